This is an optimization exercise on Yosys and OpenROAD, whose aim is a short achievable clock period and few clock cycles, not a production implementation. At most, simulation tests tie the RTL to the original design; equivalence was not proved. Runs are listed by start time; runs that overlapped did not see each other's results, and the first one shown may already differ from the original design. Not every run is shown, and edits may drop behaviour that the tests do not exercise. Only the layout flow was run in run 1; the RTL was not checked for function there. Power and IR drop assume default switching activity.

## config.mk

```make
export PLATFORM = sky130hd
export DESIGN_NAME = one_hz_cpu
export DESIGN_NICKNAME = one_hz_cpu
export VERILOG_FILES = /design/flow/design.v
export SDC_FILE = /design/flow/constraint.sdc
export NUM_CORES = 4
export LEC_CHECK = 0
export CAP_MARGIN = 20
export CORE_MARGIN = 2
export CORE_UTILIZATION = 40
export SLEW_MARGIN = 20
```

## constraint.sdc

```tcl
create_clock -name core_clock -period 10.0 [get_ports {clk}]
set_input_delay 2.0000 -clock core_clock [delete_from_list [all_inputs] [get_ports {clk}]]
set_output_delay 2.0000 -clock core_clock [all_outputs]
set_load 0.01 [all_outputs]
```

## design.v

```verilog
localparam [3:0] ALU_ADD  = 4'b0000;
localparam [3:0] ALU_SL   = 4'b0001;
localparam [3:0] ALU_SEQ  = 4'b0010;
localparam [3:0] ALU_SNE  = 4'b0011;
localparam [3:0] ALU_XOR  = 4'b0100;
localparam [3:0] ALU_SR   = 4'b0101;
localparam [3:0] ALU_OR   = 4'b0110;
localparam [3:0] ALU_AND  = 4'b0111;
localparam [3:0] ALU_SUB  = 4'b1010;
localparam [3:0] ALU_SRA  = 4'b1011;
localparam [3:0] ALU_SLT  = 4'b1100;
localparam [3:0] ALU_SGE  = 4'b1101;
localparam [3:0] ALU_SLTU = 4'b1110;
localparam [3:0] ALU_SGEU = 4'b1111;
localparam OPR2_RS2 = 1'b0;
localparam OPR2_IMM = 1'b1;
localparam [2:0] BR_BEQ  = 3'b000;
localparam [2:0] BR_BNE  = 3'b001;
localparam [2:0] BR_BLT  = 3'b010;
localparam [2:0] BR_BGE  = 3'b011;
localparam [2:0] BR_BLTU = 3'b100;
localparam [2:0] BR_BGEU = 3'b101;
localparam [2:0] BR_JAL  = 3'b110;
localparam [2:0] BR_NONE = 3'b111;
localparam [1:0] MEMFN_ST = 2'b01;
localparam [1:0] MEMFN_LD = 2'b10;
localparam [1:0] MEMFN_NM = 2'b00;
localparam [1:0] MEMSZ_B = 2'd0;
localparam [1:0] MEMSZ_H = 2'd1;
localparam [1:0] MEMSZ_W = 2'd2;
localparam LDEXT_Z = 1'b0;
localparam LDEXT_S = 1'b1;
localparam [1:0] EXU_ALU = 2'b00;
localparam [1:0] EXU_MUL = 2'b01;
localparam [1:0] EXU_JMP = 2'b10;
localparam [1:0] EXU_MEM = 2'b11;
localparam [2:0] FWD_ALU = 3'b000;
localparam [2:0] FWD_MUL = 3'b001;
localparam [2:0] FWD_BRU = 3'b010;
localparam [2:0] FWD_LSU = 3'b011;
localparam [2:0] FWD_RGF = 3'b111;
localparam [1:0] IMM_I = 2'd0;
localparam [1:0] IMM_B = 2'd1;
localparam [1:0] IMM_U = 2'd2;
localparam [1:0] IMM_J = 2'd3;
localparam [5:0] U_ADDI   = 6'd0;
localparam [5:0] U_SLTI   = 6'd1;
localparam [5:0] U_SLTIU  = 6'd2;
localparam [5:0] U_XORI   = 6'd3;
localparam [5:0] U_ORI    = 6'd4;
localparam [5:0] U_ANDI   = 6'd5;
localparam [5:0] U_SLLI   = 6'd6;
localparam [5:0] U_SRLI   = 6'd7;
localparam [5:0] U_SRAI   = 6'd8;
localparam [5:0] U_ADD    = 6'd9;
localparam [5:0] U_SUB    = 6'd10;
localparam [5:0] U_SLL    = 6'd11;
localparam [5:0] U_SLT    = 6'd12;
localparam [5:0] U_SLTU   = 6'd13;
localparam [5:0] U_XORO   = 6'd14;
localparam [5:0] U_SRL    = 6'd15;
localparam [5:0] U_SRA    = 6'd16;
localparam [5:0] U_ORO    = 6'd17;
localparam [5:0] U_ANDO   = 6'd18;
localparam [5:0] U_MUL    = 6'd19;
localparam [5:0] U_MULH   = 6'd20;
localparam [5:0] U_MULHSU = 6'd21;
localparam [5:0] U_MULHU  = 6'd22;
localparam [5:0] U_DIV    = 6'd23;
localparam [5:0] U_DIVU   = 6'd24;
localparam [5:0] U_REM    = 6'd25;
localparam [5:0] U_REMU   = 6'd26;
localparam [5:0] U_ANDN   = 6'd27;
localparam [5:0] U_ORN    = 6'd28;
localparam [5:0] U_XNORO  = 6'd29;
localparam [5:0] U_ROL    = 6'd30;
localparam [5:0] U_ROR    = 6'd31;
localparam [5:0] U_RORI   = 6'd32;
localparam [5:0] U_MIN    = 6'd33;
localparam [5:0] U_MINU   = 6'd34;
localparam [5:0] U_MAX    = 6'd35;
localparam [5:0] U_MAXU   = 6'd36;
localparam [5:0] U_GREVI  = 6'd37;
localparam [5:0] U_GORCI  = 6'd38;
localparam [5:0] U_CBSEXT = 6'd39;
localparam [5:0] U_PACK   = 6'd40;
localparam [5:0] U_LUI    = 6'd41;
localparam [5:0] U_AUIPC  = 6'd42;
localparam [5:0] U_JAL    = 6'd43;
localparam [5:0] U_JALR   = 6'd44;
localparam [5:0] U_BEQ    = 6'd45;
localparam [5:0] U_BNE    = 6'd46;
localparam [5:0] U_BLT    = 6'd47;
localparam [5:0] U_BGE    = 6'd48;
localparam [5:0] U_BLTU   = 6'd49;
localparam [5:0] U_BGEU   = 6'd50;
localparam [5:0] U_LB     = 6'd51;
localparam [5:0] U_LH     = 6'd52;
localparam [5:0] U_LW     = 6'd53;
localparam [5:0] U_LBU    = 6'd54;
localparam [5:0] U_LHU    = 6'd55;
localparam [5:0] U_SB     = 6'd56;
localparam [5:0] U_SH     = 6'd57;
localparam [5:0] U_SW     = 6'd58;
module sync_fifo #(
    parameter width = 8,
    parameter depth_log2 = 2
)
(
    input  logic             clk,
    input  logic             sclr,
    input  logic             push,
    input  logic             pop,
    input  logic [width-1:0] data,
    output logic [width-1:0] q,
    output logic             empty,
    output logic             full
);
    localparam depth = 1 << depth_log2;
    logic [width-1:0] mem [depth];
    logic [depth_log2-1:0] rd_ptr, wr_ptr;
    logic [depth_log2:0] count;
    logic do_push, do_pop;
    assign do_push = push & ~full;
    assign do_pop = pop & ~empty;
    assign empty = count == '0;
    assign full = count == depth[depth_log2:0];
    assign q = mem[rd_ptr];
    always_ff @(posedge clk) begin
        if (sclr) begin
            rd_ptr <= '0;
            wr_ptr <= '0;
            count <= '0;
        end else begin
            if (do_push) wr_ptr <= wr_ptr + 1'b1;
            if (do_pop) rd_ptr <= rd_ptr + 1'b1;
            if (do_push & ~do_pop) count <= count + 1'b1;
            else if (do_pop & ~do_push) count <= count - 1'b1;
        end
    end
    always_ff @(posedge clk) begin
        if (do_push) mem[wr_ptr] <= data;
    end
endmodule
module bht_ram #(
    parameter idx = 8
)
(
    input  logic           clk,
    input  logic           rst,
    input  logic [idx-1:0] rdaddress,
    input  logic [idx-1:0] wraddress,
    input  logic           wren,
    input  logic [1:0]     data,
    output logic [1:0]     q
);
    logic [1:0] mem [1 << idx];
    always_ff @(posedge clk) begin
        if (rst) q <= 2'b00;
        else q <= mem[rdaddress];
    end
    always_ff @(posedge clk) begin
        if (rst) begin
            for (int i = 0; i < (1 << idx); i++) mem[i] <= 2'b00;
        end else if (wren) begin
            mem[wraddress] <= data;
        end
    end
endmodule
module regfile (
    input  logic         clk,
    input  logic         rst,
    input  logic [2:0]   ld,
    input  logic [14:0]  dest,
    input  logic [95:0]  in,
    input  logic [9:0]   src,
    output logic [63:0]  out
);
    logic [31:0] data [32];
    assign out[31:0]  = data[src[4:0]];
    assign out[63:32] = data[src[9:5]];
    always_ff @(posedge clk) begin
        if (rst) begin
            for (int i = 0; i < 32; i++) begin
                data[i] <= '0;
            end
        end else begin
            for (int i = 0; i < 3; i++) begin
                if (ld[i] & (dest[i*5 +: 5] != 5'b0)) begin
                    data[dest[i*5 +: 5]] <= in[i*32 +: 32];
                end
            end
        end
    end
endmodule
module alu (
    input   logic [3:0] fn,
    input   logic [31:0] in1,
    input   logic [31:0] in2,
    output  logic [31:0] out,
    output  logic [31:0] adder_out,
    output  logic [31:0] cmp_out
);
localparam [3:0] ALU_ADD  = 4'b0000;
localparam [3:0] ALU_SL   = 4'b0001;
localparam [3:0] ALU_SEQ  = 4'b0010;
localparam [3:0] ALU_SNE  = 4'b0011;
localparam [3:0] ALU_XOR  = 4'b0100;
localparam [3:0] ALU_SR   = 4'b0101;
localparam [3:0] ALU_OR   = 4'b0110;
localparam [3:0] ALU_AND  = 4'b0111;
localparam [3:0] ALU_SUB  = 4'b1010;
localparam [3:0] ALU_SRA  = 4'b1011;
localparam [3:0] ALU_SLT  = 4'b1100;
localparam [3:0] ALU_SGE  = 4'b1101;
localparam [3:0] ALU_SLTU = 4'b1110;
localparam [3:0] ALU_SGEU = 4'b1111;
localparam OPR2_RS2 = 1'b0;
localparam OPR2_IMM = 1'b1;
localparam [2:0] BR_BEQ  = 3'b000;
localparam [2:0] BR_BNE  = 3'b001;
localparam [2:0] BR_BLT  = 3'b010;
localparam [2:0] BR_BGE  = 3'b011;
localparam [2:0] BR_BLTU = 3'b100;
localparam [2:0] BR_BGEU = 3'b101;
localparam [2:0] BR_JAL  = 3'b110;
localparam [2:0] BR_NONE = 3'b111;
localparam [1:0] MEMFN_ST = 2'b01;
localparam [1:0] MEMFN_LD = 2'b10;
localparam [1:0] MEMFN_NM = 2'b00;
localparam [1:0] MEMSZ_B = 2'd0;
localparam [1:0] MEMSZ_H = 2'd1;
localparam [1:0] MEMSZ_W = 2'd2;
localparam LDEXT_Z = 1'b0;
localparam LDEXT_S = 1'b1;
localparam [1:0] EXU_ALU = 2'b00;
localparam [1:0] EXU_MUL = 2'b01;
localparam [1:0] EXU_JMP = 2'b10;
localparam [1:0] EXU_MEM = 2'b11;
localparam [2:0] FWD_ALU = 3'b000;
localparam [2:0] FWD_MUL = 3'b001;
localparam [2:0] FWD_BRU = 3'b010;
localparam [2:0] FWD_LSU = 3'b011;
localparam [2:0] FWD_RGF = 3'b111;
localparam [1:0] IMM_I = 2'd0;
localparam [1:0] IMM_B = 2'd1;
localparam [1:0] IMM_U = 2'd2;
localparam [1:0] IMM_J = 2'd3;
localparam [5:0] U_ADDI   = 6'd0;
localparam [5:0] U_SLTI   = 6'd1;
localparam [5:0] U_SLTIU  = 6'd2;
localparam [5:0] U_XORI   = 6'd3;
localparam [5:0] U_ORI    = 6'd4;
localparam [5:0] U_ANDI   = 6'd5;
localparam [5:0] U_SLLI   = 6'd6;
localparam [5:0] U_SRLI   = 6'd7;
localparam [5:0] U_SRAI   = 6'd8;
localparam [5:0] U_ADD    = 6'd9;
localparam [5:0] U_SUB    = 6'd10;
localparam [5:0] U_SLL    = 6'd11;
localparam [5:0] U_SLT    = 6'd12;
localparam [5:0] U_SLTU   = 6'd13;
localparam [5:0] U_XORO   = 6'd14;
localparam [5:0] U_SRL    = 6'd15;
localparam [5:0] U_SRA    = 6'd16;
localparam [5:0] U_ORO    = 6'd17;
localparam [5:0] U_ANDO   = 6'd18;
localparam [5:0] U_MUL    = 6'd19;
localparam [5:0] U_MULH   = 6'd20;
localparam [5:0] U_MULHSU = 6'd21;
localparam [5:0] U_MULHU  = 6'd22;
localparam [5:0] U_DIV    = 6'd23;
localparam [5:0] U_DIVU   = 6'd24;
localparam [5:0] U_REM    = 6'd25;
localparam [5:0] U_REMU   = 6'd26;
localparam [5:0] U_ANDN   = 6'd27;
localparam [5:0] U_ORN    = 6'd28;
localparam [5:0] U_XNORO  = 6'd29;
localparam [5:0] U_ROL    = 6'd30;
localparam [5:0] U_ROR    = 6'd31;
localparam [5:0] U_RORI   = 6'd32;
localparam [5:0] U_MIN    = 6'd33;
localparam [5:0] U_MINU   = 6'd34;
localparam [5:0] U_MAX    = 6'd35;
localparam [5:0] U_MAXU   = 6'd36;
localparam [5:0] U_GREVI  = 6'd37;
localparam [5:0] U_GORCI  = 6'd38;
localparam [5:0] U_CBSEXT = 6'd39;
localparam [5:0] U_PACK   = 6'd40;
localparam [5:0] U_LUI    = 6'd41;
localparam [5:0] U_AUIPC  = 6'd42;
localparam [5:0] U_JAL    = 6'd43;
localparam [5:0] U_JALR   = 6'd44;
localparam [5:0] U_BEQ    = 6'd45;
localparam [5:0] U_BNE    = 6'd46;
localparam [5:0] U_BLT    = 6'd47;
localparam [5:0] U_BGE    = 6'd48;
localparam [5:0] U_BLTU   = 6'd49;
localparam [5:0] U_BGEU   = 6'd50;
localparam [5:0] U_LB     = 6'd51;
localparam [5:0] U_LH     = 6'd52;
localparam [5:0] U_LW     = 6'd53;
localparam [5:0] U_LBU    = 6'd54;
localparam [5:0] U_LHU    = 6'd55;
localparam [5:0] U_SB     = 6'd56;
localparam [5:0] U_SH     = 6'd57;
localparam [5:0] U_SW     = 6'd58;
    logic is_sub;
    logic is_cmp;
    logic cmp_unsigned;
    logic cmp_inverted;
    logic cmp_eq;
    assign is_sub = fn[3];
    assign is_cmp = fn >= ALU_SLT;
    assign cmp_unsigned = fn[1];
    assign cmp_inverted = fn[0];
    assign cmp_eq = !fn[3];
    logic [31:0] in2_inv;
    logic [31:0] in1_xor_in2;
    assign in2_inv = is_sub ? ~in2 : in2;
    assign in1_xor_in2 = in1 ^ in2;
    assign adder_out = in1 + in2_inv + is_sub;
    logic slt;
    assign slt = in1[31] == in2[31] 
               ? adder_out[31] 
               : cmp_unsigned ? in2[31] : in1[31];
    assign cmp_out = cmp_inverted ^ (cmp_eq ? in1_xor_in2 == 0 : slt);
    logic [4:0] shamt;
    logic [31:0] shin_r;
    logic [31:0] shin_l;
    assign shamt = in2[4:0];
    assign shin_r = in1;
    always_comb begin
        for (int n = 0; n < 32; n++) begin
            shin_l[n] = in1[31-n];
        end
    end
    logic [31:0] shin;
    logic [31:0] shout_r;
    logic [31:0] shout_l;
    logic [31:0] shout;
    assign shin = fn == ALU_SR || fn == ALU_SRA ? shin_r : shin_l;
    assign shout_r = $signed({is_sub & shin[31], shin}) >>> shamt;
    always_comb begin
        for (int n = 0; n < 32; n++) begin
            shout_l[n] = shout_r[31-n];
        end
    end
    assign shout = (fn == ALU_SR || fn == ALU_SRA ? shout_r : '0) | 
                   (fn == ALU_SL                      ? shout_l : '0);
    logic [31:0] logic_out;
    logic [31:0] shift_logic;
    assign logic_out = (fn == ALU_XOR || fn == ALU_OR ? in1_xor_in2 : '0) | 
                       (fn == ALU_OR || fn == ALU_AND ? in1 & in2 : '0);
    assign shift_logic = (is_cmp & slt) | logic_out | shout;
    assign out = fn == ALU_ADD || fn == ALU_SUB ? adder_out : shift_logic;
endmodule
module decode_unit (
    input  logic [31:0] instr,
    output logic [14:0] ctrl,
    output logic [6:0]  opcode,
    output logic [4:0]  rd,
    output logic [4:0]  rs1,
    output logic [4:0]  rs2,
    output logic [19:0] packed_imm
);
localparam [3:0] ALU_ADD  = 4'b0000;
localparam [3:0] ALU_SL   = 4'b0001;
localparam [3:0] ALU_SEQ  = 4'b0010;
localparam [3:0] ALU_SNE  = 4'b0011;
localparam [3:0] ALU_XOR  = 4'b0100;
localparam [3:0] ALU_SR   = 4'b0101;
localparam [3:0] ALU_OR   = 4'b0110;
localparam [3:0] ALU_AND  = 4'b0111;
localparam [3:0] ALU_SUB  = 4'b1010;
localparam [3:0] ALU_SRA  = 4'b1011;
localparam [3:0] ALU_SLT  = 4'b1100;
localparam [3:0] ALU_SGE  = 4'b1101;
localparam [3:0] ALU_SLTU = 4'b1110;
localparam [3:0] ALU_SGEU = 4'b1111;
localparam OPR2_RS2 = 1'b0;
localparam OPR2_IMM = 1'b1;
localparam [2:0] BR_BEQ  = 3'b000;
localparam [2:0] BR_BNE  = 3'b001;
localparam [2:0] BR_BLT  = 3'b010;
localparam [2:0] BR_BGE  = 3'b011;
localparam [2:0] BR_BLTU = 3'b100;
localparam [2:0] BR_BGEU = 3'b101;
localparam [2:0] BR_JAL  = 3'b110;
localparam [2:0] BR_NONE = 3'b111;
localparam [1:0] MEMFN_ST = 2'b01;
localparam [1:0] MEMFN_LD = 2'b10;
localparam [1:0] MEMFN_NM = 2'b00;
localparam [1:0] MEMSZ_B = 2'd0;
localparam [1:0] MEMSZ_H = 2'd1;
localparam [1:0] MEMSZ_W = 2'd2;
localparam LDEXT_Z = 1'b0;
localparam LDEXT_S = 1'b1;
localparam [1:0] EXU_ALU = 2'b00;
localparam [1:0] EXU_MUL = 2'b01;
localparam [1:0] EXU_JMP = 2'b10;
localparam [1:0] EXU_MEM = 2'b11;
localparam [2:0] FWD_ALU = 3'b000;
localparam [2:0] FWD_MUL = 3'b001;
localparam [2:0] FWD_BRU = 3'b010;
localparam [2:0] FWD_LSU = 3'b011;
localparam [2:0] FWD_RGF = 3'b111;
localparam [1:0] IMM_I = 2'd0;
localparam [1:0] IMM_B = 2'd1;
localparam [1:0] IMM_U = 2'd2;
localparam [1:0] IMM_J = 2'd3;
localparam [5:0] U_ADDI   = 6'd0;
localparam [5:0] U_SLTI   = 6'd1;
localparam [5:0] U_SLTIU  = 6'd2;
localparam [5:0] U_XORI   = 6'd3;
localparam [5:0] U_ORI    = 6'd4;
localparam [5:0] U_ANDI   = 6'd5;
localparam [5:0] U_SLLI   = 6'd6;
localparam [5:0] U_SRLI   = 6'd7;
localparam [5:0] U_SRAI   = 6'd8;
localparam [5:0] U_ADD    = 6'd9;
localparam [5:0] U_SUB    = 6'd10;
localparam [5:0] U_SLL    = 6'd11;
localparam [5:0] U_SLT    = 6'd12;
localparam [5:0] U_SLTU   = 6'd13;
localparam [5:0] U_XORO   = 6'd14;
localparam [5:0] U_SRL    = 6'd15;
localparam [5:0] U_SRA    = 6'd16;
localparam [5:0] U_ORO    = 6'd17;
localparam [5:0] U_ANDO   = 6'd18;
localparam [5:0] U_MUL    = 6'd19;
localparam [5:0] U_MULH   = 6'd20;
localparam [5:0] U_MULHSU = 6'd21;
localparam [5:0] U_MULHU  = 6'd22;
localparam [5:0] U_DIV    = 6'd23;
localparam [5:0] U_DIVU   = 6'd24;
localparam [5:0] U_REM    = 6'd25;
localparam [5:0] U_REMU   = 6'd26;
localparam [5:0] U_ANDN   = 6'd27;
localparam [5:0] U_ORN    = 6'd28;
localparam [5:0] U_XNORO  = 6'd29;
localparam [5:0] U_ROL    = 6'd30;
localparam [5:0] U_ROR    = 6'd31;
localparam [5:0] U_RORI   = 6'd32;
localparam [5:0] U_MIN    = 6'd33;
localparam [5:0] U_MINU   = 6'd34;
localparam [5:0] U_MAX    = 6'd35;
localparam [5:0] U_MAXU   = 6'd36;
localparam [5:0] U_GREVI  = 6'd37;
localparam [5:0] U_GORCI  = 6'd38;
localparam [5:0] U_CBSEXT = 6'd39;
localparam [5:0] U_PACK   = 6'd40;
localparam [5:0] U_LUI    = 6'd41;
localparam [5:0] U_AUIPC  = 6'd42;
localparam [5:0] U_JAL    = 6'd43;
localparam [5:0] U_JALR   = 6'd44;
localparam [5:0] U_BEQ    = 6'd45;
localparam [5:0] U_BNE    = 6'd46;
localparam [5:0] U_BLT    = 6'd47;
localparam [5:0] U_BGE    = 6'd48;
localparam [5:0] U_BLTU   = 6'd49;
localparam [5:0] U_BGEU   = 6'd50;
localparam [5:0] U_LB     = 6'd51;
localparam [5:0] U_LH     = 6'd52;
localparam [5:0] U_LW     = 6'd53;
localparam [5:0] U_LBU    = 6'd54;
localparam [5:0] U_LHU    = 6'd55;
localparam [5:0] U_SB     = 6'd56;
localparam [5:0] U_SH     = 6'd57;
localparam [5:0] U_SW     = 6'd58;
    logic [2:0] funct3;
    logic [6:0] funct7;
    logic [6:0] imm3125;
    logic [4:0] imm2420;
    logic [4:0] imm1107;
    logic [7:0] imm1912;
    instr_parts instr_parts_inst (
        .instr(instr), .opcode(opcode), .funct3(funct3), .funct7(funct7),
        .imm3125(imm3125), .imm2420(imm2420), .imm1107(imm1107),
        .imm1912(imm1912), .rd(rd), .rs1(rs1), .rs2(rs2)
    );
    decode_mux dec_mux_inst (
        .funct7(funct7), .funct3(funct3), .opcode(opcode), .ctrl(ctrl)
    );
    logic [4:0] packed_imm_mid;
    assign packed_imm_mid = ctrl[1:0] == IMM_B || ctrl[2] ? imm1107 : imm2420;
    assign packed_imm = {imm3125, packed_imm_mid, imm1912};
endmodule
module instr_parts (
    input  logic [31:0] instr,
    output logic [6:0]  opcode,
    output logic [2:0]  funct3,
    output logic [6:0]  funct7,
    output logic [6:0]  imm3125,
    output logic [4:0]  imm2420,
    output logic [4:0]  imm1107,
    output logic [7:0]  imm1912,
    output logic [4:0]  rd,
    output logic [4:0]  rs1,
    output logic [4:0]  rs2
);
    assign opcode = instr[6:0];
    assign funct3 = instr[14:12];
    assign funct7 = instr[31:25];
    assign imm3125 = instr[31:25];
    assign imm2420 = instr[24:20];
    assign imm1107 = instr[11:07];
    assign imm1912 = instr[19:12];
    assign rd = instr[11:7];
    assign rs1 = instr[19:15];
    assign rs2 = instr[24:20];
endmodule
module decode_mux (
    input  logic [6:0]  funct7,
    input  logic [2:0]  funct3,
    input  logic [6:0]  opcode,
    output logic [14:0] ctrl
);
localparam [3:0] ALU_ADD  = 4'b0000;
localparam [3:0] ALU_SL   = 4'b0001;
localparam [3:0] ALU_SEQ  = 4'b0010;
localparam [3:0] ALU_SNE  = 4'b0011;
localparam [3:0] ALU_XOR  = 4'b0100;
localparam [3:0] ALU_SR   = 4'b0101;
localparam [3:0] ALU_OR   = 4'b0110;
localparam [3:0] ALU_AND  = 4'b0111;
localparam [3:0] ALU_SUB  = 4'b1010;
localparam [3:0] ALU_SRA  = 4'b1011;
localparam [3:0] ALU_SLT  = 4'b1100;
localparam [3:0] ALU_SGE  = 4'b1101;
localparam [3:0] ALU_SLTU = 4'b1110;
localparam [3:0] ALU_SGEU = 4'b1111;
localparam OPR2_RS2 = 1'b0;
localparam OPR2_IMM = 1'b1;
localparam [2:0] BR_BEQ  = 3'b000;
localparam [2:0] BR_BNE  = 3'b001;
localparam [2:0] BR_BLT  = 3'b010;
localparam [2:0] BR_BGE  = 3'b011;
localparam [2:0] BR_BLTU = 3'b100;
localparam [2:0] BR_BGEU = 3'b101;
localparam [2:0] BR_JAL  = 3'b110;
localparam [2:0] BR_NONE = 3'b111;
localparam [1:0] MEMFN_ST = 2'b01;
localparam [1:0] MEMFN_LD = 2'b10;
localparam [1:0] MEMFN_NM = 2'b00;
localparam [1:0] MEMSZ_B = 2'd0;
localparam [1:0] MEMSZ_H = 2'd1;
localparam [1:0] MEMSZ_W = 2'd2;
localparam LDEXT_Z = 1'b0;
localparam LDEXT_S = 1'b1;
localparam [1:0] EXU_ALU = 2'b00;
localparam [1:0] EXU_MUL = 2'b01;
localparam [1:0] EXU_JMP = 2'b10;
localparam [1:0] EXU_MEM = 2'b11;
localparam [2:0] FWD_ALU = 3'b000;
localparam [2:0] FWD_MUL = 3'b001;
localparam [2:0] FWD_BRU = 3'b010;
localparam [2:0] FWD_LSU = 3'b011;
localparam [2:0] FWD_RGF = 3'b111;
localparam [1:0] IMM_I = 2'd0;
localparam [1:0] IMM_B = 2'd1;
localparam [1:0] IMM_U = 2'd2;
localparam [1:0] IMM_J = 2'd3;
localparam [5:0] U_ADDI   = 6'd0;
localparam [5:0] U_SLTI   = 6'd1;
localparam [5:0] U_SLTIU  = 6'd2;
localparam [5:0] U_XORI   = 6'd3;
localparam [5:0] U_ORI    = 6'd4;
localparam [5:0] U_ANDI   = 6'd5;
localparam [5:0] U_SLLI   = 6'd6;
localparam [5:0] U_SRLI   = 6'd7;
localparam [5:0] U_SRAI   = 6'd8;
localparam [5:0] U_ADD    = 6'd9;
localparam [5:0] U_SUB    = 6'd10;
localparam [5:0] U_SLL    = 6'd11;
localparam [5:0] U_SLT    = 6'd12;
localparam [5:0] U_SLTU   = 6'd13;
localparam [5:0] U_XORO   = 6'd14;
localparam [5:0] U_SRL    = 6'd15;
localparam [5:0] U_SRA    = 6'd16;
localparam [5:0] U_ORO    = 6'd17;
localparam [5:0] U_ANDO   = 6'd18;
localparam [5:0] U_MUL    = 6'd19;
localparam [5:0] U_MULH   = 6'd20;
localparam [5:0] U_MULHSU = 6'd21;
localparam [5:0] U_MULHU  = 6'd22;
localparam [5:0] U_DIV    = 6'd23;
localparam [5:0] U_DIVU   = 6'd24;
localparam [5:0] U_REM    = 6'd25;
localparam [5:0] U_REMU   = 6'd26;
localparam [5:0] U_ANDN   = 6'd27;
localparam [5:0] U_ORN    = 6'd28;
localparam [5:0] U_XNORO  = 6'd29;
localparam [5:0] U_ROL    = 6'd30;
localparam [5:0] U_ROR    = 6'd31;
localparam [5:0] U_RORI   = 6'd32;
localparam [5:0] U_MIN    = 6'd33;
localparam [5:0] U_MINU   = 6'd34;
localparam [5:0] U_MAX    = 6'd35;
localparam [5:0] U_MAXU   = 6'd36;
localparam [5:0] U_GREVI  = 6'd37;
localparam [5:0] U_GORCI  = 6'd38;
localparam [5:0] U_CBSEXT = 6'd39;
localparam [5:0] U_PACK   = 6'd40;
localparam [5:0] U_LUI    = 6'd41;
localparam [5:0] U_AUIPC  = 6'd42;
localparam [5:0] U_JAL    = 6'd43;
localparam [5:0] U_JALR   = 6'd44;
localparam [5:0] U_BEQ    = 6'd45;
localparam [5:0] U_BNE    = 6'd46;
localparam [5:0] U_BLT    = 6'd47;
localparam [5:0] U_BGE    = 6'd48;
localparam [5:0] U_BLTU   = 6'd49;
localparam [5:0] U_BGEU   = 6'd50;
localparam [5:0] U_LB     = 6'd51;
localparam [5:0] U_LH     = 6'd52;
localparam [5:0] U_LW     = 6'd53;
localparam [5:0] U_LBU    = 6'd54;
localparam [5:0] U_LHU    = 6'd55;
localparam [5:0] U_SB     = 6'd56;
localparam [5:0] U_SH     = 6'd57;
localparam [5:0] U_SW     = 6'd58;
    always_comb begin
        casez ({funct7, funct3, opcode})
            17'b???????_???_01101?? : ctrl = {1'b1, U_LUI,    EXU_ALU, 1'b1, 1'b0, 1'b0, 1'b0, IMM_U};
            17'b???????_???_00101?? : ctrl = {1'b1, U_AUIPC,  EXU_JMP, 1'b1, 1'b0, 1'b0, 1'b0, IMM_U};
            17'b???????_???_11011?? : ctrl = {1'b1, U_JAL,    EXU_JMP, 1'b1, 1'b0, 1'b0, 1'b0, IMM_J};
            17'b???????_000_11001?? : ctrl = {1'b1, U_JALR,   EXU_JMP, 1'b1, 1'b1, 1'b0, 1'b0, IMM_I};
            17'b???????_000_11000?? : ctrl = {1'b1, U_BEQ,    EXU_JMP, 1'b0, 1'b1, 1'b1, 1'b0, IMM_B};
            17'b???????_001_11000?? : ctrl = {1'b1, U_BNE,    EXU_JMP, 1'b0, 1'b1, 1'b1, 1'b0, IMM_B};
            17'b???????_100_11000?? : ctrl = {1'b1, U_BLT,    EXU_JMP, 1'b0, 1'b1, 1'b1, 1'b0, IMM_B};
            17'b???????_101_11000?? : ctrl = {1'b1, U_BGE,    EXU_JMP, 1'b0, 1'b1, 1'b1, 1'b0, IMM_B};
            17'b???????_110_11000?? : ctrl = {1'b1, U_BLTU,   EXU_JMP, 1'b0, 1'b1, 1'b1, 1'b0, IMM_B};
            17'b???????_111_11000?? : ctrl = {1'b1, U_BGEU,   EXU_JMP, 1'b0, 1'b1, 1'b1, 1'b0, IMM_B};
            17'b???????_000_00000?? : ctrl = {1'b1, U_LB,     EXU_MEM, 1'b1, 1'b1, 1'b0, 1'b0, IMM_I};
            17'b???????_001_00000?? : ctrl = {1'b1, U_LH,     EXU_MEM, 1'b1, 1'b1, 1'b0, 1'b0, IMM_I};
            17'b???????_010_00000?? : ctrl = {1'b1, U_LW,     EXU_MEM, 1'b1, 1'b1, 1'b0, 1'b0, IMM_I};
            17'b???????_100_00000?? : ctrl = {1'b1, U_LBU,    EXU_MEM, 1'b1, 1'b1, 1'b0, 1'b0, IMM_I};
            17'b???????_101_00000?? : ctrl = {1'b1, U_LHU,    EXU_MEM, 1'b1, 1'b1, 1'b0, 1'b0, IMM_I};
            17'b???????_000_01000?? : ctrl = {1'b1, U_SB,     EXU_MEM, 1'b0, 1'b1, 1'b1, 1'b1, IMM_I};
            17'b???????_001_01000?? : ctrl = {1'b1, U_SH,     EXU_MEM, 1'b0, 1'b1, 1'b1, 1'b1, IMM_I};
            17'b???????_010_01000?? : ctrl = {1'b1, U_SW,     EXU_MEM, 1'b0, 1'b1, 1'b1, 1'b1, IMM_I};
            17'b???????_000_00100?? : ctrl = {1'b1, U_ADDI,   EXU_ALU, 1'b1, 1'b1, 1'b0, 1'b0, IMM_I};
            17'b???????_010_00100?? : ctrl = {1'b1, U_SLTI,   EXU_ALU, 1'b1, 1'b1, 1'b0, 1'b0, IMM_I};
            17'b???????_011_00100?? : ctrl = {1'b1, U_SLTIU,  EXU_ALU, 1'b1, 1'b1, 1'b0, 1'b0, IMM_I};
            17'b???????_100_00100?? : ctrl = {1'b1, U_XORI,   EXU_ALU, 1'b1, 1'b1, 1'b0, 1'b0, IMM_I};
            17'b???????_110_00100?? : ctrl = {1'b1, U_ORI,    EXU_ALU, 1'b1, 1'b1, 1'b0, 1'b0, IMM_I};
            17'b???????_111_00100?? : ctrl = {1'b1, U_ANDI,   EXU_ALU, 1'b1, 1'b1, 1'b0, 1'b0, IMM_I};
            17'b?00????_001_00100?? : ctrl = {1'b1, U_SLLI,   EXU_ALU, 1'b1, 1'b1, 1'b0, 1'b0, IMM_I};
            17'b?00?0??_101_00100?? : ctrl = {1'b1, U_SRLI,   EXU_ALU, 1'b1, 1'b1, 1'b0, 1'b0, IMM_I};
            17'b?10?0??_101_00100?? : ctrl = {1'b1, U_SRAI,   EXU_ALU, 1'b1, 1'b1, 1'b0, 1'b0, IMM_I};
            17'b?0????0_000_01100?? : ctrl = {1'b1, U_ADD,    EXU_ALU, 1'b1, 1'b1, 1'b1, 1'b0, IMM_I};
            17'b?1????0_000_01100?? : ctrl = {1'b1, U_SUB,    EXU_ALU, 1'b1, 1'b1, 1'b1, 1'b0, IMM_I};
            17'b?00???0_001_01100?? : ctrl = {1'b1, U_SLL,    EXU_ALU, 1'b1, 1'b1, 1'b1, 1'b0, IMM_I};
            17'b??????0_010_01100?? : ctrl = {1'b1, U_SLT,    EXU_ALU, 1'b1, 1'b1, 1'b1, 1'b0, IMM_I};
            17'b??????0_011_01100?? : ctrl = {1'b1, U_SLTU,   EXU_ALU, 1'b1, 1'b1, 1'b1, 1'b0, IMM_I};
            17'b?0??0?0_100_01100?? : ctrl = {1'b1, U_XORO,   EXU_ALU, 1'b1, 1'b1, 1'b1, 1'b0, IMM_I};
            17'b?00?0?0_101_01100?? : ctrl = {1'b1, U_SRL,    EXU_ALU, 1'b1, 1'b1, 1'b1, 1'b0, IMM_I};
            17'b?10?0?0_101_01100?? : ctrl = {1'b1, U_SRA,    EXU_ALU, 1'b1, 1'b1, 1'b1, 1'b0, IMM_I};
            17'b?0??0?0_110_01100?? : ctrl = {1'b1, U_ORO,    EXU_ALU, 1'b1, 1'b1, 1'b1, 1'b0, IMM_I};
            17'b?0??0?0_111_01100?? : ctrl = {1'b1, U_ANDO,   EXU_ALU, 1'b1, 1'b1, 1'b1, 1'b0, IMM_I};
            17'b?0????1_000_01100?? : ctrl = {1'b0, U_MUL,    EXU_MUL, 1'b1, 1'b1, 1'b1, 1'b0, IMM_I};
            17'b?00???1_001_01100?? : ctrl = {1'b0, U_MULH,   EXU_MUL, 1'b1, 1'b1, 1'b1, 1'b0, IMM_I};
            17'b??????1_010_01100?? : ctrl = {1'b0, U_MULHSU, EXU_MUL, 1'b1, 1'b1, 1'b1, 1'b0, IMM_I};
            17'b??????1_011_01100?? : ctrl = {1'b0, U_MULHU,  EXU_MUL, 1'b1, 1'b1, 1'b1, 1'b0, IMM_I};
            17'b?0??0?1_100_01100?? : ctrl = {1'b0, U_DIV,    EXU_MUL, 1'b1, 1'b1, 1'b1, 1'b0, IMM_I};
            17'b?00?0?1_101_01100?? : ctrl = {1'b0, U_DIVU,   EXU_MUL, 1'b1, 1'b1, 1'b1, 1'b0, IMM_I};
            17'b?0??0?1_110_01100?? : ctrl = {1'b0, U_REM,    EXU_MUL, 1'b1, 1'b1, 1'b1, 1'b0, IMM_I};
            17'b?0??0?1_111_01100?? : ctrl = {1'b0, U_REMU,   EXU_MUL, 1'b1, 1'b1, 1'b1, 1'b0, IMM_I};
            17'b?1??0?0_111_01100?? : ctrl = {1'b0, U_ANDN,   EXU_ALU, 1'b1, 1'b1, 1'b1, 1'b0, IMM_I};
            17'b?1??0?0_110_01100?? : ctrl = {1'b0, U_ORN,    EXU_ALU, 1'b1, 1'b1, 1'b1, 1'b0, IMM_I};
            17'b?1??0?0_100_01100?? : ctrl = {1'b0, U_XNORO,  EXU_ALU, 1'b1, 1'b1, 1'b1, 1'b0, IMM_I};
            17'b?11????_001_01100?? : ctrl = {1'b0, U_ROL,    EXU_ALU, 1'b1, 1'b1, 1'b1, 1'b0, IMM_I};
            17'b?11?0?0_101_01100?? : ctrl = {1'b0, U_ROR,    EXU_ALU, 1'b1, 1'b1, 1'b1, 1'b0, IMM_I};
            17'b?11?0??_101_00100?? : ctrl = {1'b0, U_RORI,   EXU_ALU, 1'b1, 1'b1, 1'b0, 1'b0, IMM_I};
            17'b?0??1?1_100_01100?? : ctrl = {1'b0, U_MIN,    EXU_ALU, 1'b1, 1'b1, 1'b1, 1'b0, IMM_I};
            17'b?00?1?1_101_01100?? : ctrl = {1'b0, U_MINU,   EXU_ALU, 1'b1, 1'b1, 1'b1, 1'b0, IMM_I};
            17'b?0??1?1_110_01100?? : ctrl = {1'b0, U_MAX,    EXU_ALU, 1'b1, 1'b1, 1'b1, 1'b0, IMM_I};
            17'b?0??1?1_111_01100?? : ctrl = {1'b0, U_MAXU,   EXU_ALU, 1'b1, 1'b1, 1'b1, 1'b0, IMM_I};
            17'b?11?1??_101_00100?? : ctrl = {1'b0, U_GREVI,  EXU_ALU, 1'b1, 1'b1, 1'b0, 1'b0, IMM_I};
            17'b?01?1??_101_00100?? : ctrl = {1'b0, U_GORCI,  EXU_ALU, 1'b1, 1'b1, 1'b0, 1'b0, IMM_I};
            17'b?11????_001_00100?? : ctrl = {1'b0, U_CBSEXT, EXU_ALU, 1'b1, 1'b1, 1'b0, 1'b0, IMM_I};
            17'b?0??1?0_100_01100?? : ctrl = {1'b0, U_PACK,   EXU_ALU, 1'b1, 1'b1, 1'b1, 1'b0, IMM_I};
            default                 : ctrl = {1'b0, U_ADD,    EXU_ALU, 1'b0, 1'b0, 1'b0, 1'b0, IMM_I};
        endcase
    end
endmodule
module branch_target_calc (
    input  logic [31:0] pc,
    input  logic [31:0] instr,
    output logic [31:0] btarget,
    output logic [31:0] jtarget
);
    logic [31:0] b_imm;
    logic [31:0] j_imm;
    assign b_imm = {{20{instr[31]}}, instr[7], instr[30:25], instr[11:8], 1'b0};
    assign j_imm = {{12{instr[31]}}, instr[19:12], instr[20], instr[30:21], 1'b0};
    assign btarget = pc + b_imm;
    assign jtarget = pc + j_imm;
endmodule
module alu_decode (
    input  logic [5:0] uopcode,
    output logic [4:0] ctrl
);
localparam [3:0] ALU_ADD  = 4'b0000;
localparam [3:0] ALU_SL   = 4'b0001;
localparam [3:0] ALU_SEQ  = 4'b0010;
localparam [3:0] ALU_SNE  = 4'b0011;
localparam [3:0] ALU_XOR  = 4'b0100;
localparam [3:0] ALU_SR   = 4'b0101;
localparam [3:0] ALU_OR   = 4'b0110;
localparam [3:0] ALU_AND  = 4'b0111;
localparam [3:0] ALU_SUB  = 4'b1010;
localparam [3:0] ALU_SRA  = 4'b1011;
localparam [3:0] ALU_SLT  = 4'b1100;
localparam [3:0] ALU_SGE  = 4'b1101;
localparam [3:0] ALU_SLTU = 4'b1110;
localparam [3:0] ALU_SGEU = 4'b1111;
localparam OPR2_RS2 = 1'b0;
localparam OPR2_IMM = 1'b1;
localparam [2:0] BR_BEQ  = 3'b000;
localparam [2:0] BR_BNE  = 3'b001;
localparam [2:0] BR_BLT  = 3'b010;
localparam [2:0] BR_BGE  = 3'b011;
localparam [2:0] BR_BLTU = 3'b100;
localparam [2:0] BR_BGEU = 3'b101;
localparam [2:0] BR_JAL  = 3'b110;
localparam [2:0] BR_NONE = 3'b111;
localparam [1:0] MEMFN_ST = 2'b01;
localparam [1:0] MEMFN_LD = 2'b10;
localparam [1:0] MEMFN_NM = 2'b00;
localparam [1:0] MEMSZ_B = 2'd0;
localparam [1:0] MEMSZ_H = 2'd1;
localparam [1:0] MEMSZ_W = 2'd2;
localparam LDEXT_Z = 1'b0;
localparam LDEXT_S = 1'b1;
localparam [1:0] EXU_ALU = 2'b00;
localparam [1:0] EXU_MUL = 2'b01;
localparam [1:0] EXU_JMP = 2'b10;
localparam [1:0] EXU_MEM = 2'b11;
localparam [2:0] FWD_ALU = 3'b000;
localparam [2:0] FWD_MUL = 3'b001;
localparam [2:0] FWD_BRU = 3'b010;
localparam [2:0] FWD_LSU = 3'b011;
localparam [2:0] FWD_RGF = 3'b111;
localparam [1:0] IMM_I = 2'd0;
localparam [1:0] IMM_B = 2'd1;
localparam [1:0] IMM_U = 2'd2;
localparam [1:0] IMM_J = 2'd3;
localparam [5:0] U_ADDI   = 6'd0;
localparam [5:0] U_SLTI   = 6'd1;
localparam [5:0] U_SLTIU  = 6'd2;
localparam [5:0] U_XORI   = 6'd3;
localparam [5:0] U_ORI    = 6'd4;
localparam [5:0] U_ANDI   = 6'd5;
localparam [5:0] U_SLLI   = 6'd6;
localparam [5:0] U_SRLI   = 6'd7;
localparam [5:0] U_SRAI   = 6'd8;
localparam [5:0] U_ADD    = 6'd9;
localparam [5:0] U_SUB    = 6'd10;
localparam [5:0] U_SLL    = 6'd11;
localparam [5:0] U_SLT    = 6'd12;
localparam [5:0] U_SLTU   = 6'd13;
localparam [5:0] U_XORO   = 6'd14;
localparam [5:0] U_SRL    = 6'd15;
localparam [5:0] U_SRA    = 6'd16;
localparam [5:0] U_ORO    = 6'd17;
localparam [5:0] U_ANDO   = 6'd18;
localparam [5:0] U_MUL    = 6'd19;
localparam [5:0] U_MULH   = 6'd20;
localparam [5:0] U_MULHSU = 6'd21;
localparam [5:0] U_MULHU  = 6'd22;
localparam [5:0] U_DIV    = 6'd23;
localparam [5:0] U_DIVU   = 6'd24;
localparam [5:0] U_REM    = 6'd25;
localparam [5:0] U_REMU   = 6'd26;
localparam [5:0] U_ANDN   = 6'd27;
localparam [5:0] U_ORN    = 6'd28;
localparam [5:0] U_XNORO  = 6'd29;
localparam [5:0] U_ROL    = 6'd30;
localparam [5:0] U_ROR    = 6'd31;
localparam [5:0] U_RORI   = 6'd32;
localparam [5:0] U_MIN    = 6'd33;
localparam [5:0] U_MINU   = 6'd34;
localparam [5:0] U_MAX    = 6'd35;
localparam [5:0] U_MAXU   = 6'd36;
localparam [5:0] U_GREVI  = 6'd37;
localparam [5:0] U_GORCI  = 6'd38;
localparam [5:0] U_CBSEXT = 6'd39;
localparam [5:0] U_PACK   = 6'd40;
localparam [5:0] U_LUI    = 6'd41;
localparam [5:0] U_AUIPC  = 6'd42;
localparam [5:0] U_JAL    = 6'd43;
localparam [5:0] U_JALR   = 6'd44;
localparam [5:0] U_BEQ    = 6'd45;
localparam [5:0] U_BNE    = 6'd46;
localparam [5:0] U_BLT    = 6'd47;
localparam [5:0] U_BGE    = 6'd48;
localparam [5:0] U_BLTU   = 6'd49;
localparam [5:0] U_BGEU   = 6'd50;
localparam [5:0] U_LB     = 6'd51;
localparam [5:0] U_LH     = 6'd52;
localparam [5:0] U_LW     = 6'd53;
localparam [5:0] U_LBU    = 6'd54;
localparam [5:0] U_LHU    = 6'd55;
localparam [5:0] U_SB     = 6'd56;
localparam [5:0] U_SH     = 6'd57;
localparam [5:0] U_SW     = 6'd58;
    always_comb begin
        case (uopcode)
            U_LUI    : ctrl = {ALU_ADD,  OPR2_IMM};
            U_ADDI   : ctrl = {ALU_ADD,  OPR2_IMM};
            U_SLTI   : ctrl = {ALU_SLT,  OPR2_IMM};
            U_SLTIU  : ctrl = {ALU_SLTU, OPR2_IMM};
            U_XORI   : ctrl = {ALU_XOR,  OPR2_IMM};
            U_ORI    : ctrl = {ALU_OR,   OPR2_IMM};
            U_ANDI   : ctrl = {ALU_AND,  OPR2_IMM};
            U_SLLI   : ctrl = {ALU_SL,   OPR2_IMM};
            U_SRLI   : ctrl = {ALU_SR,   OPR2_IMM};
            U_SRAI   : ctrl = {ALU_SRA,  OPR2_IMM};
            U_ADD    : ctrl = {ALU_ADD,  OPR2_RS2};
            U_SUB    : ctrl = {ALU_SUB,  OPR2_RS2};
            U_SLL    : ctrl = {ALU_SL,   OPR2_RS2};
            U_SLT    : ctrl = {ALU_SLT,  OPR2_RS2};
            U_SLTU   : ctrl = {ALU_SLTU, OPR2_RS2};
            U_XORO   : ctrl = {ALU_XOR,  OPR2_RS2};
            U_SRL    : ctrl = {ALU_SR,   OPR2_RS2};
            U_SRA    : ctrl = {ALU_SRA,  OPR2_RS2};
            U_ORO    : ctrl = {ALU_OR,   OPR2_RS2};
            U_ANDO   : ctrl = {ALU_AND,  OPR2_RS2};
            default  : ctrl = {ALU_ADD,  OPR2_IMM};
        endcase
    end
endmodule
module bru_decode (
    input  logic [5:0] uopcode,
    output logic [2:0] brfn
);
localparam [3:0] ALU_ADD  = 4'b0000;
localparam [3:0] ALU_SL   = 4'b0001;
localparam [3:0] ALU_SEQ  = 4'b0010;
localparam [3:0] ALU_SNE  = 4'b0011;
localparam [3:0] ALU_XOR  = 4'b0100;
localparam [3:0] ALU_SR   = 4'b0101;
localparam [3:0] ALU_OR   = 4'b0110;
localparam [3:0] ALU_AND  = 4'b0111;
localparam [3:0] ALU_SUB  = 4'b1010;
localparam [3:0] ALU_SRA  = 4'b1011;
localparam [3:0] ALU_SLT  = 4'b1100;
localparam [3:0] ALU_SGE  = 4'b1101;
localparam [3:0] ALU_SLTU = 4'b1110;
localparam [3:0] ALU_SGEU = 4'b1111;
localparam OPR2_RS2 = 1'b0;
localparam OPR2_IMM = 1'b1;
localparam [2:0] BR_BEQ  = 3'b000;
localparam [2:0] BR_BNE  = 3'b001;
localparam [2:0] BR_BLT  = 3'b010;
localparam [2:0] BR_BGE  = 3'b011;
localparam [2:0] BR_BLTU = 3'b100;
localparam [2:0] BR_BGEU = 3'b101;
localparam [2:0] BR_JAL  = 3'b110;
localparam [2:0] BR_NONE = 3'b111;
localparam [1:0] MEMFN_ST = 2'b01;
localparam [1:0] MEMFN_LD = 2'b10;
localparam [1:0] MEMFN_NM = 2'b00;
localparam [1:0] MEMSZ_B = 2'd0;
localparam [1:0] MEMSZ_H = 2'd1;
localparam [1:0] MEMSZ_W = 2'd2;
localparam LDEXT_Z = 1'b0;
localparam LDEXT_S = 1'b1;
localparam [1:0] EXU_ALU = 2'b00;
localparam [1:0] EXU_MUL = 2'b01;
localparam [1:0] EXU_JMP = 2'b10;
localparam [1:0] EXU_MEM = 2'b11;
localparam [2:0] FWD_ALU = 3'b000;
localparam [2:0] FWD_MUL = 3'b001;
localparam [2:0] FWD_BRU = 3'b010;
localparam [2:0] FWD_LSU = 3'b011;
localparam [2:0] FWD_RGF = 3'b111;
localparam [1:0] IMM_I = 2'd0;
localparam [1:0] IMM_B = 2'd1;
localparam [1:0] IMM_U = 2'd2;
localparam [1:0] IMM_J = 2'd3;
localparam [5:0] U_ADDI   = 6'd0;
localparam [5:0] U_SLTI   = 6'd1;
localparam [5:0] U_SLTIU  = 6'd2;
localparam [5:0] U_XORI   = 6'd3;
localparam [5:0] U_ORI    = 6'd4;
localparam [5:0] U_ANDI   = 6'd5;
localparam [5:0] U_SLLI   = 6'd6;
localparam [5:0] U_SRLI   = 6'd7;
localparam [5:0] U_SRAI   = 6'd8;
localparam [5:0] U_ADD    = 6'd9;
localparam [5:0] U_SUB    = 6'd10;
localparam [5:0] U_SLL    = 6'd11;
localparam [5:0] U_SLT    = 6'd12;
localparam [5:0] U_SLTU   = 6'd13;
localparam [5:0] U_XORO   = 6'd14;
localparam [5:0] U_SRL    = 6'd15;
localparam [5:0] U_SRA    = 6'd16;
localparam [5:0] U_ORO    = 6'd17;
localparam [5:0] U_ANDO   = 6'd18;
localparam [5:0] U_MUL    = 6'd19;
localparam [5:0] U_MULH   = 6'd20;
localparam [5:0] U_MULHSU = 6'd21;
localparam [5:0] U_MULHU  = 6'd22;
localparam [5:0] U_DIV    = 6'd23;
localparam [5:0] U_DIVU   = 6'd24;
localparam [5:0] U_REM    = 6'd25;
localparam [5:0] U_REMU   = 6'd26;
localparam [5:0] U_ANDN   = 6'd27;
localparam [5:0] U_ORN    = 6'd28;
localparam [5:0] U_XNORO  = 6'd29;
localparam [5:0] U_ROL    = 6'd30;
localparam [5:0] U_ROR    = 6'd31;
localparam [5:0] U_RORI   = 6'd32;
localparam [5:0] U_MIN    = 6'd33;
localparam [5:0] U_MINU   = 6'd34;
localparam [5:0] U_MAX    = 6'd35;
localparam [5:0] U_MAXU   = 6'd36;
localparam [5:0] U_GREVI  = 6'd37;
localparam [5:0] U_GORCI  = 6'd38;
localparam [5:0] U_CBSEXT = 6'd39;
localparam [5:0] U_PACK   = 6'd40;
localparam [5:0] U_LUI    = 6'd41;
localparam [5:0] U_AUIPC  = 6'd42;
localparam [5:0] U_JAL    = 6'd43;
localparam [5:0] U_JALR   = 6'd44;
localparam [5:0] U_BEQ    = 6'd45;
localparam [5:0] U_BNE    = 6'd46;
localparam [5:0] U_BLT    = 6'd47;
localparam [5:0] U_BGE    = 6'd48;
localparam [5:0] U_BLTU   = 6'd49;
localparam [5:0] U_BGEU   = 6'd50;
localparam [5:0] U_LB     = 6'd51;
localparam [5:0] U_LH     = 6'd52;
localparam [5:0] U_LW     = 6'd53;
localparam [5:0] U_LBU    = 6'd54;
localparam [5:0] U_LHU    = 6'd55;
localparam [5:0] U_SB     = 6'd56;
localparam [5:0] U_SH     = 6'd57;
localparam [5:0] U_SW     = 6'd58;
    always_comb begin
        case (uopcode)
            U_AUIPC  : brfn = BR_NONE;
            U_JAL    : brfn = BR_JAL;
            U_JALR   : brfn = BR_JAL;
            U_BEQ    : brfn = BR_BEQ;
            U_BNE    : brfn = BR_BNE;
            U_BLT    : brfn = BR_BLT;
            U_BGE    : brfn = BR_BGE;
            U_BLTU   : brfn = BR_BLTU;
            U_BGEU   : brfn = BR_BGEU;
            default  : brfn = BR_NONE;
        endcase
    end
endmodule
module imm_dec (
    input   logic [19:0]       packed_imm,
    input   logic [1:0]        imm_type,
    output  logic [31:0]       imm
);
localparam [3:0] ALU_ADD  = 4'b0000;
localparam [3:0] ALU_SL   = 4'b0001;
localparam [3:0] ALU_SEQ  = 4'b0010;
localparam [3:0] ALU_SNE  = 4'b0011;
localparam [3:0] ALU_XOR  = 4'b0100;
localparam [3:0] ALU_SR   = 4'b0101;
localparam [3:0] ALU_OR   = 4'b0110;
localparam [3:0] ALU_AND  = 4'b0111;
localparam [3:0] ALU_SUB  = 4'b1010;
localparam [3:0] ALU_SRA  = 4'b1011;
localparam [3:0] ALU_SLT  = 4'b1100;
localparam [3:0] ALU_SGE  = 4'b1101;
localparam [3:0] ALU_SLTU = 4'b1110;
localparam [3:0] ALU_SGEU = 4'b1111;
localparam OPR2_RS2 = 1'b0;
localparam OPR2_IMM = 1'b1;
localparam [2:0] BR_BEQ  = 3'b000;
localparam [2:0] BR_BNE  = 3'b001;
localparam [2:0] BR_BLT  = 3'b010;
localparam [2:0] BR_BGE  = 3'b011;
localparam [2:0] BR_BLTU = 3'b100;
localparam [2:0] BR_BGEU = 3'b101;
localparam [2:0] BR_JAL  = 3'b110;
localparam [2:0] BR_NONE = 3'b111;
localparam [1:0] MEMFN_ST = 2'b01;
localparam [1:0] MEMFN_LD = 2'b10;
localparam [1:0] MEMFN_NM = 2'b00;
localparam [1:0] MEMSZ_B = 2'd0;
localparam [1:0] MEMSZ_H = 2'd1;
localparam [1:0] MEMSZ_W = 2'd2;
localparam LDEXT_Z = 1'b0;
localparam LDEXT_S = 1'b1;
localparam [1:0] EXU_ALU = 2'b00;
localparam [1:0] EXU_MUL = 2'b01;
localparam [1:0] EXU_JMP = 2'b10;
localparam [1:0] EXU_MEM = 2'b11;
localparam [2:0] FWD_ALU = 3'b000;
localparam [2:0] FWD_MUL = 3'b001;
localparam [2:0] FWD_BRU = 3'b010;
localparam [2:0] FWD_LSU = 3'b011;
localparam [2:0] FWD_RGF = 3'b111;
localparam [1:0] IMM_I = 2'd0;
localparam [1:0] IMM_B = 2'd1;
localparam [1:0] IMM_U = 2'd2;
localparam [1:0] IMM_J = 2'd3;
localparam [5:0] U_ADDI   = 6'd0;
localparam [5:0] U_SLTI   = 6'd1;
localparam [5:0] U_SLTIU  = 6'd2;
localparam [5:0] U_XORI   = 6'd3;
localparam [5:0] U_ORI    = 6'd4;
localparam [5:0] U_ANDI   = 6'd5;
localparam [5:0] U_SLLI   = 6'd6;
localparam [5:0] U_SRLI   = 6'd7;
localparam [5:0] U_SRAI   = 6'd8;
localparam [5:0] U_ADD    = 6'd9;
localparam [5:0] U_SUB    = 6'd10;
localparam [5:0] U_SLL    = 6'd11;
localparam [5:0] U_SLT    = 6'd12;
localparam [5:0] U_SLTU   = 6'd13;
localparam [5:0] U_XORO   = 6'd14;
localparam [5:0] U_SRL    = 6'd15;
localparam [5:0] U_SRA    = 6'd16;
localparam [5:0] U_ORO    = 6'd17;
localparam [5:0] U_ANDO   = 6'd18;
localparam [5:0] U_MUL    = 6'd19;
localparam [5:0] U_MULH   = 6'd20;
localparam [5:0] U_MULHSU = 6'd21;
localparam [5:0] U_MULHU  = 6'd22;
localparam [5:0] U_DIV    = 6'd23;
localparam [5:0] U_DIVU   = 6'd24;
localparam [5:0] U_REM    = 6'd25;
localparam [5:0] U_REMU   = 6'd26;
localparam [5:0] U_ANDN   = 6'd27;
localparam [5:0] U_ORN    = 6'd28;
localparam [5:0] U_XNORO  = 6'd29;
localparam [5:0] U_ROL    = 6'd30;
localparam [5:0] U_ROR    = 6'd31;
localparam [5:0] U_RORI   = 6'd32;
localparam [5:0] U_MIN    = 6'd33;
localparam [5:0] U_MINU   = 6'd34;
localparam [5:0] U_MAX    = 6'd35;
localparam [5:0] U_MAXU   = 6'd36;
localparam [5:0] U_GREVI  = 6'd37;
localparam [5:0] U_GORCI  = 6'd38;
localparam [5:0] U_CBSEXT = 6'd39;
localparam [5:0] U_PACK   = 6'd40;
localparam [5:0] U_LUI    = 6'd41;
localparam [5:0] U_AUIPC  = 6'd42;
localparam [5:0] U_JAL    = 6'd43;
localparam [5:0] U_JALR   = 6'd44;
localparam [5:0] U_BEQ    = 6'd45;
localparam [5:0] U_BNE    = 6'd46;
localparam [5:0] U_BLT    = 6'd47;
localparam [5:0] U_BGE    = 6'd48;
localparam [5:0] U_BLTU   = 6'd49;
localparam [5:0] U_BGEU   = 6'd50;
localparam [5:0] U_LB     = 6'd51;
localparam [5:0] U_LH     = 6'd52;
localparam [5:0] U_LW     = 6'd53;
localparam [5:0] U_LBU    = 6'd54;
localparam [5:0] U_LHU    = 6'd55;
localparam [5:0] U_SB     = 6'd56;
localparam [5:0] U_SH     = 6'd57;
localparam [5:0] U_SW     = 6'd58;
    logic sign;
    assign sign = packed_imm[19];
    assign imm[31]    = sign;
    assign imm[30:20] = imm_type == IMM_U ? packed_imm[18:8] : {11{sign}};
    assign imm[19:12] = imm_type == IMM_U || imm_type == IMM_J ? packed_imm[7:0] : {8{sign}};
    assign imm[11]    = imm_type == IMM_U
                      ? 1'b0
                      : imm_type == IMM_J || imm_type == IMM_B
                        ? packed_imm[8]
                        : sign;
    assign imm[10:5]  = imm_type == IMM_U ? 6'b0 : packed_imm[18:13];
    assign imm[4:1]   = imm_type == IMM_U ? 4'b0 : packed_imm[12:9];
    assign imm[0]     = imm_type == IMM_I ? packed_imm[8] : 1'b0;
endmodule
module mem_decode (
    input  logic [5:0] uopcode,
    output logic [4:0] ctrl
);
localparam [3:0] ALU_ADD  = 4'b0000;
localparam [3:0] ALU_SL   = 4'b0001;
localparam [3:0] ALU_SEQ  = 4'b0010;
localparam [3:0] ALU_SNE  = 4'b0011;
localparam [3:0] ALU_XOR  = 4'b0100;
localparam [3:0] ALU_SR   = 4'b0101;
localparam [3:0] ALU_OR   = 4'b0110;
localparam [3:0] ALU_AND  = 4'b0111;
localparam [3:0] ALU_SUB  = 4'b1010;
localparam [3:0] ALU_SRA  = 4'b1011;
localparam [3:0] ALU_SLT  = 4'b1100;
localparam [3:0] ALU_SGE  = 4'b1101;
localparam [3:0] ALU_SLTU = 4'b1110;
localparam [3:0] ALU_SGEU = 4'b1111;
localparam OPR2_RS2 = 1'b0;
localparam OPR2_IMM = 1'b1;
localparam [2:0] BR_BEQ  = 3'b000;
localparam [2:0] BR_BNE  = 3'b001;
localparam [2:0] BR_BLT  = 3'b010;
localparam [2:0] BR_BGE  = 3'b011;
localparam [2:0] BR_BLTU = 3'b100;
localparam [2:0] BR_BGEU = 3'b101;
localparam [2:0] BR_JAL  = 3'b110;
localparam [2:0] BR_NONE = 3'b111;
localparam [1:0] MEMFN_ST = 2'b01;
localparam [1:0] MEMFN_LD = 2'b10;
localparam [1:0] MEMFN_NM = 2'b00;
localparam [1:0] MEMSZ_B = 2'd0;
localparam [1:0] MEMSZ_H = 2'd1;
localparam [1:0] MEMSZ_W = 2'd2;
localparam LDEXT_Z = 1'b0;
localparam LDEXT_S = 1'b1;
localparam [1:0] EXU_ALU = 2'b00;
localparam [1:0] EXU_MUL = 2'b01;
localparam [1:0] EXU_JMP = 2'b10;
localparam [1:0] EXU_MEM = 2'b11;
localparam [2:0] FWD_ALU = 3'b000;
localparam [2:0] FWD_MUL = 3'b001;
localparam [2:0] FWD_BRU = 3'b010;
localparam [2:0] FWD_LSU = 3'b011;
localparam [2:0] FWD_RGF = 3'b111;
localparam [1:0] IMM_I = 2'd0;
localparam [1:0] IMM_B = 2'd1;
localparam [1:0] IMM_U = 2'd2;
localparam [1:0] IMM_J = 2'd3;
localparam [5:0] U_ADDI   = 6'd0;
localparam [5:0] U_SLTI   = 6'd1;
localparam [5:0] U_SLTIU  = 6'd2;
localparam [5:0] U_XORI   = 6'd3;
localparam [5:0] U_ORI    = 6'd4;
localparam [5:0] U_ANDI   = 6'd5;
localparam [5:0] U_SLLI   = 6'd6;
localparam [5:0] U_SRLI   = 6'd7;
localparam [5:0] U_SRAI   = 6'd8;
localparam [5:0] U_ADD    = 6'd9;
localparam [5:0] U_SUB    = 6'd10;
localparam [5:0] U_SLL    = 6'd11;
localparam [5:0] U_SLT    = 6'd12;
localparam [5:0] U_SLTU   = 6'd13;
localparam [5:0] U_XORO   = 6'd14;
localparam [5:0] U_SRL    = 6'd15;
localparam [5:0] U_SRA    = 6'd16;
localparam [5:0] U_ORO    = 6'd17;
localparam [5:0] U_ANDO   = 6'd18;
localparam [5:0] U_MUL    = 6'd19;
localparam [5:0] U_MULH   = 6'd20;
localparam [5:0] U_MULHSU = 6'd21;
localparam [5:0] U_MULHU  = 6'd22;
localparam [5:0] U_DIV    = 6'd23;
localparam [5:0] U_DIVU   = 6'd24;
localparam [5:0] U_REM    = 6'd25;
localparam [5:0] U_REMU   = 6'd26;
localparam [5:0] U_ANDN   = 6'd27;
localparam [5:0] U_ORN    = 6'd28;
localparam [5:0] U_XNORO  = 6'd29;
localparam [5:0] U_ROL    = 6'd30;
localparam [5:0] U_ROR    = 6'd31;
localparam [5:0] U_RORI   = 6'd32;
localparam [5:0] U_MIN    = 6'd33;
localparam [5:0] U_MINU   = 6'd34;
localparam [5:0] U_MAX    = 6'd35;
localparam [5:0] U_MAXU   = 6'd36;
localparam [5:0] U_GREVI  = 6'd37;
localparam [5:0] U_GORCI  = 6'd38;
localparam [5:0] U_CBSEXT = 6'd39;
localparam [5:0] U_PACK   = 6'd40;
localparam [5:0] U_LUI    = 6'd41;
localparam [5:0] U_AUIPC  = 6'd42;
localparam [5:0] U_JAL    = 6'd43;
localparam [5:0] U_JALR   = 6'd44;
localparam [5:0] U_BEQ    = 6'd45;
localparam [5:0] U_BNE    = 6'd46;
localparam [5:0] U_BLT    = 6'd47;
localparam [5:0] U_BGE    = 6'd48;
localparam [5:0] U_BLTU   = 6'd49;
localparam [5:0] U_BGEU   = 6'd50;
localparam [5:0] U_LB     = 6'd51;
localparam [5:0] U_LH     = 6'd52;
localparam [5:0] U_LW     = 6'd53;
localparam [5:0] U_LBU    = 6'd54;
localparam [5:0] U_LHU    = 6'd55;
localparam [5:0] U_SB     = 6'd56;
localparam [5:0] U_SH     = 6'd57;
localparam [5:0] U_SW     = 6'd58;
    always_comb begin
        case (uopcode)
            U_LB  : ctrl = {MEMFN_LD, MEMSZ_B, LDEXT_S};
            U_LH  : ctrl = {MEMFN_LD, MEMSZ_H, LDEXT_S};
            U_LW  : ctrl = {MEMFN_LD, MEMSZ_W, LDEXT_S};
            U_LBU : ctrl = {MEMFN_LD, MEMSZ_B, LDEXT_Z};
            U_LHU : ctrl = {MEMFN_LD, MEMSZ_H, LDEXT_Z};
            U_SB  : ctrl = {MEMFN_ST, MEMSZ_B, LDEXT_Z};
            U_SH  : ctrl = {MEMFN_ST, MEMSZ_H, LDEXT_Z};
            U_SW  : ctrl = {MEMFN_ST, MEMSZ_W, LDEXT_Z};
            default : ctrl = {MEMFN_NM, 2'b00, LDEXT_Z};
        endcase
    end
endmodule
module mbe_gen (
    input  logic [4:0]  ctrl,
    input  logic [31:0] addr,
    output logic [3:0]  mbe
);
localparam [3:0] ALU_ADD  = 4'b0000;
localparam [3:0] ALU_SL   = 4'b0001;
localparam [3:0] ALU_SEQ  = 4'b0010;
localparam [3:0] ALU_SNE  = 4'b0011;
localparam [3:0] ALU_XOR  = 4'b0100;
localparam [3:0] ALU_SR   = 4'b0101;
localparam [3:0] ALU_OR   = 4'b0110;
localparam [3:0] ALU_AND  = 4'b0111;
localparam [3:0] ALU_SUB  = 4'b1010;
localparam [3:0] ALU_SRA  = 4'b1011;
localparam [3:0] ALU_SLT  = 4'b1100;
localparam [3:0] ALU_SGE  = 4'b1101;
localparam [3:0] ALU_SLTU = 4'b1110;
localparam [3:0] ALU_SGEU = 4'b1111;
localparam OPR2_RS2 = 1'b0;
localparam OPR2_IMM = 1'b1;
localparam [2:0] BR_BEQ  = 3'b000;
localparam [2:0] BR_BNE  = 3'b001;
localparam [2:0] BR_BLT  = 3'b010;
localparam [2:0] BR_BGE  = 3'b011;
localparam [2:0] BR_BLTU = 3'b100;
localparam [2:0] BR_BGEU = 3'b101;
localparam [2:0] BR_JAL  = 3'b110;
localparam [2:0] BR_NONE = 3'b111;
localparam [1:0] MEMFN_ST = 2'b01;
localparam [1:0] MEMFN_LD = 2'b10;
localparam [1:0] MEMFN_NM = 2'b00;
localparam [1:0] MEMSZ_B = 2'd0;
localparam [1:0] MEMSZ_H = 2'd1;
localparam [1:0] MEMSZ_W = 2'd2;
localparam LDEXT_Z = 1'b0;
localparam LDEXT_S = 1'b1;
localparam [1:0] EXU_ALU = 2'b00;
localparam [1:0] EXU_MUL = 2'b01;
localparam [1:0] EXU_JMP = 2'b10;
localparam [1:0] EXU_MEM = 2'b11;
localparam [2:0] FWD_ALU = 3'b000;
localparam [2:0] FWD_MUL = 3'b001;
localparam [2:0] FWD_BRU = 3'b010;
localparam [2:0] FWD_LSU = 3'b011;
localparam [2:0] FWD_RGF = 3'b111;
localparam [1:0] IMM_I = 2'd0;
localparam [1:0] IMM_B = 2'd1;
localparam [1:0] IMM_U = 2'd2;
localparam [1:0] IMM_J = 2'd3;
localparam [5:0] U_ADDI   = 6'd0;
localparam [5:0] U_SLTI   = 6'd1;
localparam [5:0] U_SLTIU  = 6'd2;
localparam [5:0] U_XORI   = 6'd3;
localparam [5:0] U_ORI    = 6'd4;
localparam [5:0] U_ANDI   = 6'd5;
localparam [5:0] U_SLLI   = 6'd6;
localparam [5:0] U_SRLI   = 6'd7;
localparam [5:0] U_SRAI   = 6'd8;
localparam [5:0] U_ADD    = 6'd9;
localparam [5:0] U_SUB    = 6'd10;
localparam [5:0] U_SLL    = 6'd11;
localparam [5:0] U_SLT    = 6'd12;
localparam [5:0] U_SLTU   = 6'd13;
localparam [5:0] U_XORO   = 6'd14;
localparam [5:0] U_SRL    = 6'd15;
localparam [5:0] U_SRA    = 6'd16;
localparam [5:0] U_ORO    = 6'd17;
localparam [5:0] U_ANDO   = 6'd18;
localparam [5:0] U_MUL    = 6'd19;
localparam [5:0] U_MULH   = 6'd20;
localparam [5:0] U_MULHSU = 6'd21;
localparam [5:0] U_MULHU  = 6'd22;
localparam [5:0] U_DIV    = 6'd23;
localparam [5:0] U_DIVU   = 6'd24;
localparam [5:0] U_REM    = 6'd25;
localparam [5:0] U_REMU   = 6'd26;
localparam [5:0] U_ANDN   = 6'd27;
localparam [5:0] U_ORN    = 6'd28;
localparam [5:0] U_XNORO  = 6'd29;
localparam [5:0] U_ROL    = 6'd30;
localparam [5:0] U_ROR    = 6'd31;
localparam [5:0] U_RORI   = 6'd32;
localparam [5:0] U_MIN    = 6'd33;
localparam [5:0] U_MINU   = 6'd34;
localparam [5:0] U_MAX    = 6'd35;
localparam [5:0] U_MAXU   = 6'd36;
localparam [5:0] U_GREVI  = 6'd37;
localparam [5:0] U_GORCI  = 6'd38;
localparam [5:0] U_CBSEXT = 6'd39;
localparam [5:0] U_PACK   = 6'd40;
localparam [5:0] U_LUI    = 6'd41;
localparam [5:0] U_AUIPC  = 6'd42;
localparam [5:0] U_JAL    = 6'd43;
localparam [5:0] U_JALR   = 6'd44;
localparam [5:0] U_BEQ    = 6'd45;
localparam [5:0] U_BNE    = 6'd46;
localparam [5:0] U_BLT    = 6'd47;
localparam [5:0] U_BGE    = 6'd48;
localparam [5:0] U_BLTU   = 6'd49;
localparam [5:0] U_BGEU   = 6'd50;
localparam [5:0] U_LB     = 6'd51;
localparam [5:0] U_LH     = 6'd52;
localparam [5:0] U_LW     = 6'd53;
localparam [5:0] U_LBU    = 6'd54;
localparam [5:0] U_LHU    = 6'd55;
localparam [5:0] U_SB     = 6'd56;
localparam [5:0] U_SH     = 6'd57;
localparam [5:0] U_SW     = 6'd58;
    always_comb begin
        casez ({ctrl[2:1], addr[1:0]})
            {MEMSZ_B, 2'b00} : mbe = 4'b0001;
            {MEMSZ_B, 2'b01} : mbe = 4'b0010;
            {MEMSZ_B, 2'b10} : mbe = 4'b0100;
            {MEMSZ_B, 2'b11} : mbe = 4'b1000;
            {MEMSZ_H, 2'b0?} : mbe = 4'b0011;
            {MEMSZ_H, 2'b1?} : mbe = 4'b1100;
            {MEMSZ_W, 2'b??} : mbe = 4'b1111;
            default          : mbe = 4'b0000;
        endcase
    end
endmodule
module mem_wdata_align (
    input  logic [31:0] addr,
    input  logic [31:0] data_ualgn,
    output logic [31:0] data_algn
);
    always_comb begin
        case (addr[1:0])
            2'b01   : data_algn = {data_ualgn[23:0], 8'b0};
            2'b10   : data_algn = {data_ualgn[15:0], 16'b0};
            2'b11   : data_algn = {data_ualgn[7:0], 24'b0};
            default : data_algn = data_ualgn;
        endcase
    end
endmodule
module one_hz_cpu (
    input  logic        clk,
    input  logic        rst,
    output logic [31:0] pc,
    input  logic [31:0] inst_rdata,
    output logic        inst_read,
    input  logic        inst_resp,
    output logic [31:0] data_address,
    input  logic [31:0] data_rdata,
    output logic [31:0] data_wdata,
    output logic        data_read,
    output logic        data_write,
    output logic [3:0]  data_mbe,
    input  logic        data_resp
);
localparam [3:0] ALU_ADD  = 4'b0000;
localparam [3:0] ALU_SL   = 4'b0001;
localparam [3:0] ALU_SEQ  = 4'b0010;
localparam [3:0] ALU_SNE  = 4'b0011;
localparam [3:0] ALU_XOR  = 4'b0100;
localparam [3:0] ALU_SR   = 4'b0101;
localparam [3:0] ALU_OR   = 4'b0110;
localparam [3:0] ALU_AND  = 4'b0111;
localparam [3:0] ALU_SUB  = 4'b1010;
localparam [3:0] ALU_SRA  = 4'b1011;
localparam [3:0] ALU_SLT  = 4'b1100;
localparam [3:0] ALU_SGE  = 4'b1101;
localparam [3:0] ALU_SLTU = 4'b1110;
localparam [3:0] ALU_SGEU = 4'b1111;
localparam OPR2_RS2 = 1'b0;
localparam OPR2_IMM = 1'b1;
localparam [2:0] BR_BEQ  = 3'b000;
localparam [2:0] BR_BNE  = 3'b001;
localparam [2:0] BR_BLT  = 3'b010;
localparam [2:0] BR_BGE  = 3'b011;
localparam [2:0] BR_BLTU = 3'b100;
localparam [2:0] BR_BGEU = 3'b101;
localparam [2:0] BR_JAL  = 3'b110;
localparam [2:0] BR_NONE = 3'b111;
localparam [1:0] MEMFN_ST = 2'b01;
localparam [1:0] MEMFN_LD = 2'b10;
localparam [1:0] MEMFN_NM = 2'b00;
localparam [1:0] MEMSZ_B = 2'd0;
localparam [1:0] MEMSZ_H = 2'd1;
localparam [1:0] MEMSZ_W = 2'd2;
localparam LDEXT_Z = 1'b0;
localparam LDEXT_S = 1'b1;
localparam [1:0] EXU_ALU = 2'b00;
localparam [1:0] EXU_MUL = 2'b01;
localparam [1:0] EXU_JMP = 2'b10;
localparam [1:0] EXU_MEM = 2'b11;
localparam [2:0] FWD_ALU = 3'b000;
localparam [2:0] FWD_MUL = 3'b001;
localparam [2:0] FWD_BRU = 3'b010;
localparam [2:0] FWD_LSU = 3'b011;
localparam [2:0] FWD_RGF = 3'b111;
localparam [1:0] IMM_I = 2'd0;
localparam [1:0] IMM_B = 2'd1;
localparam [1:0] IMM_U = 2'd2;
localparam [1:0] IMM_J = 2'd3;
localparam [5:0] U_ADDI   = 6'd0;
localparam [5:0] U_SLTI   = 6'd1;
localparam [5:0] U_SLTIU  = 6'd2;
localparam [5:0] U_XORI   = 6'd3;
localparam [5:0] U_ORI    = 6'd4;
localparam [5:0] U_ANDI   = 6'd5;
localparam [5:0] U_SLLI   = 6'd6;
localparam [5:0] U_SRLI   = 6'd7;
localparam [5:0] U_SRAI   = 6'd8;
localparam [5:0] U_ADD    = 6'd9;
localparam [5:0] U_SUB    = 6'd10;
localparam [5:0] U_SLL    = 6'd11;
localparam [5:0] U_SLT    = 6'd12;
localparam [5:0] U_SLTU   = 6'd13;
localparam [5:0] U_XORO   = 6'd14;
localparam [5:0] U_SRL    = 6'd15;
localparam [5:0] U_SRA    = 6'd16;
localparam [5:0] U_ORO    = 6'd17;
localparam [5:0] U_ANDO   = 6'd18;
localparam [5:0] U_MUL    = 6'd19;
localparam [5:0] U_MULH   = 6'd20;
localparam [5:0] U_MULHSU = 6'd21;
localparam [5:0] U_MULHU  = 6'd22;
localparam [5:0] U_DIV    = 6'd23;
localparam [5:0] U_DIVU   = 6'd24;
localparam [5:0] U_REM    = 6'd25;
localparam [5:0] U_REMU   = 6'd26;
localparam [5:0] U_ANDN   = 6'd27;
localparam [5:0] U_ORN    = 6'd28;
localparam [5:0] U_XNORO  = 6'd29;
localparam [5:0] U_ROL    = 6'd30;
localparam [5:0] U_ROR    = 6'd31;
localparam [5:0] U_RORI   = 6'd32;
localparam [5:0] U_MIN    = 6'd33;
localparam [5:0] U_MINU   = 6'd34;
localparam [5:0] U_MAX    = 6'd35;
localparam [5:0] U_MAXU   = 6'd36;
localparam [5:0] U_GREVI  = 6'd37;
localparam [5:0] U_GORCI  = 6'd38;
localparam [5:0] U_CBSEXT = 6'd39;
localparam [5:0] U_PACK   = 6'd40;
localparam [5:0] U_LUI    = 6'd41;
localparam [5:0] U_AUIPC  = 6'd42;
localparam [5:0] U_JAL    = 6'd43;
localparam [5:0] U_JALR   = 6'd44;
localparam [5:0] U_BEQ    = 6'd45;
localparam [5:0] U_BNE    = 6'd46;
localparam [5:0] U_BLT    = 6'd47;
localparam [5:0] U_BGE    = 6'd48;
localparam [5:0] U_BLTU   = 6'd49;
localparam [5:0] U_BGEU   = 6'd50;
localparam [5:0] U_LB     = 6'd51;
localparam [5:0] U_LH     = 6'd52;
localparam [5:0] U_LW     = 6'd53;
localparam [5:0] U_LBU    = 6'd54;
localparam [5:0] U_LHU    = 6'd55;
localparam [5:0] U_SB     = 6'd56;
localparam [5:0] U_SH     = 6'd57;
localparam [5:0] U_SW     = 6'd58;
    localparam [31:0] start_addr = 32'h00000060;
    localparam [31:0] nop_inst = 32'h00000013;
    logic [31:0] pc_f0;
    logic [9:0] bh_f0;
    logic hold_redir;
    logic [31:0] hold_target;
    logic [9:0] hold_bh_snap;
    logic [31:0] pc_f1;
    logic [9:0] bh_f1;
    logic taken_f1;
    logic [1:0] bht_resp_f1;
    logic [3:0] btb_resp_f1;  
    logic [31:0] nxl_target;  
    logic [31:0] btb_target;
    logic [31:0] ras_target;
    logic [31:0] instr_f1;
    logic instr_valid_f1;
    logic is_br_f1;
    logic [31:0] pc_dc;
    logic [1:0] bht_resp_dc;
    logic [9:0] bh_dc;
    logic taken_dc;
    logic [31:0] instr_dc;
    logic instr_valid_dc;
    logic dec_redir;
    logic [31:0] dec_target;
    logic [49:0] ctrl_sigs_dc;
    logic is_br_dc;
    logic is_jal_dc;
    logic taken_dec;
    logic [31:0] pc_is;
    logic [1:0] bht_resp_is;
    logic [9:0] bh_is;
    logic [49:0] ctrl_sigs_is;
    logic [3:0] alufn_is;
    logic [4:0] lsu_ctrl_is;
    logic [2:0] brfn_is;
    logic alu_has_rd_ex;
    logic [4:0] alu_rd_ex;
    logic [3:0] alufn_ex;
    logic [31:0] alu_opr1_ex;
    logic [31:0] alu_opr2_ex;
    logic [31:0] alu_res_ex;
    logic lsu_has_rd_ex;
    logic [4:0] lsu_rd_ex;
    logic [4:0] lsu_ctrl_ex;
    logic [31:0] lsu_valu_ex;
    logic [31:0] lsu_base_ex;
    logic [31:0] lsu_ofst_ex;
    logic mem_stall;
    logic [31:0] lsu_res_ex;
    logic [31:0] pc_br;
    logic [1:0] bru_bht_resp_ex;
    logic bru_has_rd_ex;
    logic [4:0] bru_rd_ex;
    logic [2:0] brfn_ex;
    logic [31:0] bru_cmp1_ex;
    logic [31:0] bru_cmp2_ex;
    logic [31:0] bru_base_ex;
    logic [31:0] bru_ofst_ex;
    logic [31:0] bru_add1_ex;
    logic bru_taken_ex;
    logic [9:0] bru_bh_ex;
    logic bru_redir;
    logic bru_is_br;
    logic [1:0] bru_bht_update;
    logic [31:0] bru_res_ex;
    logic [31:0] bru_target;
    logic [9:0] bru_bh_snap;
    logic alu_has_rd_wb;
    logic [4:0] alu_rd_wb;
    logic [31:0] alu_res_wb;
    logic lsu_has_rd_wb;
    logic [4:0] lsu_rd_wb;
    logic [31:0] lsu_res_wb;
    logic bru_has_rd_wb;
    logic [4:0] bru_rd_wb;
    logic [31:0] bru_res_wb;
    logic stall;
    logic mispred;
    assign mispred = bru_redir;
    assign inst_read = ~stall;
    assign pc = pc_f0;
    logic bht_says_take_f1;
    assign bht_says_take_f1 = bht_resp_f1[1];
    always_comb begin
        casez ({
            inst_resp,
            hold_redir,
            bru_redir,
            dec_redir,
            btb_resp_f1[3:1],
            bht_says_take_f1
        })
            8'b0??????? : {pc_f0, taken_f1} = {pc_f1,       1'b0};
            8'b11?????? : {pc_f0, taken_f1} = {hold_target, 1'b0};
            8'b101????? : {pc_f0, taken_f1} = {bru_target,  1'b0};
            8'b1001???? : {pc_f0, taken_f1} = {dec_target,  1'b0};
            8'b100011?? : {pc_f0, taken_f1} = {ras_target,  1'b1};
            8'b1000101? : {pc_f0, taken_f1} = {btb_target,  1'b1};
            8'b10001001 : {pc_f0, taken_f1} = {btb_target,  1'b1};
            default     : {pc_f0, taken_f1} = {nxl_target,  1'b0};
        endcase
    end
    always_ff @(posedge clk) begin
        if (rst) begin
            hold_redir <= 1'b0;
            hold_target <= start_addr;
            hold_bh_snap <= 10'b0;
        end
        else if (mispred & ~inst_resp) begin
            hold_redir <= 1'b1;
            hold_target <= bru_target;
            hold_bh_snap <= bru_bh_snap;
        end
        else if (hold_redir & inst_resp) begin
            hold_redir <= 1'b0;
            hold_target <= bru_target;
            hold_bh_snap <= bru_bh_snap;
        end
    end
    always_comb begin
        casez ({
            inst_resp,
            hold_redir,
            bru_redir,
            dec_redir & is_br_dc,
            is_br_f1
        })
            5'b11??? : bh_f0 = hold_bh_snap;
            5'b101?? : bh_f0 = bru_bh_snap;
            5'b1001? : bh_f0 = {bh_f1[9:1], 1'b1};
            5'b10001 : bh_f0 = {bh_f1[8:0], bht_says_take_f1};
            default  : bh_f0 = bh_f1;
        endcase
    end
    assign btb_resp_f1 = 4'b0000;
    assign btb_target = 32'h00000218;
    bht_ram #(
        .idx(8)
    )
    bht (
        .clk,
        .rst,
        .rdaddress(pc_f0[9:2] ^ bh_f0[7:0]),
        .wraddress(pc_br[9:2] ^ bru_bh_ex[7:0]),
        .wren(bru_is_br),
        .data(bru_bht_update),
        .q(bht_resp_f1)
    );
    rg #(
        .rst_val(start_addr)
    )
    fetch1_pc_reg (
        .clk,
        .rst,
        .ld(~stall),
        .din(pc_f0),
        .dout(pc_f1)
    );
    rg #(
        .size(10)
    )
    fetch1_bh_reg (
        .clk,
        .rst,
        .ld(~stall),
        .din(bh_f0),
        .dout(bh_f1)
    );
    assign nxl_target = pc_f1 + 4;
    assign ras_target = 32'h0;
    assign is_br_f1 = inst_resp ? inst_rdata[6:2] == 5'b11000 : 1'b0;
    assign instr_f1 = inst_rdata;
    assign instr_valid_f1 = ~(dec_redir | ~inst_resp | hold_redir);
    rg decode_pc_reg (
        .clk,
        .rst,
        .ld(~stall),
        .din(pc_f1),
        .dout(pc_dc)
    );
    rg #(
        .size(10)
    )
    decode_bh_reg (
        .clk,
        .rst,
        .ld(~stall),
        .din(bh_f1),
        .dout(bh_dc)
    );
    rg #(
        .size(1)
    )
    decode_taken_reg (
        .clk,
        .rst,
        .ld(~stall),
        .din(taken_f1),
        .dout(taken_dc)
    );
    rg #(
        .size(2)
    )
    decode_bht_resp_reg (
        .clk,
        .rst(rst | mispred),
        .ld(~stall),
        .din(bht_resp_f1),
        .dout(bht_resp_dc)
    );
    rg #(
        .rst_val(nop_inst)
    )
    decode_instr_reg (
        .clk,
        .rst(rst | mispred),
        .ld(~stall),
        .din(instr_f1),
        .dout(instr_dc)
    );
    rg #(
        .size(1)
    )
    decode_instr_valid_reg (
        .clk,
        .rst(rst | mispred),
        .ld(~stall),
        .din(instr_valid_f1),
        .dout(instr_valid_dc)
    );
    rg #(
        .size(1)
    )
    decode_is_br_reg (
        .clk,
        .rst(rst | mispred),
        .ld(~stall),
        .din(is_br_f1),
        .dout(is_br_dc)
    );
    logic [14:0] dctrl;
    logic [6:0] dopcode;
    logic [4:0] drd, drs1, drs2;
    logic [19:0] dpacked_imm;
    logic [31:0] dbtarget, djtarget;
    decode_unit dec0 (
        .instr(instr_dc),
        .ctrl(dctrl),
        .opcode(dopcode),
        .rd(drd),
        .rs1(drs1),
        .rs2(drs2),
        .packed_imm(dpacked_imm)
    );
    branch_target_calc btc0 (
        .pc(pc_dc),
        .instr(instr_dc),
        .btarget(dbtarget),
        .jtarget(djtarget)
    );
    assign is_jal_dc = dopcode[6:2] == 5'b11011;
    assign dec_target = is_jal_dc ? djtarget : dbtarget;
    logic dec_says_take;
    assign dec_says_take = ((is_jal_dc)
                         | (is_br_dc & bht_resp_dc[1])
                         | (is_br_dc & |bht_resp_dc & instr_dc[31]))
                         & instr_valid_dc;
    assign dec_redir = dec_says_take & ~taken_dc;
    assign taken_dec = (dec_says_take & inst_resp) | taken_dc;
    assign ctrl_sigs_dc = {
        dctrl[13:8],
        dctrl[7:6],
        dctrl[5],
        dctrl[4],
        dctrl[3],
        drd,
        drs1,
        drs2,
        dctrl[1:0],
        dpacked_imm,
        taken_dec,
        1'b0
    };
    logic needs_pc_dc;
    assign needs_pc_dc = dctrl[7:6] == EXU_JMP;
    logic push_iq0, pop_iq0, empty_iq0, full_iq0;
    logic push_pq0, pop_pq0, empty_pq0, full_pq0;
    assign stall = full_iq0 | full_pq0;
    assign push_iq0 = ~stall & instr_valid_dc;
    assign push_pq0 = push_iq0 & needs_pc_dc;
    logic [49:0] ctrl_sigs_iq;
    sync_fifo #(
        .width(50),
        .depth_log2(3)
    )
    iq0 (
        .clk,
        .sclr(rst | mispred),
        .push(push_iq0),
        .pop(pop_iq0),
        .data(ctrl_sigs_dc),
        .q(ctrl_sigs_iq),
        .empty(empty_iq0),
        .full(full_iq0)
    );
    logic [41:0] pq_q;
    sync_fifo #(
        .width(42),
        .depth_log2(2)
    )
    pq0 (
        .clk,
        .sclr(rst | mispred),
        .push(push_pq0),
        .pop(pop_pq0),
        .data({pc_dc[31:2], bh_dc, bht_resp_dc}),
        .q(pq_q),
        .empty(empty_pq0),
        .full(full_pq0)
    );
    assign pc_is = {pq_q[41:12], 2'b00};
    assign bh_is = pq_q[11:2];
    assign bht_resp_is = pq_q[1:0];
    logic [49:0] nop_sigs;
    assign nop_sigs = {U_ADDI, EXU_ALU, 3'b000, 15'b0, IMM_I, 20'b0, 1'b0, 1'b0};
    logic [49:0] ctrl_sigs_rd;
    assign ctrl_sigs_rd = empty_iq0 ? nop_sigs : ctrl_sigs_iq;
    logic [5:0]  iq_uopcode;
    logic [4:0]  iq_rd, iq_rs1, iq_rs2;
    logic [1:0]  iq_imm_type;
    logic [19:0] iq_packed_imm;
    assign iq_uopcode    = ctrl_sigs_iq[49:44];
    assign iq_rd         = ctrl_sigs_iq[38:34];
    assign iq_rs1        = ctrl_sigs_iq[33:29];
    assign iq_rs2        = ctrl_sigs_iq[28:24];
    assign iq_imm_type   = ctrl_sigs_iq[23:22];
    assign iq_packed_imm = ctrl_sigs_iq[21:2];
    logic [2:0] rs1_sel_is, rs2_sel_is;
    logic [4:0] lsu_rd_fwd, bru_rd_fwd, mul_rd_fwd, alu_rd_fwd;
    assign lsu_rd_fwd = 5'b0;
    assign mul_rd_fwd = 5'b0;
    logic can_issue;
    scoreboard sb0 (
        .clk,
        .rst,
        .mispred,
        .exu_type(ctrl_sigs_rd[43:42]),
        .has_rd(ctrl_sigs_rd[41]),
        .has_rs1(ctrl_sigs_rd[40]),
        .has_rs2(ctrl_sigs_rd[39]),
        .rd(iq_rd),
        .rs1(iq_rs1),
        .rs2(iq_rs2),
        .ready(can_issue),
        .rs1_sel(rs1_sel_is),
        .rs2_sel(rs2_sel_is),
        .has_rd_wb({alu_has_rd_wb, lsu_has_rd_wb, bru_has_rd_wb}),
        .rd_wb({alu_rd_wb, lsu_rd_wb, bru_rd_wb}),
        .exu_fwd({lsu_rd_fwd, bru_rd_fwd, mul_rd_fwd, alu_rd_fwd}),
        .exu_status({mem_stall, 1'b0, 1'b1, 1'b0})
    );
    assign ctrl_sigs_is = can_issue ? ctrl_sigs_rd : nop_sigs;
    logic [5:0] is_uopcode;
    logic [1:0] is_exu_type;
    logic is_has_rd;
    logic [4:0] is_rd;
    logic is_taken;
    assign is_uopcode  = ctrl_sigs_is[49:44];
    assign is_exu_type = ctrl_sigs_is[43:42];
    assign is_has_rd   = ctrl_sigs_is[41];
    assign is_rd       = ctrl_sigs_is[38:34];
    assign is_taken    = ctrl_sigs_is[1];
    logic needs_pc_is;
    assign needs_pc_is = ctrl_sigs_iq[43:42] == EXU_JMP;
    assign pop_iq0 = ~empty_iq0 & can_issue;
    assign pop_pq0 = ~empty_pq0 & can_issue & needs_pc_is;
    logic [31:0] rgf_rs1_is, rgf_rs2_is;
    regfile rf (
        .clk,
        .rst,
        .ld({alu_has_rd_wb, lsu_has_rd_wb, bru_has_rd_wb}),
        .dest({alu_rd_wb, lsu_rd_wb, bru_rd_wb}),
        .in({alu_res_wb, lsu_res_wb, bru_res_wb}),
        .src({iq_rs2, iq_rs1}),
        .out({rgf_rs2_is, rgf_rs1_is})
    );
    logic [31:0] imm_out_is;
    imm_dec imm_dec0 (
        .packed_imm(iq_packed_imm),
        .imm_type(iq_imm_type),
        .imm(imm_out_is)
    );
    logic is_lui_is;
    assign is_lui_is = iq_uopcode == U_LUI;
    logic [4:0] alu_ctrl;
    alu_decode alu_dec0 (
        .uopcode(iq_uopcode),
        .ctrl(alu_ctrl)
    );
    assign alufn_is = alu_ctrl[4:1];
    logic alu_has_rd_is;
    assign alu_has_rd_is = is_exu_type == EXU_ALU && is_has_rd;
    logic alu_opr2_sel_is;
    assign alu_opr2_sel_is = alu_ctrl[0];
    mem_decode mem_dec0 (
        .uopcode(is_uopcode),
        .ctrl(lsu_ctrl_is)
    );
    logic lsu_has_rd_is;
    assign lsu_has_rd_is = is_exu_type == EXU_MEM && is_has_rd;
    logic is_jalr_is;
    assign is_jalr_is = iq_uopcode == U_JALR;
    logic is_auipc_is;
    assign is_auipc_is = iq_uopcode == U_AUIPC;
    bru_decode bru_dec0 (
        .uopcode(is_uopcode),
        .brfn(brfn_is)
    );
    logic bru_has_rd_is;
    assign bru_has_rd_is = is_exu_type == EXU_JMP && is_has_rd;
    logic [31:0] rgf_rs1_ex, rgf_rs2_ex;
    logic [31:0] imm_out_ex;
    logic [2:0] rs1_sel_ex, rs2_sel_ex;
    rg exec_rs1_reg (
        .clk,
        .rst(1'b0),
        .ld(1'b1),
        .din(rgf_rs1_is),
        .dout(rgf_rs1_ex)
    );
    rg exec_rs2_reg (
        .clk,
        .rst(1'b0),
        .ld(1'b1),
        .din(rgf_rs2_is),
        .dout(rgf_rs2_ex)
    );
    rg exec_imm_reg (
        .clk,
        .rst(1'b0),
        .ld(1'b1),
        .din(imm_out_is),
        .dout(imm_out_ex)
    );
    rg #(
        .size(3)
    )
    exec_rs1_sel_reg (
        .clk,
        .rst(1'b0),
        .ld(1'b1),
        .din(rs1_sel_is),
        .dout(rs1_sel_ex)
    );
    rg #(
        .size(3)
    )
    exec_rs2_sel_reg (
        .clk,
        .rst(1'b0),
        .ld(1'b1),
        .din(rs2_sel_is),
        .dout(rs2_sel_ex)
    );
    logic [31:0] rs1_out, rs2_out;
    always_comb begin
        case (rs1_sel_ex)
            FWD_ALU : rs1_out = alu_res_wb;
            FWD_MUL : rs1_out = 32'b0;
            FWD_BRU : rs1_out = bru_res_wb;
            FWD_LSU : rs1_out = 32'b0;
            default : rs1_out = rgf_rs1_ex;
        endcase
    end
    always_comb begin
        case (rs2_sel_ex)
            FWD_ALU : rs2_out = alu_res_wb;
            FWD_MUL : rs2_out = 32'b0;
            FWD_BRU : rs2_out = bru_res_wb;
            FWD_LSU : rs2_out = 32'b0;
            default : rs2_out = rgf_rs2_ex;
        endcase
    end
    rg #(
        .size(1)
    )
    exec_alu_has_rd_reg (
        .clk,
        .rst(rst | mispred),
        .ld(1'b1),
        .din(alu_has_rd_is),
        .dout(alu_has_rd_ex)
    );
    rg #(
        .size(5)
    )
    exec_alu_rd_reg (
        .clk,
        .rst(rst | mispred),
        .ld(1'b1),
        .din(is_rd),
        .dout(alu_rd_ex)
    );
    rg #(
        .size(4)
    )
    alu_fn_reg (
        .clk,
        .rst(rst | mispred),
        .ld(1'b1),
        .din(alufn_is),
        .dout(alufn_ex)
    );
    logic is_lui_ex;
    rg #(
        .size(1)
    )
    alu_is_lui_reg (
        .clk,
        .rst(1'b0),
        .ld(1'b1),
        .din(is_lui_is),
        .dout(is_lui_ex)
    );
    logic alu_opr2_sel_ex;
    rg #(
        .size(1)
    )
    alu_opr2_sel_reg (
        .clk,
        .rst(1'b0),
        .ld(1'b1),
        .din(alu_opr2_sel_is),
        .dout(alu_opr2_sel_ex)
    );
    assign alu_opr1_ex = is_lui_ex ? 32'b0 : rs1_out;
    assign alu_opr2_ex = alu_opr2_sel_ex == OPR2_RS2 ? rs2_out : imm_out_ex;
    alu alu0 (
        .fn(alufn_ex),
        .in1(alu_opr1_ex),
        .in2(alu_opr2_ex),
        .out(alu_res_ex),
        .adder_out(),
        .cmp_out()
    );
    assign alu_rd_fwd = alu_has_rd_ex ? alu_rd_ex : 5'b0;
    rg #(
        .size(1)
    )
    wb_alu_has_rd_reg (
        .clk,
        .rst,
        .ld(1'b1),
        .din(alu_has_rd_ex),
        .dout(alu_has_rd_wb)
    );
    rg #(
        .size(5)
    )
    wb_alu_rd_reg (
        .clk,
        .rst,
        .ld(1'b1),
        .din(alu_rd_ex),
        .dout(alu_rd_wb)
    );
    rg wb_alu_res_reg (
        .clk,
        .rst,
        .ld(1'b1),
        .din(alu_res_ex),
        .dout(alu_res_wb)
    );
    rg #(
        .size(1)
    )
    agu_has_rd_reg (
        .clk,
        .rst(rst | (mispred & ~mem_stall)),
        .ld(~mem_stall),
        .din(lsu_has_rd_is),
        .dout(lsu_has_rd_ex)
    );
    rg #(
        .size(5)
    )
    agu_rd_reg (
        .clk,
        .rst(rst | (mispred & ~mem_stall)),
        .ld(~mem_stall),
        .din(is_rd),
        .dout(lsu_rd_ex)
    );
    rg #(
        .size(5)
    )
    agu_mem_ctrl_reg (
        .clk,
        .rst(rst | (mispred & ~mem_stall)),
        .ld(~mem_stall),
        .din(lsu_ctrl_is),
        .dout(lsu_ctrl_ex)
    );
    logic [31:0] lsu_valu_hold;
    logic [31:0] lsu_base_hold;
    logic [31:0] lsu_ofst_hold;
    logic rmem_stall;
    always_ff @(posedge clk) begin
        rmem_stall <= mem_stall;
    end
    rg agu_mem_valu_hold_reg (
        .clk,
        .rst(1'b0),
        .ld(~rmem_stall),
        .din(rs2_out),
        .dout(lsu_valu_hold)
    );
    rg agu_mem_base_hold_reg (
        .clk,
        .rst(1'b0),
        .ld(~rmem_stall),
        .din(rs1_out),
        .dout(lsu_base_hold)
    );
    rg agu_mem_ofst_hold_reg (
        .clk,
        .rst(1'b0),
        .ld(~rmem_stall),
        .din(imm_out_ex),
        .dout(lsu_ofst_hold)
    );
    assign lsu_valu_ex = rmem_stall ? lsu_valu_hold : rs2_out;
    assign lsu_base_ex = rmem_stall ? lsu_base_hold : rs1_out;
    assign lsu_ofst_ex = rmem_stall ? lsu_ofst_hold : imm_out_ex;
    logic agu_has_rd_ex;
    logic [4:0] agu_rd_ex;
    logic [4:0] agu_ctrl_ex;
    logic [31:0] agu_valu_ex;
    logic [31:0] agu_base_ex;
    logic [31:0] agu_ofst_ex;
    logic [31:0] agu_addr_ex;
    logic [3:0] agu_mbe_ex;
    assign agu_has_rd_ex = lsu_has_rd_ex;
    assign agu_rd_ex = lsu_rd_ex;
    assign agu_ctrl_ex = lsu_ctrl_ex;
    assign agu_base_ex = lsu_base_ex;
    assign agu_ofst_ex = lsu_ofst_ex;
    assign agu_addr_ex = agu_base_ex + agu_ofst_ex;
    mbe_gen mbe_gen0 (
        .ctrl(agu_ctrl_ex),
        .addr(agu_addr_ex),
        .mbe(agu_mbe_ex)
    );
    mem_wdata_align mem_wdata_align0 (
        .addr(agu_addr_ex),
        .data_ualgn(lsu_valu_ex),
        .data_algn(agu_valu_ex)
    );
    logic mem_has_rd_ex;
    logic [4:0] mem_rd_ex;
    logic [4:0] mem_ctrl_ex;
    logic [31:0] mem_valu_ex;
    logic [31:0] mem_addr_ex;
    logic [3:0] mem_mbe_ex;
    logic mem_busy;
    assign mem_busy = |mem_ctrl_ex[4:3];
    assign mem_stall = mem_busy & ~data_resp;
    assign data_mbe = mem_stall ? mem_mbe_ex : agu_mbe_ex;
    assign data_address = {mem_stall ? mem_addr_ex[31:2] : agu_addr_ex[31:2], 2'b0};
    assign data_wdata = mem_stall ? mem_valu_ex : agu_valu_ex;
    assign data_read = mem_stall ? mem_ctrl_ex[4] : agu_ctrl_ex[4];
    assign data_write = mem_stall ? mem_ctrl_ex[3] : agu_ctrl_ex[3];
    rg #(
        .size(1)
    )
    mem_has_rd_reg (
        .clk,
        .rst,
        .ld(~mem_stall),
        .din(agu_has_rd_ex),
        .dout(mem_has_rd_ex)
    );
    rg #(
        .size(5)
    )
    mem_rd_reg (
        .clk,
        .rst,
        .ld(~mem_stall),
        .din(agu_rd_ex),
        .dout(mem_rd_ex)
    );
    rg #(
        .size(5)
    )
    mem_mem_ctrl_reg (
        .clk,
        .rst,
        .ld(~mem_stall),
        .din(agu_ctrl_ex),
        .dout(mem_ctrl_ex)
    );
    rg mem_mem_val_reg (
        .clk,
        .rst,
        .ld(~mem_stall),
        .din(agu_valu_ex),
        .dout(mem_valu_ex)
    );
    rg mem_mem_addr_reg (
        .clk,
        .rst,
        .ld(~mem_stall),
        .din(agu_addr_ex),
        .dout(mem_addr_ex)
    );
    rg #(
        .size(4)
    )
    mem_mbe_reg (
        .clk,
        .rst,
        .ld(~mem_stall),
        .din(agu_mbe_ex),
        .dout(mem_mbe_ex)
    );
    logic [31:0] mem_res_ex;
    logic [7:0] ld_byte;
    logic [15:0] ld_half;
    assign ld_byte = data_rdata[mem_addr_ex[1:0]*8 +: 8];
    assign ld_half = data_rdata[mem_addr_ex[1]*16 +: 16];
    always_comb begin
        case ({mem_ctrl_ex[2:1], mem_ctrl_ex[0]})
            {MEMSZ_B, LDEXT_S} : mem_res_ex = {{24{ld_byte[7]}}, ld_byte};
            {MEMSZ_B, LDEXT_Z} : mem_res_ex = {24'b0, ld_byte};
            {MEMSZ_H, LDEXT_S} : mem_res_ex = {{16{ld_half[15]}}, ld_half};
            {MEMSZ_H, LDEXT_Z} : mem_res_ex = {16'b0, ld_half};
            default            : mem_res_ex = data_rdata;
        endcase
    end
    assign lsu_res_ex = mem_res_ex;
    rg #(
        .size(1)
    )
    wb_lsu_has_rd_reg (
        .clk,
        .rst,
        .ld(1'b1),
        .din(mem_has_rd_ex & data_resp),
        .dout(lsu_has_rd_wb)
    );
    rg #(
        .size(5)
    )
    wb_lsu_rd_reg (
        .clk,
        .rst,
        .ld(1'b1),
        .din(mem_rd_ex),
        .dout(lsu_rd_wb)
    );
    rg wb_lsu_res_reg (
        .clk,
        .rst,
        .ld(1'b1),
        .din(lsu_res_ex),
        .dout(lsu_res_wb)
    );
    rg bru_pc_reg (
        .clk,
        .rst(1'b0),
        .ld(1'b1),
        .din(pc_is),
        .dout(pc_br)
    );
    rg #(
        .size(10)
    )
    bru_bh_reg (
        .clk,
        .rst(1'b0),
        .ld(1'b1),
        .din(bh_is),
        .dout(bru_bh_ex)
    );
    rg #(
        .size(1)
    )
    exec_bru_has_rd_reg (
        .clk,
        .rst(rst | mispred),
        .ld(1'b1),
        .din(bru_has_rd_is),
        .dout(bru_has_rd_ex)
    );
    rg #(
        .size(5)
    )
    exec_bru_rd_reg (
        .clk,
        .rst(rst | mispred),
        .ld(1'b1),
        .din(is_rd),
        .dout(bru_rd_ex)
    );
    rg #(
        .size(3),
        .rst_val(BR_NONE)
    )
    bru_fn_reg (
        .clk,
        .rst(rst | mispred),
        .ld(1'b1),
        .din(brfn_is),
        .dout(brfn_ex)
    );
    rg #(
        .size(1)
    )
    bru_taken_reg (
        .clk,
        .rst(rst | mispred),
        .ld(1'b1),
        .din(is_taken),
        .dout(bru_taken_ex)
    );
    rg #(
        .size(2)
    )
    bru_bht_resp_reg (
        .clk,
        .rst(1'b0),
        .ld(1'b1),
        .din(bht_resp_is),
        .dout(bru_bht_resp_ex)
    );
    logic is_jalr_ex;
    rg #(
        .size(1)
    )
    bru_is_jalr_reg (
        .clk,
        .rst(1'b0),
        .ld(1'b1),
        .din(is_jalr_is),
        .dout(is_jalr_ex)
    );
    logic is_auipc_ex;
    rg #(
        .size(1)
    )
    bru_is_auipc_reg (
        .clk,
        .rst(1'b0),
        .ld(1'b1),
        .din(is_auipc_is),
        .dout(is_auipc_ex)
    );
    assign bru_cmp1_ex = rs1_out;
    assign bru_cmp2_ex = rs2_out;
    assign bru_base_ex = is_jalr_ex ? rs1_out : pc_br;
    assign bru_ofst_ex = imm_out_ex;
    assign bru_add1_ex = is_auipc_ex ? imm_out_ex : 32'd4;
    logic eq;
    logic lt;
    logic ltu;
    assign eq  = bru_cmp1_ex == bru_cmp2_ex;
    assign lt  = $signed(bru_cmp1_ex) <  $signed(bru_cmp2_ex);
    assign ltu = bru_cmp1_ex <  bru_cmp2_ex;
    assign bru_res_ex = pc_br + bru_add1_ex;
    logic [31:0] bru_jmp_target;
    logic [31:0] bru_no_jmp_target;
    assign bru_jmp_target = bru_base_ex + bru_ofst_ex;
    assign bru_no_jmp_target = pc_br + 4;
    logic bru_says_take;
    always_comb begin
        case (brfn_ex)
            BR_BEQ  : {bru_says_take, bru_is_br} = {eq,   1'b1};
            BR_BNE  : {bru_says_take, bru_is_br} = {!eq,  1'b1};
            BR_BLT  : {bru_says_take, bru_is_br} = {lt,   1'b1};
            BR_BGE  : {bru_says_take, bru_is_br} = {!lt,  1'b1};
            BR_BLTU : {bru_says_take, bru_is_br} = {ltu,  1'b1};
            BR_BGEU : {bru_says_take, bru_is_br} = {!ltu, 1'b1};
            BR_JAL  : {bru_says_take, bru_is_br} = {1'b1, 1'b0};
            default : {bru_says_take, bru_is_br} = {1'b0, 1'b0};
        endcase
    end
    assign bru_redir = bru_says_take ^ bru_taken_ex;
    assign bru_target = bru_says_take
                      ? bru_jmp_target
                      : bru_no_jmp_target;
    assign bru_bh_snap = bru_is_br
                       ? {bru_bh_ex[8:0], bru_says_take}
                       : bru_bh_ex;
    always_comb begin
        case ({bru_bht_resp_ex, bru_says_take})
            3'b000 : bru_bht_update = 2'b00;
            3'b001 : bru_bht_update = 2'b01;
            3'b010 : bru_bht_update = 2'b00;
            3'b011 : bru_bht_update = 2'b10;
            3'b100 : bru_bht_update = 2'b01;
            3'b101 : bru_bht_update = 2'b11;
            3'b110 : bru_bht_update = 2'b10;
            3'b111 : bru_bht_update = 2'b11;
            default : bru_bht_update = 2'b01;
        endcase
    end
    assign bru_rd_fwd = bru_has_rd_ex ? bru_rd_ex : 5'b0;
    rg #(
        .size(1)
    )
    wb_bru_has_rd_reg (
        .clk,
        .rst,
        .ld(1'b1),
        .din(bru_has_rd_ex),
        .dout(bru_has_rd_wb)
    );
    rg #(
        .size(5)
    )
    wb_bru_rd_reg (
        .clk,
        .rst,
        .ld(1'b1),
        .din(bru_rd_ex),
        .dout(bru_rd_wb)
    );
    rg wb_bru_res_reg (
        .clk,
        .rst,
        .ld(1'b1),
        .din(bru_res_ex),
        .dout(bru_res_wb)
    );
endmodule
module scoreboard (
    input   logic        clk,
    input   logic        rst,
    input   logic        mispred,
    input   logic [1:0]  exu_type,
    input   logic        has_rd,
    input   logic        has_rs1,
    input   logic        has_rs2,
    input   logic [4:0]  rd,
    input   logic [4:0]  rs1,
    input   logic [4:0]  rs2,
    output  logic        ready,
    output  logic [2:0]  rs1_sel,
    output  logic [2:0]  rs2_sel,
    input   logic [2:0]  has_rd_wb,
    input   logic [14:0] rd_wb,
    input   logic [19:0] exu_fwd,
    input   logic [3:0]  exu_status
);
localparam [3:0] ALU_ADD  = 4'b0000;
localparam [3:0] ALU_SL   = 4'b0001;
localparam [3:0] ALU_SEQ  = 4'b0010;
localparam [3:0] ALU_SNE  = 4'b0011;
localparam [3:0] ALU_XOR  = 4'b0100;
localparam [3:0] ALU_SR   = 4'b0101;
localparam [3:0] ALU_OR   = 4'b0110;
localparam [3:0] ALU_AND  = 4'b0111;
localparam [3:0] ALU_SUB  = 4'b1010;
localparam [3:0] ALU_SRA  = 4'b1011;
localparam [3:0] ALU_SLT  = 4'b1100;
localparam [3:0] ALU_SGE  = 4'b1101;
localparam [3:0] ALU_SLTU = 4'b1110;
localparam [3:0] ALU_SGEU = 4'b1111;
localparam OPR2_RS2 = 1'b0;
localparam OPR2_IMM = 1'b1;
localparam [2:0] BR_BEQ  = 3'b000;
localparam [2:0] BR_BNE  = 3'b001;
localparam [2:0] BR_BLT  = 3'b010;
localparam [2:0] BR_BGE  = 3'b011;
localparam [2:0] BR_BLTU = 3'b100;
localparam [2:0] BR_BGEU = 3'b101;
localparam [2:0] BR_JAL  = 3'b110;
localparam [2:0] BR_NONE = 3'b111;
localparam [1:0] MEMFN_ST = 2'b01;
localparam [1:0] MEMFN_LD = 2'b10;
localparam [1:0] MEMFN_NM = 2'b00;
localparam [1:0] MEMSZ_B = 2'd0;
localparam [1:0] MEMSZ_H = 2'd1;
localparam [1:0] MEMSZ_W = 2'd2;
localparam LDEXT_Z = 1'b0;
localparam LDEXT_S = 1'b1;
localparam [1:0] EXU_ALU = 2'b00;
localparam [1:0] EXU_MUL = 2'b01;
localparam [1:0] EXU_JMP = 2'b10;
localparam [1:0] EXU_MEM = 2'b11;
localparam [2:0] FWD_ALU = 3'b000;
localparam [2:0] FWD_MUL = 3'b001;
localparam [2:0] FWD_BRU = 3'b010;
localparam [2:0] FWD_LSU = 3'b011;
localparam [2:0] FWD_RGF = 3'b111;
localparam [1:0] IMM_I = 2'd0;
localparam [1:0] IMM_B = 2'd1;
localparam [1:0] IMM_U = 2'd2;
localparam [1:0] IMM_J = 2'd3;
localparam [5:0] U_ADDI   = 6'd0;
localparam [5:0] U_SLTI   = 6'd1;
localparam [5:0] U_SLTIU  = 6'd2;
localparam [5:0] U_XORI   = 6'd3;
localparam [5:0] U_ORI    = 6'd4;
localparam [5:0] U_ANDI   = 6'd5;
localparam [5:0] U_SLLI   = 6'd6;
localparam [5:0] U_SRLI   = 6'd7;
localparam [5:0] U_SRAI   = 6'd8;
localparam [5:0] U_ADD    = 6'd9;
localparam [5:0] U_SUB    = 6'd10;
localparam [5:0] U_SLL    = 6'd11;
localparam [5:0] U_SLT    = 6'd12;
localparam [5:0] U_SLTU   = 6'd13;
localparam [5:0] U_XORO   = 6'd14;
localparam [5:0] U_SRL    = 6'd15;
localparam [5:0] U_SRA    = 6'd16;
localparam [5:0] U_ORO    = 6'd17;
localparam [5:0] U_ANDO   = 6'd18;
localparam [5:0] U_MUL    = 6'd19;
localparam [5:0] U_MULH   = 6'd20;
localparam [5:0] U_MULHSU = 6'd21;
localparam [5:0] U_MULHU  = 6'd22;
localparam [5:0] U_DIV    = 6'd23;
localparam [5:0] U_DIVU   = 6'd24;
localparam [5:0] U_REM    = 6'd25;
localparam [5:0] U_REMU   = 6'd26;
localparam [5:0] U_ANDN   = 6'd27;
localparam [5:0] U_ORN    = 6'd28;
localparam [5:0] U_XNORO  = 6'd29;
localparam [5:0] U_ROL    = 6'd30;
localparam [5:0] U_ROR    = 6'd31;
localparam [5:0] U_RORI   = 6'd32;
localparam [5:0] U_MIN    = 6'd33;
localparam [5:0] U_MINU   = 6'd34;
localparam [5:0] U_MAX    = 6'd35;
localparam [5:0] U_MAXU   = 6'd36;
localparam [5:0] U_GREVI  = 6'd37;
localparam [5:0] U_GORCI  = 6'd38;
localparam [5:0] U_CBSEXT = 6'd39;
localparam [5:0] U_PACK   = 6'd40;
localparam [5:0] U_LUI    = 6'd41;
localparam [5:0] U_AUIPC  = 6'd42;
localparam [5:0] U_JAL    = 6'd43;
localparam [5:0] U_JALR   = 6'd44;
localparam [5:0] U_BEQ    = 6'd45;
localparam [5:0] U_BNE    = 6'd46;
localparam [5:0] U_BLT    = 6'd47;
localparam [5:0] U_BGE    = 6'd48;
localparam [5:0] U_BLTU   = 6'd49;
localparam [5:0] U_BGEU   = 6'd50;
localparam [5:0] U_LB     = 6'd51;
localparam [5:0] U_LH     = 6'd52;
localparam [5:0] U_LW     = 6'd53;
localparam [5:0] U_LBU    = 6'd54;
localparam [5:0] U_LHU    = 6'd55;
localparam [5:0] U_SB     = 6'd56;
localparam [5:0] U_SH     = 6'd57;
localparam [5:0] U_SW     = 6'd58;
    logic [31:0] reg_states;
    logic [1:0] reg_locs [32];
    logic [4:0] fwd_rs1, fwd_rs2;
    assign fwd_rs1 = exu_fwd[reg_locs[rs1]*5 +: 5];
    assign fwd_rs2 = exu_fwd[reg_locs[rs2]*5 +: 5];
    assign ready = ~(
        ((reg_states[rd]) & has_rd)   |
        ((reg_states[rs1] & ~(fwd_rs1 == rs1)) & has_rs1) |
        ((reg_states[rs2] & ~(fwd_rs2 == rs2)) & has_rs2) |
        (exu_status[exu_type])
    );
    assign rs1_sel = reg_states[rs1] ? {1'b0, reg_locs[rs1]} : FWD_RGF;
    assign rs2_sel = reg_states[rs2] ? {1'b0, reg_locs[rs2]} : FWD_RGF;
    always_ff @(posedge clk) begin
        if (rst) begin
            reg_states <= '0;
        end else begin
            if (ready & ~mispred & rd != '0 & has_rd) begin
                reg_states[rd] <= has_rd;
                reg_locs[rd] <= exu_type;
            end
            for (int i = 0; i < 3; i++) begin
                if (has_rd_wb[i]) begin
                    reg_states[rd_wb[i*5 +: 5]] <= 1'b0;
                end
            end
        end
    end
endmodule
module rg #(
    parameter size = 32,
    parameter [size-1:0] rst_val = '0
)
(
    input  logic            clk,
    input  logic            rst,
    input  logic            ld,
    input  logic [size-1:0] din,
    output logic [size-1:0] dout
);
    always_ff @(posedge clk) begin
        if (rst) dout <= rst_val;
        else if (ld) dout <= din;
    end
endmodule
```

## run.sh

```bash
#!/bin/bash
# synth_recipe.tcl (not shown) runs the flow's synth.tcl, then flattens the netlist and writes it again
# the make line also repeats each setting of config.mk as NAME=value (left out here)
make -C /OpenROAD-flow-scripts/flow DESIGN_CONFIG=/design/flow/config.mk WORK_HOME=/design/flow/orfs CLKGATE_MAP_FILE= SYNTH_SCRIPT=/design/flow/synth_recipe.tcl finish
```

==> impl_metrics.py, run 1 <==
metrics = {
    "layout": {
        "layout_commonest_cell": "nand2_1",
        "syn2layout_area_growth_pct": 11.63,
        "drive_gt1_share_pct": 10.76,
        "layout_common_cells": "2,976 x nand2_1, 2,112 x edfxtp_1, 1,116 x o31ai_1",
        "finalNetCount": 15013,
        "final_core_util_pct": 44.76,
    },
    "route": {
        "drcViolationCount": 0,
        "vias_per_cell": 6.290,
        "routed_wl_um": 564800,
        "antenna_left": 0,
        "wl_per_cell_um": 28.22,
        "firstDrtPassIters": 9,
        "drtIter0Drc": 15884,
        "via_count": 125905,
    },
    "pwr": {
        "comb_power_share_pct": 54.4,
        "p_switching_uw": 28310,
        "seqPwrFrac_pct": 25.8,
        "clockPowerShare_pct": 19.7,
        "power_density_nw_per_um2": 349.8,
        "leakagePower_uw": 0.05767,
        "vdd_ir_drop_max_v": 0.0003328,
        "swShare_pct": 47.39,
        "internal-power_uw": 31420,
    },
    "sta": {
        "drv_slew": 0,
        "rsz0062_at_grt": "no",
        "max_slew_margin_pct": 9.609,
        "period_needed_ns": 9.647,
        "hold_viol_final": 0,
        "setup_viol": 0,
        "period_share_pct": 96.47,
        "final.setup.worst_slack_ns": 0.3533,
        "tightest_slew_ns": 1.335,
        "max_freq_mhz": 103.7,
        "hold_ws_ns": 0.4468,
        "final.setup.tns_ns": 0,
        "finClkSkew_ns": 0.04919,
    },
    "floorplan": {
        "row_count": 227,
        "die_height_um": 622.4,
        "die_area_um2": 387400,
        "ios": 171,
        "start_util_pct": 40.10,
        "coreArea_um2": 381400,
        "die_x_um": 622.4,
    },
    "setup_path": {
        "worst-path-max-fanout": 16,
        "worstSetupPathType": "flip-flop to output port",
        "timing.reg2reg.setup_slack_ns": 1.60,
        "rr_worst_depth": 23,
        "cp.arrival_ns": 7.65,
        "critPathCaptureType": "output port",
        "setup.worst_path.start_class": "flip-flop",
        "critPathRequiredTime_ns": 8.00,
    },
    "synthesis": {
        "synth_cell_types": 104,
        "synthFlopType": "edfxtp_1",
        "ys_ff_latch": 2778,
        "synth_area_per_cell_um2": 9.981,
        "yosys_warnings": 23,
        "ys_seq_area_share_pct": 50.18,
        "synth_edf_count": 2112,
        "synth_area_um2": 153000,
        "postSynthCellCount": 15326,
        "async_reset_ff_share_pct": 0,
    },
    "worst_hold_path": {
        "holdPathStages": 2,
        "hp-class": "flip-flop to flip-flop",
    },
    "run": {
        "drv_cap": 0,
    },
    "placed_design": {
        "dp_hpwl_um": 351600,
        "dp_slack_ns": 1.063,
        "gp_congestion": 0.9638,
        "io_buffers": 166,
    },
    "clocking": {
        "cts_tree": "yes",
        "cts_buffers": 316,
        "cts_setup_buffers": 0,
        "cts_hold_buf": 0,
        "htree_num_levels": 5,
        "clockRootBuffer": "clkbuf_16",
        "clk_pin_slew_ns": 0.06,
        "cts_buffer_depth": 4,
        "clk_latency_ns": 0.97,
        "cts.sinks": 2778,
        "post_cts_resized": 0,
    },
    "grt": {
        "overflow": 0,
        "grt_max_degree": 147,
        "grt_usage_pct": 28.04,
        "antenna_found_initial": 28,
        "grt_pass1_wl_um": 812700,
        "grt_pass1_vias": 119033,
    },
    "status": {
        "status": "no timing/DRC/antenna violations",
    },
}
==> sequential cells by signal (all words and copies together) (netlist names), 64 cells and up, named ones only <==
name	cells
bht.mem	512
pq0.mem	160
rf.data	1024
iq0.mem	352
sb0.reg_locs	64
==> layer usage <==
metal / vias to the layer above / wire length (um) / track usage [%]
met1: 61370 / 218800 / 36.41
li1: 56008 / - / -
met4: 16 / 31520 / 14.46
met2: 7007 / 256700 / 44.53
met5: - / 98 / 0
met3: 1504 / 57590 / 5.364
==> metrics by stage <==
| step | total power [uW] | cells | cell area, um2 |
|---|---|---|---|
| floorplan | 34340 | 15327 | 153000 |
| detailed placement | 47070 | 19403 | 160000 |
| finish | 59730 | 20016 | 170800 |
| CTS | 58840 | 19975 | 170300 |
| global route | 62050 | 20011 | 170700 |
| global placement | 46870 | 19391 | 159700 |
==> cells by family (layout without fill, tap and decap cells) <==
kind of cell             after synthesis  after routing  share of synthesized area (%)
AO/OA/AOI/OAI                       4026           4026                          18.55
XOR/XNOR                             277            277                          1.596
adder cells (fa/ha/maj)              256            256                          2.128
buffers and inverters               1781           1398                          4.508
flip-flops                          2778           2778                          50.18
multiplexers                         754            754                          7.240
other                                  1             36                       0.002452
AND/OR/NAND/NOR                     5453           5453                          15.80
==> layout make-up <==
cell class,instances,area (um2)
Clock inverter,155,1519
Tap cell,5038,6304
Multi-Input combinational cell,10768,70720
Sequential cell,2778,76780
Fill cell,35316,210700
Inverter,201,764.5
Timing Repair Buffer,625,5742
Antenna cell,34,85.08
Clock buffer,417,8832
==> power groups by stage <==
stage | Clock (uW) | Sequential [uW] | Combinational (uW)
5_1_grt | 12300 | 15500 | 34200
2_1_floorplan | 0 | 14800 | 19500
4_1_cts | 11900 | 15400 | 31600
6_report | 11800 | 15400 | 32500
3_5_place_dp | 0 | 15600 | 31400
3_3_place_gp | 0 | 15600 | 31300
==> Yosys cell counts, types with 90 or more instances <==
master       n  area share (%)
a211oi_1   659             3.2
buf_1       90            0.22
clkbuf_1  1414             3.5
nand3_1    151            0.49
xnor2_1    149            0.85
mux2i_1    340             2.2
edfxtp_1  2112              41
and2_1     661             2.7
mux4_2     265             3.9
a311oi_1   405             2.3
ha_1       248             2.0
nor2_1     638             1.6
nor3_1     653             2.1
inv_1      197            0.48
mux2_2     146             1.1
xor2_1     126            0.72
o21ai_0    502             1.6
a21oi_1    528             1.7
dfxtp_1    666             8.7
a31oi_1    196            0.80
o31ai_1   1118             5.5
nand2_1   3002             7.4
==> worst paths after layout <==
check,from,endpoint
hold / removal,mem_rd_reg.dout[2]$_SDFFE_PP0N_,mem_rd_reg.dout[2]$_SDFFE_PP0N_
setup reg to reg,exec_rs1_sel_reg.dout[0]$_SDFF_PP1_,bht.q[0]$_SDFF_PP0_
hold reg to reg,mem_rd_reg.dout[2]$_SDFFE_PP0N_,mem_rd_reg.dout[2]$_SDFFE_PP0N_
setup / recovery,exec_rs1_sel_reg.dout[0]$_SDFF_PP1_,pc[7]
==> critical path: stages (launching register included) <==
cell and delay, ns:
dfxtp_1 0.30, or2_1 0.36, buf_4 0.24, o21ai_0 0.61, ha_1 0.40, nand4_1 0.18, buf_4 0.18, nor4_1 0.36
and3_1 0.46, nand3_1 0.15, nor3_1 0.52, o221ai_1 0.29, o2111a_1 0.41, nor2_2 0.77, buf_4 0.30, nand2_1 0.07
o21ai_0 0.24, inv_1 0.28, clkdlybuf4s50_1 0.55
==> run 2, diff against run 1 <==
==> design.v (replaced) <==
module one_hz_cpu (
    input  logic        clk,
    input  logic        rst,
    output logic [31:0] pc,
    input  logic [31:0] inst_rdata,
    output logic        inst_read,
    input  logic        inst_resp,
    output logic [31:0] data_address,
    input  logic [31:0] data_rdata,
    output logic [31:0] data_wdata,
    output logic        data_read,
    output logic        data_write,
    output logic [3:0]  data_mbe,
    input  logic        data_resp
);
    localparam [29:0] START = 30'h18;  
    localparam [1:0] T_BR  = 2'd0;
    localparam [1:0] T_JMP = 2'd1;
    localparam [1:0] T_RET = 2'd2;
    logic        freeze;         
    logic        ex_redir;       
    logic [29:0] ex_target;
    logic        d_redir;        
    logic [29:0] d_target;
    logic        d_fire;         
    logic [29:0] fpc;
    logic        ireq;
    logic        ibusy, idrop;
    logic [29:0] o_pc, o_pn;
    logic        o_pt, o_hit;
    logic [1:0]  o_ctr;
    logic [31:0] q_inst [4];
    logic [29:0] q_pc   [4];
    logic [29:0] q_pn   [4];
    logic        q_pt   [4];
    logic        q_hit  [4];
    logic [1:0]  q_ctr  [4];
    logic [2:0]  qn;
    logic [29:0] link_d, link_ex;
    logic [63:0] btb_v;
    logic [7:0]  btb_tag [64];
    logic [29:0] btb_tgt [64];
    logic [1:0]  btb_typ [64];
    logic [1:0]  btb_ctr [64];
    logic        ex_valid;
    logic [3:0]  ex_aluop;
    logic [31:0] ex_a, ex_b, ex_s;
    logic        ex_am, ex_aw, ex_bm, ex_bw, ex_sm, ex_sw;
    logic        ex_br, ex_jal, ex_jalr, ex_link, ex_ret, ex_call;
    logic [2:0]  ex_f3;
    logic        ex_pt, ex_tgtmis, ex_hit;
    logic [1:0]  ex_ctr;
    logic [29:0] ex_tgt, ex_pc4, ex_pc;
    logic [31:0] ex_jexp;
    logic        ex_load, ex_store, ex_wen;
    logic [4:0]  ex_rd;
    logic        m_valid, m_wen, m_load;
    logic [4:0]  m_rd;
    logic [31:0] m_res;
    logic [2:0]  m_f3;
    logic [1:0]  m_alo;
    logic        dbusy;
    logic        w_valid, w_wen, w_load;
    logic [4:0]  w_rd;
    logic [31:0] w_res;
    logic [2:0]  w_f3;
    logic [1:0]  w_alo;
    logic [31:0] w_data;
    logic [31:0] rf [32];
    assign pc = {fpc, 2'b00};
    assign inst_read = ireq;
    logic        acc_i;
    assign acc_i = ireq & (~ibusy | inst_resp);
    logic [5:0]  bidx;
    logic        b_hit, b_pt;
    logic [29:0] b_next, fpc4;
    logic [1:0]  b_typ, b_ctr;
    assign bidx  = fpc[5:0];
    assign b_typ = btb_typ[bidx];
    assign b_ctr = btb_ctr[bidx];
    assign b_hit = btb_v[bidx] & (btb_tag[bidx] == fpc[13:6]);
    assign b_pt  = b_hit & ((b_typ != T_BR) | b_ctr[1]);
    assign fpc4  = fpc + 30'd1;
    assign b_next = ~b_pt ? fpc4 : (b_typ == T_RET ? link_d : btb_tgt[bidx]);
    logic push;
    assign push = inst_resp & ibusy & ~idrop;
    logic [2:0] qn_push;
    assign qn_push = qn + {2'b0, push};
    always_ff @(posedge clk) begin
        if (rst) begin
            fpc   <= START;
            ireq  <= 1'b1;
            ibusy <= 1'b0;
            idrop <= 1'b0;
        end else begin
            if (ex_redir)      fpc <= ex_target;
            else if (d_redir)  fpc <= d_target;
            else if (acc_i)    fpc <= b_next;
            if (acc_i) begin
                ibusy <= 1'b1;
                idrop <= ex_redir | d_redir;
            end else if (inst_resp) begin
                ibusy <= 1'b0;
                idrop <= 1'b0;
            end else if (ex_redir | d_redir) begin
                idrop <= 1'b1;
            end
            if (ex_redir | d_redir)
                ireq <= 1'b1;
            else
                ireq <= (qn_push + {2'b0, acc_i | (ibusy & ~inst_resp)}) <= 3'd3;
        end
    end
    always_ff @(posedge clk) begin
        if (acc_i) begin
            o_pc  <= fpc;
            o_pn  <= b_next;
            o_pt  <= b_pt;
            o_hit <= b_hit;
            o_ctr <= b_ctr;
        end
    end
    logic pop;
    assign pop = d_fire;
    always_ff @(posedge clk) begin
        if (rst | ex_redir | d_redir) begin
            qn <= 3'd0;
        end else begin
            qn <= qn + {2'b0, push} - {2'b0, pop};
        end
    end
    always_ff @(posedge clk) begin
        for (int i = 0; i < 4; i++) begin
            if (push && ((pop && qn == i + 1) || (!pop && qn == i))) begin
                q_inst[i] <= inst_rdata;
                q_pc[i]   <= o_pc;
                q_pn[i]   <= o_pn;
                q_pt[i]   <= o_pt;
                q_hit[i]  <= o_hit;
                q_ctr[i]  <= o_ctr;
            end else if (pop && i < 3) begin
                q_inst[i] <= q_inst[i + 1];
                q_pc[i]   <= q_pc[i + 1];
                q_pn[i]   <= q_pn[i + 1];
                q_pt[i]   <= q_pt[i + 1];
                q_hit[i]  <= q_hit[i + 1];
                q_ctr[i]  <= q_ctr[i + 1];
            end
        end
    end
    logic        d_valid;
    logic [31:0] inst;
    logic [29:0] d_pc, d_pn;
    logic        d_pt, d_hit;
    logic [1:0]  d_ctr;
    assign d_valid = qn != 3'd0;
    assign inst  = q_inst[0];
    assign d_pc  = q_pc[0];
    assign d_pn  = q_pn[0];
    assign d_pt  = q_pt[0];
    assign d_hit = q_hit[0];
    assign d_ctr = q_ctr[0];
    logic [6:0] opc;
    logic [2:0] f3;
    logic [4:0] rd, rs1, rs2;
    assign opc = inst[6:0];
    assign f3  = inst[14:12];
    assign rd  = inst[11:7];
    assign rs1 = inst[19:15];
    assign rs2 = inst[24:20];
    logic is_lui, is_auipc, is_jal, is_jalr, is_br, is_load, is_store, is_opi, is_op;
    assign is_lui   = opc[6:2] == 5'b01101;
    assign is_auipc = opc[6:2] == 5'b00101;
    assign is_jal   = opc[6:2] == 5'b11011;
    assign is_jalr  = opc[6:2] == 5'b11001;
    assign is_br    = opc[6:2] == 5'b11000;
    assign is_load  = opc[6:2] == 5'b00000;
    assign is_store = opc[6:2] == 5'b01000;
    assign is_opi   = opc[6:2] == 5'b00100;
    assign is_op    = opc[6:2] == 5'b01100;
    logic use1, use2, wen;
    assign use1 = is_jalr | is_br | is_load | is_store | is_opi | is_op;
    assign use2 = is_br | is_store | is_op;
    assign wen  = (is_lui | is_auipc | is_jal | is_jalr | is_load | is_opi | is_op) & (rd != 5'd0);
    logic [31:0] imm_i, imm_s, imm_b, imm_u, imm_j;
    assign imm_i = {{20{inst[31]}}, inst[31:20]};
    assign imm_s = {{20{inst[31]}}, inst[31:25], inst[11:7]};
    assign imm_b = {{19{inst[31]}}, inst[31], inst[7], inst[30:25], inst[11:8], 1'b0};
    assign imm_u = {inst[31:12], 12'b0};
    assign imm_j = {{11{inst[31]}}, inst[31], inst[19:12], inst[20], inst[30:21], 1'b0};
    logic [31:0] imm;
    always_comb begin
        if (is_store)                imm = imm_s;
        else if (is_lui | is_auipc)  imm = imm_u;
        else                         imm = imm_i;
    end
    logic [3:0] aluop;
    always_comb begin
        aluop = 4'd0;
        if (is_op | is_opi) begin
            case (f3)
                3'd0: aluop = (is_op & inst[30]) ? 4'd1 : 4'd0;
                3'd1: aluop = 4'd2;
                3'd2: aluop = 4'd3;
                3'd3: aluop = 4'd4;
                3'd4: aluop = 4'd5;
                3'd5: aluop = inst[30] ? 4'd7 : 4'd6;
                3'd6: aluop = 4'd8;
                default: aluop = 4'd9;
            endcase
        end
    end
    logic [29:0] d_tgt, d_pc4;
    assign d_tgt = d_pc + (is_jal ? imm_j[31:2] : imm_b[31:2]);
    assign d_pc4 = d_pc + 30'd1;
    logic is_ret, is_call;
    assign is_ret  = is_jalr & (rs1 == 5'd1) & (rd == 5'd0) & (inst[31:20] == 12'd0);
    assign is_call = (is_jal | is_jalr) & (rd == 5'd1);
    logic d_take_jal, d_take_br, d_take_ret, d_unpred;
    assign d_take_jal = is_jal & ~d_pt;
    assign d_take_br  = is_br & ~d_pt & ~d_hit & inst[31];
    assign d_take_ret = is_ret & ~d_pt;
    assign d_unpred   = d_pt & ~(is_jal | is_br | is_jalr);
    logic [29:0] n_pn;
    logic        n_pt;
    always_comb begin
        d_target = d_tgt;
        if (d_take_ret) d_target = link_d;
        else if (d_unpred) d_target = d_pc4;
    end
    assign n_pt = d_pt | d_take_jal | d_take_br | d_take_ret;
    assign n_pn = (d_take_jal | d_take_br | d_take_ret) ? d_target : d_pn;
    logic        w_we;
    assign w_we = w_valid & w_wen;
    logic [31:0] r1, r2;
    assign r1 = (rs1 == 5'd0) ? 32'd0 : (w_we && w_rd == rs1) ? w_data : rf[rs1];
    assign r2 = (rs2 == 5'd0) ? 32'd0 : (w_we && w_rd == rs2) ? w_data : rf[rs2];
    logic ex_fwd_ok, m_fwd_ok;
    assign ex_fwd_ok = ex_valid & ex_wen & ~ex_load;
    assign m_fwd_ok  = m_valid & m_wen & ~m_load;
    logic interlock;
    assign interlock = ((ex_valid & ex_wen & ex_load) &
                        ((use1 & (ex_rd == rs1)) | (use2 & (ex_rd == rs2)))) |
                       ((m_valid & m_wen & m_load) &
                        ((use1 & (m_rd == rs1)) | (use2 & (m_rd == rs2))));
    logic [1:0] sel1, sel2;
    assign sel1 = (ex_fwd_ok && ex_rd == rs1) ? 2'd1 : (m_fwd_ok && m_rd == rs1) ? 2'd2 : 2'd0;
    assign sel2 = (ex_fwd_ok && ex_rd == rs2) ? 2'd1 : (m_fwd_ok && m_rd == rs2) ? 2'd2 : 2'd0;
    assign d_fire  = d_valid & ~interlock & ~freeze;
    assign d_redir = d_fire & (d_take_jal | d_take_br | d_take_ret | d_unpred);
    logic [31:0] jexp;
    assign jexp = d_take_ret ? {link_d, 2'b00} : {d_pn, 2'b00} - imm_i;
    always_ff @(posedge clk) begin
        if (rst | ex_redir) begin
            ex_valid <= 1'b0;
        end else if (~freeze) begin
            ex_valid <= d_fire;
        end
    end
    always_ff @(posedge clk) begin
        if (~freeze) begin
            ex_aluop <= aluop;
            ex_a     <= is_lui ? 32'd0 : is_auipc ? {d_pc, 2'b00} : r1;
            ex_b     <= is_op ? r2 : imm;
            ex_s     <= r2;
            ex_am    <= ~(is_lui | is_auipc) & (sel1 == 2'd1);
            ex_aw    <= ~(is_lui | is_auipc) & (sel1 == 2'd2);
            ex_bm    <= is_op & (sel2 == 2'd1);
            ex_bw    <= is_op & (sel2 == 2'd2);
            ex_sm    <= sel2 == 2'd1;
            ex_sw    <= sel2 == 2'd2;
            ex_br    <= is_br;
            ex_jal   <= is_jal;
            ex_jalr  <= is_jalr;
            ex_link  <= is_jal | is_jalr;
            ex_ret   <= is_ret;
            ex_call  <= is_call;
            ex_f3    <= f3;
            ex_pt    <= n_pt;
            ex_tgtmis <= ~(d_take_jal | d_take_br) & (d_pn != d_tgt);
            ex_hit   <= d_hit;
            ex_ctr   <= d_ctr;
            ex_tgt   <= d_tgt;
            ex_pc4   <= d_pc4;
            ex_pc    <= d_pc;
            ex_jexp  <= jexp;
            ex_load  <= is_load;
            ex_store <= is_store;
            ex_wen   <= wen;
            ex_rd    <= rd;
        end
    end
    logic [31:0] a, b, s;
    assign a = ex_am ? m_res : ex_aw ? w_res : ex_a;
    assign b = ex_bm ? m_res : ex_bw ? w_res : ex_b;
    assign s = ex_sm ? m_res : ex_sw ? w_res : ex_s;
    logic [31:0] sum, diff, alu_out;
    logic        slt, sltu;
    assign sum  = a + b;
    assign diff = a - b;
    assign sltu = a < b;
    assign slt  = $signed(a) < $signed(b);
    always_comb begin
        case (ex_aluop)
            4'd0:    alu_out = sum;
            4'd1:    alu_out = diff;
            4'd2:    alu_out = a << b[4:0];
            4'd3:    alu_out = {31'd0, slt};
            4'd4:    alu_out = {31'd0, sltu};
            4'd5:    alu_out = a ^ b;
            4'd6:    alu_out = a >> b[4:0];
            4'd7:    alu_out = $signed(a) >>> b[4:0];
            4'd8:    alu_out = a | b;
            default: alu_out = a & b;
        endcase
    end
    logic eq, blt, bltu, taken;
    assign eq   = a == s;
    assign blt  = $signed(a) < $signed(s);
    assign bltu = a < s;
    always_comb begin
        case (ex_f3)
            3'd0:    taken = eq;
            3'd1:    taken = ~eq;
            3'd4:    taken = blt;
            3'd5:    taken = ~blt;
            3'd6:    taken = bltu;
            default: taken = ~bltu;
        endcase
    end
    logic mispred;
    always_comb begin
        if (ex_br)        mispred = (taken != ex_pt) | (taken & ex_tgtmis);
        else if (ex_jal)  mispred = ex_tgtmis;
        else if (ex_jalr) mispred = ~ex_pt | (a != ex_jexp);
        else              mispred = 1'b0;
    end
    logic ex_fire;
    assign ex_fire = ex_valid & ~freeze;
    assign ex_redir = ex_fire & mispred;
    assign ex_target = ex_jalr ? sum[31:2] : (ex_br & ~taken) ? ex_pc4 : ex_tgt;
    logic       bw;
    logic [1:0] bw_typ, bw_ctr;
    logic [29:0] bw_tgt;
    always_comb begin
        bw = 1'b0;
        bw_typ = T_JMP;
        bw_ctr = 2'd2;
        bw_tgt = ex_tgt;
        if (ex_br) begin
            bw_typ = T_BR;
            if (ex_hit) begin
                bw = 1'b1;
                bw_ctr = taken ? (ex_ctr == 2'd3 ? 2'd3 : ex_ctr + 2'd1)
                               : (ex_ctr == 2'd0 ? 2'd0 : ex_ctr - 2'd1);
            end else begin
                bw = taken;
            end
        end else if (ex_jal) begin
            bw = 1'b1;
        end else if (ex_jalr) begin
            bw = 1'b1;
            bw_typ = ex_ret ? T_RET : T_JMP;
            bw_tgt = sum[31:2];
        end
    end
    logic        u_we;
    logic [13:0] u_pc;
    logic [29:0] u_tgt;
    logic [1:0]  u_typ, u_ctr;
    always_ff @(posedge clk) begin
        if (rst) u_we <= 1'b0;
        else u_we <= ex_fire & bw;
        u_pc  <= ex_pc[13:0];
        u_tgt <= bw_tgt;
        u_typ <= bw_typ;
        u_ctr <= bw_ctr;
    end
    always_ff @(posedge clk) begin
        if (rst) begin
            btb_v <= 64'd0;
        end else if (u_we) begin
            btb_v[u_pc[5:0]] <= 1'b1;
        end
    end
    always_ff @(posedge clk) begin
        if (u_we) begin
            btb_tag[u_pc[5:0]] <= u_pc[13:6];
            btb_tgt[u_pc[5:0]] <= u_tgt;
            btb_typ[u_pc[5:0]] <= u_typ;
            btb_ctr[u_pc[5:0]] <= u_ctr;
        end
    end
    always_ff @(posedge clk) begin
        if (rst) begin
            link_d  <= 30'd0;
            link_ex <= 30'd0;
        end else begin
            if (ex_fire & ex_call) link_ex <= ex_pc4;
            if (ex_redir)
                link_d <= ex_call ? ex_pc4 : link_ex;
            else if (d_fire & is_call)
                link_d <= d_pc4;
        end
    end
    logic [1:0]  alo;
    logic [3:0]  mbe;
    logic [31:0] wd;
    assign alo = sum[1:0];
    always_comb begin
        case (ex_f3[1:0])
            2'd0:    mbe = 4'b0001 << alo;
            2'd1:    mbe = alo[1] ? 4'b1100 : 4'b0011;
            default: mbe = 4'b1111;
        endcase
        case (alo)
            2'd1:    wd = {s[23:0], 8'b0};
            2'd2:    wd = {s[15:0], 16'b0};
            2'd3:    wd = {s[7:0], 24'b0};
            default: wd = s;
        endcase
    end
    logic m_mem;
    assign m_mem = data_read | data_write;
    always_ff @(posedge clk) begin
        if (rst) begin
            m_valid    <= 1'b0;
            data_read  <= 1'b0;
            data_write <= 1'b0;
        end else if (~freeze) begin
            m_valid    <= ex_valid;
            data_read  <= ex_valid & ex_load;
            data_write <= ex_valid & ex_store;
        end
    end
    always_ff @(posedge clk) begin
        if (~freeze) begin
            m_wen        <= ex_wen;
            m_load       <= ex_load;
            m_rd         <= ex_rd;
            m_res        <= ex_link ? {ex_pc4, 2'b00} : alu_out;
            m_f3         <= ex_f3;
            m_alo        <= alo;
            data_address <= {sum[31:2], 2'b00};
            data_mbe     <= mbe;
            data_wdata   <= wd;
        end
    end
    always_ff @(posedge clk) begin
        if (rst) dbusy <= 1'b0;
        else dbusy <= (m_mem & (~dbusy | data_resp)) | (dbusy & ~data_resp);
    end
    assign freeze = ~data_resp & dbusy & ((w_valid & w_load) | m_mem);
    always_ff @(posedge clk) begin
        if (rst) begin
            w_valid <= 1'b0;
        end else if (~freeze) begin
            w_valid <= m_valid;
        end
    end
    always_ff @(posedge clk) begin
        if (~freeze) begin
            w_wen  <= m_wen;
            w_load <= m_load;
            w_rd   <= m_rd;
            w_res  <= m_res;
            w_f3   <= m_f3;
            w_alo  <= m_alo;
        end
    end
    logic [7:0]  lb;
    logic [15:0] lh;
    logic [31:0] ld;
    assign lb = data_rdata[w_alo * 8 +: 8];
    assign lh = w_alo[1] ? data_rdata[31:16] : data_rdata[15:0];
    always_comb begin
        case (w_f3)
            3'd0:    ld = {{24{lb[7]}}, lb};
            3'd1:    ld = {{16{lh[15]}}, lh};
            3'd4:    ld = {24'd0, lb};
            3'd5:    ld = {16'd0, lh};
            default: ld = data_rdata;
        endcase
    end
    assign w_data = w_load ? ld : w_res;
    always_ff @(posedge clk) begin
        if (w_we & (~w_load | data_resp)) rf[w_rd] <= w_data;
    end
endmodule
--- a/config.mk
+++ b/config.mk
@@ -6,6 +6,8 @@
 export NUM_CORES = 4
 export LEC_CHECK = 0
+export ABC_CLOCK_PERIOD_IN_PS = 3000
 export CAP_MARGIN = 20
 export CORE_MARGIN = 2
 export CORE_UTILIZATION = 40
+export SETUP_SLACK_MARGIN = 5
 export SLEW_MARGIN = 20
==> run 2 against run 1 <==
Net effect:
- clock power rose by 59%
- hold slack got worse by 0.10 ns
- critical path depth rose by 1
- cell count fell by 1.7%
- clock skew rose by 0.043 ns
- non-clock buffer count rose by 75
- sequential share of layout area rose by 13 points
- combinational power rose by 5%
- flip-flop and latch count rose by 1993
- wire length rose by 29%
- count of clock-buffer cells in the layout rose by 279
- largest cell class unchanged
- largest power group unchanged
==> impl_metrics.py, run 2 <==
metrics = {
    "placed_design": {
        "dp_hpwl_um": 445400,
        "gp_congestion": 0.9636,
        "placed_cell_area_um2": 220700,
        "dp_slack_ns": 2.159,
        "io_buffers": 164,
    },
    "grt": {
        "grt_usage_pct": 26.87,
        "overflow": 0,
        "grt_max_degree": 125,
        "grt_pass1_wl_um": 993300,
        "antenna_found_initial": 64,
        "grt_pass1_vias": 121717,
    },
    "synthesis": {
        "synth_area_per_cell_um2": 17.74,
        "synthFlopType": "edfxtp_1",
        "ys_seq_area_share_pct": 67.33,
        "ys_ff_latch": 4771,
        "postSynthCellCount": 11802,
        "yosys.area.top_type": "edfxtp_1",
        "synthTopCellsByCount": "4,540 x edfxtp_1, 1,437 x mux4_2, 671 x nor2_1, 605 x nand2_1, 467 x clkbuf_1",
        "synth_edf_count": 4540,
        "synth_area_um2": 209300,
        "synth_top_area_share_pct": 65.12,
        "async_reset_ff_share_pct": 0,
        "synth_most_common_cell": "edfxtp_1",
        "yosys_warnings": 7,
        "synthTopCellsByArea": "edfxtp_1 65%, mux4_2 15%, mux2i_1 2.2%, dfxtp_1 2.2%, mux2_2 2.0%",
        "synth_cell_types": 102,
    },
    "layout": {
        "finalInstanceArea_um2": 241500,
        "multi_input_area_um2": 67350,
        "fill_cells": 43769,
        "syn2layout_area_growth_pct": 15.37,
        "drive_gt1_share_pct": 28.34,
        "layout_common_cells": "4,540 x edfxtp_1, 1,437 x mux4_2, 591 x nand2_1",
        "finalNetCount": 12558,
        "layout_commonest_cell": "edfxtp_1",
        "largest_reg_flops": 1920,
        "seqCellArea_um2": 141100,
    },
    "clocking": {
        "cts_hold_buf": 0,
        "htree_num_levels": 6,
        "cts_buffer_depth": 4,
        "clk_latency_ns": 1.06,
        "clk_pin_slew_ns": 0.06,
        "cts_buffers": 521,
        "clockRootBuffer": "clkbuf_16",
        "cts.sinks": 4771,
        "cts_tree": "yes",
    },
    "route": {
        "via_count": 122815,
        "routed_wl_um": 729400,
        "wl_per_cell_um": 37.08,
        "drtIter0Drc": 16940,
        "antenna_left": 0,
        "firstDrtPassIters": 6,
        "drcViolationCount": 0,
        "vias_per_cell": 6.244,
    },
    "status": {
        "status": "no timing/DRC/antenna violations",
    },
    "floorplan": {
        "die_height_um": 727.4,
        "row_count": 265,
        "start_util_pct": 40.16,
        "die_area_um2": 529200,
        "coreArea_um2": 521200,
        "die_x_um": 727.4,
        "ios": 171,
    },
    "setup_path": {
        "cp.arrival_ns": 5.91,
        "critPathCaptureType": "flip-flop",
        "crit_chain": "buf_6 > bufbuf_16 > mux2i_1 > o21a_2 > clkinvlp_4 > ha_1 > a211o_1 > a2111oi_4 > buf_4 > o221a_2 > nor3b_2 > o21ai_2 > a31oi_4 > a221oi_4 > buf_4 > nand3b_1 > o31ai_1 > a2111oi_2 > o21ai_2",
        "cpPeakStageDelay_ns": 0.46,
        "cp_slowest_cell": "o21ai_2",
        "cpLargestDelayFamily": "compound AO/OA/AOI/OAI gates",
        "timing.reg2reg.setup_slack_ns": 4.82,
        "endpoint": "m_res[31]$_DFFE_PN_",
        "r2r-end": "m_res[31]$_DFFE_PN_",
        "setup.worst_path.start_class": "flip-flop",
        "cp.depth": 19,
        "critPathRequiredTime_ns": 10.73,
        "worstSetupPathType": "flip-flop to flip-flop",
        "r2r_start": "ex_aw$_DFFE_PN_",
        "cp_num_buf_inv": 5,
        "crit_start": "ex_aw$_DFFE_PN_",
        "worst-path-max-fanout": 10,
        "rr_worst_depth": 19,
    },
    "sta": {
        "setup_viol": 0,
        "final.setup.tns_ns": 0,
        "max_slew_margin_pct": 14.46,
        "hold_viol_final": 0,
        "final.setup.worst_slack_ns": 4.822,
        "period_share_pct": 51.78,
        "period_needed_ns": 5.178,
        "tightest_slew_ns": 1.283,
        "drv_slew": 0,
        "finClkSkew_ns": 0.09247,
        "rsz0062_at_grt": "yes",
        "hold_ws_ns": 0.3473,
        "max_freq_mhz": 193.1,
    },
    "worst_hold_path": {
        "holdPathStages": 0,
        "hp-class": "flip-flop to flip-flop",
    },
    "pwr": {
        "leakagePower_uw": 0.07748,
        "power_density_nw_per_um2": 344.7,
        "vdd_ir_drop_max_v": 0.0004328,
    },
    "run": {
        "drv_cap": 0,
    },
}
[run 2: changes by cell type after synthesis, moves of 126 or more]
cell	change
o21ai_0	-232
mux2i_1	+126
edfxtp_1	+2428
mux4_2	+1172
nor3_1	-582
o31ai_1	-1092
a311oi_1	-391
and2_1	-634
a211oi_1	-569
a31oi_1	-127
dfxtp_1	-435
clkbuf_1	-947
mux2_2	+232
nand2_1	-2397
[run 2: logic make-up after synthesis]
logic type / after synthesis / share of synthesized area (%)
AO/OA/AOI/OAI: 1530 / 4.762
multiplexers: 2292 / 19.85
XOR/XNOR: 249 / 1.063
adder cells (fa/ha/maj): 204 / 1.229
buffers and inverters: 940 / 1.887
flip-flops: 4771 / 67.33
AND/OR/NAND/NOR: 1815 / 3.874
other: 1 / 0.001791
[run 2: worst reg2reg max path: cells and delay by family (launching register included)]
kind                     cells  cell delay, ns
AO/OA/AOI/OAI               10            2.88
adder cells (fa/ha/maj)      1            0.25
AND/OR/NAND/NOR              2            0.19
flip-flops                   1            0.34
multiplexers                 1            0.18
buffers and inverters        5            1.06
[run 2: how the worst min path moves through the flow]
stage | startpoint | to | slack, ns
after floorplan | ex_pc[0]$_DFFE_PN_ | u_pc[0]$_DFF_P_ | 0.32
after global placement | ex_pc[4]$_DFFE_PN_ | u_pc[4]$_DFF_P_ | 0.33
after detailed placement | ex_pc[1]$_DFFE_PN_ | u_pc[1]$_DFF_P_ | 0.33
after CTS | ex_pc[4]$_DFFE_PN_ | u_pc[4]$_DFF_P_ | 0.35
after global routing | ex_pc[4]$_DFFE_PN_ | u_pc[4]$_DFF_P_ | 0.36
final | ex_pc[4]$_DFFE_PN_ | u_pc[4]$_DFF_P_ | 0.35
[run 2: what timing repair did]
action                                  4_1_cts  5_1_grt
hold endpoints to repair                      0        0
gates resized for setup                     309      168
setup buffers                               101       39
pin swaps                                    41       61
cloned                                       21        5
endpoints found under the setup margin      447      472
[run 2: final cells by class]
cell class,instances,area share (%)
sequential,4771,58.42
multi-input combinational,6099,27.89
clock inverter,234,0.9144
clock buffer,696,5.901
timing repair buffer,700,2.905
antenna,33,0.03419
tap,6942,3.596
inverter,194,0.3419
[run 2: through the flow]
step	std cells	power, uW	util (%)
6_report	19669	83260	46.34
5_1_grt	19648	85760	46.33
3_3_place_gp	18534	61570	42.32
2_1_floorplan	11805	47930	-
4_1_cts	19590	82290	46.05
3_5_place_dp	18538	62060	42.35
[run 2: layer usage]
metal | up-vias | GRT usage, % | share of wire [%]
met5 | - | 0 | 0.029
met4 | 32 | 14.13 | 6.2
met3 | 1560 | 5.324 | 9.1
met2 | 6853 | 43.14 | 47
met1 | 65286 | 34.75 | 37
li1 | 49084 | - | -
[run 2: report_power, final]
group          switching (uW)  internal [uW]
logic                   21100          12800
clock network            8070          10700
registers                3400          27100
total                   32600          50700
Testbench counts for the RTL of run 2, summed over its fixed seeds: cycles 163,016.
==> run 3, diff against run 2 <==
--- a/design.v
+++ b/design.v
@@ -46,8 +46,9 @@
     logic [3:0]  ex_aluop;
     logic [31:0] ex_a, ex_b, ex_s;
-    logic        ex_am, ex_aw, ex_bm, ex_bw, ex_sm, ex_sw;
+    logic        ex_am, ex_bm, ex_sm;
+    logic [29:0] ex_pn;
     logic        ex_br, ex_jal, ex_jalr, ex_link, ex_ret, ex_call;
     logic [2:0]  ex_f3;
-    logic        ex_pt, ex_tgtmis, ex_hit;
+    logic        ex_pt, ex_hit;
     logic [1:0]  ex_ctr;
     logic [29:0] ex_tgt, ex_pc4, ex_pc;
@@ -233,10 +234,12 @@
     logic        w_we;
     assign w_we = w_valid & w_wen;
-    logic [31:0] r1, r2;
-    assign r1 = (rs1 == 5'd0) ? 32'd0 : (w_we && w_rd == rs1) ? w_data : rf[rs1];
-    assign r2 = (rs2 == 5'd0) ? 32'd0 : (w_we && w_rd == rs2) ? w_data : rf[rs2];
     logic ex_fwd_ok, m_fwd_ok;
     assign ex_fwd_ok = ex_valid & ex_wen & ~ex_load;
     assign m_fwd_ok  = m_valid & m_wen & ~m_load;
+    logic [31:0] r1, r2;
+    assign r1 = (rs1 == 5'd0) ? 32'd0 : (m_fwd_ok && m_rd == rs1) ? m_res :
+                (w_we && w_rd == rs1) ? w_data : rf[rs1];
+    assign r2 = (rs2 == 5'd0) ? 32'd0 : (m_fwd_ok && m_rd == rs2) ? m_res :
+                (w_we && w_rd == rs2) ? w_data : rf[rs2];
     logic interlock;
     assign interlock = ((ex_valid & ex_wen & ex_load) &
@@ -244,7 +247,7 @@
                        ((m_valid & m_wen & m_load) &
                         ((use1 & (m_rd == rs1)) | (use2 & (m_rd == rs2))));
-    logic [1:0] sel1, sel2;
-    assign sel1 = (ex_fwd_ok && ex_rd == rs1) ? 2'd1 : (m_fwd_ok && m_rd == rs1) ? 2'd2 : 2'd0;
-    assign sel2 = (ex_fwd_ok && ex_rd == rs2) ? 2'd1 : (m_fwd_ok && m_rd == rs2) ? 2'd2 : 2'd0;
+    logic sel1, sel2;
+    assign sel1 = ex_fwd_ok && ex_rd == rs1;
+    assign sel2 = ex_fwd_ok && ex_rd == rs2;
     assign d_fire  = d_valid & ~interlock & ~freeze;
     assign d_redir = d_fire & (d_take_jal | d_take_br | d_take_ret | d_unpred);
@@ -264,10 +267,8 @@
             ex_b     <= is_op ? r2 : imm;
             ex_s     <= r2;
-            ex_am    <= ~(is_lui | is_auipc) & (sel1 == 2'd1);
-            ex_aw    <= ~(is_lui | is_auipc) & (sel1 == 2'd2);
-            ex_bm    <= is_op & (sel2 == 2'd1);
-            ex_bw    <= is_op & (sel2 == 2'd2);
-            ex_sm    <= sel2 == 2'd1;
-            ex_sw    <= sel2 == 2'd2;
+            ex_am    <= ~(is_lui | is_auipc) & sel1;
+            ex_bm    <= is_op & sel2;
+            ex_sm    <= sel2;
+            ex_pn    <= n_pn;
             ex_br    <= is_br;
             ex_jal   <= is_jal;
@@ -278,5 +279,4 @@
             ex_f3    <= f3;
             ex_pt    <= n_pt;
-            ex_tgtmis <= ~(d_take_jal | d_take_br) & (d_pn != d_tgt);
             ex_hit   <= d_hit;
             ex_ctr   <= d_ctr;
@@ -292,7 +292,7 @@
     end
     logic [31:0] a, b, s;
-    assign a = ex_am ? m_res : ex_aw ? w_res : ex_a;
-    assign b = ex_bm ? m_res : ex_bw ? w_res : ex_b;
-    assign s = ex_sm ? m_res : ex_sw ? w_res : ex_s;
+    assign a = ex_am ? m_res : ex_a;
+    assign b = ex_bm ? m_res : ex_b;
+    assign s = ex_sm ? m_res : ex_s;
     logic [31:0] sum, diff, alu_out;
     logic        slt, sltu;
@@ -329,4 +329,6 @@
         endcase
     end
+    logic ex_tgtmis;
+    assign ex_tgtmis = ex_pn != ex_tgt;
     logic mispred;
     always_comb begin
==> run 3 against run 2 <==
Net effect:
- synthesized area rose by 0.17%
- cell area fell by 0.32%
- critical path depth fell by 7
- hold slack improved by 0.0017 ns
- flip-flop and latch count rose by 26
- first-iteration DRC count rose by 7.9%
- maximum frequency rose by 2.8%
==> impl_metrics.py, run 3 <==
metrics = {
    "clocking": {
        "cts_tree": "yes",
        "cts_buffer_depth": 4,
        "clockRootBuffer": "clkbuf_16",
        "htree_num_levels": 5,
        "cts_hold_buf": 0,
        "cts.sinks": 4797,
        "clk_pin_slew_ns": 0.07,
        "clk_latency_ns": 1.08,
        "cts_buffers": 484,
    },
    "synthesis": {
        "synth_area_per_cell_um2": 17.85,
        "synth-xor-area-share_pct": 1.069,
        "synth_area_um2": 209700,
        "postSynthCellCount": 11750,
        "yosys.area_share.adder_pct": 1.227,
        "ys_ff_latch": 4797,
        "synthSimpleGateAreaFrac_pct": 3.705,
        "synth_edf_count": 4566,
        "synth_compound_area_share_pct": 4.621,
        "yosys_warnings": 7,
        "synth_cell_types": 91,
        "synth_most_common_cell": "edfxtp_1",
        "synthTopCellsByCount": "4,566 x edfxtp_1, 1,436 x mux4_2, 637 x nor2_1, 575 x nand2_1, 482 x a21oi_1",
        "synth_top_area_share_pct": 65.38,
        "synth_top_family_by_area": "multiplexers",
        "ys_seq_area_share_pct": 67.59,
        "async_reset_ff_share_pct": 0,
        "synthMuxAreaShare_pct": 19.93,
        "synthTopCellsByArea": "edfxtp_1 65%, mux4_2 15%, dfxtp_1 2.2%, mux2i_1 2.1%, mux2_2 2.1%",
        "yosys.area.top_type": "edfxtp_1",
        "synthFlopType": "edfxtp_1",
    },
    "placed_design": {
        "gp_congestion": 0.9735,
        "io_buffers": 164,
        "dp_cells": 18525,
        "dp_hpwl_um": 442100,
    },
    "setup_path": {
        "crit_chain": "buf_16 > inv_2 > nor3_1 > a2111oi_1 > a21oi_2 > o21ai_0 > and3_2 > buf_6 > mux2i_1 > nor2_1 > a211o_1 > a221o_1",
        "cpPeakStageDelay_ns": 0.66,
        "cp_slowest_cell": "a2111oi_1",
        "worst-path-max-fanout": 46,
        "critPathRequiredTime_ns": 10.90,
        "critPathCaptureType": "flip-flop",
        "timing.reg2reg.setup_slack_ns": 4.96,
        "rr_worst_depth": 12,
        "cp.arrival_ns": 5.94,
        "setup.worst_path.start_class": "flip-flop",
        "worstSetupPathType": "flip-flop to flip-flop",
    },
    "sta": {
        "setup_viol": 0,
        "drv_slew": 0,
        "period_share_pct": 50.37,
        "rsz0062_at_grt": "yes",
        "finClkSkew_ns": 0.1693,
        "max_slew_margin_pct": 15.55,
        "hold_viol_final": 0,
        "period_needed_ns": 5.037,
        "max_freq_mhz": 198.5,
        "tightest_slew_ns": 1.258,
        "final.setup.tns_ns": 0,
    },
    "layout": {
        "fill_cells": 43765,
        "drive_gt1_share_pct": 27.13,
        "multi_input_area_um2": 66880,
        "fin_cells": 19562,
        "finalNetCount": 12429,
        "largest_reg_flops": 1920,
        "syn2layout_area_growth_pct": 14.81,
        "layout_commonest_cell": "edfxtp_1",
        "seqCellArea_um2": 141900,
        "layout_common_cells": "4,566 x edfxtp_1, 1,436 x mux4_2, 571 x nand2_1",
    },
    "grt": {
        "antenna_found_initial": 67,
        "grt_usage_pct": 26.59,
        "overflow": 0,
        "grt_pass1_vias": 120346,
        "grt_max_degree": 141,
        "grt_pass1_wl_um": 985000,
    },
    "worst_hold_path": {
        "worstHoldEndpoint": "u_pc[4]$_DFF_P_",
        "holdCritStartpoint": "ex_pc[4]$_DFFE_PN_",
        "hp-class": "flip-flop to flip-flop",
        "holdPathStages": 0,
    },
    "floorplan": {
        "coreArea_um2": 521600,
        "die_height_um": 728.1,
        "start_util_pct": 40.21,
        "die_area_um2": 530100,
        "ios": 171,
        "die_x_um": 728.1,
        "row_count": 265,
    },
    "pwr": {
        "comb_power_share_pct": 40.0,
        "power_density_nw_per_um2": 343.7,
        "finalPower_uw": 82740,
        "internal-power_uw": 50380,
        "leakagePower_uw": 0.07790,
        "seqPwrFrac_pct": 37.5,
        "swShare_pct": 39.11,
        "p_switching_uw": 32360,
        "vdd_ir_drop_max_v": 0.0002251,
        "clockPowerShare_pct": 22.5,
    },
    "status": {
        "status": "no timing/DRC/antenna violations",
    },
    "route": {
        "drtIter0Drc": 18282,
        "via_count": 123170,
        "routed_wl_um": 723900,
        "firstDrtPassIters": 6,
        "antenna_left": 0,
        "drcViolationCount": 0,
        "vias_per_cell": 6.296,
        "wl_per_cell_um": 37.00,
    },
    "run": {
        "drv_cap": 0,
    },
}
[run 3: cell types whose count changed in the layout (fill, tap and decap cells not counted), sizes merged, moves of 21 or more]
cell	delta
o211ai	-62
xnor2	+21
o21a	-54
o21ai	+40
a21oi	+43
clkbuf	-60
a211o	+39
nand2	-30
buf	-59
edfxtp	+26
nor2	-35
bufinv	+29
[run 3: metrics by stage]
stage | utilization [%] | cell area (um2) | setup slack [ns] | hold slack, ns
floorplan | - | 210800 | -1.997 | 0.3233
global placement | 42.55 | 221900 | 2.706 | 0.3320
detailed placement | 42.56 | 222000 | 2.834 | 0.3278
CTS | 45.95 | 239700 | 5.001 | 0.3515
global route | 46.14 | 240700 | 4.981 | 0.3577
finish | 46.16 | 240800 | 4.963 | 0.3490
[run 3: kinds of logic (layout without fill, tap and decap cells)]
group | after synthesis | after routing
other cells | 1 | 42
compound gates | 1525 | 1525
flops | 4797 | 4797
fa+ha+maj | 204 | 204
xor+xnor | 256 | 256
buf+inv | 925 | 1750
mux | 2298 | 2298
simple gates | 1744 | 1748
[run 3: layout make-up]
cell class | instances | share of cell area (%)
Clock buffer | 637 | 5.480
Tap cell | 6942 | 3.608
Sequential cell | 4797 | 58.94
Timing Repair Buffer | 635 | 2.562
Multi-Input combinational cell | 6035 | 27.78
Timing Repair inverter | 2 | 0.004158
Antenna cell | 38 | 0.03950
Clock inverter | 273 | 1.265
Inverter | 203 | 0.3290
[run 3: power by group through the flow]
stage	Clock, uW	Sequential [uW]	Combinational, uW
after floorplan	0	29300	19100
after global placement	0	31200	30800
after detailed placement	0	31400	31100
after CTS	18800	30900	32100
after global routing	19500	31200	34300
final	18600	31000	33100
[run 3: how the worst max path moves through the flow]
stage                                from                      to  slack, ns  cells after the start
after floorplan                 data_resp   q_ctr[3][0]$_DFFE_PP_      -2.00                      8
after global placement    ex_am$_DFFE_PN_     fpc[4]$_SDFFE_PP1P_       2.71                     15
after detailed placement        data_resp   q_pn[0][29]$_DFFE_PN_       2.83                     11
after CTS                 ex_am$_DFFE_PN_    fpc[19]$_SDFFE_PP0P_       5.00                     19
after global routing      ex_bm$_DFFE_PN_  m_res[0]$_SDFFCE_PP0N_       4.98                     18
final                           flip-flop               flip-flop       4.96                     12
[run 3: metal layers]
metal | vias to the layer above | part of all wire [%] | track usage, %
li1 | 48783 | - | -
met1 | 65868 | 39 | 36.65
met2 | 7169 | 46 | 41.18
met3 | 1320 | 10 | 5.515
met4 | 30 | 4.9 | 11.25
met5 | - | 0.029 | 0
[run 3: what timing repair did]
| action | 4_1_cts | 5_1_grt |
|---|---|---|
| gates cloned | 14 | 4 |
| buffers inserted | 41 | 27 |
| gates resized for setup | 151 | 101 |
| pin swaps | 10 | 25 |
| setup endpoints to repair | 784 | 261 |
[run 3: worst max-delay path, delay by kind of cell, from the launching register on]
kind,cells,cell delay (ns)
AO/OA/AOI/OAI,5,1.93
buffers and inverters,3,1.22
flip-flops,1,0.42
multiplexers,1,0.54
AND/OR/NAND/NOR,3,0.55
Testbench counts for the RTL of run 3, summed over its fixed seeds: cycles 163,016.
==> run 4, diff against run 3 <==
==> flow/run.sh (new file) <==
#!/bin/bash
set -euo pipefail
bash standard.sh SETUP_SLACK_MARGIN=8 finish > flow_make.log 2>&1
==> standard.sh (new file) <==
#!/bin/bash
# synth_recipe.tcl (not shown) runs the flow's synth.tcl, then flattens the netlist and writes it again
# the make line also repeats each setting of config.mk as NAME=value (left out here)
make -C /OpenROAD-flow-scripts/flow DESIGN_CONFIG=/design/flow/config.mk WORK_HOME=/design/flow/orfs CLKGATE_MAP_FILE= SYNTH_SCRIPT=/design/flow/synth_recipe.tcl "${@:-finish}"
--- a/config.mk
+++ b/config.mk
@@ -10,4 +10,3 @@
 export CORE_MARGIN = 2
 export CORE_UTILIZATION = 40
-export SETUP_SLACK_MARGIN = 5
 export SLEW_MARGIN = 20
removed: run.sh
==> run 4 against run 3 <==
Net effect:
- sequential share of layout area shrank 12 points
- sequential power about the same
- clock power is 3% higher
- still clean
- largest cell class unchanged
- total power increased by 25%
- worst setup slack lost 0.036 ns
- highest routed layer unchanged
- count of clock-buffer cells in the layout is the same
- hold slack worse by 0.0052 ns
- first-iteration DRC count increased by 54%
- synthesized cell count did not move
==> impl_metrics.py, run 4 <==
metrics = {
    "synthesis": {
        "synth_area_um2": 209700,
        "synthSimpleGateAreaFrac_pct": 3.705,
        "ys_ff_latch": 4797,
        "postSynthCellCount": 11750,
        "synth_most_common_cell": "edfxtp_1",
        "synth_cell_types": 91,
        "yosys_warnings": 7,
        "ys_seq_area_share_pct": 67.59,
        "synth_compound_area_share_pct": 4.621,
        "synth_edf_count": 4566,
        "async_reset_ff_share_pct": 0,
        "synth_top_family_by_area": "multiplexers",
        "synthFlopType": "edfxtp_1",
        "synthTopCellsByArea": "edfxtp_1 65%, mux4_2 15%, dfxtp_1 2.2%, mux2i_1 2.1%, mux2_2 2.1%",
        "synthMuxAreaShare_pct": 19.93,
        "synth-xor-area-share_pct": 1.069,
        "synth_top_area_share_pct": 65.38,
        "yosys.area_share.adder_pct": 1.227,
        "yosys.area.top_type": "edfxtp_1",
        "synthTopCellsByCount": "4,566 x edfxtp_1, 1,436 x mux4_2, 637 x nor2_1, 575 x nand2_1, 482 x a21oi_1",
        "synth_area_per_cell_um2": 17.85,
    },
    "pwr": {
        "power_density_nw_per_um2": 343.6,
        "vdd_ir_drop_max_v": 0.0002476,
        "leakagePower_uw": 0.1035,
    },
    "placed_design": {
        "dp_hpwl_um": 442100,
        "io_buffers": 164,
        "gp_congestion": 0.9735,
    },
    "layout": {
        "largest_reg_flops": 1920,
        "fill_cells": 36249,
        "seqCellArea_um2": 142000,
        "finalNetCount": 15164,
        "drive_gt1_share_pct": 48.75,
        "syn2layout_area_growth_pct": 43.59,
        "layout_commonest_cell": "edfxtp_1",
        "multi_input_area_um2": 77280,
        "layout_common_cells": "4,566 x edfxtp_1, 1,441 x mux4_2, 817 x buf_6",
        "final_core_util_pct": 57.73,
    },
    "setup_path": {
        "cp_num_buf_inv": 4,
        "crit_chain": "buf_6 > buf_4 > mux4_2 > a22oi_1 > o211ai_1 > xnor2_1 > o21ai_2 > nand3_4 > and3_4 > buf_6 > buf_16 > o21ai_0 > a211o_1 > a221o_1",
        "critPathRequiredTime_ns": 10.94,
        "worst-path-max-fanout": 11,
        "path_common_cell": "buf_6",
        "critPathCaptureType": "flip-flop",
        "worstSetupPathType": "flip-flop to flip-flop",
        "setup.worst_path.start_class": "flip-flop",
        "cpLargestDelayFamily": "compound AO/OA/AOI/OAI gates",
        "cp.arrival_ns": 6.01,
        "cpPeakStageDelay_ns": 0.68,
        "cp_slowest_cell": "o211ai_1",
    },
    "floorplan": {
        "coreArea_um2": 521600,
        "start_util_pct": 40.21,
        "row_count": 265,
        "ios": 171,
        "die_x_um": 728.1,
        "die_height_um": 728.1,
        "die_area_um2": 530100,
    },
    "clocking": {
        "cts_tree": "yes",
        "cts_buffer_depth": 4,
        "clk_pin_slew_ns": 0.07,
        "cts_buffers": 484,
        "clockRootBuffer": "clkbuf_16",
        "htree_num_levels": 5,
        "cts.sinks": 4797,
        "clk_latency_ns": 1.19,
    },
    "route": {
        "drtIter0Drc": 28235,
        "firstDrtPassIters": 9,
        "vias_per_cell": 6.849,
        "wl_per_cell_um": 46.31,
        "drcViolationCount": 0,
        "routed_wl_um": 1036000,
        "via_count": 153148,
        "antenna_left": 0,
    },
    "sta": {
        "finClkSkew_ns": 0.2491,
        "period_needed_ns": 5.073,
        "tightest_slew_ns": 1.298,
        "period_share_pct": 50.73,
        "hold_viol_final": 0,
        "drv_slew": 0,
        "setup_viol": 0,
        "rsz0062_at_grt": "yes",
        "max_freq_mhz": 197.1,
        "max_slew_margin_pct": 13.06,
        "final.setup.tns_ns": 0,
    },
    "grt": {
        "grt_pass1_wl_um": 1267000,
        "grt_max_degree": 71,
        "grt_pass1_vias": 139942,
        "antenna_found_initial": 94,
        "grt_usage_pct": 35.43,
        "overflow": 0,
    },
    "status": {
        "status": "no timing/DRC/antenna violations",
    },
    "run": {
        "drv_cap": 0,
    },
    "worst_hold_path": {
        "holdCritStartpoint": "ex_pc[1]$_DFFE_PN_",
        "hp-class": "flip-flop to flip-flop",
    },
}
## run 4: cell counts after synthesis
No cell type changed its count.
## run 4: worst paths after layout
check	endpoint	slack [ns]	cells after the start
min reg2reg	u_pc[1]$_DFF_P_	0.34	0
min	u_pc[1]$_DFF_P_	0.34	0
max reg2reg	flip-flop	4.93	14
max	flip-flop	4.93	14
## run 4: layout make-up
class,count,area share (%)
clock inverter,273,1.012
timing repair inverter,9,0.03283
antenna,103,0.08560
timing repair buffer,3290,18.46
clock buffer,637,4.381
sequential,4797,47.16
multi-input combinational,6108,25.66
inverter,203,0.3170
tap,6942,2.885
## run 4: kinds of logic after synthesis
family / after synthesis
fa+ha+maj: 204
xor+xnor: 256
flops: 4797
other cells: 1
mux: 2298
compound gates: 1525
simple gates: 1744
buf+inv: 925
## run 4: what timing repair did
item                                    in CTS  in global routing
hold buffers                                 0                  0
buffers inserted                          1470                551
pin swaps                                  584                568
gates resized for setup                   4608               1348
endpoints found under the hold margin        0                  0
gates cloned                               655                147
endpoints found under the setup margin    6533               6383
## run 4: power by group
part | internal, uW | switching (uW)
registers | 27300 | 3750
clock network | 10700 | 8490
logic | 23500 | 29700
total | 61600 | 41900
## run 4: worst reg2reg max path: stages, from the launching register on
cell and delay, ns:
dfxtp_4 0.56, buf_6 0.34, buf_4 0.39, mux4_2 0.36, a22oi_1 0.51, o211ai_1 0.68
xnor2_1 0.45, o21ai_2 0.16, nand3_4 0.16, and3_4 0.30, buf_6 0.14, buf_16 0.13
o21ai_0 0.10, a211o_1 0.30, a221o_1 0.31
## run 4: per-stage QoR
step                      setup slack [ns]  area [um2]  hold WS [ns]  std cells  power (uW)
after floorplan                     -1.997      210800        0.3233      11753       48320
after global placement               2.706      221900        0.3320      18520       61960
after detailed placement             2.834      222000        0.3278      18525       62480
after CTS                            5.502      286500        0.3507      21560       95530
after global routing                 5.076      301000        0.3508      22299      104400
final                                4.927      301100        0.3438      22362      103500
## run 4: metal layers
layer	global-route usage [%]	up-vias	wire, um
met2	50.95	15460	429800
met4	25.62	70	109400
li1	-	54856	-
met3	14.82	4614	169800
met1	42.82	78148	324900
met5	0.5533	-	1665
==> run 5, diff against run 4 <==
--- a/design.v
+++ b/design.v
@@ -33,4 +33,7 @@
     logic [29:0] q_pc   [4];
     logic [29:0] q_pn   [4];
+    logic [29:0] q_tgtj [4];     
+    logic [29:0] q_tgtb [4];
+    logic [29:0] q_pc4  [4];
     logic        q_pt   [4];
     logic        q_hit  [4];
@@ -38,9 +41,9 @@
     logic [2:0]  qn;
     logic [29:0] link_d, link_ex;
-    logic [63:0] btb_v;
-    logic [7:0]  btb_tag [64];
-    logic [29:0] btb_tgt [64];
-    logic [1:0]  btb_typ [64];
-    logic [1:0]  btb_ctr [64];
+    logic [127:0] btb_v;
+    logic [7:0]  btb_tag [128];
+    logic [29:0] btb_tgt [128];
+    logic [1:0]  btb_typ [128];
+    logic [1:0]  btb_ctr [128];
     logic        ex_valid;
     logic [3:0]  ex_aluop;
@@ -73,12 +76,12 @@
     logic        acc_i;
     assign acc_i = ireq & (~ibusy | inst_resp);
-    logic [5:0]  bidx;
+    logic [6:0]  bidx;
     logic        b_hit, b_pt;
     logic [29:0] b_next, fpc4;
     logic [1:0]  b_typ, b_ctr;
-    assign bidx  = fpc[5:0];
+    assign bidx  = fpc[6:0];
     assign b_typ = btb_typ[bidx];
     assign b_ctr = btb_ctr[bidx];
-    assign b_hit = btb_v[bidx] & (btb_tag[bidx] == fpc[13:6]);
+    assign b_hit = btb_v[bidx] & (btb_tag[bidx] == fpc[14:7]);
     assign b_pt  = b_hit & ((b_typ != T_BR) | b_ctr[1]);
     assign fpc4  = fpc + 30'd1;
@@ -131,8 +134,15 @@
         end
     end
+    logic [29:0] n_tgt_j, n_tgt_b, o_pc4;
+    assign n_tgt_j = o_pc + {{12{inst_rdata[31]}}, inst_rdata[19:12], inst_rdata[20], inst_rdata[30:22]};
+    assign n_tgt_b = o_pc + {{20{inst_rdata[31]}}, inst_rdata[7], inst_rdata[30:25], inst_rdata[11:9]};
+    assign o_pc4 = o_pc + 30'd1;
     always_ff @(posedge clk) begin
         for (int i = 0; i < 4; i++) begin
             if (push && ((pop && qn == i + 1) || (!pop && qn == i))) begin
                 q_inst[i] <= inst_rdata;
+                q_tgtj[i] <= n_tgt_j;
+                q_tgtb[i] <= n_tgt_b;
+                q_pc4[i]  <= o_pc4;
                 q_pc[i]   <= o_pc;
                 q_pn[i]   <= o_pn;
@@ -142,4 +152,7 @@
             end else if (pop && i < 3) begin
                 q_inst[i] <= q_inst[i + 1];
+                q_tgtj[i] <= q_tgtj[i + 1];
+                q_tgtb[i] <= q_tgtb[i + 1];
+                q_pc4[i]  <= q_pc4[i + 1];
                 q_pc[i]   <= q_pc[i + 1];
                 q_pn[i]   <= q_pn[i + 1];
@@ -213,6 +226,6 @@
     end
     logic [29:0] d_tgt, d_pc4;
-    assign d_tgt = d_pc + (is_jal ? imm_j[31:2] : imm_b[31:2]);
-    assign d_pc4 = d_pc + 30'd1;
+    assign d_tgt = is_jal ? q_tgtj[0] : q_tgtb[0];
+    assign d_pc4 = q_pc4[0];
     logic is_ret, is_call;
     assign is_ret  = is_jalr & (rs1 == 5'd1) & (rd == 5'd0) & (inst[31:20] == 12'd0);
@@ -297,8 +310,19 @@
     logic [31:0] sum, diff, alu_out;
     logic        slt, sltu;
-    assign sum  = a + b;
-    assign diff = a - b;
-    assign sltu = a < b;
-    assign slt  = $signed(a) < $signed(b);
+    logic [31:0] sum_rr, sum_mr, sum_rm, sum_mm;
+    logic [32:0] dif_rr, dif_mr, dif_rm;
+    assign sum_rr = ex_a + ex_b;
+    assign sum_mr = m_res + ex_b;
+    assign sum_rm = ex_a + m_res;
+    assign sum_mm = {m_res[30:0], 1'b0};
+    assign dif_rr = {1'b0, ex_a} - {1'b0, ex_b};
+    assign dif_mr = {1'b0, m_res} - {1'b0, ex_b};
+    assign dif_rm = {1'b0, ex_a} - {1'b0, m_res};
+    assign sum = ex_am ? (ex_bm ? sum_mm : sum_mr) : (ex_bm ? sum_rm : sum_rr);
+    logic [32:0] dif;
+    assign dif = ex_am ? (ex_bm ? 33'd0 : dif_mr) : (ex_bm ? dif_rm : dif_rr);
+    assign diff = dif[31:0];
+    assign sltu = dif[32];
+    assign slt  = (a[31] ^ b[31]) ? a[31] : dif[31];
     always_comb begin
         case (ex_aluop)
@@ -316,7 +340,16 @@
     end
     logic eq, blt, bltu, taken;
-    assign eq   = a == s;
-    assign blt  = $signed(a) < $signed(s);
-    assign bltu = a < s;
+    logic [32:0] cd_rr, cd_mr, cd_rm, cd;
+    logic        eq_rr, eq_mr, eq_rm;
+    assign cd_rr = {1'b0, ex_a} - {1'b0, ex_s};
+    assign cd_mr = {1'b0, m_res} - {1'b0, ex_s};
+    assign cd_rm = {1'b0, ex_a} - {1'b0, m_res};
+    assign eq_rr = ex_a == ex_s;
+    assign eq_mr = m_res == ex_s;
+    assign eq_rm = ex_a == m_res;
+    assign cd = ex_am ? (ex_sm ? 33'd0 : cd_mr) : (ex_sm ? cd_rm : cd_rr);
+    assign eq = ex_am ? (ex_sm ? 1'b1 : eq_mr) : (ex_sm ? eq_rm : eq_rr);
+    assign bltu = cd[32];
+    assign blt  = (a[31] ^ s[31]) ? a[31] : cd[31];
     always_comb begin
         case (ex_f3)
@@ -331,9 +364,12 @@
     logic ex_tgtmis;
     assign ex_tgtmis = ex_pn != ex_tgt;
+    logic jeq_r, jeq_m;
+    assign jeq_r = ex_a == ex_jexp;
+    assign jeq_m = m_res == ex_jexp;
     logic mispred;
     always_comb begin
         if (ex_br)        mispred = (taken != ex_pt) | (taken & ex_tgtmis);
         else if (ex_jal)  mispred = ex_tgtmis;
-        else if (ex_jalr) mispred = ~ex_pt | (a != ex_jexp);
+        else if (ex_jalr) mispred = ~ex_pt | ~(ex_am ? jeq_m : jeq_r);
         else              mispred = 1'b0;
     end
@@ -368,5 +404,5 @@
     end
     logic        u_we;
-    logic [13:0] u_pc;
+    logic [14:0] u_pc;
     logic [29:0] u_tgt;
     logic [1:0]  u_typ, u_ctr;
@@ -374,5 +410,5 @@
         if (rst) u_we <= 1'b0;
         else u_we <= ex_fire & bw;
-        u_pc  <= ex_pc[13:0];
+        u_pc  <= ex_pc[14:0];
         u_tgt <= bw_tgt;
         u_typ <= bw_typ;
@@ -381,15 +417,15 @@
     always_ff @(posedge clk) begin
         if (rst) begin
-            btb_v <= 64'd0;
+            btb_v <= 128'd0;
         end else if (u_we) begin
-            btb_v[u_pc[5:0]] <= 1'b1;
+            btb_v[u_pc[6:0]] <= 1'b1;
         end
     end
     always_ff @(posedge clk) begin
         if (u_we) begin
-            btb_tag[u_pc[5:0]] <= u_pc[13:6];
-            btb_tgt[u_pc[5:0]] <= u_tgt;
-            btb_typ[u_pc[5:0]] <= u_typ;
-            btb_ctr[u_pc[5:0]] <= u_ctr;
+            btb_tag[u_pc[6:0]] <= u_pc[14:7];
+            btb_tgt[u_pc[6:0]] <= u_tgt;
+            btb_typ[u_pc[6:0]] <= u_typ;
+            btb_ctr[u_pc[6:0]] <= u_ctr;
         end
     end
==> flow/run.sh (replaced) <==
#!/bin/bash
set -euo pipefail
bash standard.sh SETUP_SLACK_MARGIN=8 TNS_END_PERCENT=5 finish > flow_make.log 2>&1
==> run 5 against run 4 <==
Net effect:
- now fails the layout checks on antenna rules
- maximum frequency rose by 0.68%
- utilization fell by 9.7 points
- worst setup slack improved by 0.034 ns
- clock skew fell by 0.16 ns
- synthesized area rose by 60%
- flip-flop and latch count rose by 3115
- critical path depth rose by 6
==> impl_metrics.py, run 5 <==
metrics = {
    "layout": {
        "drive_gt1_share_pct": 31.38,
        "layout_commonest_cell": "edfxtp_1",
        "syn2layout_area_growth_pct": 19.56,
        "seqCellArea_um2": 234900,
        "multi_input_area_um2": 103500,
        "finalNetCount": 20600,
        "largest_reg_flops": 3840,
        "layout_common_cells": "7,615 x edfxtp_1, 2,340 x mux4_2, 1,620 x nand2_1",
        "fill_cells": 68824,
    },
    "clocking": {
        "htree_num_levels": 6,
        "cts_buffers": 769,
        "cts_hold_buf": 0,
        "cts_tree": "yes",
        "cts.sinks": 7912,
        "clockRootBuffer": "clkbuf_16",
        "cts_buffer_depth": 4,
        "clk_latency_ns": 1.19,
        "clk_pin_slew_ns": 0.07,
    },
    "sta": {
        "period_share_pct": 50.39,
        "rsz0062_at_grt": "yes",
        "max_freq_mhz": 198.5,
        "hold_viol_final": 0,
        "final.setup.tns_ns": 0,
        "max_slew_margin_pct": 15.07,
        "tightest_slew_ns": 1.261,
        "finClkSkew_ns": 0.09179,
        "hold_ws_ns": 0.3424,
        "final.setup.worst_slack_ns": 4.961,
        "period_needed_ns": 5.039,
        "setup_viol": 0,
        "drv_slew": 0,
    },
    "run": {
        "drv_cap": 0,
    },
    "route": {
        "via_count": 198280,
        "wl_per_cell_um": 35.97,
        "drtIter0Drc": 29264,
        "drcViolationCount": 0,
        "antenna_left": 1,
        "firstDrtPassIters": 9,
        "routed_wl_um": 1151000,
        "vias_per_cell": 6.198,
    },
    "floorplan": {
        "die_height_um": 921.0,
        "row_count": 336,
        "start_util_pct": 40.17,
        "die_area_um2": 848300,
        "ios": 171,
        "die_x_um": 921.0,
        "coreArea_um2": 837400,
    },
    "synthesis": {
        "synth_top_area_share_pct": 67.98,
        "synth_cell_types": 95,
        "synthTopCellsByArea": "edfxtp_1 68%, mux4_2 16%, nand2_1 1.9%, dfxtp_1 1.8%, ha_1 1.4%",
        "synth_area_um2": 336400,
        "ys_ff_latch": 7912,
        "synth_area_per_cell_um2": 18.00,
        "async_reset_ff_share_pct": 0,
        "postSynthCellCount": 18682,
        "synth_edf_count": 7615,
        "ys_seq_area_share_pct": 69.75,
        "synthTopCellsByCount": "7,615 x edfxtp_1, 2,340 x mux4_2, 1,689 x nand2_1, 853 x nor2_1, 698 x clkbuf_1",
        "yosys_warnings": 10,
        "synth_most_common_cell": "edfxtp_1",
        "yosys.area.top_type": "edfxtp_1",
        "synthFlopType": "edfxtp_1",
    },
    "grt": {
        "grt_usage_pct": 25.61,
        "overflow": 0,
        "antenna_found_initial": 86,
        "grt_max_degree": 146,
        "grt_pass1_vias": 189117,
        "grt_pass1_wl_um": 1530000,
    },
    "placed_design": {
        "gp_congestion": 0.9700,
        "dp_slack_ns": 3.011,
        "io_buffers": 164,
        "dp_hpwl_um": 633900,
    },
    "pwr": {
        "leakagePower_uw": 0.1315,
        "power_density_nw_per_um2": 338.8,
        "vdd_ir_drop_max_v": 0.0002892,
    },
    "setup_path": {
        "worstSetupPathType": "flip-flop to flip-flop",
        "setup.worst_path.start_class": "flip-flop",
        "cp.arrival_ns": 6.10,
        "worst-path-max-fanout": 9,
        "rr_worst_depth": 20,
        "critPathCaptureType": "flip-flop",
        "critPathRequiredTime_ns": 11.06,
    },
    "worst_hold_path": {
        "holdPathStages": 0,
        "hp-class": "flip-flop to flip-flop",
    },
    "status": {
        "violations": "antenna rules",
        "status": "failed layout checks",
    },
}
run 5: path summary, 6_finish.rpt:
check | from | slack (ns) | end
setup / recovery | m_res[0]$_SDFFCE_PP0N_ | 4.96 | fpc[8]$_SDFFE_PP0P_
setup reg to reg | m_res[0]$_SDFFCE_PP0N_ | 4.96 | fpc[8]$_SDFFE_PP0P_
hold / removal | ex_pc[5]$_DFFE_PN_ | 0.34 | u_pc[5]$_DFF_P_
hold reg to reg | ex_pc[5]$_DFFE_PN_ | 0.34 | u_pc[5]$_DFF_P_
run 5: routing by layer:
layer	vias to the layer above	part of all wire (%)	global-route usage (%)
li1	78613	-	-
met1	105174	38	34.45
met2	12159	45	39.62
met3	2314	11	6.157
met4	20	6.0	11.94
met5	-	0.011	0
run 5: power breakdown:
| group | total [uW] | switching, uW | internal (uW) |
|---|---|---|---|
| logic | 58500 | 34900 | 23600 |
| clock network | 28900 | 12900 | 16000 |
| registers | 48900 | 4470 | 44400 |
| total | 136000 | 52300 | 84000 |
run 5: repair_timing:
item | in CTS | in global routing
setup buffers | 465 | 279
pin swaps | 420 | 210
cloned | 173 | 140
endpoints found under the setup margin | 10742 | 12072
gates resized for setup | 1632 | 856
run 5: area by class of cell:
cell class | count | area share, %
diodes | 46 | 0.02862
clock buffers | 957 | 5.031
clock inverters | 451 | 1.076
inverters | 373 | 0.3758
multi-input cells | 9336 | 25.73
flip-flops and latches | 7912 | 58.41
well taps | 11154 | 3.470
repair buffers | 1762 | 5.872
repair inverters | 1 | 0.002178
run 5: critical path, stage by stage, from the launching register on:
cell and delay [ns]:
edfxtp_1 0.38, buf_12 0.14, ha_4 0.12, inv_2 0.04, fa_2 0.37, a21oi_2 0.19, o2bb2ai_2 0.08, o41a_1 0.43
a221o_1 0.39, o41ai_4 0.36, o31ai_4 0.09, o2111a_1 0.29, a221oi_4 0.22, and4_4 0.36, mux2i_4 0.32, nand4bb_4 0.19
buf_12 0.17, buf_12 0.17, nor2_4 0.09, clkbuf_16 0.23, a32o_1 0.21
run 5: logic make-up (layout without fill, tap and decap cells):
| kind of cell | after synthesis | after routing | synth area share (%) |
|---|---|---|---|
| flops | 7912 | 7912 | 69.75 |
| simple gates | 3320 | 3346 | 4.228 |
| mux | 2942 | 2943 | 17.54 |
| compound gates | 2283 | 2291 | 4.260 |
| buf+inv | 1472 | 3544 | 1.828 |
| fa+ha+maj | 378 | 378 | 1.421 |
| xor+xnor | 374 | 374 | 0.9738 |
| other cells | 1 | 50 | 0.001115 |
run 5: per-stage QoR:
| step | area [um2] | total power (uW) | utilization, % | cells |
|---|---|---|---|---|
| final | 402200 | 136200 | 48.02 | 31992 |
| after global routing | 402100 | 139700 | 48.01 | 31954 |
| after CTS | 393700 | 131200 | 47.02 | 31523 |
| after detailed placement | 354100 | 94360 | 42.28 | 29477 |
| after global placement | 354000 | 93810 | 42.27 | 29477 |
| after floorplan | 336500 | 74430 | - | 18685 |
Testbench counts for the RTL of run 5, summed over its fixed seeds: cycles 161,501.
==> run 6, diff against run 5 <==
--- a/design.v
+++ b/design.v
@@ -1,2 +1,65 @@
+module gp_node (
+    input  logic gh,
+    input  logic ph,
+    input  logic gl,
+    input  logic pl,
+    output logic g,
+    output logic p
+);
+    assign g = gh | (ph & gl);
+    assign p = ph & pl;
+endmodule
+module ks_add32 (
+    input  logic [31:0] a,
+    input  logic [31:0] b,
+    input  logic        cin,
+    output logic [31:0] s,
+    output logic        cout
+);
+    logic [31:0] g0, p0, x;
+    logic [31:0] g [6];
+    logic [31:0] p [6];
+    assign x  = a ^ b;
+    assign g0 = (a & b) | {31'd0, x[0] & cin};
+    assign p0 = x;
+    assign g[0] = g0;
+    assign p[0] = p0;
+    for (genvar k = 1; k <= 5; k++) begin : lvl
+        for (genvar i = 0; i < 32; i++) begin : bit_
+            if (i >= (1 << (k - 1))) begin : n
+                gp_node u (.gh(g[k-1][i]), .ph(p[k-1][i]),
+                           .gl(g[k-1][i - (1 << (k - 1))]), .pl(p[k-1][i - (1 << (k - 1))]),
+                           .g(g[k][i]), .p(p[k][i]));
+            end else begin : w
+                assign g[k][i] = g[k-1][i];
+                assign p[k][i] = p[k-1][i];
+            end
+        end
+    end
+    assign s = x ^ {g[5][30:0], cin};
+    assign cout = g[5][31];
+endmodule
+module cmp32 (
+    input  logic [31:0] a,
+    input  logic [31:0] b,
+    output logic        ltu,
+    output logic        lts,
+    output logic        eq
+);
+    logic [31:0] l [6];
+    logic [31:0] e [6];
+    assign l[0] = ~a & b;
+    assign e[0] = ~(a ^ b);
+    for (genvar k = 1; k <= 5; k++) begin : lvl
+        for (genvar i = 0; i < (32 >> k); i++) begin : n
+            gp_node u (.gh(l[k-1][2*i+1]), .ph(e[k-1][2*i+1]),
+                       .gl(l[k-1][2*i]), .pl(e[k-1][2*i]),
+                       .g(l[k][i]), .p(e[k][i]));
+        end
+    end
+    assign ltu = l[5][0];
+    assign eq  = e[5][0];
+    assign lts = (a[31] ^ b[31]) ? a[31] : ltu;
+endmodule
 module one_hz_cpu (
     input  logic        clk,
@@ -41,9 +104,9 @@
     logic [2:0]  qn;
     logic [29:0] link_d, link_ex;
-    logic [127:0] btb_v;
-    logic [7:0]  btb_tag [128];
-    logic [29:0] btb_tgt [128];
-    logic [1:0]  btb_typ [128];
-    logic [1:0]  btb_ctr [128];
+    logic [63:0] btb_v;
+    logic [7:0]  btb_tag [64];
+    logic [29:0] btb_tgt [64];
+    logic [1:0]  btb_typ [64];
+    logic [1:0]  btb_ctr [64];
     logic        ex_valid;
     logic [3:0]  ex_aluop;
@@ -76,12 +139,12 @@
     logic        acc_i;
     assign acc_i = ireq & (~ibusy | inst_resp);
-    logic [6:0]  bidx;
+    logic [5:0]  bidx;
     logic        b_hit, b_pt;
     logic [29:0] b_next, fpc4;
     logic [1:0]  b_typ, b_ctr;
-    assign bidx  = fpc[6:0];
+    assign bidx  = fpc[5:0];
     assign b_typ = btb_typ[bidx];
     assign b_ctr = btb_ctr[bidx];
-    assign b_hit = btb_v[bidx] & (btb_tag[bidx] == fpc[14:7]);
+    assign b_hit = btb_v[bidx] & (btb_tag[bidx] == fpc[13:6]);
     assign b_pt  = b_hit & ((b_typ != T_BR) | b_ctr[1]);
     assign fpc4  = fpc + 30'd1;
@@ -312,11 +375,15 @@
     logic [31:0] sum_rr, sum_mr, sum_rm, sum_mm;
     logic [32:0] dif_rr, dif_mr, dif_rm;
-    assign sum_rr = ex_a + ex_b;
-    assign sum_mr = m_res + ex_b;
-    assign sum_rm = ex_a + m_res;
+    logic c_rr, c_mr, c_rm;
+    ks_add32 add_rr (.a(ex_a), .b(ex_b), .cin(1'b0), .s(sum_rr), .cout());
+    ks_add32 add_mr (.a(m_res), .b(ex_b), .cin(1'b0), .s(sum_mr), .cout());
+    ks_add32 add_rm (.a(ex_a), .b(m_res), .cin(1'b0), .s(sum_rm), .cout());
     assign sum_mm = {m_res[30:0], 1'b0};
-    assign dif_rr = {1'b0, ex_a} - {1'b0, ex_b};
-    assign dif_mr = {1'b0, m_res} - {1'b0, ex_b};
-    assign dif_rm = {1'b0, ex_a} - {1'b0, m_res};
+    ks_add32 sub_rr (.a(ex_a), .b(~ex_b), .cin(1'b1), .s(dif_rr[31:0]), .cout(c_rr));
+    ks_add32 sub_mr (.a(m_res), .b(~ex_b), .cin(1'b1), .s(dif_mr[31:0]), .cout(c_mr));
+    ks_add32 sub_rm (.a(ex_a), .b(~m_res), .cin(1'b1), .s(dif_rm[31:0]), .cout(c_rm));
+    assign dif_rr[32] = ~c_rr;
+    assign dif_mr[32] = ~c_mr;
+    assign dif_rm[32] = ~c_rm;
     assign sum = ex_am ? (ex_bm ? sum_mm : sum_mr) : (ex_bm ? sum_rm : sum_rr);
     logic [32:0] dif;
@@ -340,16 +407,11 @@
     end
     logic eq, blt, bltu, taken;
-    logic [32:0] cd_rr, cd_mr, cd_rm, cd;
-    logic        eq_rr, eq_mr, eq_rm;
-    assign cd_rr = {1'b0, ex_a} - {1'b0, ex_s};
-    assign cd_mr = {1'b0, m_res} - {1'b0, ex_s};
-    assign cd_rm = {1'b0, ex_a} - {1'b0, m_res};
-    assign eq_rr = ex_a == ex_s;
-    assign eq_mr = m_res == ex_s;
-    assign eq_rm = ex_a == m_res;
-    assign cd = ex_am ? (ex_sm ? 33'd0 : cd_mr) : (ex_sm ? cd_rm : cd_rr);
-    assign eq = ex_am ? (ex_sm ? 1'b1 : eq_mr) : (ex_sm ? eq_rm : eq_rr);
-    assign bltu = cd[32];
-    assign blt  = (a[31] ^ s[31]) ? a[31] : cd[31];
+    logic        eq_rr, eq_mr, eq_rm, lu_rr, lu_mr, lu_rm, ls_rr, ls_mr, ls_rm;
+    cmp32 cmp_rr (.a(ex_a), .b(ex_s), .ltu(lu_rr), .lts(ls_rr), .eq(eq_rr));
+    cmp32 cmp_mr (.a(m_res), .b(ex_s), .ltu(lu_mr), .lts(ls_mr), .eq(eq_mr));
+    cmp32 cmp_rm (.a(ex_a), .b(m_res), .ltu(lu_rm), .lts(ls_rm), .eq(eq_rm));
+    assign eq   = ex_am ? (ex_sm ? 1'b1 : eq_mr) : (ex_sm ? eq_rm : eq_rr);
+    assign bltu = ex_am ? (ex_sm ? 1'b0 : lu_mr) : (ex_sm ? lu_rm : lu_rr);
+    assign blt  = ex_am ? (ex_sm ? 1'b0 : ls_mr) : (ex_sm ? ls_rm : ls_rr);
     always_comb begin
         case (ex_f3)
@@ -404,5 +466,5 @@
     end
     logic        u_we;
-    logic [14:0] u_pc;
+    logic [13:0] u_pc;
     logic [29:0] u_tgt;
     logic [1:0]  u_typ, u_ctr;
@@ -410,5 +472,5 @@
         if (rst) u_we <= 1'b0;
         else u_we <= ex_fire & bw;
-        u_pc  <= ex_pc[14:0];
+        u_pc  <= ex_pc[13:0];
         u_tgt <= bw_tgt;
         u_typ <= bw_typ;
@@ -417,15 +479,15 @@
     always_ff @(posedge clk) begin
         if (rst) begin
-            btb_v <= 128'd0;
+            btb_v <= 64'd0;
         end else if (u_we) begin
-            btb_v[u_pc[6:0]] <= 1'b1;
+            btb_v[u_pc[5:0]] <= 1'b1;
         end
     end
     always_ff @(posedge clk) begin
         if (u_we) begin
-            btb_tag[u_pc[6:0]] <= u_pc[14:7];
-            btb_tgt[u_pc[6:0]] <= u_tgt;
-            btb_typ[u_pc[6:0]] <= u_typ;
-            btb_ctr[u_pc[6:0]] <= u_ctr;
+            btb_tag[u_pc[5:0]] <= u_pc[13:6];
+            btb_tgt[u_pc[5:0]] <= u_tgt;
+            btb_typ[u_pc[5:0]] <= u_typ;
+            btb_ctr[u_pc[5:0]] <= u_ctr;
         end
     end
--- a/config.mk
+++ b/config.mk
@@ -11,2 +11,3 @@
 export CORE_UTILIZATION = 40
 export SLEW_MARGIN = 20
+export SYNTH_HIERARCHICAL = 1
==> run 6 against run 5 <==
Net effect:
- now clean on timing, DRC and antenna
- sequential share of layout area is 6.0 points lower
- maximum frequency is 10% higher
- count of clock-buffer cells in the layout is 230 lower
- critical path depth is 5 lower
- cell area is 27% lower
- critical path type unchanged
- total power is 21% lower
- die area is 29% lower
- sequential power is about 30% lower
- clock power is 29% lower
- worst setup slack better by 0.47 ns
- first-iteration DRC count is 25% lower
==> impl_metrics.py, run 6 <==
metrics = {
    "status": {
        "status": "no timing/DRC/antenna violations",
    },
    "setup_path": {
        "cpLargestDelayFamily": "compound AO/OA/AOI/OAI gates",
        "cp.arrival_ns": 5.34,
        "cpPeakStageDelay_ns": 0.64,
        "cp_num_buf_inv": 1,
        "crit_chain": "buf_4 > ha_1 > and2_1 > and2_1 > a21o_1 > a21o_1 > a21o_1 > xor2_2 > mux4_2 > nand2_1 > o21ai_0 > a221oi_1 > o21ai_1 > o32ai_4 > o21ai_0",
        "crit_start": "m_res[15]$_DFFE_PN_",
        "rr_worst_depth": 15,
        "worst-path-max-fanout": 11,
        "worstSetupPathType": "flip-flop to flip-flop",
        "timing.reg2reg.setup_slack_ns": 5.43,
        "critPathCaptureType": "flip-flop",
        "cp.depth": 15,
        "endpoint": "m_res[27]$_DFFE_PN_",
        "critPathRequiredTime_ns": 10.77,
        "r2r_start": "m_res[15]$_DFFE_PN_",
        "r2r-end": "m_res[27]$_DFFE_PN_",
        "cp_slowest_cell": "mux4_2",
        "path_common_cell": "a21o_1",
        "setup.worst_path.start_class": "flip-flop",
    },
    "grt": {
        "grt_usage_pct": 27.98,
        "grt_pass1_vias": 145096,
        "antenna_found_initial": 59,
        "grt_max_degree": 153,
        "overflow": 0,
        "grt_pass1_wl_um": 1183000,
    },
    "route": {
        "wl_per_cell_um": 35.79,
        "firstDrtPassIters": 7,
        "antenna_left": 0,
        "drcViolationCount": 0,
        "routed_wl_um": 889300,
        "via_count": 153515,
        "drtIter0Drc": 22031,
        "vias_per_cell": 6.178,
    },
    "synthesis": {
        "postSynthCellCount": 14936,
        "yosys_warnings": 26,
        "synth_area_um2": 239500,
        "synth_area_per_cell_um2": 16.03,
    },
    "clocking": {
        "htree_num_levels": 6,
        "clk_latency_ns": 1.11,
        "cts_buffers": 556,
        "cts_tree": "yes",
        "cts_buffer_depth": 4,
        "clockRootBuffer": "clkbuf_16",
        "clk_pin_slew_ns": 0.06,
        "cts.sinks": 5157,
    },
    "layout": {
        "layout_commonest_cell": "edfxtp_1",
        "seqCellArea_um2": 152800,
        "fill_cells": 49558,
        "multi_input_area_um2": 88800,
        "finalNetCount": 16856,
        "drive_gt1_share_pct": 31.98,
        "layout_common_cells": "4,926 x edfxtp_1, 1,505 x mux4_2, 983 x nand2_1",
        "syn2layout_area_growth_pct": 21.85,
        "largest_reg_flops": 1920,
    },
    "pwr": {
        "power_density_nw_per_um2": 370.6,
        "finalPower_uw": 108200,
        "vdd_ir_drop_max_v": 0.0003748,
        "leakagePower_uw": 0.1039,
    },
    "floorplan": {
        "coreArea_um2": 597300,
        "row_count": 284,
        "die_x_um": 777.8,
        "die_height_um": 777.8,
        "start_util_pct": 40.09,
        "ios": 171,
        "die_area_um2": 604900,
    },
    "sta": {
        "period_needed_ns": 4.572,
        "period_share_pct": 45.72,
        "setup_viol": 0,
        "max_freq_mhz": 218.7,
        "rsz0062_at_grt": "yes",
        "tightest_slew_ns": 1.273,
        "drv_slew": 0,
        "finClkSkew_ns": 0.09487,
        "max_slew_margin_pct": 14.73,
        "hold_viol_final": 0,
        "final.setup.worst_slack_ns": 5.428,
        "hold_ws_ns": 0.3547,
    },
    "run": {
        "drv_cap": 0,
    },
    "placed_design": {
        "gp_congestion": 1.023,
        "io_buffers": 164,
        "dp_hpwl_um": 514900,
        "dp_slack_ns": 3.152,
    },
    "worst_hold_path": {
        "hp-class": "flip-flop to flip-flop",
    },
}
run 6: how the worst min path moves through the flow:
stage | startpoint | to | slack, ns | depth (start not counted)
after floorplan | ex_pc[0]$_DFFE_PN_ | u_pc[0]$_DFF_P_ | 0.32 | 0
after global placement | ex_pc[6]$_DFFE_PN_ | u_pc[6]$_DFF_P_ | 0.33 | 0
after detailed placement | ex_pc[2]$_DFFE_PN_ | u_pc[2]$_DFF_P_ | 0.33 | 0
after CTS | ex_pc[12]$_DFFE_PN_ | u_pc[12]$_DFF_P_ | 0.35 | 0
after global routing | ex_pc[12]$_DFFE_PN_ | u_pc[12]$_DFF_P_ | 0.37 | 0
final | ex_pc[12]$_DFFE_PN_ | u_pc[12]$_DFF_P_ | 0.35 | 0
run 6: layout make-up:
| type | count | share of cell area [%] |
|---|---|---|
| sequential | 5157 | 52.37 |
| multi-input combinational | 8580 | 30.43 |
| timing repair buffer | 1663 | 6.980 |
| clock buffer | 727 | 5.108 |
| tap | 8008 | 3.434 |
| clock inverter | 272 | 1.059 |
| inverter | 382 | 0.5578 |
| antenna | 51 | 0.04373 |
| timing repair inverter | 10 | 0.01844 |
run 6: stage by stage:
| step | instances | util [%] | TNS (ns) | cell area, um2 |
|---|---|---|---|---|
| after floorplan | 14944 | - | -2833.25 | 239600 |
| after global placement | 22690 | 42.23 | 0 | 252200 |
| after detailed placement | 22696 | 42.25 | 0 | 252400 |
| after CTS | 24348 | 47.46 | 0 | 283500 |
| after global routing | 24818 | 48.84 | 0 | 291700 |
| final | 24850 | 48.85 | 0 | 291800 |
run 6: routing by layer:
metal	up-vias	global-route usage [%]	share of wire, %
li1	61912	-	-
met1	80190	37.23	38
met2	9367	43.12	45
met3	2018	5.839	10
met4	28	15.49	6.8
met5	-	0	0.019
run 6: what timing repair did:
item | 4_1_cts | 5_1_grt
setup buffers | 521 | 386
gates cloned | 132 | 62
hold buffers | 0 | 0
pin swaps | 309 | 209
setup endpoints to repair | 7222 | 7225
resized for setup | 1305 | 1185
run 6: power breakdown:
part	internal, uW	switching (uW)
sequential	30000	4210
clock	11600	8910
combinational	21900	31500
run 6: worst reg2reg max path: cells and delay by family, from the launching register on:
| family | cells | cell delay [ns] |
|---|---|---|
| adder cells (fa/ha/maj) | 1 | 0.41 |
| AO/OA/AOI/OAI | 8 | 1.67 |
| AND/OR/NAND/NOR | 3 | 0.50 |
| buffers and inverters | 1 | 0.45 |
| flip-flops | 1 | 0.40 |
| XOR/XNOR | 1 | 0.22 |
| multiplexers | 1 | 0.64 |
Testbench counts for the RTL of run 6, summed over its fixed seeds: cycles 163,016.
==> run 7, diff against run 6 <==
--- a/design.v
+++ b/design.v
@@ -84,4 +84,7 @@
     logic        ex_redir;       
     logic [29:0] ex_target;
+    logic        mr_redir;       
+    logic [29:0] mr_target;
+    logic        d_done;         
     logic        d_redir;        
     logic [29:0] d_target;
@@ -110,5 +113,5 @@
     logic [1:0]  btb_ctr [64];
     logic        ex_valid;
-    logic [3:0]  ex_aluop;
+    logic [10:0] ex_op;          
     logic [31:0] ex_a, ex_b, ex_s;
     logic        ex_am, ex_bm, ex_sm;
@@ -161,17 +164,17 @@
             idrop <= 1'b0;
         end else begin
-            if (ex_redir)      fpc <= ex_target;
+            if (mr_redir)      fpc <= mr_target;
             else if (d_redir)  fpc <= d_target;
             else if (acc_i)    fpc <= b_next;
             if (acc_i) begin
                 ibusy <= 1'b1;
-                idrop <= ex_redir | d_redir;
+                idrop <= mr_redir | d_redir;
             end else if (inst_resp) begin
                 ibusy <= 1'b0;
                 idrop <= 1'b0;
-            end else if (ex_redir | d_redir) begin
+            end else if (mr_redir | d_redir) begin
                 idrop <= 1'b1;
             end
-            if (ex_redir | d_redir)
+            if (mr_redir | d_redir)
                 ireq <= 1'b1;
             else
@@ -191,6 +194,8 @@
     assign pop = d_fire;
     always_ff @(posedge clk) begin
-        if (rst | ex_redir | d_redir) begin
+        if (rst | mr_redir) begin
             qn <= 3'd0;
+        end else if (d_redir) begin
+            qn <= d_fire ? 3'd0 : 3'd1;
         end else begin
             qn <= qn + {2'b0, push} - {2'b0, pop};
@@ -327,9 +332,13 @@
     assign sel2 = ex_fwd_ok && ex_rd == rs2;
     assign d_fire  = d_valid & ~interlock & ~freeze;
-    assign d_redir = d_fire & (d_take_jal | d_take_br | d_take_ret | d_unpred);
+    assign d_redir = d_valid & ~d_done & (d_take_jal | d_take_br | d_take_ret | d_unpred);
+    always_ff @(posedge clk) begin
+        if (rst | mr_redir | d_fire) d_done <= 1'b0;
+        else if (d_redir) d_done <= 1'b1;
+    end
     logic [31:0] jexp;
     assign jexp = d_take_ret ? {link_d, 2'b00} : {d_pn, 2'b00} - imm_i;
     always_ff @(posedge clk) begin
-        if (rst | ex_redir) begin
+        if (rst | mr_redir) begin
             ex_valid <= 1'b0;
         end else if (~freeze) begin
@@ -339,5 +348,5 @@
     always_ff @(posedge clk) begin
         if (~freeze) begin
-            ex_aluop <= aluop;
+            ex_op    <= (is_jal | is_jalr) ? 11'b1 << 10 : 11'b1 << aluop;
             ex_a     <= is_lui ? 32'd0 : is_auipc ? {d_pc, 2'b00} : r1;
             ex_b     <= is_op ? r2 : imm;
@@ -392,18 +401,17 @@
     assign sltu = dif[32];
     assign slt  = (a[31] ^ b[31]) ? a[31] : dif[31];
-    always_comb begin
-        case (ex_aluop)
-            4'd0:    alu_out = sum;
-            4'd1:    alu_out = diff;
-            4'd2:    alu_out = a << b[4:0];
-            4'd3:    alu_out = {31'd0, slt};
-            4'd4:    alu_out = {31'd0, sltu};
-            4'd5:    alu_out = a ^ b;
-            4'd6:    alu_out = a >> b[4:0];
-            4'd7:    alu_out = $signed(a) >>> b[4:0];
-            4'd8:    alu_out = a | b;
-            default: alu_out = a & b;
-        endcase
-    end
+    logic [31:0] sra;
+    assign sra = $signed(a) >>> b[4:0];
+    assign alu_out = ({32{ex_op[0]}} & sum) |
+                     ({32{ex_op[1]}} & diff) |
+                     ({32{ex_op[2]}} & (a << b[4:0])) |
+                     ({32{ex_op[3]}} & {31'd0, slt}) |
+                     ({32{ex_op[4]}} & {31'd0, sltu}) |
+                     ({32{ex_op[5]}} & (a ^ b)) |
+                     ({32{ex_op[6]}} & (a >> b[4:0])) |
+                     ({32{ex_op[7]}} & sra) |
+                     ({32{ex_op[8]}} & (a | b)) |
+                     ({32{ex_op[9]}} & (a & b)) |
+                     ({32{ex_op[10]}} & {ex_pc4, 2'b00});
     logic eq, blt, bltu, taken;
     logic        eq_rr, eq_mr, eq_rm, lu_rr, lu_mr, lu_rm, ls_rr, ls_mr, ls_rm;
@@ -438,5 +446,17 @@
     logic ex_fire;
     assign ex_fire = ex_valid & ~freeze;
-    assign ex_redir = ex_fire & mispred;
+    assign ex_redir = ex_fire & mispred & ~mr_redir;
+    logic [29:0] mr_sum, mr_tgt, mr_pc4;
+    logic        mr_jalr, mr_taken;
+    always_ff @(posedge clk) begin
+        if (rst) mr_redir <= 1'b0;
+        else mr_redir <= ex_redir;
+        mr_sum   <= sum[31:2];
+        mr_tgt   <= ex_tgt;
+        mr_pc4   <= ex_pc4;
+        mr_jalr  <= ex_jalr;
+        mr_taken <= taken | ~ex_br;
+    end
+    assign mr_target = mr_jalr ? mr_sum : mr_taken ? mr_tgt : mr_pc4;
     assign ex_target = ex_jalr ? sum[31:2] : (ex_br & ~taken) ? ex_pc4 : ex_tgt;
     logic       bw;
@@ -471,5 +491,5 @@
     always_ff @(posedge clk) begin
         if (rst) u_we <= 1'b0;
-        else u_we <= ex_fire & bw;
+        else u_we <= ex_fire & bw & ~mr_redir;
         u_pc  <= ex_pc[13:0];
         u_tgt <= bw_tgt;
@@ -497,7 +517,7 @@
             link_ex <= 30'd0;
         end else begin
-            if (ex_fire & ex_call) link_ex <= ex_pc4;
-            if (ex_redir)
-                link_d <= ex_call ? ex_pc4 : link_ex;
+            if (ex_fire & ex_call & ~mr_redir) link_ex <= ex_pc4;
+            if (mr_redir)
+                link_d <= link_ex;
             else if (d_fire & is_call)
                 link_d <= d_pc4;
@@ -529,7 +549,7 @@
             data_write <= 1'b0;
         end else if (~freeze) begin
-            m_valid    <= ex_valid;
-            data_read  <= ex_valid & ex_load;
-            data_write <= ex_valid & ex_store;
+            m_valid    <= ex_valid & ~mr_redir;
+            data_read  <= ex_valid & ~mr_redir & ex_load;
+            data_write <= ex_valid & ~mr_redir & ex_store;
         end
     end
@@ -539,5 +559,5 @@
             m_load       <= ex_load;
             m_rd         <= ex_rd;
-            m_res        <= ex_link ? {ex_pc4, 2'b00} : alu_out;
+            m_res        <= alu_out;
             m_f3         <= ex_f3;
             m_alo        <= alo;
==> run 7 against run 6 <==
Net effect:
- die area rose by 0.32%
- clock power rose by 2%
- utilization rose by 0.16 points
- first-iteration DRC count rose by 3.3%
- maximum frequency up 4.6%
- non-clock buffer count is 22 higher
- largest power group unchanged
- highest routed layer unchanged
==> impl_metrics.py, run 7 <==
metrics = {
    "setup_path": {
        "cp.depth": 15,
        "setup.worst_path.start_class": "flip-flop",
        "worstSetupPathType": "flip-flop to flip-flop",
        "critPathRequiredTime_ns": 10.96,
        "cpLargestDelayFamily": "multiplexers",
        "cpPeakStageDelay_ns": 0.49,
        "worst-path-max-fanout": 7,
        "cp_slowest_cell": "mux4_2",
        "timing.reg2reg.setup_slack_ns": 5.63,
        "critPathCaptureType": "flip-flop",
        "cp_num_buf_inv": 5,
        "r2r-end": "fpc[0]$_SDFFE_PP0N_",
        "crit_chain": "buf_16 > buf_16 > buf_12 > mux4_2 > mux2_4 > a222oi_1 > nand3_1 > a31oi_4 > o2111ai_4 > nor4b_4 > buf_6 > buf_12 > mux2i_4 > nor2_2 > o32ai_4",
        "endpoint": "fpc[0]$_SDFFE_PP0N_",
        "rr_worst_depth": 15,
        "cp.arrival_ns": 5.33,
    },
    "sta": {
        "setup_viol": 0,
        "final.setup.worst_slack_ns": 5.630,
        "hold_viol_final": 0,
        "final.setup.tns_ns": 0,
        "period_needed_ns": 4.371,
        "period_share_pct": 43.71,
        "rsz0062_at_grt": "yes",
        "finClkSkew_ns": 0.07586,
        "drv_slew": 0,
        "hold_ws_ns": 0.4179,
        "tightest_slew_ns": 1.188,
        "max_freq_mhz": 228.8,
        "max_slew_margin_pct": 18.53,
    },
    "route": {
        "via_count": 152315,
        "firstDrtPassIters": 8,
        "antenna_left": 0,
        "drcViolationCount": 0,
        "drtIter0Drc": 22749,
        "vias_per_cell": 6.172,
        "routed_wl_um": 885100,
        "wl_per_cell_um": 35.86,
    },
    "floorplan": {
        "ios": 171,
        "row_count": 284,
        "die_x_um": 779.0,
        "die_area_um2": 606800,
        "start_util_pct": 40.15,
        "die_height_um": 779.0,
        "coreArea_um2": 598400,
    },
    "grt": {
        "grt_usage_pct": 27.60,
        "grtUsageMet2_pct": 41.85,
        "grt_max_degree": 173,
        "overflow": 0,
        "grt_pass1_vias": 142929,
        "antenna_found_initial": 56,
        "busiest_layer": "met2",
        "use_met1_pct": 37.64,
        "grt_util_met3_pct": 5.981,
        "grt_pass1_wl_um": 1169000,
    },
    "status": {
        "status": "no timing/DRC/antenna violations",
    },
    "clocking": {
        "cts_buffers": 561,
        "cts_buffer_depth": 4,
        "cts_tree": "yes",
        "clockRootBuffer": "clkbuf_16",
        "clk_pin_slew_ns": 0.06,
        "htree_num_levels": 6,
        "cts.sinks": 5257,
        "clk_latency_ns": 1.12,
    },
    "placed_design": {
        "io_buffers": 164,
        "gp_congestion": 1.003,
        "dp_slack_ns": 2.991,
        "dp_hpwl_um": 507500,
    },
    "pwr": {
        "leakagePower_uw": 0.1048,
        "vdd_ir_drop_max_v": 0.0003152,
        "power_density_nw_per_um2": 369.8,
    },
    "synthesis": {
        "postSynthCellCount": 14722,
        "yosys_warnings": 26,
        "synth_area_um2": 240300,
        "synth_area_per_cell_um2": 16.32,
    },
    "run": {
        "drv_cap": 0,
    },
    "layout": {
        "largest_reg_flops": 1920,
        "multi_input_area_um2": 87600,
        "finalNetCount": 16703,
        "drive_gt1_share_pct": 31.41,
        "layout_common_cells": "4,932 x edfxtp_1, 1,485 x mux4_2, 1,050 x nand2_1",
        "syn2layout_area_growth_pct": 22.07,
        "fill_cells": 49806,
        "layout_commonest_cell": "edfxtp_1",
        "seqCellArea_um2": 154800,
    },
    "worst_hold_path": {
        "hp-class": "flip-flop to flip-flop",
        "holdCritStartpoint": "ex_tgt[22]$_DFFE_PN_",
    },
}
==> run 7: layout make-up <==
class                           instances  share of cell area [%]
Antenna cell                           29                 0.02474
Clock buffer                          728                   5.202
Clock inverter                        280                  0.9889
Inverter                              399                  0.5589
Multi-Input combinational cell       8292                   29.87
Sequential cell                      5257                   52.80
Tap cell                             8008                   3.416
Timing Repair Buffer                 1685                   7.141
Timing Repair inverter                  1                0.002560
==> run 7: timing repair <==
item,4_1_cts,5_1_grt
setup buffers,439,502
cloned,113,77
hold buffers,0,0
endpoints found under the setup margin,7271,7272
pin swaps,176,242
resized for setup,1025,1234
==> run 7: worst min path at each step <==
| stage | to | depth (start not counted) |
|---|---|---|
| after floorplan | u_pc[0]$_DFF_P_ | 0 |
| after global placement | mr_jalr$_DFF_P_ | 0 |
| after detailed placement | mr_pc4[19]$_DFF_P_ | 0 |
| after CTS | mr_tgt[22]$_DFF_P_ | 0 |
| after global routing | mr_tgt[22]$_DFF_P_ | 0 |
| final | mr_tgt[22]$_DFF_P_ | 0 |
==> run 7: stage by stage <==
step                      total power [uW]  util, %  cell area [um2]  std cells
after floorplan                      58770        -           240300      14730
after global placement               75890    42.28           253000      22505
after detailed placement             76200    42.30           253100      22509
after CTS                           101100    47.14           282100      24069
after global routing                111400    49.00           293200      24658
final                               108400    49.01           293300      24679
==> run 7: routing by layer <==
metal  share of wire (%)  vias to the layer above
met1                  38                    79623
met5               0.020                        -
li1                    -                    61322
met3                  11                     1867
met2                  44                     9475
met4                 6.4                       28
==> run 7: power by group <==
part / internal (uW) / leakage (uW) / switching, uW
clock network: 11900 / 0.00885 / 8950
registers: 30600 / 0.0483 / 4120
logic: 22300 / 0.0477 / 30600
Testbench counts for the RTL of run 7, summed over its fixed seeds: cycles 165,802.
==> run 8, diff against run 7 <==
--- a/design.v
+++ b/design.v
@@ -91,5 +91,10 @@
     logic        d_fire;         
     logic [29:0] fpc;
-    logic        ireq;
+    logic [29:0] fpc_n;          
+    logic [29:0] pc_r;           
+    logic        ireq;           
+    logic        ireq_n;         
+    logic        ireq_o;         
+    logic [63:0] fidx;           
     logic        ibusy, idrop;
     logic [29:0] o_pc, o_pn;
@@ -138,6 +143,8 @@
     logic [31:0] w_data;
     logic [31:0] rf [32];
-    assign pc = {fpc, 2'b00};
-    assign inst_read = ireq;
+    assign pc = {pc_r, 2'b00};
+    assign fpc = ~fpc_n;
+    assign inst_read = ireq_o;
+    assign ireq = ~ireq_n;
     logic        acc_i;
     assign acc_i = ireq & (~ibusy | inst_resp);
@@ -147,10 +154,33 @@
     logic [1:0]  b_typ, b_ctr;
     assign bidx  = fpc[5:0];
-    assign b_typ = btb_typ[bidx];
-    assign b_ctr = btb_ctr[bidx];
-    assign b_hit = btb_v[bidx] & (btb_tag[bidx] == fpc[13:6]);
+    logic [7:0]  b_tag;
+    logic [29:0] b_tgt;
+    logic        b_v;
+    always_comb begin
+        b_typ = 2'd0;
+        b_ctr = 2'd0;
+        b_tag = 8'd0;
+        b_tgt = 30'd0;
+        b_v   = 1'b0;
+        for (int i = 0; i < 64; i++) begin
+            b_typ = b_typ | ({2{fidx[i]}} & btb_typ[i]);
+            b_ctr = b_ctr | ({2{fidx[i]}} & btb_ctr[i]);
+            b_tag = b_tag | ({8{fidx[i]}} & btb_tag[i]);
+            b_tgt = b_tgt | ({30{fidx[i]}} & btb_tgt[i]);
+            b_v   = b_v | (fidx[i] & btb_v[i]);
+        end
+    end
+    assign b_hit = b_v & (b_tag == fpc[13:6]);
     assign b_pt  = b_hit & ((b_typ != T_BR) | b_ctr[1]);
     assign fpc4  = fpc + 30'd1;
-    assign b_next = ~b_pt ? fpc4 : (b_typ == T_RET ? link_d : btb_tgt[bidx]);
+    assign b_next = ~b_pt ? fpc4 : (b_typ == T_RET ? link_d : b_tgt);
+    logic [29:0] fpc_nx;
+    always_comb begin
+        if (mr_redir)      fpc_nx = mr_target;
+        else if (d_redir)  fpc_nx = d_target;
+        else if (acc_i)    fpc_nx = b_next;
+        else               fpc_nx = fpc;
+    end
+    logic ireq_nx;
     logic push;
     assign push = inst_resp & ibusy & ~idrop;
@@ -159,12 +189,17 @@
     always_ff @(posedge clk) begin
         if (rst) begin
-            fpc   <= START;
-            ireq  <= 1'b1;
+            fpc_n <= ~START;
+            pc_r  <= START;
+            fidx  <= 64'd1 << START[5:0];
+            ireq_n <= 1'b0;
+            ireq_o <= 1'b1;
             ibusy <= 1'b0;
             idrop <= 1'b0;
         end else begin
-            if (mr_redir)      fpc <= mr_target;
-            else if (d_redir)  fpc <= d_target;
-            else if (acc_i)    fpc <= b_next;
+            fpc_n <= ~fpc_nx;
+            pc_r  <= fpc_nx;
+            fidx  <= 64'd1 << fpc_nx[5:0];
+            ireq_n <= ~ireq_nx;
+            ireq_o <= ireq_nx;
             if (acc_i) begin
                 ibusy <= 1'b1;
@@ -176,10 +211,8 @@
                 idrop <= 1'b1;
             end
-            if (mr_redir | d_redir)
-                ireq <= 1'b1;
-            else
-                ireq <= (qn_push + {2'b0, acc_i | (ibusy & ~inst_resp)}) <= 3'd3;
         end
     end
+    assign ireq_nx = (mr_redir | d_redir) |
+                     ((qn_push + {2'b0, acc_i | (ibusy & ~inst_resp)}) <= 3'd3);
     always_ff @(posedge clk) begin
         if (acc_i) begin
==> run 8 against run 7 <==
Net effect:
- hold slack got worse by 0.080 ns
- critical endpoint is now pc_r[26]$_SDFF_PP0_
- highest routed layer unchanged
- utilization about the same
- clock skew up 0.087 ns
==> impl_metrics.py, run 8 <==
metrics = {
    "placed_design": {
        "dp_slack_ns": 3.242,
        "gp_congestion": 0.9600,
        "dp_hpwl_um": 597500,
        "io_buffers": 164,
        "dp_cells": 23595,
    },
    "pwr": {
        "swShare_pct": 41.68,
        "p_switching_uw": 44890,
        "comb_power_share_pct": 48.0,
        "vdd_ir_drop_max_v": 0.0003264,
        "internal-power_uw": 62820,
        "finalPower_uw": 107700,
        "leakagePower_uw": 0.1044,
        "clockPowerShare_pct": 19.4,
        "power_density_nw_per_um2": 373.4,
        "seqPwrFrac_pct": 32.6,
    },
    "synthesis": {
        "synth_area_um2": 236100,
        "synth_area_per_cell_um2": 14.73,
        "yosys_warnings": 26,
        "postSynthCellCount": 16029,
    },
    "route": {
        "drtIter0Drc": 34810,
        "antenna_left": 0,
        "routed_wl_um": 1056000,
        "firstDrtPassIters": 9,
        "drcViolationCount": 0,
        "via_count": 172444,
        "vias_per_cell": 6.654,
        "wl_per_cell_um": 40.73,
    },
    "clocking": {
        "cts.sinks": 5346,
        "cts_hold_buf": 0,
        "htree_num_levels": 6,
        "cts_buffer_depth": 4,
        "clockRootBuffer": "clkbuf_16",
        "clk_pin_slew_ns": 0.06,
        "clk_latency_ns": 1.19,
        "cts_buffers": 565,
        "cts_tree": "yes",
    },
    "setup_path": {
        "crit_chain": "buf_4 > a22o_1 > a221oi_1 > nand4_1 > nor4_4 > xnor2_2 > nor4_4 > nand3_4 > buf_4 > inv_12 > mux2_2 > o211ai_1 > o21ai_0 > o21a_2",
        "cpPeakStageDelay_ns": 0.49,
        "cp_slowest_cell": "dfxtp_4",
        "critPathRequiredTime_ns": 10.94,
        "cpLargestDelayFamily": "simple AND/OR/NAND/NOR gates",
        "cp_num_buf_inv": 3,
        "worst-path-max-fanout": 7,
        "critPathCaptureType": "flip-flop",
        "setup.worst_path.start_class": "flip-flop",
        "worstSetupPathType": "flip-flop to flip-flop",
        "cp.arrival_ns": 5.29,
    },
    "grt": {
        "grt_usage_pct": 33.50,
        "grt_pass1_wl_um": 1359000,
        "overflow": 0,
        "antenna_found_initial": 125,
        "grt_pass1_vias": 154108,
        "grt_max_degree": 163,
    },
    "floorplan": {
        "row_count": 282,
        "die_area_um2": 596400,
        "start_util_pct": 40.09,
        "ios": 171,
        "coreArea_um2": 588900,
        "die_height_um": 772.3,
        "die_x_um": 772.3,
    },
    "sta": {
        "rsz0062_at_grt": "yes",
        "period_share_pct": 43.49,
        "final.setup.tns_ns": 0,
        "period_needed_ns": 4.349,
        "finClkSkew_ns": 0.1627,
        "drv_slew": 0,
        "final.setup.worst_slack_ns": 5.651,
        "hold_viol_final": 0,
        "max_freq_mhz": 229.9,
        "setup_viol": 0,
        "max_slew_margin_pct": 6.871,
        "tightest_slew_ns": 1.397,
    },
    "layout": {
        "largest_reg_flops": 1920,
        "layout_commonest_cell": "edfxtp_1",
        "finalNetCount": 17962,
        "syn2layout_area_growth_pct": 22.17,
        "fill_cells": 49312,
        "seqCellArea_um2": 156800,
        "drive_gt1_share_pct": 25.11,
        "multi_input_area_um2": 81320,
        "final_core_util_pct": 48.98,
        "fin_cells": 25917,
        "layout_common_cells": "4,932 x edfxtp_1, 1,363 x nand2_1, 981 x buf_4",
    },
    "run": {
        "drv_cap": 0,
    },
    "status": {
        "status": "no timing/DRC/antenna violations",
    },
    "worst_hold_path": {
        "hp-class": "flip-flop to flip-flop",
    },
}
## run 8: metrics by stage
| step | instance area, um2 | hold WS [ns] |
|---|---|---|
| after floorplan | 236200 | 0.3233 |
| after global placement | 249300 | 0.3303 |
| after detailed placement | 249500 | 0.3326 |
| after CTS | 278300 | 0.3376 |
| after global routing | 288200 | 0.3551 |
| final | 288400 | 0.3375 |
## run 8: what timing repair did
action,CTS,global route
setup endpoints to repair,7379,7357
resized for setup,1107,1143
cloned,83,66
pin swaps,179,195
buffers inserted,556,397
hold endpoints to repair,0,0
## run 8: worst register-to-register path, delay by kind of cell, from the launching register on
family / cells / cell delay, ns
compound gates: 5 / 1.19
xor+xnor: 1 / 0.18
buf+inv: 3 / 0.67
flops: 1 / 0.49
mux: 1 / 0.40
simple gates: 4 / 1.19
## run 8: metal layers
layer  share of wire [%]  GRT usage [%]
met3                  16          11.70
met5               0.053        0.08045
met4                 7.7          20.71
met1                  35          44.49
met2                  41          46.95
## run 8: cell type report
| class | count | share of cell area (%) |
|---|---|---|
| Sequential cell | 5346 | 54.35 |
| Clock inverter | 283 | 0.9517 |
| Tap cell | 7810 | 3.388 |
| Timing Repair Buffer | 1747 | 7.055 |
| Inverter | 410 | 0.5843 |
| Multi-Input combinational cell | 9381 | 28.19 |
| Timing Repair inverter | 5 | 0.02169 |
| Antenna cell | 196 | 0.1700 |
| Clock buffer | 739 | 5.286 |
## run 8: power groups by stage
stage / clock network, uW / logic (uW) / registers [uW]
final: 20900 / 51700 / 35100
after detailed placement: 0 / 39500 / 36000
after floorplan: 0 / 22800 / 33700
after CTS: 20800 / 44700 / 35000
after global routing: 21700 / 52900 / 35300
after global placement: 0 / 39300 / 35900
## run 8: worst paths after layout
kind                            slack (ns)                   to               start  depth (start not counted)
worst max-delay path                  5.65  pc_r[26]$_SDFF_PP0_  fidx[9]$_SDFF_PP0_                         14
worst min-delay path                  0.34      u_pc[8]$_DFF_P_  ex_pc[8]$_DFFE_PN_                          0
worst max register to register        5.65  pc_r[26]$_SDFF_PP0_  fidx[9]$_SDFF_PP0_                         14
worst min register to register        0.34      u_pc[8]$_DFF_P_  ex_pc[8]$_DFFE_PN_                          0
Testbench counts for the RTL of run 8, summed over its fixed seeds: cycles 165,802.
==> run 9, diff against run 8 <==
--- a/design.v
+++ b/design.v
@@ -119,4 +119,5 @@
     logic        ex_valid;
     logic [10:0] ex_op;          
+    logic [6:0]  ex_as;          
     logic [31:0] ex_a, ex_b, ex_s;
     logic        ex_am, ex_bm, ex_sm;
@@ -364,4 +365,7 @@
     assign sel1 = ex_fwd_ok && ex_rd == rs1;
     assign sel2 = ex_fwd_ok && ex_rd == rs2;
+    logic n_am, n_bm;
+    assign n_am = ~(is_lui | is_auipc) & sel1;
+    assign n_bm = is_op & sel2;
     assign d_fire  = d_valid & ~interlock & ~freeze;
     assign d_redir = d_valid & ~d_done & (d_take_jal | d_take_br | d_take_ret | d_unpred);
@@ -382,9 +386,16 @@
         if (~freeze) begin
             ex_op    <= (is_jal | is_jalr) ? 11'b1 << 10 : 11'b1 << aluop;
+            ex_as    <= {aluop == 4'd1 & ~n_am &  n_bm,
+                         aluop == 4'd1 &  n_am & ~n_bm,
+                         aluop == 4'd1 & ~n_am & ~n_bm,
+                         aluop == 4'd0 & ~(is_jal | is_jalr) &  n_am &  n_bm,
+                         aluop == 4'd0 & ~(is_jal | is_jalr) & ~n_am &  n_bm,
+                         aluop == 4'd0 & ~(is_jal | is_jalr) &  n_am & ~n_bm,
+                         aluop == 4'd0 & ~(is_jal | is_jalr) & ~n_am & ~n_bm};
             ex_a     <= is_lui ? 32'd0 : is_auipc ? {d_pc, 2'b00} : r1;
             ex_b     <= is_op ? r2 : imm;
             ex_s     <= r2;
-            ex_am    <= ~(is_lui | is_auipc) & sel1;
-            ex_bm    <= is_op & sel2;
+            ex_am    <= n_am;
+            ex_bm    <= n_bm;
             ex_sm    <= sel2;
             ex_pn    <= n_pn;
@@ -436,6 +447,11 @@
     logic [31:0] sra;
     assign sra = $signed(a) >>> b[4:0];
-    assign alu_out = ({32{ex_op[0]}} & sum) |
-                     ({32{ex_op[1]}} & diff) |
+    assign alu_out = ({32{ex_as[0]}} & sum_rr) |
+                     ({32{ex_as[1]}} & sum_mr) |
+                     ({32{ex_as[2]}} & sum_rm) |
+                     ({32{ex_as[3]}} & sum_mm) |
+                     ({32{ex_as[4]}} & dif_rr[31:0]) |
+                     ({32{ex_as[5]}} & dif_mr[31:0]) |
+                     ({32{ex_as[6]}} & dif_rm[31:0]) |
                      ({32{ex_op[2]}} & (a << b[4:0])) |
                      ({32{ex_op[3]}} & {31'd0, slt}) |
==> run 9 against run 8 <==
Net effect:
- synthesized cell count barely moved
- sequential power barely moved
- global-route usage fell by 0.50 points
- hold slack got worse by 0.017 ns
- critical path type unchanged
- largest power group unchanged
==> impl_metrics.py, run 9 <==
metrics = {
    "setup_path": {
        "cp.arrival_ns": 5.50,
        "worst-path-max-fanout": 7,
        "r2r_start": "fidx[14]$_SDFF_PP0_",
        "setup.worst_path.start_class": "flip-flop",
        "rr_worst_depth": 15,
        "critPathCaptureType": "flip-flop",
        "worstSetupPathType": "flip-flop to flip-flop",
        "timing.reg2reg.setup_slack_ns": 5.55,
        "r2r-end": "fidx[56]$_SDFF_PP0_",
        "critPathRequiredTime_ns": 11.06,
    },
    "route": {
        "drcViolationCount": 0,
        "firstDrtPassIters": 9,
        "met2_length_um": 428700,
        "top_layer_used": "met5",
        "via_count": 173630,
        "vias_per_cell": 6.669,
        "wl_met1_um": 373500,
        "drtIter0Drc": 33214,
        "routed_wl_um": 1056000,
        "wl_per_cell_um": 40.57,
        "antenna_left": 0,
        "route.met3.wl_um": 173500,
    },
    "placed_design": {
        "dp_hpwl_um": 594100,
        "gp_congestion": 1.034,
        "placed_cell_area_um2": 249800,
        "io_buffers": 164,
        "dp_cells": 23620,
    },
    "synthesis": {
        "yosys_warnings": 26,
        "synth_area_per_cell_um2": 14.72,
        "postSynthCellCount": 16039,
        "synth_area_um2": 236100,
    },
    "floorplan": {
        "ios": 171,
        "coreArea_um2": 588900,
        "die_height_um": 772.3,
        "die_area_um2": 596500,
        "row_count": 282,
        "start_util_pct": 40.10,
        "die_x_um": 772.3,
    },
    "sta": {
        "drv_slew": 0,
        "period_share_pct": 44.47,
        "max_slew_margin_pct": 8.454,
        "period_needed_ns": 4.447,
        "rsz0062_at_grt": "yes",
        "tightest_slew_ns": 1.373,
        "final.setup.tns_ns": 0,
        "finClkSkew_ns": 0.1388,
        "setup_viol": 0,
        "hold_viol_final": 0,
        "max_freq_mhz": 224.9,
    },
    "grt": {
        "grt_max_degree": 171,
        "grt_pass1_vias": 154165,
        "antenna_found_initial": 129,
        "overflow": 0,
        "grt_usage_pct": 33.01,
        "grt_pass1_wl_um": 1345000,
    },
    "pwr": {
        "comb_power_share_pct": 49.7,
        "swShare_pct": 42.26,
        "vdd_ir_drop_max_v": 0.0002740,
        "clockPowerShare_pct": 18.9,
        "power_density_nw_per_um2": 379.1,
        "p_switching_uw": 46940,
        "seqPwrFrac_pct": 31.4,
        "internal-power_uw": 64140,
        "leakagePower_uw": 0.1064,
        "finalPower_uw": 111100,
    },
    "clocking": {
        "clk_latency_ns": 1.18,
        "cts_buffer_depth": 4,
        "cts_buffers": 562,
        "cts.sinks": 5351,
        "htree_num_levels": 6,
        "clk_pin_slew_ns": 0.06,
        "clockRootBuffer": "clkbuf_16",
        "cts_tree": "yes",
    },
    "run": {
        "drv_cap": 0,
    },
    "layout": {
        "largest_reg_flops": 1920,
        "drive_gt1_share_pct": 26.92,
        "finalNetCount": 18096,
        "layout_common_cells": "4,937 x edfxtp_1, 1,486 x nand2_1, 1,024 x buf_4",
        "finalInstanceArea_um2": 293000,
        "syn2layout_area_growth_pct": 24.08,
        "final_core_util_pct": 49.75,
        "layout_commonest_cell": "edfxtp_1",
        "fill_cells": 48908,
        "fin_cells": 26035,
    },
    "worst_hold_path": {
        "hp-class": "flip-flop to flip-flop",
        "holdPathStages": 0,
        "holdCritStartpoint": "ex_pc[2]$_DFFE_PN_",
        "worstHoldEndpoint": "u_pc[2]$_DFF_P_",
    },
    "status": {
        "status": "no timing/DRC/antenna violations",
    },
}
==> run 9: worst max path at each step <==
stage | from | to | slack, ns | cells past startpoint
global placement | data_resp | q_inst[2][10]$_DFFE_PP_ | 3.44 | 9
detailed placement | data_resp | q_tgtb[2][2]$_DFFE_PP_ | 3.35 | 9
CTS | ex_a[25]$_SDFFCE_PN0N_ | u_ctr[0]$_SDFF_PN0_ | 5.70 | 16
global route | fidx[14]$_SDFF_PP0_ | fidx[28]$_SDFF_PP0_ | 5.65 | 14
floorplan | data_resp | link_ex[0]$_SDFFE_PP0P_ | 0.57 | 7
finish | fidx[14]$_SDFF_PP0_ | fidx[56]$_SDFF_PP0_ | 5.55 | 15
==> run 9: worst max-delay path, stage by stage, from the launching register on <==
cell and delay (ns):
dfxtp_4 0.39, buf_12 0.16, a22o_1 0.24, a221oi_4 0.22, nand4_1 0.30, nor4_4 0.86
xnor2_2 0.22, nand4_4 0.16, buf_6 0.16, or3_4 0.44, buf_6 0.17, o211ai_4 0.17
buf_12 0.15, or2b_4 0.31, or2_4 0.29, nor2_4 0.11
==> run 9: layer usage <==
metal	global-route usage [%]	up-vias
li1	-	66402
met5	0.2414	-
met1	44.54	88060
met4	19.77	86
met2	45.72	15669
met3	11.55	3413
==> run 9: layout make-up <==
type                       instances  area, um2  share of cell area, %
clock inverter                   283       2823                 0.9634
sequential                      5351     156900                  53.56
clock buffer                     750      15250                  5.203
timing repair inverter             1      5.005               0.001708
antenna                          166      415.4                 0.1418
tap                             7810       9772                  3.335
multi-input combinational       9381      83300                  28.43
timing repair buffer            1897      22890                  7.811
inverter                         396       1610                 0.5496
==> run 9: power by group through the flow <==
| stage | sequential [uW] | clock [uW] | combinational [uW] |
|---|---|---|---|
| finish | 34900 | 21000 | 55200 |
| detailed placement | 35900 | 0 | 39500 |
| CTS | 35100 | 20900 | 43700 |
| global route | 35100 | 21700 | 55900 |
| floorplan | 33800 | 0 | 22600 |
| global placement | 35800 | 0 | 39400 |
==> run 9: metrics by stage <==
stage               worst slack, ns  hold slack, ns
floorplan                    0.5680          0.3233
finish                        5.553          0.3207
global placement              3.441          0.3270
CTS                           5.701          0.3366
global route                  5.649          0.3445
detailed placement            3.345          0.3345
==> run 9: timing repair <==
action	CTS	global route
pin swaps	107	510
endpoints found under the setup margin	7348	7354
setup buffers	360	668
endpoints found under the hold margin	0	0
resized for setup	784	1961
hold buffers	0	0
gates cloned	83	103
Testbench counts for the RTL of run 9, summed over its fixed seeds: cycles 165,802.
==> run 10, diff against run 9 <==
--- a/design.v
+++ b/design.v
@@ -97,4 +97,5 @@
     logic        ireq_o;         
     logic [63:0] fidx;           
+    logic [63:0] tm;             
     logic        ibusy, idrop;
     logic [29:0] o_pc, o_pn;
@@ -143,4 +144,7 @@
     logic [1:0]  w_alo;
     logic [31:0] w_data;
+    logic        l_we;
+    logic [4:0]  l_rd;
+    logic [31:0] l_data;
     logic [31:0] rf [32];
     assign pc = {pc_r, 2'b00};
@@ -167,11 +171,15 @@
             b_typ = b_typ | ({2{fidx[i]}} & btb_typ[i]);
             b_ctr = b_ctr | ({2{fidx[i]}} & btb_ctr[i]);
-            b_tag = b_tag | ({8{fidx[i]}} & btb_tag[i]);
             b_tgt = b_tgt | ({30{fidx[i]}} & btb_tgt[i]);
-            b_v   = b_v | (fidx[i] & btb_v[i]);
+            b_v   = b_v | (fidx[i] & btb_v[i] & tm[i]);
         end
     end
-    assign b_hit = b_v & (b_tag == fpc[13:6]);
-    assign b_pt  = b_hit & ((b_typ != T_BR) | b_ctr[1]);
+    logic [63:0] e_tk;
+    always_comb begin
+        for (int i = 0; i < 64; i++)
+            e_tk[i] = btb_v[i] & tm[i] & ((btb_typ[i] != T_BR) | btb_ctr[i][1]);
+    end
+    assign b_hit = b_v;
+    assign b_pt  = |(fidx & e_tk);
     assign fpc4  = fpc + 30'd1;
     assign b_next = ~b_pt ? fpc4 : (b_typ == T_RET ? link_d : b_tgt);
@@ -193,4 +201,18 @@
             pc_r  <= START;
             fidx  <= 64'd1 << START[5:0];
+        end else begin
+            fpc_n <= ~fpc_nx;
+            pc_r  <= fpc_nx;
+            fidx  <= 64'd1 << fpc_nx[5:0];
+        end
+    end
+    logic [29:0] fpc_nxr;
+    assign fpc_nxr = rst ? START : fpc_nx;
+    always_ff @(posedge clk) begin
+        for (int i = 0; i < 64; i++)
+            tm[i] <= (u_wdec[i] ? u_pc[13:6] : btb_tag[i]) == fpc_nxr[13:6];
+    end
+    always_ff @(posedge clk) begin
+        if (rst) begin
             ireq_n <= 1'b0;
             ireq_o <= 1'b1;
@@ -198,7 +220,4 @@
             idrop <= 1'b0;
         end else begin
-            fpc_n <= ~fpc_nx;
-            pc_r  <= fpc_nx;
-            fidx  <= 64'd1 << fpc_nx[5:0];
             ireq_n <= ~ireq_nx;
             ireq_o <= ireq_nx;
@@ -237,6 +256,13 @@
     end
     logic [29:0] n_tgt_j, n_tgt_b, o_pc4;
-    assign n_tgt_j = o_pc + {{12{inst_rdata[31]}}, inst_rdata[19:12], inst_rdata[20], inst_rdata[30:22]};
-    assign n_tgt_b = o_pc + {{20{inst_rdata[31]}}, inst_rdata[7], inst_rdata[30:25], inst_rdata[11:9]};
+    logic [31:0] n_sum_j, n_sum_b;
+    ks_add32 tj_add (.a({2'b00, o_pc}),
+                     .b({{14{inst_rdata[31]}}, inst_rdata[19:12], inst_rdata[20], inst_rdata[30:22]}),
+                     .cin(1'b0), .s(n_sum_j), .cout());
+    ks_add32 tb_add (.a({2'b00, o_pc}),
+                     .b({{22{inst_rdata[31]}}, inst_rdata[7], inst_rdata[30:25], inst_rdata[11:9]}),
+                     .cin(1'b0), .s(n_sum_b), .cout());
+    assign n_tgt_j = n_sum_j[29:0];
+    assign n_tgt_b = n_sum_b[29:0];
     assign o_pc4 = o_pc + 30'd1;
     always_ff @(posedge clk) begin
@@ -348,5 +374,5 @@
     assign n_pn = (d_take_jal | d_take_br | d_take_ret) ? d_target : d_pn;
     logic        w_we;
-    assign w_we = w_valid & w_wen;
+    assign w_we = w_valid & w_wen & ~w_load;
     logic ex_fwd_ok, m_fwd_ok;
     assign ex_fwd_ok = ex_valid & ex_wen & ~ex_load;
@@ -354,12 +380,16 @@
     logic [31:0] r1, r2;
     assign r1 = (rs1 == 5'd0) ? 32'd0 : (m_fwd_ok && m_rd == rs1) ? m_res :
-                (w_we && w_rd == rs1) ? w_data : rf[rs1];
+                (w_we && w_rd == rs1) ? w_res :
+                (l_we && l_rd == rs1) ? l_data : rf[rs1];
     assign r2 = (rs2 == 5'd0) ? 32'd0 : (m_fwd_ok && m_rd == rs2) ? m_res :
-                (w_we && w_rd == rs2) ? w_data : rf[rs2];
+                (w_we && w_rd == rs2) ? w_res :
+                (l_we && l_rd == rs2) ? l_data : rf[rs2];
     logic interlock;
     assign interlock = ((ex_valid & ex_wen & ex_load) &
                         ((use1 & (ex_rd == rs1)) | (use2 & (ex_rd == rs2)))) |
                        ((m_valid & m_wen & m_load) &
-                        ((use1 & (m_rd == rs1)) | (use2 & (m_rd == rs2))));
+                        ((use1 & (m_rd == rs1)) | (use2 & (m_rd == rs2)))) |
+                       ((w_valid & w_wen & w_load) &
+                        ((use1 & (w_rd == rs1)) | (use2 & (w_rd == rs2))));
     logic sel1, sel2;
     assign sel1 = ex_fwd_ok && ex_rd == rs1;
@@ -534,11 +564,11 @@
         end
     end
-    logic        u_we;
+    logic [63:0] u_wdec;
     logic [13:0] u_pc;
     logic [29:0] u_tgt;
     logic [1:0]  u_typ, u_ctr;
     always_ff @(posedge clk) begin
-        if (rst) u_we <= 1'b0;
-        else u_we <= ex_fire & bw & ~mr_redir;
+        if (rst) u_wdec <= 64'd0;
+        else u_wdec <= (ex_fire & bw & ~mr_redir) ? (64'd1 << ex_pc[5:0]) : 64'd0;
         u_pc  <= ex_pc[13:0];
         u_tgt <= bw_tgt;
@@ -549,14 +579,16 @@
         if (rst) begin
             btb_v <= 64'd0;
-        end else if (u_we) begin
-            btb_v[u_pc[5:0]] <= 1'b1;
+        end else begin
+            btb_v <= btb_v | u_wdec;
         end
     end
     always_ff @(posedge clk) begin
-        if (u_we) begin
-            btb_tag[u_pc[5:0]] <= u_pc[13:6];
-            btb_tgt[u_pc[5:0]] <= u_tgt;
-            btb_typ[u_pc[5:0]] <= u_typ;
-            btb_ctr[u_pc[5:0]] <= u_ctr;
+        for (int i = 0; i < 64; i++) begin
+            if (u_wdec[i]) begin
+                btb_tag[i] <= u_pc[13:6];
+                btb_tgt[i] <= u_tgt;
+                btb_typ[i] <= u_typ;
+                btb_ctr[i] <= u_ctr;
+            end
         end
     end
@@ -591,5 +623,6 @@
     end
     logic m_mem;
-    assign m_mem = data_read | data_write;
+    logic m_nomem;
+    assign m_mem = ~m_nomem;
     always_ff @(posedge clk) begin
         if (rst) begin
@@ -597,8 +630,10 @@
             data_read  <= 1'b0;
             data_write <= 1'b0;
+            m_nomem    <= 1'b1;
         end else if (~freeze) begin
             m_valid    <= ex_valid & ~mr_redir;
             data_read  <= ex_valid & ~mr_redir & ex_load;
             data_write <= ex_valid & ~mr_redir & ex_store;
+            m_nomem    <= ~(ex_valid & ~mr_redir & (ex_load | ex_store));
         end
     end
@@ -652,7 +687,13 @@
         endcase
     end
-    assign w_data = w_load ? ld : w_res;
     always_ff @(posedge clk) begin
-        if (w_we & (~w_load | data_resp)) rf[w_rd] <= w_data;
+        if (rst) l_we <= 1'b0;
+        else l_we <= w_valid & w_wen & w_load & data_resp;
+        l_rd   <= w_rd;
+        l_data <= ld;
+    end
+    always_ff @(posedge clk) begin
+        if (l_we) rf[l_rd] <= l_data;
+        if (w_we) rf[w_rd] <= w_res;
     end
 endmodule
==> run 10 against run 9 <==
Net effect:
- now fails the layout checks on capacitance limit, slew limit
- cell area is 9.6% higher
- global-route usage is 1.2 points higher
- total power is 7.5% higher
- sequential power is 3% higher
- combinational power is 12% higher
- hold slack better by 0.012 ns
- die area is 12% higher
- utilization is 0.95 points lower
- critical path type unchanged
- critical endpoint is now u_tgt[18]$_DFF_P_
- highest routed layer unchanged
==> impl_metrics.py, run 10 <==
metrics = {
    "pwr": {
        "seqPwrFrac_pct": 30.2,
        "leakagePower_uw": 0.1210,
        "clockPowerShare_pct": 18.0,
        "comb_power_share_pct": 51.9,
        "power_density_nw_per_um2": 371.9,
        "vdd_ir_drop_max_v": 0.0003757,
        "p_switching_uw": 52120,
        "swShare_pct": 43.64,
        "internal-power_uw": 67320,
    },
    "floorplan": {
        "die_area_um2": 666900,
        "row_count": 298,
        "ios": 171,
        "die_x_um": 816.6,
        "die_height_um": 816.6,
        "start_util_pct": 40.14,
        "coreArea_um2": 658100,
    },
    "route": {
        "via_count": 199844,
        "wl_per_cell_um": 40.59,
        "routed_wl_um": 1217000,
        "firstDrtPassIters": 9,
        "drcViolationCount": 0,
        "vias_per_cell": 6.665,
        "antenna_left": 0,
        "drtIter0Drc": 34665,
    },
    "sta": {
        "max_slew_margin_pct": -31.69,
        "tightest_slew_ns": 1.955,
        "period_share_pct": 42.88,
        "hold_viol_final": 0,
        "finClkSkew_ns": 0.1007,
        "rsz0062_at_grt": "yes",
        "drv_slew": 8,
        "final.setup.tns_ns": 0,
        "period_needed_ns": 4.288,
        "max_freq_mhz": 233.2,
        "setup_viol": 0,
    },
    "layout": {
        "seqCellArea_um2": 155200,
        "drive_gt1_share_pct": 30.78,
        "final_core_util_pct": 48.80,
        "largest_reg_flops": 1920,
        "syn2layout_area_growth_pct": 21.60,
        "layout_commonest_cell": "edfxtp_1",
        "multi_input_area_um2": 110700,
        "layout_common_cells": "4,425 x edfxtp_1, 1,805 x mux2_2, 1,202 x nand2_1",
        "finalNetCount": 21158,
        "fill_cells": 56384,
    },
    "clocking": {
        "clk_latency_ns": 1.16,
        "clockRootBuffer": "clkbuf_16",
        "cts_buffer_depth": 4,
        "htree_num_levels": 6,
        "cts_hold_buf": 0,
        "cts_tree": "yes",
        "cts.sinks": 5511,
        "clk_pin_slew_ns": 0.06,
        "cts_buffers": 569,
    },
    "grt": {
        "grt_usage_pct": 34.22,
        "grt_max_degree": 160,
        "grt_pass1_vias": 182175,
        "overflow": 0,
        "grt_pass1_wl_um": 1576000,
        "antenna_found_initial": 105,
    },
    "setup_path": {
        "critPathCaptureType": "flip-flop",
        "cp.arrival_ns": 5.30,
        "critPathRequiredTime_ns": 11.01,
        "worst-path-max-fanout": 5,
        "worstSetupPathType": "flip-flop to flip-flop",
        "setup.worst_path.start_class": "flip-flop",
    },
    "run": {
        "drv_cap": 1,
    },
    "status": {
        "violations": "capacitance limit, slew limit",
        "status": "failed layout checks",
    },
    "placed_design": {
        "io_buffers": 164,
        "gp_congestion": 1.022,
        "dp_hpwl_um": 707400,
    },
    "worst_hold_path": {
        "hp-class": "flip-flop to flip-flop",
    },
    "synthesis": {
        "yosys_warnings": 30,
        "synth_area_per_cell_um2": 13.52,
        "postSynthCellCount": 19541,
        "synth_area_um2": 264100,
    },
}
## run 10: what timing repair did
item,in CTS,in global routing
setup endpoints to repair,5130,5151
setup buffers,546,457
cloned,98,85
pin swaps,192,408
gates resized for setup,1165,1303
## run 10: final timing paths
| check | start | to | slack [ns] | depth (start not counted) |
|---|---|---|---|---|
| worst min-delay path | ex_pc[7]$_DFFE_PN_ | u_pc[7]$_DFF_P_ | 0.33 | 0 |
| worst min register to register | ex_pc[7]$_DFFE_PN_ | u_pc[7]$_DFF_P_ | 0.33 | 0 |
| worst max-delay path | m_res[11]$_DFFE_PN_ | u_tgt[18]$_DFF_P_ | 5.71 | 11 |
| worst max register to register | m_res[11]$_DFFE_PN_ | u_tgt[18]$_DFF_P_ | 5.71 | 11 |
## run 10: per-stage QoR
stage,power [uW],std cells,cell area (um2),setup slack (ns),hold WS (ns)
detailed placement,83770,27573,277400,2.724,0.3288
global placement,83480,27565,277200,2.745,0.3274
global route,121200,29929,321000,5.724,0.3606
floorplan,61200,19551,264300,0.4756,0.3233
CTS,110200,29254,308500,5.993,0.3284
finish,119400,29982,321200,5.712,0.3323
## run 10: layer usage
metal / share of wire [%] / routed length [um] / global-route usage [%]
met1: 36 / 433900 / 44.51
met2: 41 / 500000 / 48.76
met5: 0.027 / 327 / 0.04274
met4: 9.0 / 109200 / 24.19
met3: 14 / 173600 / 10.26
## run 10: critical path, cell delays in order, from the launching register on
cell and delay, ns:
edfxtp_1 0.46, buf_6 0.16, buf_12 0.13, ha_2 0.30, and2_1 0.20, and2_1 0.20
a21o_1 0.18, a21o_1 0.17, a21o_1 0.18, xor2_1 1.00, mux4_2 0.73, mux2_2 0.46
## run 10: final cells by class
type | count | area share, %
repair buffers | 1909 | 7.281
flip-flops and latches | 5511 | 48.32
diodes | 177 | 0.1379
inverters | 533 | 0.6759
well taps | 8700 | 3.389
clock buffers | 799 | 5.011
clock inverters | 238 | 0.6926
repair inverters | 6 | 0.02883
multi-input cells | 12109 | 34.46
## run 10: power groups by stage
| stage | Combinational, uW | Sequential (uW) | Clock (uW) |
|---|---|---|---|
| floorplan | 27500 | 33700 | 0 |
| global placement | 46300 | 37200 | 0 |
| detailed placement | 46500 | 37300 | 0 |
| CTS | 53000 | 35900 | 21400 |
| global route | 62700 | 36200 | 22300 |
| finish | 61900 | 36100 | 21400 |
Testbench counts for the RTL of run 10, summed over its fixed seeds: cycles 166,997.
==> run 11, diff against run 10 <==
--- a/design.v
+++ b/design.v
@@ -207,9 +207,29 @@
         end
     end
-    logic [29:0] fpc_nxr;
-    assign fpc_nxr = rst ? START : fpc_nx;
+    logic [7:0]  tag_eff [64];
+    logic [7:0]  fpc_tag1;
+    logic [63:0] tm_mr, tm_d, tm_ln, tm_bt, tm_f0, tm_f1, tm_nx;
+    assign fpc_tag1 = fpc[13:6] + 8'd1;
+    always_comb begin
+        for (int i = 0; i < 64; i++) begin
+            tag_eff[i] = u_wdec[i] ? u_pc[13:6] : btb_tag[i];
+            tm_mr[i] = tag_eff[i] == mr_target[13:6];
+            tm_d[i]  = tag_eff[i] == d_target[13:6];
+            tm_ln[i] = tag_eff[i] == link_d[13:6];
+            tm_bt[i] = tag_eff[i] == b_tgt[13:6];
+            tm_f0[i] = tag_eff[i] == fpc[13:6];
+            tm_f1[i] = tag_eff[i] == fpc_tag1;
+        end
+        if (mr_redir)      tm_nx = tm_mr;
+        else if (d_redir)  tm_nx = tm_d;
+        else if (acc_i & b_pt)
+            tm_nx = (b_typ == T_RET) ? tm_ln : tm_bt;
+        else if (acc_i & (&fpc[5:0]))
+            tm_nx = tm_f1;
+        else
+            tm_nx = tm_f0;
+    end
     always_ff @(posedge clk) begin
-        for (int i = 0; i < 64; i++)
-            tm[i] <= (u_wdec[i] ? u_pc[13:6] : btb_tag[i]) == fpc_nxr[13:6];
+        tm <= tm_nx;
     end
     always_ff @(posedge clk) begin
==> run 11 against run 10 <==
Net effect:
- the run now finishes clean
- critical path depth fell by 8
- hold slack improved by 0.0084 ns
- critical path type unchanged
- clock skew rose by 0.0036 ns
- worst setup slack improved by 0.19 ns
- critical endpoint is now rf[11][11]$_DFFE_PP_
- register-to-register slack improved by 0.19 ns
- flip-flop and latch count did not move
- count of clock-buffer cells in the layout fell by 9
- synthesized area fell by 0.91%
- wire length fell by 2.0%
==> impl_metrics.py, run 11 <==
metrics = {
    "route": {
        "vias_per_cell": 6.623,
        "drtIter0Drc": 34078,
        "drcViolationCount": 0,
        "antenna_left": 0,
        "via_count": 194353,
        "routed_wl_um": 1193000,
        "firstDrtPassIters": 10,
        "wl_per_cell_um": 40.64,
    },
    "sta": {
        "period_needed_ns": 4.100,
        "finClkSkew_ns": 0.1043,
        "final.setup.worst_slack_ns": 5.900,
        "drv_slew": 0,
        "rsz0062_at_grt": "yes",
        "max_slew_margin_pct": 13.73,
        "setup_viol": 0,
        "max_freq_mhz": 243.9,
        "tightest_slew_ns": 1.294,
        "period_share_pct": 41.00,
        "final.setup.tns_ns": 0,
        "hold_viol_final": 0,
    },
    "clocking": {
        "cts_buffer_depth": 4,
        "clk_pin_slew_ns": 0.06,
        "clockRootBuffer": "clkbuf_16",
        "cts.sinks": 5511,
        "clk_latency_ns": 1.19,
        "cts_buffers": 569,
        "cts_hold_buf": 0,
        "cts_tree": "yes",
        "htree_num_levels": 6,
    },
    "setup_path": {
        "worstSetupPathType": "flip-flop to flip-flop",
        "crit_start": "l_we$_SDFF_PP0_",
        "critPathCaptureType": "flip-flop",
        "cp.arrival_ns": 4.87,
        "worst-path-max-fanout": 20,
        "critPathRequiredTime_ns": 10.77,
        "r2r-end": "rf[11][11]$_DFFE_PP_",
        "rr_worst_depth": 3,
        "endpoint": "rf[11][11]$_DFFE_PP_",
        "timing.reg2reg.setup_slack_ns": 5.90,
        "r2r_start": "l_we$_SDFF_PP0_",
        "setup.worst_path.start_class": "flip-flop",
    },
    "grt": {
        "antenna_found_initial": 124,
        "grt_pass1_wl_um": 1539000,
        "grt_pass1_vias": 176587,
        "grt_max_degree": 179,
        "overflow": 0,
        "grt_usage_pct": 33.94,
    },
    "synthesis": {
        "synth_area_per_cell_um2": 13.78,
        "synth_area_um2": 261700,
        "yosys_warnings": 31,
        "postSynthCellCount": 18987,
    },
    "placed_design": {
        "io_buffers": 164,
        "dp_slack_ns": 2.375,
        "placed_cell_area_um2": 274700,
        "gp_congestion": 1.037,
        "dp_hpwl_um": 678800,
    },
    "pwr": {
        "leakagePower_uw": 0.1184,
        "vdd_ir_drop_max_v": 0.0003089,
        "power_density_nw_per_um2": 383.5,
    },
    "layout": {
        "layout_common_cells": "4,425 x edfxtp_1, 1,865 x mux2_2, 1,090 x a21o_1",
        "finalInstanceArea_um2": 317200,
        "largest_reg_flops": 1920,
        "drive_gt1_share_pct": 30.98,
        "syn2layout_area_growth_pct": 21.19,
        "finalNetCount": 20571,
        "layout_commonest_cell": "edfxtp_1",
        "fill_cells": 56022,
    },
    "floorplan": {
        "die_area_um2": 660800,
        "row_count": 297,
        "ios": 171,
        "die_height_um": 812.9,
        "die_x_um": 812.9,
        "start_util_pct": 40.09,
        "coreArea_um2": 652900,
    },
    "worst_hold_path": {
        "hp-class": "flip-flop to flip-flop",
    },
    "run": {
        "drv_cap": 0,
    },
    "status": {
        "status": "no timing/DRC/antenna violations",
    },
}
## run 11: cell count changes in the layout (fill, tap and decap cells not counted), sizes merged, moves of 82 or more
cell,previous run,this run
buf,1659,1577
nand2,1258,1128
mux2i,457,311
xnor2,272,576
nor2,754,655
inv,551,429
## run 11: worst min-delay path by stage
stage / startpoint / end / slack [ns] / cells past startpoint
final: ex_pc[11]$_DFFE_PN_ / u_pc[11]$_DFF_P_ / 0.34 / 0
after detailed placement: ex_pc[11]$_DFFE_PN_ / u_pc[11]$_DFF_P_ / 0.33 / 0
after global placement: ex_pc[7]$_DFFE_PN_ / u_pc[7]$_DFF_P_ / 0.33 / 0
after floorplan: ex_pc[10]$_DFFE_PN_ / u_pc[10]$_DFF_P_ / 0.32 / 0
after global routing: ex_pc[11]$_DFFE_PN_ / u_pc[11]$_DFF_P_ / 0.35 / 0
after CTS: ex_pc[11]$_DFFE_PN_ / u_pc[11]$_DFF_P_ / 0.34 / 0
## run 11: through the flow
step,hold WS (ns),utilization [%],instances,total power [uW]
after floorplan,0.3233,-,18997,62900
after global placement,0.3276,42.04,26970,84830
after detailed placement,0.3278,42.08,26985,85150
after CTS,0.3419,46.91,28700,113100
after global routing,0.3504,48.54,29244,123400
final,0.3407,48.58,29346,121700
## run 11: area by class of cell
class	instances	area, um2	share of cell area, %
repair inverters	2	23.77	0.007495
repair buffers	1826	22910	7.224
clock buffers	790	15880	5.008
inverters	426	1774	0.5593
clock inverters	230	2163	0.6820
well taps	8671	10850	3.420
flip-flops and latches	5511	155200	48.93
multi-input cells	11715	107900	34.03
diodes	175	437.9	0.1381
## run 11: worst max-delay path, stage by stage (launching register included)
cell     delay, ns
dfxtp_1       0.88
nand3_1       0.93
o21ai_4       1.24
buf_4         0.66
## run 11: repair_timing
action                                  in CTS  in global routing
buffers inserted                           589                369
endpoints found under the hold margin        0                  0
resized for setup                         1247               1085
cloned                                     106                 89
endpoints found under the setup margin    4832               4831
pin swaps                                  247                327
## run 11: layer usage
metal / track usage (%) / vias up / share of wire (%)
li1: - / 75401 / -
met1: 43.81 / 98472 / 35
met2: 48.18 / 16598 / 41
met3: 11.39 / 3822 / 15
met4: 23.16 / 60 / 8.7
met5: 0 / - / 0.043
## run 11: power breakdown
group	switching (uW)	total, uW	internal (uW)
logic	38700	64100	25400
clock network	9510	21300	11800
registers	5170	36300	31100
total	53300	122000	68300
Testbench counts for the RTL of run 11, summed over its fixed seeds: cycles 166,997.
==> run 12, diff against run 11 <==
--- a/design.v
+++ b/design.v
@@ -135,4 +135,6 @@
     logic [4:0]  m_rd;
     logic [31:0] m_res;
+    logic [31:0] m_resn;         
+    logic [31:0] m_res2;         
     logic [2:0]  m_f3;
     logic [1:0]  m_alo;
@@ -399,8 +401,9 @@
     assign m_fwd_ok  = m_valid & m_wen & ~m_load;
     logic [31:0] r1, r2;
-    assign r1 = (rs1 == 5'd0) ? 32'd0 : (m_fwd_ok && m_rd == rs1) ? m_res :
+    assign m_res2 = ~m_resn;
+    assign r1 = (rs1 == 5'd0) ? 32'd0 : (m_fwd_ok && m_rd == rs1) ? m_res2 :
                 (w_we && w_rd == rs1) ? w_res :
                 (l_we && l_rd == rs1) ? l_data : rf[rs1];
-    assign r2 = (rs2 == 5'd0) ? 32'd0 : (m_fwd_ok && m_rd == rs2) ? m_res :
+    assign r2 = (rs2 == 5'd0) ? 32'd0 : (m_fwd_ok && m_rd == rs2) ? m_res2 :
                 (w_we && w_rd == rs2) ? w_res :
                 (l_we && l_rd == rs2) ? l_data : rf[rs2];
@@ -473,5 +476,5 @@
     assign a = ex_am ? m_res : ex_a;
     assign b = ex_bm ? m_res : ex_b;
-    assign s = ex_sm ? m_res : ex_s;
+    assign s = ex_sm ? m_res2 : ex_s;
     logic [31:0] sum, diff, alu_out;
     logic        slt, sltu;
@@ -516,6 +519,6 @@
     logic        eq_rr, eq_mr, eq_rm, lu_rr, lu_mr, lu_rm, ls_rr, ls_mr, ls_rm;
     cmp32 cmp_rr (.a(ex_a), .b(ex_s), .ltu(lu_rr), .lts(ls_rr), .eq(eq_rr));
-    cmp32 cmp_mr (.a(m_res), .b(ex_s), .ltu(lu_mr), .lts(ls_mr), .eq(eq_mr));
-    cmp32 cmp_rm (.a(ex_a), .b(m_res), .ltu(lu_rm), .lts(ls_rm), .eq(eq_rm));
+    cmp32 cmp_mr (.a(m_res2), .b(ex_s), .ltu(lu_mr), .lts(ls_mr), .eq(eq_mr));
+    cmp32 cmp_rm (.a(ex_a), .b(m_res2), .ltu(lu_rm), .lts(ls_rm), .eq(eq_rm));
     assign eq   = ex_am ? (ex_sm ? 1'b1 : eq_mr) : (ex_sm ? eq_rm : eq_rr);
     assign bltu = ex_am ? (ex_sm ? 1'b0 : lu_mr) : (ex_sm ? lu_rm : lu_rr);
@@ -535,5 +538,5 @@
     logic jeq_r, jeq_m;
     assign jeq_r = ex_a == ex_jexp;
-    assign jeq_m = m_res == ex_jexp;
+    assign jeq_m = m_res2 == ex_jexp;
     logic mispred;
     always_comb begin
@@ -664,4 +667,5 @@
             m_rd         <= ex_rd;
             m_res        <= alu_out;
+            m_resn       <= ~alu_out;
             m_f3         <= ex_f3;
             m_alo        <= alo;
@@ -688,5 +692,5 @@
             w_load <= m_load;
             w_rd   <= m_rd;
-            w_res  <= m_res;
+            w_res  <= m_res2;
             w_f3   <= m_f3;
             w_alo  <= m_alo;
==> run 12 against run 11 <==
Net effect:
- cell count is 0.19% higher
- worst setup slack worse by 0.27 ns
- combinational power is 3.6% lower
- die area is 0.69% higher
- count of clock-buffer cells in the layout is 21 higher
- hold slack worse by 0.0087 ns
- critical path type unchanged
==> impl_metrics.py, run 12 <==
metrics = {
    "placed_design": {
        "gp_congestion": 0.9950,
        "dp_cells": 27193,
        "placed_cell_area_um2": 276200,
        "dp_hpwl_um": 702100,
        "io_buffers": 164,
    },
    "sta": {
        "finClkSkew_ns": 0.1227,
        "setup_viol": 0,
        "period_needed_ns": 4.372,
        "drv_slew": 0,
        "max_slew_margin_pct": 15.93,
        "max_freq_mhz": 228.7,
        "hold_viol_final": 0,
        "final.setup.tns_ns": 0,
        "tightest_slew_ns": 1.248,
        "rsz0062_at_grt": "yes",
        "period_share_pct": 43.72,
    },
    "setup_path": {
        "critPathRequiredTime_ns": 11.01,
        "cp.arrival_ns": 5.38,
        "setup.worst_path.start_class": "flip-flop",
        "critPathCaptureType": "flip-flop",
        "worstSetupPathType": "flip-flop to flip-flop",
        "worst-path-max-fanout": 8,
    },
    "route": {
        "firstDrtPassIters": 9,
        "routed_wl_um": 1194000,
        "antenna_left": 0,
        "vias_per_cell": 6.571,
        "via_count": 193213,
        "drtIter0Drc": 32802,
        "wl_per_cell_um": 40.61,
        "drcViolationCount": 0,
    },
    "grt": {
        "overflow": 0,
        "grt_usage_pct": 33.85,
        "grt_max_degree": 166,
        "use_met1_pct": 43.22,
        "grtUsageMet2_pct": 50.21,
        "grt_util_met3_pct": 10.07,
        "grt_pass1_wl_um": 1551000,
        "antenna_found_initial": 121,
        "grt_pass1_vias": 177184,
        "busiest_layer": "met2",
    },
    "synthesis": {
        "postSynthCellCount": 19175,
        "synth_area_um2": 263500,
        "synth_area_per_cell_um2": 13.74,
        "yosys_warnings": 31,
    },
    "layout": {
        "finalNetCount": 20582,
        "drive_gt1_share_pct": 29.92,
        "layout_commonest_cell": "edfxtp_1",
        "syn2layout_area_growth_pct": 19.72,
        "largest_reg_flops": 1920,
        "fill_cells": 56773,
        "finalInstanceArea_um2": 315500,
        "layout_common_cells": "4,457 x edfxtp_1, 1,883 x mux2_2, 1,228 x nand2_1",
        "fin_cells": 29402,
    },
    "floorplan": {
        "row_count": 298,
        "start_util_pct": 40.09,
        "ios": 171,
        "coreArea_um2": 657300,
        "die_area_um2": 665400,
        "die_x_um": 815.7,
        "die_height_um": 815.7,
    },
    "pwr": {
        "power_density_nw_per_um2": 380.5,
        "leakagePower_uw": 0.1184,
        "vdd_ir_drop_max_v": 0.0002699,
    },
    "run": {
        "drv_cap": 0,
    },
    "clocking": {
        "clk_latency_ns": 1.19,
        "htree_num_levels": 6,
        "cts_hold_buf": 0,
        "cts_tree": "yes",
        "cts.sinks": 5543,
        "cts_buffer_depth": 4,
        "clk_pin_slew_ns": 0.06,
        "cts_buffers": 577,
        "clockRootBuffer": "clkbuf_16",
    },
    "status": {
        "status": "no timing/DRC/antenna violations",
    },
    "worst_hold_path": {
        "hp-class": "flip-flop to flip-flop",
    },
}
run 12: cell count changes in the layout (fill, tap and decap cells not counted), moves of 53 or more:
cell | previous run | this run
buf_12 | 301 | 185
a221oi_1 | 417 | 320
xnor2_2 | 39 | 100
o21ai_0 | 355 | 409
clkdlybuf4s50_1 | 39 | 138
a22o_1 | 472 | 366
nand3_1 | 156 | 391
a22oi_1 | 273 | 452
buf_4 | 925 | 857
dlygate4sd2_1 | 93 | 6
xor2_1 | 440 | 493
nand2_1 | 1068 | 1228
xnor2_1 | 532 | 192
a21o_1 | 1090 | 1204
run 12: final timing paths:
kind / from / to / slack, ns / cells after the start
hold reg to reg: ex_pc[9]$_DFFE_PN_ / u_pc[9]$_DFF_P_ / 0.33 / 0
setup / recovery: m_resn[9]$_DFFE_PN_ / u_wdec[42]$_SDFF_PP0_ / 5.63 / 22
setup reg to reg: m_resn[9]$_DFFE_PN_ / u_wdec[42]$_SDFF_PP0_ / 5.63 / 22
hold / removal: ex_pc[9]$_DFFE_PN_ / u_pc[9]$_DFF_P_ / 0.33 / 0
run 12: what timing repair did:
action / in CTS / in global routing
gates resized for setup: 955 / 934
buffers inserted: 469 / 312
gates cloned: 131 / 65
pin swaps: 157 / 207
endpoints found under the setup margin: 5088 / 5046
run 12: layout make-up:
class	count	area, um2	area share [%]
flip-flops and latches	5543	156200	49.49
well taps	8700	10890	3.450
clock inverters	239	2362	0.7487
repair inverters	1	8.758	0.002776
clock buffers	811	16150	5.118
diodes	169	422.9	0.1340
multi-input cells	11899	107400	34.03
inverters	407	1715	0.5437
repair buffers	1633	20450	6.482
run 12: worst max-delay path, stage by stage, from the launching register on:
cell,delay (ns)
edfxtp_1,0.60
clkinvlp_4,0.18
buf_8,0.18
inv_4,0.06
ha_4,0.18
a21o_1,0.15
a21o_1,0.16
a21o_1,0.15
a21o_1,0.19
a21o_1,0.19
mux2_4,0.25
mux2i_1,0.12
mux4_2,0.26
xor2_1,0.16
mux2i_1,0.11
buf_6,0.19
inv_4,0.07
nand2_4,0.06
o2111ai_4,0.38
inv_2,0.08
nand3b_1,0.28
buf_12,0.21
nor2_1,0.05
run 12: per-layer routing:
metal,vias to the layer above,share of wire (%)
met3,3544,13
met5,-,0.068
met1,98457,36
li1,75791,-
met2,15363,43
met4,58,7.9
run 12: power breakdown:
part	switching, uW	internal, uW	leakage, uW	total [uW]
clock network	9520	12100	0.00903	21700
logic	37900	23900	0.0588	61800
registers	5080	31500	0.0505	36600
total	52500	67600	0.118	120000
run 12: per-stage QoR:
stage | hold WS (ns) | util, % | power [uW] | setup slack [ns]
floorplan | 0.3233 | - | 63560 | 0.04125
global placement | 0.3292 | 42.00 | 85770 | 3.021
detailed placement | 0.3259 | 42.02 | 86050 | 2.960
CTS | 0.3389 | 46.62 | 113000 | 5.729
global route | 0.3497 | 47.96 | 122200 | 5.539
finish | 0.3320 | 48.00 | 120100 | 5.628
Testbench counts for the RTL of run 12, summed over its fixed seeds: cycles 166,997.
==> run 13, diff against run 12 <==
--- a/config.mk
+++ b/config.mk
@@ -7,7 +7,7 @@
 export LEC_CHECK = 0
 export ABC_CLOCK_PERIOD_IN_PS = 3000
-export CAP_MARGIN = 20
+export CAP_MARGIN = 40
 export CORE_MARGIN = 2
 export CORE_UTILIZATION = 40
-export SLEW_MARGIN = 20
+export SLEW_MARGIN = 40
 export SYNTH_HIERARCHICAL = 1
==> run 13 against run 12 <==
Net effect:
- largest cell class unchanged
- maximum frequency rose by 1.6%
- count of clock-buffer cells in the layout shrank 17
- largest power group unchanged
- clock power decreased by 2%
==> impl_metrics.py, run 13 <==
metrics = {
    "clocking": {
        "clk_pin_slew_ns": 0.07,
        "htree_num_levels": 6,
        "cts_buffer_depth": 4,
        "cts.sinks": 5543,
        "cts_tree": "yes",
        "clockRootBuffer": "clkbuf_16",
        "clk_latency_ns": 1.16,
        "cts_hold_buf": 0,
        "cts_buffers": 572,
    },
    "worst_hold_path": {
        "holdPathStages": 0,
        "hp-class": "flip-flop to flip-flop",
    },
    "floorplan": {
        "ios": 171,
        "start_util_pct": 40.09,
        "row_count": 298,
        "die_area_um2": 665400,
        "die_x_um": 815.7,
        "coreArea_um2": 657300,
        "die_height_um": 815.7,
    },
    "sta": {
        "hold_viol_final": 0,
        "hold_ws_ns": 0.3489,
        "period_share_pct": 43.02,
        "final.setup.worst_slack_ns": 5.698,
        "tightest_slew_ns": 1.174,
        "max_freq_mhz": 232.5,
        "period_needed_ns": 4.302,
        "final.setup.tns_ns": 0,
        "rsz0062_at_grt": "yes",
        "finClkSkew_ns": 0.1257,
        "max_slew_margin_pct": 21.51,
        "setup_viol": 0,
        "drv_slew": 0,
    },
    "placed_design": {
        "io_buffers": 164,
        "gp_congestion": 0.9950,
        "dp_slack_ns": 3.085,
        "dp_hpwl_um": 714300,
    },
    "layout": {
        "finalNetCount": 20582,
        "syn2layout_area_growth_pct": 19.56,
        "layout_commonest_cell": "edfxtp_1",
        "drive_gt1_share_pct": 29.49,
        "layout_common_cells": "4,457 x edfxtp_1, 1,926 x mux2_2, 1,228 x nand2_1",
        "largest_reg_flops": 1920,
    },
    "grt": {
        "antenna_found_initial": 122,
        "overflow": 0,
        "grt_pass1_wl_um": 1559000,
        "grt_usage_pct": 34.03,
        "grt_pass1_vias": 177678,
        "grt_max_degree": 123,
    },
    "setup_path": {
        "rr_worst_depth": 12,
        "endpoint": "m_res[16]$_DFFE_PN_",
        "crit_start": "ex_a[0]$_SDFFCE_PP0N_",
        "setup.worst_path.start_class": "flip-flop",
        "r2r_start": "ex_a[0]$_SDFFCE_PP0N_",
        "cp.arrival_ns": 5.11,
        "timing.reg2reg.setup_slack_ns": 5.70,
        "critPathCaptureType": "flip-flop",
        "worstSetupPathType": "flip-flop to flip-flop",
        "worst-path-max-fanout": 8,
        "r2r-end": "m_res[16]$_DFFE_PN_",
        "critPathRequiredTime_ns": 10.80,
    },
    "pwr": {
        "power_density_nw_per_um2": 380.7,
        "vdd_ir_drop_max_v": 0.0002719,
        "finalPower_uw": 120000,
        "leakagePower_uw": 0.1181,
    },
    "route": {
        "antenna_left": 0,
        "via_count": 192542,
        "vias_per_cell": 6.556,
        "firstDrtPassIters": 9,
        "wl_per_cell_um": 40.59,
        "routed_wl_um": 1192000,
        "drcViolationCount": 0,
        "drtIter0Drc": 33066,
    },
    "status": {
        "status": "no timing/DRC/antenna violations",
    },
    "run": {
        "drv_cap": 0,
    },
    "synthesis": {
        "yosys_warnings": 31,
        "synth_area_per_cell_um2": 13.74,
        "synth_area_um2": 263500,
        "postSynthCellCount": 19175,
    },
}
run 13: cell type report:
| type | count | area [um2] |
|---|---|---|
| Fill cell | 56908 | 342300 |
| Sequential cell | 5543 | 156200 |
| Multi-Input combinational cell | 11892 | 106300 |
| Timing Repair Buffer | 1645 | 21460 |
| Clock buffer | 794 | 15830 |
| Tap cell | 8700 | 10890 |
| Clock inverter | 248 | 2312 |
| Inverter | 407 | 1713 |
| Antenna cell | 141 | 352.8 |
| Timing Repair inverter | 1 | 8.758 |
run 13: worst min-delay path by stage:
stage | from | slack, ns | to
CTS | ex_pc[8]$_DFFE_PN_ | 0.35 | u_pc[8]$_DFF_P_
detailed placement | ex_pc[11]$_DFFE_PN_ | 0.33 | u_pc[11]$_DFF_P_
global route | ex_pc[6]$_DFFE_PN_ | 0.37 | u_pc[6]$_DFF_P_
global placement | ex_pc[8]$_DFFE_PN_ | 0.33 | u_pc[8]$_DFF_P_
floorplan | ex_pc[10]$_DFFE_PN_ | 0.32 | u_pc[10]$_DFF_P_
finish | ex_pc[13]$_DFFE_PN_ | 0.35 | u_pc[13]$_DFF_P_
run 13: layer usage:
layer  track usage (%)  part of all wire, %  wire, um  vias to the layer above
met1             43.57                   36    425900                    97972
met4             22.31                  8.2     98040                       60
met2             50.05                   43    507800                    15225
met3             10.23                   13    159400                     3592
met5            0.2564                0.075       896                        -
li1                  -                    -         -                    75693
run 13: metrics by stage:
step	util, %	instance area (um2)	std cells
3_3_place_gp	42.00	276100	27185
4_1_cts	46.88	308100	28923
6_report	47.93	315100	29371
2_1_floorplan	-	263700	19185
5_1_grt	47.91	314900	29302
3_5_place_dp	42.31	278100	27279
run 13: critical path, stage by stage, from the launching register on:
cell and delay [ns]:
edfxtp_1 0.38, buf_6 0.18, fa_2 0.50, a21o_4 0.29, a21o_1 0.23, a21o_1 0.23
a21o_1 0.22, xor2_1 0.15, a22oi_2 0.40, nand4_1 0.48, a211oi_2 0.55, o21ai_2 0.15
a21o_1 0.24
run 13: repair_timing:
item / CTS / global route
buffers inserted: 462 / 239
endpoints found under the setup margin: 5048 / 4988
resized for setup: 919 / 651
gates cloned: 140 / 63
pin swaps: 174 / 165
run 13: power by group:
group          internal (uW)  leakage, uW  switching (uW)  total, uW
Sequential             31500       0.0506            4790      36300
Combinational          24200       0.0587           38200      62400
Clock                  11600      0.00885            9650      21300

separate check: timing with driven ports:
How much do the figures lean on ideal ports? The routed layouts below were timed once more, with nothing changed but the port constraints.
Step 1 sets driving cells, clkbuf_16 on the clock port and buf_2 on the other inputs (assumed; they add their load-dependent delay and slew).
Step 2 times the ports against the registers' clock, not the clock port: input delays grow and output delays shrink by t, the midpoint of the rising clock arrivals with the driver on.
Three values: ideal, step 1, step 2; two values: the first two.
| run | t, ns | slack for setup (ns) | slew at the worst register clock pin (ns) | worst data-port slew with drivers (ns) |
|---|---|---|---|---|
| run 1 | 1.052 | 0.353 / 0.241 / 1.293 | 0.07 / 0.07 | 0.07 |
| run 2 | 1.133 | 4.822 / 4.822 / 3.978 | 0.07 / 0.07 | 0.37 |
| run 3 | 1.116 | 4.963 / 4.963 / 3.937 | 0.07 / 0.07 | 0.22 |
| run 4 | 1.189 | 4.927 / 4.927 / 4.822 | 0.09 / 0.09 | 0.28 |
| run 5 | 1.289 | 4.961 / 4.961 / 4.582 | 0.07 / 0.07 | 0.19 |
| run 6 | 1.183 | 5.428 / 5.428 / 4.864 | 0.08 / 0.08 | 0.36 |
| run 7 | 1.204 | 5.629 / 5.629 / 4.689 | 0.07 / 0.07 | 0.23 |
| run 8 | 1.240 | 5.651 / 5.651 / 4.653 | 0.07 / 0.07 | 0.30 |
| run 9 | 1.249 | 5.553 / 5.553 / 4.682 | 0.07 / 0.07 | 0.35 |
| run 10 | 1.255 | 5.712 / 5.712 / 4.851 | 0.07 / 0.07 | 0.09 |
| run 11 | 1.269 | 5.900 / 5.900 / 5.037 | 0.07 / 0.07 | 0.06 |
| run 12 | 1.267 | 5.628 / 5.628 / 4.591 | 0.07 / 0.07 | 0.08 |
| run 13 | 1.242 | 5.698 / 5.683 / 4.734 | 0.07 / 0.07 | 0.07 |
For run 12, which loses most, drivers alone change the setup slack by 0.000 ns; drivers and shift together by -1.037 ns.
